From an optimization exercise on the open Yosys and OpenROAD flow, aimed at small area; shortcuts taken in it are not production practice. Where RTL was checked, it was by simulation tests only, not by an equivalence proof against the original. Order is by start time. A run may have started before the one above it ended, and the first run may already hold edits. Some runs may be left out. An edit can pass the tests and still lose a function that they never use. The RTL of run 8 was laid out without a check of its function.

File: design/flow/config.mk
export PLATFORM = sky130hd
export DESIGN_NAME = uart_core
export DESIGN_NICKNAME = uart_core
export VERILOG_FILES = /design/flow/design.v
export SDC_FILE = /design/flow/constraint.sdc
export NUM_CORES = 4
export LEC_CHECK = 0
export CAP_MARGIN = 20
export CORE_MARGIN = 2
export CORE_UTILIZATION = 40
export SLEW_MARGIN = 20
File: design/flow/constraint.sdc
create_clock -name core_clock -period 10.0 [get_ports {clk}]
set_input_delay 2.0000 -clock core_clock [delete_from_list [all_inputs] [get_ports {clk}]]
set_output_delay 2.0000 -clock core_clock [all_outputs]
set_load 0.01 [all_outputs]
File: design/flow/design.v
`default_nettype none
package uart_pkg;
  localparam logic [1:0] UART_PARITY_NONE = 2'd0;
  localparam logic [1:0] UART_PARITY_EVEN = 2'd1;
  localparam logic [1:0] UART_PARITY_ODD  = 2'd2;
  localparam logic [1:0] UART_PARITY_RSVD = 2'd3;
  localparam logic [1:0] UART_STOP_1     = 2'd0;
  localparam logic [1:0] UART_STOP_2     = 2'd1;
  localparam logic [1:0] UART_STOP_RSVD0 = 2'd2;
  localparam logic [1:0] UART_STOP_RSVD1 = 2'd3;
  localparam logic [1:0] UART_DATA_5 = 2'd0;
  localparam logic [1:0] UART_DATA_6 = 2'd1;
  localparam logic [1:0] UART_DATA_7 = 2'd2;
  localparam logic [1:0] UART_DATA_8 = 2'd3;
endpackage
`default_nettype none
module uart_rx_sync #(
  parameter bit RTL_DBG = 1'b1
) (
  input  wire clk,
  input  wire rst_n,
  input  wire uart_rx_i,
  output wire rx_sync_o
);
  localparam int unsigned SYNC_STAGES = 3;
  logic [SYNC_STAGES-1:0] rx_sync_q;
  always_ff @(posedge clk) begin
    if (!rst_n) begin
      rx_sync_q <= {SYNC_STAGES{1'b1}};
    end else begin
      rx_sync_q <= {rx_sync_q[SYNC_STAGES-2:0], uart_rx_i};
    end
  end
  assign rx_sync_o = rx_sync_q[SYNC_STAGES-1];
endmodule
`default_nettype none
module uart_baud_gen #(
  parameter int unsigned BAUD_ACC_W = 32,
  parameter int unsigned OVERSAMPLE = 16,
  parameter bit RTL_DBG = 1'b1
) (
  input  wire                  clk,
  input  wire                  rst_n,
  input  wire                  cfg_enable,
  input  wire [BAUD_ACC_W-1:0] cfg_baud_inc,
  output wire                  oversample_tick,
  output wire                  baud_tick
);
  localparam int unsigned OS_COUNT_W = (OVERSAMPLE <= 1) ? 1 : $clog2(OVERSAMPLE);
  localparam int unsigned OS_LAST_INT = (OVERSAMPLE <= 1) ? 0 : OVERSAMPLE - 1;
  logic [BAUD_ACC_W-1:0]  baud_acc_q;
  logic [BAUD_ACC_W:0]    baud_sum;
  logic [OS_COUNT_W-1:0]  oversample_count_q;
  logic                   oversample_tick_q;
  logic                   baud_tick_q;
  assign baud_sum = {1'b0, baud_acc_q} + {1'b0, cfg_baud_inc};
  always_ff @(posedge clk) begin
    if (!rst_n) begin
      baud_acc_q         <= '0;
      oversample_count_q <= '0;
      oversample_tick_q  <= 1'b0;
      baud_tick_q        <= 1'b0;
    end else begin
      oversample_tick_q <= 1'b0;
      baud_tick_q       <= 1'b0;
      if (!cfg_enable) begin
        baud_acc_q         <= '0;
        oversample_count_q <= '0;
      end else begin
        baud_acc_q <= baud_sum[BAUD_ACC_W-1:0];
        if (baud_sum[BAUD_ACC_W]) begin
          oversample_tick_q <= 1'b1;
          if (int'(oversample_count_q) == OS_LAST_INT) begin
            oversample_count_q <= '0;
            baud_tick_q        <= 1'b1;
          end else begin
            oversample_count_q <= oversample_count_q + 1'b1;
          end
        end
      end
    end
  end
  assign oversample_tick = oversample_tick_q;
  assign baud_tick       = baud_tick_q;
endmodule
`default_nettype none
module uart_rx #(
  parameter int unsigned OVERSAMPLE = 16,
  parameter bit RTL_DBG = 1'b1
) (
  input  wire       clk,
  input  wire       rst_n,
  input  wire       cfg_enable,
  input  wire       cfg_rx_enable,
  input  wire [1:0] cfg_parity_mode,
  input  wire [1:0] cfg_stop_bits,
  input  wire [1:0] cfg_data_bits,
  input  wire       oversample_tick,
  input  wire       rx_sync_i,
  output wire       rx_char_valid,
  output wire [7:0] rx_char_data,
  output wire       rx_char_frame_error,
  output wire       rx_char_parity_error,
  output wire       rx_char_break_detect,
  output wire       rx_busy,
  output wire       event_rx_frame_error,
  output wire       event_rx_parity_error,
  output wire       event_rx_break_detect
);
  typedef enum logic [2:0] {
    S_IDLE,
    S_START,
    S_DATA,
    S_PARITY,
    S_STOP,
    S_DONE
  } uart_rx_state_t;
  localparam int unsigned OS_COUNT_W       = (OVERSAMPLE <= 1) ? 1 : $clog2(OVERSAMPLE);
  localparam int unsigned BIT_LAST_INT     = (OVERSAMPLE <= 1) ? 0 : OVERSAMPLE - 1;
  localparam int unsigned HALF_LAST_INT    = (OVERSAMPLE <= 2) ? 0 : (OVERSAMPLE / 2) - 1;
  uart_rx_state_t s_current;
  logic [OS_COUNT_W-1:0] sample_count_q;
  logic [3:0]            data_bit_index_q;
  logic [3:0]            stop_bit_index_q;
  logic [3:0]            active_data_bits_q;
  logic [3:0]            active_stop_bits_q;
  logic [1:0]            active_parity_mode_q;
  logic [7:0]            data_q;
  logic                  all_data_zero_q;
  logic                  stop_low_seen_q;
  logic                  frame_error_q;
  logic                  parity_error_q;
  logic                  break_detect_q;
  logic                  start_armed_q;
  logic                  rx_char_valid_q;
  logic                  event_rx_frame_error_q;
  logic                  event_rx_parity_error_q;
  logic                  event_rx_break_detect_q;
  function automatic logic [3:0] decode_data_bits(input logic [1:0] data_bits);
    begin
      case (data_bits)
        uart_pkg::UART_DATA_5: decode_data_bits = 4'd5;
        uart_pkg::UART_DATA_6: decode_data_bits = 4'd6;
        uart_pkg::UART_DATA_7: decode_data_bits = 4'd7;
        uart_pkg::UART_DATA_8: decode_data_bits = 4'd8;
        default:     decode_data_bits = 4'd8;
      endcase
    end
  endfunction
  function automatic logic [3:0] decode_stop_bits(input logic [1:0] stop_bits);
    begin
      case (stop_bits)
        uart_pkg::UART_STOP_1: decode_stop_bits = 4'd1;
        uart_pkg::UART_STOP_2: decode_stop_bits = 4'd2;
        uart_pkg::UART_STOP_RSVD0,
        uart_pkg::UART_STOP_RSVD1: decode_stop_bits = 4'd1;
        default:         decode_stop_bits = 4'd1;
      endcase
    end
  endfunction
  function automatic logic parity_is_enabled(input logic [1:0] parity_mode);
    begin
      case (parity_mode)
        uart_pkg::UART_PARITY_EVEN,
        uart_pkg::UART_PARITY_ODD: parity_is_enabled = 1'b1;
        uart_pkg::UART_PARITY_NONE,
        uart_pkg::UART_PARITY_RSVD: parity_is_enabled = 1'b0;
        default:          parity_is_enabled = 1'b0;
      endcase
    end
  endfunction
  function automatic logic calc_parity_error(
    input logic [7:0] data,
    input logic [1:0] parity_mode,
    input logic       parity_bit
  );
    begin
      case (parity_mode)
        uart_pkg::UART_PARITY_EVEN: calc_parity_error = (^data) ^ parity_bit;
        uart_pkg::UART_PARITY_ODD:  calc_parity_error = !((^data) ^ parity_bit);
        default:          calc_parity_error = 1'b0;
      endcase
    end
  endfunction
  always_ff @(posedge clk) begin
    if (!rst_n) begin
      s_current                <= S_IDLE;
      sample_count_q           <= '0;
      data_bit_index_q         <= '0;
      stop_bit_index_q         <= '0;
      active_data_bits_q       <= 4'd8;
      active_stop_bits_q       <= 4'd1;
      active_parity_mode_q     <= uart_pkg::UART_PARITY_NONE;
      data_q                   <= 8'h00;
      all_data_zero_q          <= 1'b1;
      stop_low_seen_q          <= 1'b0;
      frame_error_q            <= 1'b0;
      parity_error_q           <= 1'b0;
      break_detect_q           <= 1'b0;
      start_armed_q            <= 1'b1;
      rx_char_valid_q          <= 1'b0;
      event_rx_frame_error_q   <= 1'b0;
      event_rx_parity_error_q  <= 1'b0;
      event_rx_break_detect_q  <= 1'b0;
    end else begin
      rx_char_valid_q         <= 1'b0;
      event_rx_frame_error_q  <= 1'b0;
      event_rx_parity_error_q <= 1'b0;
      event_rx_break_detect_q <= 1'b0;
      case (s_current)
        S_IDLE: begin
          sample_count_q       <= '0;
          data_bit_index_q     <= '0;
          stop_bit_index_q     <= '0;
          stop_low_seen_q      <= 1'b0;
          frame_error_q        <= 1'b0;
          parity_error_q       <= 1'b0;
          break_detect_q       <= 1'b0;
          if (rx_sync_i) begin
            start_armed_q <= 1'b1;
          end else if (start_armed_q) begin
            start_armed_q <= 1'b0;
            if (cfg_enable && cfg_rx_enable) begin
              s_current            <= S_START;
              active_data_bits_q   <= decode_data_bits(cfg_data_bits);
              active_stop_bits_q   <= decode_stop_bits(cfg_stop_bits);
              active_parity_mode_q <= cfg_parity_mode;
              data_q               <= 8'h00;
              all_data_zero_q      <= 1'b1;
            end
          end
        end
        S_START: begin
          if (oversample_tick) begin
            if (int'(sample_count_q) == HALF_LAST_INT) begin
              sample_count_q <= '0;
              if (!rx_sync_i) begin
                s_current <= S_DATA;
              end else begin
                s_current <= S_IDLE;
              end
            end else begin
              sample_count_q <= sample_count_q + 1'b1;
            end
          end
        end
        S_DATA: begin
          if (oversample_tick) begin
            if (int'(sample_count_q) == BIT_LAST_INT) begin
              sample_count_q                  <= '0;
              data_q[data_bit_index_q[2:0]]   <= rx_sync_i;
              all_data_zero_q                 <= all_data_zero_q && !rx_sync_i;
              if (data_bit_index_q == (active_data_bits_q - 4'd1)) begin
                data_bit_index_q <= '0;
                if (parity_is_enabled(active_parity_mode_q)) begin
                  s_current <= S_PARITY;
                end else begin
                  s_current <= S_STOP;
                end
              end else begin
                data_bit_index_q <= data_bit_index_q + 4'd1;
              end
            end else begin
              sample_count_q <= sample_count_q + 1'b1;
            end
          end
        end
        S_PARITY: begin
          if (oversample_tick) begin
            if (int'(sample_count_q) == BIT_LAST_INT) begin
              sample_count_q <= '0;
              parity_error_q <= calc_parity_error(data_q,
                                                   active_parity_mode_q,
                                                   rx_sync_i);
              s_current <= S_STOP;
            end else begin
              sample_count_q <= sample_count_q + 1'b1;
            end
          end
        end
        S_STOP: begin
          if (oversample_tick) begin
            if (int'(sample_count_q) == BIT_LAST_INT) begin
              sample_count_q <= '0;
              if (!rx_sync_i) begin
                frame_error_q   <= 1'b1;
                stop_low_seen_q <= 1'b1;
              end
              if (stop_bit_index_q == (active_stop_bits_q - 4'd1)) begin
                break_detect_q <= (frame_error_q || !rx_sync_i) &&
                                  all_data_zero_q &&
                                  (stop_low_seen_q || !rx_sync_i);
                stop_bit_index_q <= '0;
                s_current        <= S_DONE;
              end else begin
                stop_bit_index_q <= stop_bit_index_q + 4'd1;
              end
            end else begin
              sample_count_q <= sample_count_q + 1'b1;
            end
          end
        end
        S_DONE: begin
          rx_char_valid_q         <= 1'b1;
          event_rx_frame_error_q  <= frame_error_q;
          event_rx_parity_error_q <= parity_error_q;
          event_rx_break_detect_q <= break_detect_q;
          s_current               <= S_IDLE;
        end
        default: begin
          s_current <= S_IDLE;
        end
      endcase
    end
  end
  assign rx_char_valid        = rx_char_valid_q;
  assign rx_char_data         = data_q;
  assign rx_char_frame_error  = frame_error_q;
  assign rx_char_parity_error = parity_error_q;
  assign rx_char_break_detect = break_detect_q;
  assign rx_busy              = (s_current != S_IDLE);
  assign event_rx_frame_error = event_rx_frame_error_q;
  assign event_rx_parity_error = event_rx_parity_error_q;
  assign event_rx_break_detect = event_rx_break_detect_q;
endmodule
`default_nettype none
module uart_byte_fifo #(
  parameter int unsigned DATA_W = 8,
  parameter int unsigned DEPTH  = 16,
  parameter bit RTL_DBG = 1'b1
) (
  input  wire                             clk,
  input  wire                             rst_n,
  input  wire                             clear,
  input  wire                             push_valid,
  output wire                             push_ready,
  input  wire [DATA_W-1:0]                push_data,
  output wire                             pop_valid,
  input  wire                             pop_ready,
  output wire [DATA_W-1:0]                pop_data,
  output wire [$clog2(DEPTH + 1)-1:0]     level,
  output wire                             empty,
  output wire                             full
);
  localparam int unsigned LEVEL_W = $clog2(DEPTH + 1);
  localparam int unsigned PTR_W   = (DEPTH <= 2) ? 1 : $clog2(DEPTH);
  logic [DATA_W-1:0]  mem_q [0:DEPTH-1];
  logic [PTR_W-1:0]   wr_ptr_q;
  logic [PTR_W-1:0]   rd_ptr_q;
  logic [LEVEL_W-1:0] level_q;
  logic push_fire;
  logic pop_fire;
  assign empty = (level_q == '0);
  assign full  = (int'(level_q) == DEPTH);
  assign pop_valid  = !empty;
  assign pop_fire   = pop_valid && pop_ready;
  assign push_ready = !full || pop_fire;
  assign push_fire  = push_valid && push_ready;
  assign pop_data = mem_q[rd_ptr_q];
  assign level    = level_q;
  always_ff @(posedge clk) begin
    if (!rst_n) begin
      wr_ptr_q <= '0;
      rd_ptr_q <= '0;
      level_q  <= '0;
    end else if (clear) begin
      wr_ptr_q <= '0;
      rd_ptr_q <= '0;
      level_q  <= '0;
    end else begin
      if (push_fire) begin
        mem_q[wr_ptr_q] <= push_data;
        if (int'(wr_ptr_q) == (DEPTH - 1)) begin
          wr_ptr_q <= '0;
        end else begin
          wr_ptr_q <= wr_ptr_q + 1'b1;
        end
      end
      if (pop_fire) begin
        if (int'(rd_ptr_q) == (DEPTH - 1)) begin
          rd_ptr_q <= '0;
        end else begin
          rd_ptr_q <= rd_ptr_q + 1'b1;
        end
      end
      case ({push_fire, pop_fire})
        2'b10: begin
          level_q <= level_q + 1'b1;
        end
        2'b01: begin
          level_q <= level_q - 1'b1;
        end
        default: begin
          level_q <= level_q;
        end
      endcase
    end
  end
endmodule
`default_nettype none
module uart_tx #(
  parameter bit RTL_DBG = 1'b1
) (
  input  wire       clk,
  input  wire       rst_n,
  input  wire       cfg_enable,
  input  wire       cfg_tx_enable,
  input  wire [1:0] cfg_parity_mode,
  input  wire [1:0] cfg_stop_bits,
  input  wire [1:0] cfg_data_bits,
  input  wire       baud_tick,
  input  wire       tx_start,
  input  wire [7:0] tx_data,
  output wire       tx_ready_for_start,
  output wire       tx_busy,
  output wire       uart_tx_o,
  output wire       event_tx_done
);
  typedef enum logic [2:0] {
    S_IDLE,
    S_START,
    S_DATA,
    S_PARITY,
    S_STOP
  } uart_tx_state_t;
  uart_tx_state_t s_current;
  logic [7:0] data_q;
  logic [3:0] bit_index_q;
  logic [3:0] stop_bit_index_q;
  logic [3:0] active_data_bits_q;
  logic [3:0] active_stop_bits_q;
  logic [1:0] active_parity_mode_q;
  logic       parity_bit_q;
  logic       uart_tx_q;
  logic       event_tx_done_q;
  logic [2:0] next_bit_index;
  assign next_bit_index = bit_index_q[2:0] + 3'd1;
  function automatic logic [3:0] decode_data_bits(input logic [1:0] data_bits);
    begin
      case (data_bits)
        uart_pkg::UART_DATA_5: decode_data_bits = 4'd5;
        uart_pkg::UART_DATA_6: decode_data_bits = 4'd6;
        uart_pkg::UART_DATA_7: decode_data_bits = 4'd7;
        uart_pkg::UART_DATA_8: decode_data_bits = 4'd8;
        default:     decode_data_bits = 4'd8;
      endcase
    end
  endfunction
  function automatic logic [3:0] decode_stop_bits(input logic [1:0] stop_bits);
    begin
      case (stop_bits)
        uart_pkg::UART_STOP_1: decode_stop_bits = 4'd1;
        uart_pkg::UART_STOP_2: decode_stop_bits = 4'd2;
        uart_pkg::UART_STOP_RSVD0,
        uart_pkg::UART_STOP_RSVD1: decode_stop_bits = 4'd1;
        default:         decode_stop_bits = 4'd1;
      endcase
    end
  endfunction
  function automatic logic parity_is_enabled(input logic [1:0] parity_mode);
    begin
      case (parity_mode)
        uart_pkg::UART_PARITY_EVEN,
        uart_pkg::UART_PARITY_ODD: parity_is_enabled = 1'b1;
        uart_pkg::UART_PARITY_NONE,
        uart_pkg::UART_PARITY_RSVD: parity_is_enabled = 1'b0;
        default:          parity_is_enabled = 1'b0;
      endcase
    end
  endfunction
  function automatic logic data_parity(
    input logic [7:0] data,
    input logic [3:0] data_bits
  );
    begin
      case (data_bits)
        4'd5:    data_parity = ^data[4:0];
        4'd6:    data_parity = ^data[5:0];
        4'd7:    data_parity = ^data[6:0];
        default: data_parity = ^data[7:0];
      endcase
    end
  endfunction
  function automatic logic calc_parity_bit(
    input logic [7:0] data,
    input logic [3:0] data_bits,
    input logic [1:0] parity_mode
  );
    logic data_ones_odd;
    begin
      data_ones_odd = data_parity(data, data_bits);
      case (parity_mode)
        uart_pkg::UART_PARITY_EVEN: calc_parity_bit = data_ones_odd;
        uart_pkg::UART_PARITY_ODD:  calc_parity_bit = !data_ones_odd;
        default:          calc_parity_bit = 1'b0;
      endcase
    end
  endfunction
  always_ff @(posedge clk) begin
    if (!rst_n) begin
      s_current            <= S_IDLE;
      data_q               <= 8'h00;
      bit_index_q          <= '0;
      stop_bit_index_q     <= '0;
      active_data_bits_q   <= 4'd8;
      active_stop_bits_q   <= 4'd1;
      active_parity_mode_q <= uart_pkg::UART_PARITY_NONE;
      parity_bit_q         <= 1'b0;
      uart_tx_q            <= 1'b1;
      event_tx_done_q      <= 1'b0;
    end else begin
      event_tx_done_q <= 1'b0;
      case (s_current)
        S_IDLE: begin
          uart_tx_q        <= 1'b1;
          bit_index_q      <= '0;
          stop_bit_index_q <= '0;
          if (tx_start && cfg_enable && cfg_tx_enable) begin
            s_current            <= S_START;
            data_q               <= tx_data;
            active_data_bits_q   <= decode_data_bits(cfg_data_bits);
            active_stop_bits_q   <= decode_stop_bits(cfg_stop_bits);
            active_parity_mode_q <= cfg_parity_mode;
            parity_bit_q         <= calc_parity_bit(tx_data,
                                                    decode_data_bits(cfg_data_bits),
                                                    cfg_parity_mode);
            uart_tx_q            <= 1'b0;
          end else if (tx_start) begin
          end
        end
        S_START: begin
          if (baud_tick) begin
            s_current   <= S_DATA;
            bit_index_q <= '0;
            uart_tx_q   <= data_q[0];
          end
        end
        S_DATA: begin
          if (baud_tick) begin
            if (bit_index_q == (active_data_bits_q - 4'd1)) begin
              bit_index_q <= '0;
              if (parity_is_enabled(active_parity_mode_q)) begin
                s_current <= S_PARITY;
                uart_tx_q <= parity_bit_q;
              end else begin
                s_current        <= S_STOP;
                stop_bit_index_q <= '0;
                uart_tx_q        <= 1'b1;
              end
            end else begin
              bit_index_q <= bit_index_q + 4'd1;
              uart_tx_q   <= data_q[next_bit_index];
            end
          end
        end
        S_PARITY: begin
          if (baud_tick) begin
            s_current        <= S_STOP;
            stop_bit_index_q <= '0;
            uart_tx_q        <= 1'b1;
          end
        end
        S_STOP: begin
          uart_tx_q <= 1'b1;
          if (baud_tick) begin
            if (stop_bit_index_q == (active_stop_bits_q - 4'd1)) begin
              event_tx_done_q <= 1'b1;
              s_current       <= S_IDLE;
            end else begin
              stop_bit_index_q <= stop_bit_index_q + 4'd1;
            end
          end
        end
        default: begin
          s_current <= S_IDLE;
        end
      endcase
    end
  end
  assign tx_ready_for_start = (s_current == S_IDLE);
  assign tx_busy            = (s_current != S_IDLE);
  assign uart_tx_o          = uart_tx_q;
  assign event_tx_done      = event_tx_done_q;
endmodule
`default_nettype none
module uart_hw_flow_ctrl #(
  parameter int unsigned RX_LEVEL_W         = 5,
  parameter bit          RTS_ACTIVE_LOW     = 1'b1,
  parameter bit          CTS_ACTIVE_LOW     = 1'b1,
  parameter int unsigned RTS_DEASSERT_LEVEL = 14,
  parameter int unsigned RTS_ASSERT_LEVEL   = 8,
  parameter bit RTL_DBG = 1'b1
) (
  input  wire                    clk,
  input  wire                    rst_n,
  input  wire                    cfg_enable,
  input  wire                    cfg_rx_enable,
  input  wire                    cfg_hw_flow_enable,
  input  wire                    uart_cts_i,
  input  wire [RX_LEVEL_W-1:0]   rx_fifo_level,
  input  wire                    tx_launch_wanted,
  output wire                    tx_start_allowed,
  output wire                    uart_rts_o,
  output wire                    cts_active,
  output wire                    rts_active,
  output wire                    cts_blocked
);
  localparam int unsigned CTS_SYNC_STAGES = 3;
  localparam logic CTS_RESET_LEVEL = CTS_ACTIVE_LOW ? 1'b0 : 1'b1;
  logic [CTS_SYNC_STAGES-1:0] cts_sync_q;
  logic                       rts_active_q;
  logic                       cts_active_raw;
  logic                       rts_active_selected;
  always_ff @(posedge clk) begin
    if (!rst_n) begin
      cts_sync_q <= {CTS_SYNC_STAGES{CTS_RESET_LEVEL}};
    end else begin
      cts_sync_q <= {cts_sync_q[CTS_SYNC_STAGES-2:0], uart_cts_i};
    end
  end
  always_ff @(posedge clk) begin
    if (!rst_n) begin
      rts_active_q <= 1'b1;
    end else if (!cfg_enable || !cfg_rx_enable) begin
      rts_active_q <= 1'b0;
    end else if (!cfg_hw_flow_enable) begin
      rts_active_q <= 1'b1;
    end else if (rts_active_q && (int'(rx_fifo_level) >= RTS_DEASSERT_LEVEL)) begin
      rts_active_q <= 1'b0;
    end else if (!rts_active_q && (int'(rx_fifo_level) <= RTS_ASSERT_LEVEL)) begin
      rts_active_q <= 1'b1;
    end
  end
  assign cts_active_raw = CTS_ACTIVE_LOW ? !cts_sync_q[CTS_SYNC_STAGES-1] :
                                           cts_sync_q[CTS_SYNC_STAGES-1];
  assign cts_active      = cfg_hw_flow_enable ? cts_active_raw : 1'b1;
  assign tx_start_allowed = !cfg_hw_flow_enable || cts_active_raw;
  assign cts_blocked     = cfg_hw_flow_enable && tx_launch_wanted && !cts_active_raw;
  assign rts_active_selected = cfg_hw_flow_enable ? rts_active_q :
                                                    (cfg_enable && cfg_rx_enable);
  assign rts_active = rts_active_selected;
  assign uart_rts_o = RTS_ACTIVE_LOW ? !rts_active_selected : rts_active_selected;
endmodule
`default_nettype none
module uart_core #(
    parameter int unsigned BAUD_ACC_W         = 32,  
    parameter int unsigned OVERSAMPLE = 16,
    parameter int unsigned RX_FIFO_DEPTH = 16,
    parameter int unsigned TX_FIFO_DEPTH = 16,
    parameter bit HAS_RTS_CTS = 1'b1,
    parameter bit RTS_ACTIVE_LOW = 1'b1,
    parameter bit CTS_ACTIVE_LOW = 1'b1,
    parameter int unsigned RTS_DEASSERT_LEVEL = RX_FIFO_DEPTH - 2,
    parameter int unsigned RTS_ASSERT_LEVEL = RX_FIFO_DEPTH / 2,
    parameter bit RTL_DBG = 1'b1
) (
    input wire clk,
    input wire rst_n,
    input  wire uart_rx_i,
    output wire uart_tx_o,
    input  wire uart_cts_i,
    output wire uart_rts_o,
    input wire                  cfg_enable,           
    input wire                  cfg_rx_enable,        
    input wire                  cfg_tx_enable,        
    input wire [BAUD_ACC_W-1:0] cfg_baud_inc,         
    input wire [           1:0] cfg_parity_mode,      
    input wire [           1:0] cfg_stop_bits,        
    input wire [           1:0] cfg_data_bits,        
    input wire                  cfg_hw_flow_enable,   
    input wire                  ctrl_rx_fifo_clear,   
    input wire                  ctrl_tx_fifo_clear,   
    input  wire       tx_byte_valid,   
    output wire       tx_byte_ready,   
    input  wire [7:0] tx_byte_data,    
    output wire       rx_byte_valid,   
    input  wire       rx_byte_ready,   
    output wire [7:0] rx_byte_data,    
    output wire rx_byte_frame_error,    
    output wire rx_byte_parity_error,   
    output wire rx_byte_break_detect,   
    output wire [$clog2(RX_FIFO_DEPTH + 1)-1:0] rx_fifo_level,   
    output wire [$clog2(TX_FIFO_DEPTH + 1)-1:0] tx_fifo_level,   
    output wire rx_fifo_empty,   
    output wire rx_fifo_full,   
    output wire tx_fifo_empty,   
    output wire tx_fifo_full,   
    output wire rx_busy,      
    output wire tx_busy,      
    output wire cts_active,   
    output wire rts_active,   
    output wire cts_blocked,  
    output wire event_rx_overrun,        
    output wire event_rx_frame_error,    
    output wire event_rx_parity_error,   
    output wire event_rx_break_detect,   
    output wire event_tx_done            
);
  localparam int unsigned RX_LEVEL_W = $clog2(RX_FIFO_DEPTH + 1);
  localparam int unsigned TX_LEVEL_W = $clog2(TX_FIFO_DEPTH + 1);
  localparam int unsigned RX_FIFO_DATA_W = 11;
  localparam int unsigned TX_FIFO_DATA_W = 8;
  logic                      rx_sync;
  logic                      oversample_tick;
  logic                      baud_tick;
  logic                      rx_char_valid;
  logic [               7:0] rx_char_data;
  logic                      rx_char_frame_error;
  logic                      rx_char_parity_error;
  logic                      rx_char_break_detect;
  logic                      rx_fifo_push_valid;
  logic                      rx_fifo_push_ready;
  logic [RX_FIFO_DATA_W-1:0] rx_fifo_push_data;
  logic                      rx_fifo_pop_valid;
  logic [RX_FIFO_DATA_W-1:0] rx_fifo_pop_data;
  logic [    RX_LEVEL_W-1:0] rx_fifo_level_w;
  logic                      rx_fifo_empty_w;
  logic                      rx_fifo_full_w;
  logic                      tx_fifo_push_valid;
  logic                      tx_fifo_push_ready;
  logic                      tx_fifo_pop_ready;
  logic                      tx_fifo_pop_valid;
  logic [TX_FIFO_DATA_W-1:0] tx_fifo_pop_data;
  logic [    TX_LEVEL_W-1:0] tx_fifo_level_w;
  logic                      tx_fifo_empty_w;
  logic                      tx_fifo_full_w;
  logic                      tx_ready_for_start;
  logic                      tx_launch_wanted;
  logic                      tx_start_allowed;
  logic                      tx_start;
  logic                      flow_uart_rts;
  logic                      flow_cts_active;
  logic                      flow_rts_active;
  logic                      flow_cts_blocked;
  uart_rx_sync #(
      .RTL_DBG(RTL_DBG)
  ) u_rx_sync (
      .clk      (clk),
      .rst_n    (rst_n),
      .uart_rx_i(uart_rx_i),
      .rx_sync_o(rx_sync)
  );
  uart_baud_gen #(
      .BAUD_ACC_W     (BAUD_ACC_W),
      .OVERSAMPLE     (OVERSAMPLE),
      .RTL_DBG        (RTL_DBG)
  ) u_baud_gen (
      .clk            (clk),
      .rst_n          (rst_n),
      .cfg_enable     (cfg_enable),
      .cfg_baud_inc   (cfg_baud_inc),
      .oversample_tick(oversample_tick),
      .baud_tick      (baud_tick)
  );
  uart_rx #(
      .OVERSAMPLE     (OVERSAMPLE),
      .RTL_DBG        (RTL_DBG)
  ) u_rx (
      .clk                  (clk),
      .rst_n                (rst_n),
      .cfg_enable           (cfg_enable),
      .cfg_rx_enable        (cfg_rx_enable),
      .cfg_parity_mode      (cfg_parity_mode),
      .cfg_stop_bits        (cfg_stop_bits),
      .cfg_data_bits        (cfg_data_bits),
      .oversample_tick      (oversample_tick),
      .rx_sync_i            (rx_sync),
      .rx_char_valid        (rx_char_valid),
      .rx_char_data         (rx_char_data),
      .rx_char_frame_error  (rx_char_frame_error),
      .rx_char_parity_error (rx_char_parity_error),
      .rx_char_break_detect (rx_char_break_detect),
      .rx_busy              (rx_busy),
      .event_rx_frame_error (event_rx_frame_error),
      .event_rx_parity_error(event_rx_parity_error),
      .event_rx_break_detect(event_rx_break_detect)
  );
  assign rx_fifo_push_valid = rx_char_valid && !ctrl_rx_fifo_clear;
  assign rx_fifo_push_data = {
    rx_char_break_detect, rx_char_parity_error, rx_char_frame_error, rx_char_data
  };
  uart_byte_fifo #(
      .DATA_W         (RX_FIFO_DATA_W),
      .DEPTH          (RX_FIFO_DEPTH),
      .RTL_DBG        (RTL_DBG)
  ) u_rx_fifo (
      .clk       (clk),
      .rst_n     (rst_n),
      .clear     (ctrl_rx_fifo_clear),
      .push_valid(rx_fifo_push_valid),
      .push_ready(rx_fifo_push_ready),
      .push_data (rx_fifo_push_data),
      .pop_valid (rx_fifo_pop_valid),
      .pop_ready (rx_byte_ready),
      .pop_data  (rx_fifo_pop_data),
      .level     (rx_fifo_level_w),
      .empty     (rx_fifo_empty_w),
      .full      (rx_fifo_full_w)
  );
  assign event_rx_overrun     = rx_char_valid && !ctrl_rx_fifo_clear && !rx_fifo_push_ready;
  assign rx_byte_valid        = rx_fifo_pop_valid;
  assign rx_byte_data         = rx_fifo_pop_data[7:0];
  assign rx_byte_frame_error  = rx_fifo_pop_data[8];
  assign rx_byte_parity_error = rx_fifo_pop_data[9];
  assign rx_byte_break_detect = rx_fifo_pop_data[10];
  assign rx_fifo_level        = rx_fifo_level_w;
  assign rx_fifo_empty        = rx_fifo_empty_w;
  assign rx_fifo_full         = rx_fifo_full_w;
  assign tx_fifo_push_valid   = tx_byte_valid && !ctrl_tx_fifo_clear;
  assign tx_byte_ready        = tx_fifo_push_ready && !ctrl_tx_fifo_clear;
  uart_byte_fifo #(
      .DATA_W         (TX_FIFO_DATA_W),
      .DEPTH          (TX_FIFO_DEPTH),
      .RTL_DBG        (RTL_DBG)
  ) u_tx_fifo (
      .clk       (clk),
      .rst_n     (rst_n),
      .clear     (ctrl_tx_fifo_clear),
      .push_valid(tx_fifo_push_valid),
      .push_ready(tx_fifo_push_ready),
      .push_data (tx_byte_data),
      .pop_valid (tx_fifo_pop_valid),
      .pop_ready (tx_fifo_pop_ready),
      .pop_data  (tx_fifo_pop_data),
      .level     (tx_fifo_level_w),
      .empty     (tx_fifo_empty_w),
      .full      (tx_fifo_full_w)
  );
  assign tx_launch_wanted  = cfg_enable && cfg_tx_enable && tx_fifo_pop_valid && tx_ready_for_start;
  assign tx_start          = tx_launch_wanted && tx_start_allowed && baud_tick;
  assign tx_fifo_pop_ready = tx_start;
  uart_tx #(
      .RTL_DBG(RTL_DBG)
  ) u_tx (
      .clk               (clk),
      .rst_n             (rst_n),
      .cfg_enable        (cfg_enable),
      .cfg_tx_enable     (cfg_tx_enable),
      .cfg_parity_mode   (cfg_parity_mode),
      .cfg_stop_bits     (cfg_stop_bits),
      .cfg_data_bits     (cfg_data_bits),
      .baud_tick         (baud_tick),
      .tx_start          (tx_start),
      .tx_data           (tx_fifo_pop_data),
      .tx_ready_for_start(tx_ready_for_start),
      .tx_busy           (tx_busy),
      .uart_tx_o         (uart_tx_o),
      .event_tx_done     (event_tx_done)
  );
  generate
    if (HAS_RTS_CTS) begin : g_hw_flow_ctrl
      uart_hw_flow_ctrl #(
          .RX_LEVEL_W        (RX_LEVEL_W),
          .RTS_ACTIVE_LOW    (RTS_ACTIVE_LOW),
          .CTS_ACTIVE_LOW    (CTS_ACTIVE_LOW),
          .RTS_DEASSERT_LEVEL(RTS_DEASSERT_LEVEL),
          .RTS_ASSERT_LEVEL  (RTS_ASSERT_LEVEL),
          .RTL_DBG           (RTL_DBG)
      ) u_hw_flow_ctrl (
          .clk               (clk),
          .rst_n             (rst_n),
          .cfg_enable        (cfg_enable),
          .cfg_rx_enable     (cfg_rx_enable),
          .cfg_hw_flow_enable(cfg_hw_flow_enable),
          .uart_cts_i        (uart_cts_i),
          .rx_fifo_level     (rx_fifo_level_w),
          .tx_launch_wanted  (tx_launch_wanted),
          .tx_start_allowed  (tx_start_allowed),
          .uart_rts_o        (flow_uart_rts),
          .cts_active        (flow_cts_active),
          .rts_active        (flow_rts_active),
          .cts_blocked       (flow_cts_blocked)
      );
    end else begin : g_no_hw_flow_ctrl
      assign tx_start_allowed = 1'b1;
      assign flow_uart_rts    = RTS_ACTIVE_LOW ? 1'b1 : 1'b0;
      assign flow_cts_active  = 1'b1;
      assign flow_rts_active  = 1'b0;
      assign flow_cts_blocked = 1'b0;
    end
  endgenerate
  assign uart_rts_o  = flow_uart_rts;
  assign cts_active  = flow_cts_active;
  assign rts_active  = flow_rts_active;
  assign cts_blocked = flow_cts_blocked;
  assign tx_fifo_level = tx_fifo_level_w;
  assign tx_fifo_empty = tx_fifo_empty_w;
  assign tx_fifo_full  = tx_fifo_full_w;
endmodule
File: design/flow/run.sh
#!/bin/bash
# synth_recipe.tcl (not shown) runs the flow's synth.tcl, then flattens the netlist and writes it again
# the make line also repeats each setting of config.mk as NAME=value (left out here)
make -C /OpenROAD-flow-scripts/flow DESIGN_CONFIG=/design/flow/config.mk WORK_HOME=/design/flow/orfs CLKGATE_MAP_FILE= SYNTH_SCRIPT=/design/flow/synth_recipe.tcl finish
==> results of run 1 <==
## sequential cells by signal, indices dropped and copies added, names as in the netlist, 4 cells and up, named ones only
| name | cells |
|---|---|
| u_baud_gen.baud_acc_q | 32 |
| u_baud_gen.oversample_count_q | 4 |
| u_rx.active_data_bits_q | 4 |
| u_rx.data_bit_index_q | 4 |
| u_rx.data_q | 8 |
| u_rx.sample_count_q | 4 |
| u_rx.stop_bit_index_q | 4 |
| u_rx_fifo.level_q | 5 |
| u_rx_fifo.mem_q | 176 |
| u_rx_fifo.rd_ptr_q | 4 |
| u_rx_fifo.wr_ptr_q | 4 |
| u_tx.active_data_bits_q | 4 |
| u_tx.bit_index_q | 4 |
| u_tx.data_q | 8 |
| u_tx.stop_bit_index_q | 4 |
| u_tx_fifo.level_q | 5 |
| u_tx_fifo.mem_q | 128 |
| u_tx_fifo.rd_ptr_q | 4 |
| u_tx_fifo.wr_ptr_q | 4 |
## metrics by stage
stage          setup slack, ps  std cells
3_5_place_dp              3220       2221
2_1_floorplan             4960       1513
5_1_grt                   3060       2311
6_report                  3250       2311
3_3_place_gp              3300       2219
4_1_cts                   3250       2311
## Yosys cell counts (7+ instances only)
master and count:
a22oi_1 15, xnor2_1 31, nand3_1 31, nor2b_1 12, edfxtp_1 304, a21oi_1 104
a21o_1 14, mux2i_1 14, mux4_2 90, or3_1 19, xor2_1 43, a211oi_1 8
inv_1 50, a31oi_1 11, nor2_1 144, nor3_1 24, nand2b_1 14, o21ai_0 40
clkbuf_1 49, nand2_1 127, o211ai_1 7, o21bai_1 10, o21ai_1 7, dfxtp_1 149
nand4_1 8, and2_1 12, buf_1 10, and3_1 7, ha_1 72
## how the worst min path moves through the flow
stage / from / endpoint / slack (ps)
after floorplan: u_rx_sync.rx_sync_q[0] / u_rx_sync.rx_sync_q[1] / 390
after global placement: u_rx_sync.rx_sync_q[1] / u_rx_sync.rx_sync_q[2] / 390
after CTS: u_rx_sync.rx_sync_q[1] / u_rx_sync.rx_sync_q[2] / 410
after detailed placement: u_rx_sync.rx_sync_q[1] / u_rx_sync.rx_sync_q[2] / 390
after global routing: u_rx_sync.rx_sync_q[0] / u_rx_sync.rx_sync_q[1] / 430
final: u_rx_sync.rx_sync_q[1] / u_rx_sync.rx_sync_q[2] / 410
## layout make-up
type                    instances  area, um2
fillers                      4322      26000
flip-flops and latches        453      12100
multi-input cells             942       7400
clock buffers                  75       1380
repair buffers                110       1060
well taps                     664        831
inverters                      52        195
clock inverters                15        149
## logic make-up after synthesis
family                   synth area share, %
AO/OA/AOI/OAI                           7.88
multiplexers                            10.9
buffers and inverters                   2.41
flip-flops                              60.7
AND/OR/NAND/NOR                         9.99
XOR/XNOR                                3.49
adder cells (fa/ha/maj)                 4.71
## worst register-to-register path, stage by stage (launching register included)
cell and delay (ps):
dfxtp_1 430, or3_1 490, nor3_1 160, nand3_1 620, a21oi_1 460, and2_1 360, inv_1 150, ha_1 330
xor2_1 190, ha_1 220, o21ai_0 150, a21oi_1 90, a21oi_1 180, xor2_1 90, or3_1 320, a21oi_1 140
## layer usage
layer  vias to the layer above  wire, um  part of all wire, %  GRT usage, %
li1                       5827         -                    -             -
met1                      5880     18100                   45          21.2
met2                       239     19900                   49          27.2
met3                        64      1620                  4.0          2.54
met4                         2       935                  2.3          5.46
met5                         -        13                0.032             0
==> flow_summary.toml, run 1 <==
[timing]
rsz0062_at_grt = "false"
finalMaxSlewViolations = 0
setup_viol = 0
max-slew-margin-rel_pct = 27.5
layout_min_cycle_time_ps = 6750
hold_viol = 0
setup_tns_ps = 0
fmax_mhz = 148
holdWs_ps = 405
skew_ps = 29.4
tightestPinTransition_ps = 1080
finalCritPeriodShare_pct = 67.5

[place]
port_buffers = 96
dp_hpwl_um = 27100
gp_congestion = 0.861
placed_cell_area_um2 = 21600

[floorplanning]
die_w_um = 227
core_area_um2 = 49200
pin_count = 97
dieArea_um2 = 51700
start_util_pct = 40.6
core.rowCount = 81
die_h_um = 227

[setup_path]
critPathRequiredTime_ps = 8000
critical_path_depth = 6
cp_max_fo = 20
path_cells = "clkdlybuf4s50_1, nand2_1, nor3_1, nand3_1, a21oi_1, clkdlybuf4s50_1"
r2r_cells = 15
rrSetupSlack_ps = 5540
critPathLaunch = "cfg_enable"
r2r-end = "u_tx_fifo.level_q[4]"
cp-endpoint = "tx_byte_ready"
arrival_ps = 4750
slowest_delay_ps = 690
r2r-start = "u_tx.s_current[2]"
cp_top_family = "buffers and inverters"
cpMaxStageDelayCell = "clkdlybuf4s50_1"
path_class = "primary input to primary output"
cpMostUsedCell = "clkdlybuf4s50_1"
path_buf_inv = 2
crit_path_start_kind = "primary input"
endpoint_kind = "primary output"

[global_route]
grt_max_degree = 45
grt_pass1_vias = 12000
grt_pass1_wl_um = 65200
track_usage_pct = 16.1
overflow = 0
grt_antenna_before_repair = 1

[clock_tree]
cts_resized = 0
htree_levels = 2
cts_made_buffers = 49
cts-root-buf = "clkbuf_16"
insertion_delay_ps = 590
cts_tree = "done"
cts-hold-fix-buffers = 0
clockBufferDepth = 3
clock_sinks = 453
cts_setup_buffers = 0
clk_pin_slew_ps = 60

[yosys]
synth_edf_count = 304
yosys.cell_types.count = 71
synth_top_area_share_pct = 45.7
synth_seq_cells = 453
syn_area_um2 = 20000
avgSynthCellArea_um2 = 13.2
synthesis.nets = 1645
yosys_most_used_dff = "edfxtp_1"
synth_area_leaders = "edfxtp_1 (46%), dfxtp_1 (15%), mux4_2 (10%)"
ys_seq_area_share_pct = 60.7
syn_inst = 1513
synth_top_area_cell = "edfxtp_1"
yosys_warnings = 7
async_flop_share_pct = 0

[status]
outcome = "timing/DRC/antenna clean"

[layout]
drive_gt1_share_pct = 11.6
n_antenna_cell = 0
utilization_pct = 47.1
final_common_cell = "edfxtp_1"
most-common-layout-cells = "edfxtp_1 (304), dfxtp_1 (146), nor2_1 (141)"
area_growth_pct = 15.9
design_area_um2 = 23100
nets = 1740

[route]
drc = 0
routed_wl_um = 40500
wire_per_inst_um = 17.5
vias = 12000
drt_pass1_iterations = 5
drt-vias-per-instance = 5.20
postRouteAntennaNets = 0
initialDrtViolationCount = 688

[job]
max_cap_viol_count = 0

[hold_path]
hold_path_depth = 1
hp-class = "flip-flop to flip-flop"
Power of run 1 is not shown: the default activity estimate is doubtful for this run.
==> run 2: changes to the inputs <==
==> design/flow/design.v (replaced) <==
`default_nettype none
package uart_pkg;
  localparam logic [1:0] UART_PARITY_NONE = 2'd0;
  localparam logic [1:0] UART_PARITY_EVEN = 2'd1;
  localparam logic [1:0] UART_PARITY_ODD  = 2'd2;
  localparam logic [1:0] UART_PARITY_RSVD = 2'd3;
  localparam logic [1:0] UART_STOP_1     = 2'd0;
  localparam logic [1:0] UART_STOP_2     = 2'd1;
  localparam logic [1:0] UART_STOP_RSVD0 = 2'd2;
  localparam logic [1:0] UART_STOP_RSVD1 = 2'd3;
  localparam logic [1:0] UART_DATA_5 = 2'd0;
  localparam logic [1:0] UART_DATA_6 = 2'd1;
  localparam logic [1:0] UART_DATA_7 = 2'd2;
  localparam logic [1:0] UART_DATA_8 = 2'd3;
endpackage
`default_nettype none
module uart_core (
    input wire clk,
    input wire rst_n,
    input  wire uart_rx_i,
    output wire uart_tx_o,
    input  wire uart_cts_i,
    output wire uart_rts_o,
    input wire        cfg_enable,
    input wire        cfg_rx_enable,
    input wire        cfg_tx_enable,
    input wire [31:0] cfg_baud_inc,
    input wire [ 1:0] cfg_parity_mode,
    input wire [ 1:0] cfg_stop_bits,
    input wire [ 1:0] cfg_data_bits,
    input wire        cfg_hw_flow_enable,
    input wire        ctrl_rx_fifo_clear,
    input wire        ctrl_tx_fifo_clear,
    input  wire       tx_byte_valid,
    output wire       tx_byte_ready,
    input  wire [7:0] tx_byte_data,
    output wire       rx_byte_valid,
    input  wire       rx_byte_ready,
    output wire [7:0] rx_byte_data,
    output wire rx_byte_frame_error,
    output wire rx_byte_parity_error,
    output wire rx_byte_break_detect,
    output wire [4:0] rx_fifo_level,
    output wire [4:0] tx_fifo_level,
    output wire rx_fifo_empty,
    output wire rx_fifo_full,
    output wire tx_fifo_empty,
    output wire tx_fifo_full,
    output wire rx_busy,
    output wire tx_busy,
    output wire cts_active,
    output wire rts_active,
    output wire cts_blocked,
    output wire event_rx_overrun,
    output wire event_rx_frame_error,
    output wire event_rx_parity_error,
    output wire event_rx_break_detect,
    output wire event_tx_done
);
  logic [31:0] acc_q;
  logic [ 3:0] os_cnt_q;
  logic        ot_q;   
  logic        bt_q;   
  logic [32:0] acc_c;
  logic [31:0] acc_s;
  logic        nco_run;
  assign nco_run  = rst_n & cfg_enable;
  assign acc_c[0] = 1'b0;
  for (genvar i = 0; i < 32; i++) begin : g_acc
    assign acc_s[i]   = acc_q[i] ^ cfg_baud_inc[i] ^ acc_c[i];
    assign acc_c[i+1] = (acc_q[i] & cfg_baud_inc[i]) | (acc_c[i] & (acc_q[i] ^ cfg_baud_inc[i]));
  end
  always_ff @(posedge clk) begin
    acc_q <= nco_run ? acc_s : 32'd0;
    ot_q  <= nco_run & acc_c[32];
    bt_q  <= nco_run & acc_c[32] & (&os_cnt_q);
    if (!nco_run) os_cnt_q <= 4'd0;
    else if (acc_c[32]) os_cnt_q <= os_cnt_q + 4'd1;
  end
  logic [2:0] rx_sync_q;
  logic [2:0] cts_sync_q;
  logic       rx;
  always_ff @(posedge clk) begin
    if (!rst_n) begin
      rx_sync_q  <= 3'b111;
      cts_sync_q <= 3'b000;
    end else begin
      rx_sync_q  <= {rx_sync_q[1:0], uart_rx_i};
      cts_sync_q <= {cts_sync_q[1:0], uart_cts_i};
    end
  end
  assign rx = rx_sync_q[2];
  localparam logic [2:0] R_IDLE = 3'd0, R_IDLEV = 3'd1, R_START = 3'd2, R_DATA = 3'd3,
                         R_PAR = 3'd4, R_STOP = 3'd5, R_DONE = 3'd6;
  logic [2:0] r_st_q;
  logic [3:0] r_cnt_q;
  logic [2:0] r_bi_q;
  logic [1:0] r_nd_q;     
  logic       r_ns_q;     
  logic       r_pen_q;    
  logic       r_podd_q;   
  logic [7:0] r_data_q;
  logic       r_fe_q;
  logic       r_pe_q;
  logic       r_armed_q;
  logic       r_idle;
  logic       r_valid;
  logic       r_brk;
  logic       r_full_tick;
  logic [7:0] r_data_shift;
  assign r_idle      = (r_st_q == R_IDLE) || (r_st_q == R_IDLEV);
  assign r_valid     = (r_st_q == R_IDLEV);
  assign r_full_tick = ot_q && (r_cnt_q == 4'd15);
  assign r_brk       = r_fe_q && (r_data_q == 8'd0);
  for (genvar j = 0; j < 8; j++) begin : g_rsh
    if (j < 4) begin : g_lo
      assign r_data_shift[j] = r_data_q[j+1];
    end else if (j < 7) begin : g_mid
      assign r_data_shift[j] = (r_nd_q == 2'(j - 4)) ? rx : r_data_q[j+1];
    end else begin : g_top
      assign r_data_shift[j] = (r_nd_q == 2'd3) ? rx : 1'b0;
    end
  end
  always_ff @(posedge clk) begin
    if (!rst_n) begin
      r_st_q    <= R_IDLE;
      r_armed_q <= 1'b1;
    end else begin
      case (r_st_q)
        R_IDLE, R_IDLEV: begin
          r_cnt_q <= 4'd0;
          r_bi_q  <= 3'd0;
          r_st_q  <= R_IDLE;
          if (rx) begin
            r_armed_q <= 1'b1;
          end else if (r_armed_q) begin
            r_armed_q <= 1'b0;
            if (cfg_enable && cfg_rx_enable) begin
              r_st_q   <= R_START;
              r_nd_q   <= cfg_data_bits;
              r_ns_q   <= (cfg_stop_bits == 2'd1);
              r_pen_q  <= cfg_parity_mode[0] ^ cfg_parity_mode[1];
              r_podd_q <= cfg_parity_mode[1];
            end
          end
        end
        R_START: begin
          if (ot_q) begin
            if (r_cnt_q == 4'd7) begin
              r_cnt_q <= 4'd0;
              r_st_q  <= rx ? R_IDLE : R_DATA;
            end else begin
              r_cnt_q <= r_cnt_q + 4'd1;
            end
          end
        end
        R_DATA: begin
          if (ot_q) r_cnt_q <= r_cnt_q + 4'd1;
          if (r_full_tick) begin
            r_data_q <= r_data_shift;
            r_pe_q   <= r_pen_q & (((r_bi_q == 3'd0) ? r_podd_q : r_pe_q) ^ rx);
            if (r_bi_q == {1'b1, r_nd_q}) begin
              r_bi_q <= 3'd0;
              r_st_q <= r_pen_q ? R_PAR : R_STOP;
            end else begin
              r_bi_q <= r_bi_q + 3'd1;
            end
          end
        end
        R_PAR: begin
          if (ot_q) r_cnt_q <= r_cnt_q + 4'd1;
          if (r_full_tick) begin
            r_pe_q <= r_pe_q ^ rx;
            r_st_q <= R_STOP;
          end
        end
        R_STOP: begin
          if (ot_q) r_cnt_q <= r_cnt_q + 4'd1;
          if (r_full_tick) begin
            r_fe_q <= !rx || (r_bi_q[0] && r_fe_q);
            if (r_bi_q[0] == r_ns_q) r_st_q <= R_DONE;
            else r_bi_q[0] <= 1'b1;
          end
        end
        R_DONE: begin
          r_st_q <= R_IDLEV;
        end
        default: begin
          r_st_q <= R_IDLE;
        end
      endcase
    end
  end
  logic [9:0] ring_q [0:15];
  logic [3:0] r_head_q;
  logic       r_pend_q;
  logic [4:0] r_lev_q;
  logic [9:0] r_din;
  logic [9:0] r_dout;
  logic       r_empty;
  logic       r_full;
  logic       r_pop;
  logic       r_push_ready;
  logic       r_push;
  logic [3:0] r_tail_pos;
  logic       r_wr;
  assign r_din        = {r_pe_q, r_fe_q, r_data_q};
  assign r_empty      = (r_lev_q == 5'd0);
  assign r_full       = r_lev_q[4];
  assign r_pop        = !r_empty && rx_byte_ready;
  assign r_push_ready = !r_full || r_pop;
  assign r_push       = r_valid && !ctrl_rx_fifo_clear && r_push_ready;
  assign r_tail_pos   = r_head_q - r_lev_q[3:0] + 4'd1;
  assign r_wr         = r_pend_q && (r_tail_pos == 4'd15);
  assign r_dout       = (r_pend_q && (r_lev_q == 5'd1)) ? r_din : ring_q[r_head_q];
  always_ff @(posedge clk) begin
    ring_q[0] <= r_wr ? r_din : ring_q[15];
    for (int k = 1; k < 16; k++) ring_q[k] <= ring_q[k-1];
    r_head_q <= r_head_q + {3'd0, !r_pop};
  end
  always_ff @(posedge clk) begin
    if (!rst_n) begin
      r_pend_q <= 1'b0;
      r_lev_q  <= 5'd0;
    end else begin
      if (r_push) r_pend_q <= 1'b1;
      else if (r_wr) r_pend_q <= 1'b0;
      if (ctrl_rx_fifo_clear) r_lev_q <= 5'd0;
      else if (r_push && !r_pop) r_lev_q <= r_lev_q + 5'd1;
      else if (r_pop && !r_push) r_lev_q <= r_lev_q - 5'd1;
    end
  end
  assign rx_byte_valid        = !r_empty;
  assign rx_byte_data         = r_dout[7:0];
  assign rx_byte_frame_error  = r_dout[8];
  assign rx_byte_parity_error = r_dout[9];
  assign rx_byte_break_detect = r_dout[8] && (r_dout[7:0] == 8'd0);
  assign rx_fifo_level        = r_lev_q;
  assign rx_fifo_empty        = r_empty;
  assign rx_fifo_full         = r_full;
  assign event_rx_overrun     = r_valid && !ctrl_rx_fifo_clear && !r_push_ready;
  assign event_rx_frame_error = r_valid && r_fe_q;
  assign event_rx_parity_error = r_valid && r_pe_q;
  assign event_rx_break_detect = r_valid && r_brk;
  assign rx_busy              = !r_idle;
  logic [7:0] tm_q [0:15];
  logic [4:0] t_lev_q;
  logic       t_empty;
  logic       t_full;
  logic       t_push_ready;
  logic       t_push;
  logic [7:0] t_head;
  logic       tx_start;
  assign t_empty      = (t_lev_q == 5'd0);
  assign t_full       = t_lev_q[4];
  assign t_push_ready = !t_full || tx_start;
  assign t_push       = tx_byte_valid && !ctrl_tx_fifo_clear && t_push_ready;
  assign t_head       = tm_q[t_lev_q[3:0] - 4'd1];
  always_ff @(posedge clk) begin
    if (t_push) begin
      tm_q[0] <= tx_byte_data;
      for (int k = 1; k < 16; k++) tm_q[k] <= tm_q[k-1];
    end
  end
  always_ff @(posedge clk) begin
    if (!rst_n || ctrl_tx_fifo_clear) t_lev_q <= 5'd0;
    else if (t_push && !tx_start) t_lev_q <= t_lev_q + 5'd1;
    else if (tx_start && !t_push) t_lev_q <= t_lev_q - 5'd1;
  end
  assign tx_byte_ready = t_push_ready && !ctrl_tx_fifo_clear;
  assign tx_fifo_level = t_lev_q;
  assign tx_fifo_empty = t_empty;
  assign tx_fifo_full  = t_full;
  localparam logic [2:0] T_IDLE = 3'd0, T_IDLED = 3'd1, T_START = 3'd2, T_DATA = 3'd3,
                         T_PAR = 3'd4, T_STOP = 3'd5;
  logic [2:0] t_st_q;
  logic [7:0] t_data_q;
  logic [2:0] t_bi_q;
  logic [1:0] t_nd_q;
  logic       t_ns_q;
  logic       t_pen_q;
  logic       t_par_q;
  logic       t_idle;
  logic       t_bit;
  logic       launch_wanted;
  logic       cts_ok;
  assign t_idle = (t_st_q == T_IDLE) || (t_st_q == T_IDLED);
  assign t_bit  = t_data_q[t_bi_q];
  always_ff @(posedge clk) begin
    if (!rst_n) begin
      t_st_q <= T_IDLE;
    end else begin
      case (t_st_q)
        T_IDLE, T_IDLED: begin
          t_bi_q <= 3'd0;
          t_st_q <= T_IDLE;
          if (tx_start) begin
            t_st_q   <= T_START;
            t_data_q <= t_head;
            t_nd_q   <= cfg_data_bits;
            t_ns_q   <= (cfg_stop_bits == 2'd1);
            t_pen_q  <= cfg_parity_mode[0] ^ cfg_parity_mode[1];
            t_par_q  <= cfg_parity_mode[1];
          end
        end
        T_START: begin
          if (bt_q) t_st_q <= T_DATA;
        end
        T_DATA: begin
          if (bt_q) begin
            t_par_q <= t_par_q ^ t_bit;
            if (t_bi_q == {1'b1, t_nd_q}) begin
              t_bi_q <= 3'd0;
              t_st_q <= t_pen_q ? T_PAR : T_STOP;
            end else begin
              t_bi_q <= t_bi_q + 3'd1;
            end
          end
        end
        T_PAR: begin
          if (bt_q) t_st_q <= T_STOP;
        end
        T_STOP: begin
          if (bt_q) begin
            if (t_bi_q[0] == t_ns_q) t_st_q <= T_IDLED;
            else t_bi_q[0] <= 1'b1;
          end
        end
        default: begin
          t_st_q <= T_IDLE;
        end
      endcase
    end
  end
  assign uart_tx_o     = (t_st_q == T_START) ? 1'b0 :
                         (t_st_q == T_DATA)  ? t_bit :
                         (t_st_q == T_PAR)   ? t_par_q : 1'b1;
  assign tx_busy       = !t_idle;
  assign event_tx_done = (t_st_q == T_IDLED);
  logic rts_q;
  assign cts_ok        = !cts_sync_q[2];
  assign launch_wanted = cfg_enable && cfg_tx_enable && !t_empty && t_idle;
  assign tx_start      = launch_wanted && (!cfg_hw_flow_enable || cts_ok) && bt_q;
  always_ff @(posedge clk) begin
    if (!rst_n) rts_q <= 1'b1;
    else if (!cfg_enable || !cfg_rx_enable) rts_q <= 1'b0;
    else if (!cfg_hw_flow_enable) rts_q <= 1'b1;
    else if (rts_q && (r_lev_q >= 5'd14)) rts_q <= 1'b0;
    else if (!rts_q && (r_lev_q <= 5'd8)) rts_q <= 1'b1;
  end
  assign cts_active  = !cfg_hw_flow_enable || cts_ok;
  assign cts_blocked = cfg_hw_flow_enable && launch_wanted && !cts_ok;
  assign rts_active  = cfg_hw_flow_enable ? rts_q : (cfg_enable && cfg_rx_enable);
  assign uart_rts_o  = !rts_active;
endmodule
==> run 2 against run 1 <==
Effect of this change:
- sequential share of layout area down 0.51 points
- flip-flop and latch count fell by 60
- cell count down 19%
- register-to-register slack lost 7100 ps
- via count fell by 17%
- synthesized cell count fell by 19%
- die area fell by 22%
- worst setup slack worse by 6000 ps
- clock skew is 4.8 ps lower
- the layout now fails its checks (negative setup slack)
==> flow_summary.toml, run 2 <==
[yosys]
synth_top_area_share_pct = 32.2
synthesis.nets = 1335
syn_inst = 1223
synth_seq_cells = 393
synth_top_area_cell = "edfxtp_1"
synth_most_common_cell = "dfxtp_1"
ys_seq_area_share_pct = 61.6
yosys_warnings = 3
syn_area_um2 = 15500
synth_common_cells = "dfxtp_1 (227), edfxtp_1 (166), nor2_1 (85)"
async_flop_share_pct = 0
synth_edf_count = 166
synth_area_leaders = "edfxtp_1 (32%), dfxtp_1 (29%), fa_1 (4.3%)"
yosys_most_used_dff = "dfxtp_1"
avgSynthCellArea_um2 = 12.6
yosys.cell_types.count = 87

[clock_tree]
clockBufferDepth = 3
cts_tree = "done"
insertion_delay_ps = 560
clk_pin_slew_ps = 60
clock_sinks = 393
htree_levels = 2
cts-root-buf = "clkbuf_16"
cts_made_buffers = 42
cts-hold-fix-buffers = 0

[floorplanning]
start_util_pct = 40.3
pin_count = 97
die_w_um = 201
core.rowCount = 72
die_h_um = 201
core_area_um2 = 38400
dieArea_um2 = 40300

[setup_path]
r2r-start = "acc_q[0]"
cpMostUsedCell = "fa_2"
endpoint_kind = "flip-flop"
cpMaxStageDelayCell = "fa_2"
cp_max_fo = 5
critPathRequiredTime_ps = 10440
crit_path_start_kind = "primary input"
r2r_cells = 36
path_class = "primary input to flip-flop"
critPathLaunch = "cfg_baud_inc[0]"
arrival_ps = 13220
slowest_delay_ps = 390

[layout]
reg_top3 = "ring_q x160, tm_q x128, acc_q x32"
regMostFlops = "ring_q"
area_growth_pct = 18.8
nets = 1424
n_antenna_cell = 0
largest_reg_flops = 160
most-common-layout-cells = "dfxtp_1 (224), edfxtp_1 (166), clkdlybuf4s50_1 (93)"
final_common_cell = "dfxtp_1"
fillers = 3476
drive_gt1_share_pct = 13.2

[timing]
finalCritPeriodShare_pct = 128
rsz0062_at_grt = "true"
setup_tns_ps = -29320
tightestPinTransition_ps = 1140
fmax_mhz = 78.3
hold_viol = 0
fin_ws_ps = -2780
finalMaxSlewViolations = 0
max-slew-margin-rel_pct = 23.7
setup_viol = 15
layout_min_cycle_time_ps = 12780
skew_ps = 24.5

[route]
drt-vias-per-instance = 5.36
drc = 0
initialDrtViolationCount = 745
routed_wl_um = 35700
wire_per_inst_um = 19.2
vias = 9976
drt_pass1_iterations = 5
postRouteAntennaNets = 0

[place]
gp_congestion = 0.809
port_buffers = 96
dp_hpwl_um = 23100

[status]
failed_checks = "negative setup slack"
outcome = "failed layout checks"

[global_route]
grt_pass1_vias = 9826
grt_antenna_before_repair = 0
grt_pass1_wl_um = 56600
track_usage_pct = 17.7
grt_max_degree = 66
overflow = 0

[hold_path]
hold_path_depth = 0
hp-class = "flip-flop to flip-flop"
hold_start = "ring_q[12][9]"

[job]
max_cap_viol_count = 0
[run 2: changes by cell type after synthesis, sizes merged, moves of 51 or more]
cell / before / now
nand2: 127 / 56
dfxtp: 149 / 227
edfxtp: 304 / 166
ha: 72 / 21
nor2: 144 / 86
mux4: 90 / 5
[run 2: cells by family after synthesis]
| group | after synthesis | share of synthesized area (%) |
|---|---|---|
| flops | 393 | 61.6 |
| simple gates | 329 | 11.4 |
| compound gates | 238 | 10.7 |
| buf+inv | 105 | 3.15 |
| mux | 73 | 5.37 |
| fa+ha+maj | 55 | 6.03 |
| xor+xnor | 30 | 1.70 |
[run 2: through the flow]
stage                     instance area [um2]  util (%)  hold slack, ps  worst slack [ps]  cells
after floorplan                         15600         -             322             -2890   1223
after global placement                  16900      44.2             326             -3620   1784
after detailed placement                16900      44.2             329             -3780   1784
after global routing                    18400      47.9             349             -3060   1862
final                                   18400      47.9             334             -2780   1862
after CTS                               18400      47.9             337             -2840   1862
[run 2: layout make-up]
cell class,instances,area [um2],area share (%)
inverter,37,139,0.756
clock inverter,14,169,0.919
sequential,393,9530,51.9
multi-input combinational,725,5560,30.2
tap,518,648,3.53
clock buffer,62,1250,6.79
timing repair buffer,113,1090,5.92
[run 2: final timing paths]
kind | to | slack (ps)
worst min-delay path | ring_q[13][9] | 330
worst max register to register | os_cnt_q[3] | -1540
worst min register to register | ring_q[13][9] | 330
worst max-delay path | os_cnt_q[3] | -2780
[run 2: metal layers]
metal | global-route usage [%] | share of wire [%]
met5 | 0 | 0
met4 | 5.37 | 2.3
met3 | 3.43 | 6.4
met2 | 26.3 | 44
met1 | 26.1 | 48
[run 2: what timing repair did]
item | CTS | global route
pin swaps | 5 | 3
gates resized for setup | 7 | 0
setup endpoints to repair | 16 | 15
buffers inserted | 2 | 0
[run 2: worst max-delay path, delay by kind of cell]
kind	cells	cell delay, ps
and+or+nand+nor	2	190
buffers and inverters	2	160
adders and majority gates	32	10670
xor gates and xnor gates	1	160
Power of run 2 is not shown: the default activity estimate is doubtful for this run.
==> run 3: changes to the inputs <==
--- a/design/flow/design.v
+++ b/design/flow/design.v
@@ -61,21 +61,34 @@
   logic [ 3:0] os_cnt_q;
   logic        ot_q;   
   logic        bt_q;   
-  logic [32:0] acc_c;
+  logic [16:0] acc_c;    
+  logic [32:16] acc_d;   
+  logic [32:16] acc_k;   
+  logic [31:16] acc_x;   
   logic [31:0] acc_s;
+  logic        acc_co;
   logic        nco_run;
   assign nco_run  = rst_n & cfg_enable;
   assign acc_c[0] = 1'b0;
-  for (genvar i = 0; i < 32; i++) begin : g_acc
+  for (genvar i = 0; i < 16; i++) begin : g_lo
     assign acc_s[i]   = acc_q[i] ^ cfg_baud_inc[i] ^ acc_c[i];
     assign acc_c[i+1] = (acc_q[i] & cfg_baud_inc[i]) | (acc_c[i] & (acc_q[i] ^ cfg_baud_inc[i]));
   end
+  assign acc_d[16] = 1'b0;
+  assign acc_k[16] = 1'b1;
+  for (genvar i = 16; i < 32; i++) begin : g_hi
+    assign acc_x[i]   = acc_q[i] ^ cfg_baud_inc[i] ^ acc_d[i];
+    assign acc_d[i+1] = (acc_q[i] & cfg_baud_inc[i]) | (acc_d[i] & (acc_q[i] ^ cfg_baud_inc[i]));
+    assign acc_k[i+1] = acc_k[i] & acc_x[i];
+    assign acc_s[i]   = acc_x[i] ^ (acc_c[16] & acc_k[i]);
+  end
+  assign acc_co = acc_d[32] | (acc_c[16] & acc_k[32]);
   always_ff @(posedge clk) begin
     acc_q <= nco_run ? acc_s : 32'd0;
-    ot_q  <= nco_run & acc_c[32];
-    bt_q  <= nco_run & acc_c[32] & (&os_cnt_q);
+    ot_q  <= nco_run & acc_co;
+    bt_q  <= nco_run & acc_co & (&os_cnt_q);
     if (!nco_run) os_cnt_q <= 4'd0;
-    else if (acc_c[32]) os_cnt_q <= os_cnt_q + 4'd1;
+    else if (acc_co) os_cnt_q <= os_cnt_q + 4'd1;
   end
   logic [2:0] rx_sync_q;
   logic [2:0] cts_sync_q;
==> run 3 against run 2 <==
Effect of this change:
- the run now finishes clean
- routed wire length hardly changed
- flip-flop and latch count unchanged
- first-iteration DRC count decreased by 5.9%
- worst hold slack improved by 11 ps
- maximum frequency up 38%
- worst setup slack improved by 3500 ps
- core utilization shrank 0.21 points
- synthesized cell count up 3.3%
- critical path type unchanged
==> flow_summary.toml, run 3 <==
[status]
outcome = "timing/DRC/antenna clean"

[route]
initialDrtViolationCount = 701
drt_pass1_iterations = 6
routed_wl_um = 35800
wire_per_inst_um = 18.8
drc = 0
postRouteAntennaNets = 0
vias = 10100
drt-vias-per-instance = 5.33

[floorplanning]
core.rowCount = 72
dieArea_um2 = 40700
die_h_um = 202
pin_count = 97
core_area_um2 = 38600
start_util_pct = 40.5
die_w_um = 202

[global_route]
track_usage_pct = 17.7
grt_antenna_before_repair = 0
overflow = 0
grt_pass1_vias = 10300
grt_max_degree = 70
grt_pass1_wl_um = 57000

[yosys]
async_flop_share_pct = 0
synth_seq_cells = 393
synthesis.nets = 1376
avgSynthCellArea_um2 = 12.4
synth_edf_count = 166
synth_area_leaders = "edfxtp_1 (32%), dfxtp_1 (29%), fa_1 (4.1%)"
synth_top_area_share_pct = 31.9
ys_seq_area_share_pct = 61.0
syn_inst = 1263
yosys.cell_types.count = 81
syn_area_um2 = 15600
synth_most_common_cell = "dfxtp_1"
synth_top_area_cell = "edfxtp_1"
yosys_warnings = 3
synth_common_cells = "dfxtp_1 (227), edfxtp_1 (166), nor2_1 (91)"
yosys_most_used_dff = "dfxtp_1"

[setup_path]
endpoint_kind = "flip-flop"
path_class = "primary input to flip-flop"
cp_max_fo = 5
arrival_ps = 9670
crit_path_start_kind = "primary input"
critPathRequiredTime_ps = 10410

[timing]
layout_min_cycle_time_ps = 9260
tightestPinTransition_ps = 1050
setup_viol = 0
finalMaxSlewViolations = 0
fmax_mhz = 108
hold_viol = 0
max-slew-margin-rel_pct = 29.8
finalCritPeriodShare_pct = 92.6
setup_tns_ps = 0
rsz0062_at_grt = "false"
skew_ps = 11.8

[clock_tree]
clockBufferDepth = 3
cts_tree = "done"
cts-hold-fix-buffers = 0
cts_setup_buffers = 0
insertion_delay_ps = 550
cts_resized = 0
cts-root-buf = "clkbuf_16"
htree_levels = 2
clock_sinks = 393
clk_pin_slew_ps = 60
cts_made_buffers = 42

[layout]
nets = 1465
reg_top3 = "ring_q x160, tm_q x128, acc_q x32"
regMostFlops = "ring_q"
most-common-layout-cells = "dfxtp_1 (225), edfxtp_1 (166), clkdlybuf4s50_1 (96)"
largest_reg_flops = 160
final_common_cell = "dfxtp_1"
fin_cells = 1903
n_antenna_cell = 0
drive_gt1_share_pct = 9.31
area_growth_pct = 17.7

[job]
max_cap_viol_count = 0

[place]
port_buffers = 96
gp_congestion = 0.825
dpl.cell_count = 1826
dp_hpwl_um = 23600

[hold_path]
hp-class = "flip-flop to flip-flop"
-- run 3: cell type report --
type | instances | area [um2]
fill | 3500 | 20200
sequential | 393 | 9530
multi-input combinational | 746 | 5570
clock buffer | 55 | 1150
timing repair buffer | 110 | 1070
tap | 518 | 648
inverter | 59 | 221
clock inverter | 22 | 201
-- run 3: cells by family (layout without fill, tap and decap cells) --
logic type | count (synthesis) | after routing | synth area share (%)
AND/OR/NAND/NOR | 340 | 340 | 11.5
adder cells (fa/ha/maj) | 56 | 56 | 6.01
multiplexers | 59 | 59 | 4.54
XOR/XNOR | 37 | 37 | 2.07
buffers and inverters | 124 | 246 | 3.40
flip-flops | 393 | 393 | 61.0
AO/OA/AOI/OAI | 254 | 254 | 11.4
-- run 3: per-layer routing --
layer	vias up	share of wire (%)	GRT usage [%]
met1	4950	46	25.1
met2	329	45	27.2
met3	77	5.9	3.13
met4	0	2.8	6.72
li1	4782	-	-
met5	-	0	0
-- run 3: stage by stage --
| stage | hold WS [ps] | worst slack [ps] | util (%) | instance area [um2] |
|---|---|---|---|---|
| after floorplan | 323 | 1100 | - | 15600 |
| after global placement | 326 | 415 | 44.2 | 17000 |
| after detailed placement | 332 | 175 | 44.2 | 17000 |
| after CTS | 344 | 734 | 47.7 | 18400 |
| after global routing | 350 | 441 | 47.7 | 18400 |
| final | 345 | 739 | 47.7 | 18400 |
-- run 3: worst max-delay path, stage by stage --
cell,delay [ps]
clkdlybuf4s50_1,460
ha_1,140
inv_1,50
fa_1,370
fa_1,390
fa_1,390
fa_1,390
fa_1,390
fa_1,390
fa_1,390
fa_1,400
fa_1,410
fa_1,400
fa_1,410
fa_1,400
fa_1,420
fa_1,420
fa_1,520
o41ai_4,510
nand4_1,180
xor2_1,180
nor2_1,60
-- run 3: final timing paths --
kind | from | endpoint | slack [ps] | cells after the start
setup reg to reg | acc_q[16] | os_cnt_q[3] | 2350 | 21
hold reg to reg | ring_q[5][5] | ring_q[6][5] | 340 | 0
hold / removal | ring_q[5][5] | ring_q[6][5] | 340 | 0
setup / recovery | cfg_baud_inc[16] | os_cnt_q[3] | 740 | 22
Power of run 3 is not shown: the default activity estimate is doubtful for this run.
==> run 4: changes to the inputs <==
--- a/design/flow/config.mk
+++ b/design/flow/config.mk
@@ -5,6 +5,7 @@
 export SDC_FILE = /design/flow/constraint.sdc
 export NUM_CORES = 4
 export LEC_CHECK = 0
+export ABC_AREA = 1
 export CAP_MARGIN = 20
 export CORE_MARGIN = 2
 export CORE_UTILIZATION = 40
==> run 4 against run 3 <==
Effect of this change:
- register-to-register slack gained 210 ps
- critical endpoint is now os_cnt_q[2]
- core utilization grew 0.78 points
- routed wire length shrank 9.9%
==> flow_summary.toml, run 4 <==
[timing]
setup_viol = 0
skew_ps = 23.4
max-slew-margin-rel_pct = 32.8
fmax_mhz = 111
rsz0062_at_grt = "false"
finalMaxSlewViolations = 0
setup_tns_ps = 0
tightestPinTransition_ps = 1010
finalCritPeriodShare_pct = 90.3
hold_viol = 0
layout_min_cycle_time_ps = 9030

[setup_path]
cp_max_fo = 10
r2r-end = "os_cnt_q[2]"
rrSetupSlack_ps = 2560
critPathRequiredTime_ps = 10440
cpMostUsedCell = "fa_1"
r2r_cells = 28
path_class = "primary input to flip-flop"
arrival_ps = 9470
cpMaxStageDelayCell = "clkdlybuf4s50_1"
endpoint_kind = "flip-flop"
r2r-start = "acc_q[0]"
slowest_delay_ps = 410
crit_path_start_kind = "primary input"

[yosys]
synth_most_common_cell = "nand2_1"
synth_common_cells = "nand2_1 (306), dfxtp_1 (227), inv_1 (182)"
yosys.cell_types.count = 53
synth_seq_cells = 393
ys_seq_area_share_pct = 62.8
yosys_most_used_dff = "dfxtp_1"
synth_top_area_share_pct = 32.8
synth_top_area_cell = "edfxtp_1"
yosys_warnings = 3
async_flop_share_pct = 0
syn_area_um2 = 15200
syn_inst = 1445
synth_edf_count = 166
avgSynthCellArea_um2 = 10.5
synthesis.nets = 1558
synth_area_leaders = "edfxtp_1 (33%), dfxtp_1 (30%), nand2_1 (7.6%)"

[clock_tree]
cts-root-buf = "clkbuf_16"
clk_pin_slew_ps = 60
clockBufferDepth = 3
cts_setup_buffers = 0
cts-hold-fix-buffers = 0
cts_resized = 0
clock_sinks = 393
htree_levels = 2
cts_tree = "done"
cts_made_buffers = 41
insertion_delay_ps = 550

[layout]
reg_top3 = "ring_q x160, tm_q x128, acc_q x32"
regMostFlops = "ring_q"
area_growth_pct = 19.7
fillers = 3492
final_common_cell = "nand2_1"
most-common-layout-cells = "nand2_1 (306), dfxtp_1 (227), inv_1 (182)"
nets = 1683
largest_reg_flops = 160
drive_gt1_share_pct = 7.55
n_antenna_cell = 0

[floorplanning]
start_util_pct = 40.5
core_area_um2 = 37500
die_w_um = 199
dieArea_um2 = 39500
core.rowCount = 71
die_h_um = 199
pin_count = 97

[hold_path]
hp-class = "flip-flop to flip-flop"
hold_start = "ring_q[9][8]"
worst_hold_path.endpoint = "ring_q[10][8]"
hold_path_depth = 0

[place]
port_buffers = 96
dp_hpwl_um = 21800
gp_congestion = 0.835

[global_route]
track_usage_pct = 16.6
grt_pass1_vias = 9954
grt_max_degree = 83
overflow = 0
grt_pass1_wl_um = 51600
grt_antenna_before_repair = 0

[route]
routed_wl_um = 32200
wire_per_inst_um = 15.2
drt-vias-per-instance = 4.81
initialDrtViolationCount = 711
vias = 10200
postRouteAntennaNets = 0
drt_pass1_iterations = 5
drc = 0

[status]
outcome = "timing/DRC/antenna clean"

[job]
max_cap_viol_count = 0
-- run 4: layer usage --
layer / vias up / GRT usage (%) / part of all wire (%)
met5: - / 0 / 0
met1: 4815 / 23.4 / 48
met4: 0 / 5.58 / 2.5
met3: 59 / 2.75 / 4.8
li1: 5067 / - / -
met2: 230 / 25.9 / 45
-- run 4: stage by stage --
step / area [um2] / hold WS [ps] / instances / setup WS (ps) / util, %
final: 18200 / 341 / 2113 / 971 / 48.5
after global routing: 18200 / 352 / 2113 / 603 / 48.5
after detailed placement: 16700 / 330 / 2038 / 403 / 44.6
after global placement: 16700 / 325 / 2038 / 603 / 44.6
after CTS: 18200 / 342 / 2113 / 987 / 48.5
after floorplan: 15200 / 324 / 1445 / 1190 / -
-- run 4: worst max-delay path, delay by kind of cell --
kind                       cells  cell delay [ps]
adders and majority gates     16             6090
and+or+nand+nor               12              960
buffers and inverters          1              410
-- run 4: logic make-up after synthesis --
kind of cell | Yosys count | synth area share [%]
adders and majority gates | 55 | 6.12
buffers and inverters | 208 | 5.30
AOI/OAI and AO/OA | 170 | 6.70
xor gates and xnor gates | 18 | 1.04
muxes | 1 | 0.0659
and+or+nand+nor | 600 | 18.0
DFF | 393 | 62.8
-- run 4: worst max-delay path by stage --
stage                    start          end  slack (ps)  cells after the start
2_1_floorplan  cfg_baud_inc[0]  os_cnt_q[0]        1190                     28
3_5_place_dp   cfg_baud_inc[0]  os_cnt_q[1]         400                     29
5_1_grt        cfg_baud_inc[0]  os_cnt_q[0]         600                     29
3_3_place_gp   cfg_baud_inc[0]  os_cnt_q[0]         600                     29
4_1_cts        cfg_baud_inc[0]  os_cnt_q[2]         990                     29
6_report       cfg_baud_inc[0]  os_cnt_q[2]         970                     29
-- run 4: layout make-up --
class                           count  area [um2]  area share (%)
Clock buffer                       54        1180            6.48
Clock inverter                     21         268            1.47
Inverter                          191         717            3.95
Multi-Input combinational cell    844        4850            26.7
Sequential cell                   393        9530            52.4
Tap cell                          511         639            3.52
Timing Repair Buffer               99         983            5.41
Power of run 4 is not shown: the default activity estimate is doubtful for this run.
==> run 5: changes to the inputs <==
--- a/design/flow/config.mk
+++ b/design/flow/config.mk
@@ -9,4 +9,5 @@
 export CAP_MARGIN = 20
 export CORE_MARGIN = 2
 export CORE_UTILIZATION = 40
+export CTS_BUF_LIST = sky130_fd_sc_hd__clkbuf_4
 export SLEW_MARGIN = 20
==> run 5 against run 4 <==
Effect of this change:
- global-route usage rose by 0.42 points
- synthesized area did not move
- final area fell by 1.1%
- worst hold slack got worse by 34 ps
- still clean on timing, DRC and antenna
- cell count rose by 4.6%
- count of clock-buffer cells in the layout rose by 90
- core utilization fell by 0.51 points
- flip-flop and latch count did not move
- register-to-register slack barely moved
- non-clock buffer count did not move
==> flow_summary.toml, run 5 <==
[status]
outcome = "timing/DRC/antenna clean"

[timing]
max-slew-margin-rel_pct = 33.1
tightestPinTransition_ps = 1000
setup_tns_ps = 0
rsz0062_at_grt = "false"
finalMaxSlewViolations = 0
finalCritPeriodShare_pct = 88.1
layout_min_cycle_time_ps = 8810
setup_viol = 0
fmax_mhz = 114
skew_ps = 54.7
hold_viol = 0

[clock_tree]
clk_pin_slew_ps = 60
cts-hold-fix-buffers = 0
cts_made_buffers = 101
clockBufferDepth = 3
htree_levels = 3
clock_sinks = 393
cts_tree = "done"
cts_setup_buffers = 0
cts_resized = 0
cts-root-buf = "clkbuf_4"
insertion_delay_ps = 770

[route]
drt_pass1_iterations = 5
vias = 10500
drc = 0
initialDrtViolationCount = 686
wire_per_inst_um = 14.8
drt-vias-per-instance = 4.75
postRouteAntennaNets = 0
routed_wl_um = 32800

[place]
dpl.cell_count = 2038
port_buffers = 96
gp_congestion = 0.835
dp_hpwl_um = 21800

[yosys]
synthesis.nets = 1558
synth_seq_cells = 393
avgSynthCellArea_um2 = 10.5
synth_top_area_cell = "edfxtp_1"
synth_common_cells = "nand2_1 (306), dfxtp_1 (227), inv_1 (182)"
synth_area_leaders = "edfxtp_1 (33%), dfxtp_1 (30%), nand2_1 (7.6%)"
yosys_most_used_dff = "dfxtp_1"
syn_inst = 1445
syn_area_um2 = 15200
synth_top_area_share_pct = 32.8
ys_seq_area_share_pct = 62.8
yosys.cell_types.count = 53
synth_most_common_cell = "nand2_1"
synth_edf_count = 166
yosys_warnings = 3
async_flop_share_pct = 0

[job]
max_cap_viol_count = 0

[layout]
multi_input_area_um2 = 4850
largest_reg_flops = 160
nets = 1743
fin_cells = 2210
drive_gt1_share_pct = 12.4
final_common_cell = "nand2_1"
seqCellArea_um2 = 9530
area_growth_pct = 18.4
fillers = 3572
most-common-layout-cells = "nand2_1 (306), dfxtp_1 (227), inv_1 (182)"
regMostFlops = "ring_q"
reg_top3 = "ring_q x160, tm_q x128, acc_q x32"

[setup_path]
endpoint_kind = "flip-flop"
crit_path_start_kind = "primary input"
cp_top_family = "adder cells"
path_buf_inv = 1
critPathRequiredTime_ps = 10650
cpMaxStageDelayCell = "clkdlybuf4s50_1"
slowest_delay_ps = 410
cpMostUsedCell = "fa_1"
path_class = "primary input to flip-flop"
cp_max_fo = 10
arrival_ps = 9450

[floorplanning]
core_area_um2 = 37500
start_util_pct = 40.5
pin_count = 97
core.rowCount = 71
dieArea_um2 = 39500
die_w_um = 199
die_h_um = 199

[global_route]
grt_antenna_before_repair = 1
grt_pass1_vias = 10500
track_usage_pct = 17.0
overflow = 0
grt_max_degree = 83
grt_pass1_wl_um = 52600

[hold_path]
hp-class = "flip-flop to flip-flop"
## run 5: cell count changes in the layout (fill, tap and decap cells not counted), sizes merged
cell,previous run,this run
clkbuf,54,144
diode,0,1
clkinv,18,26
bufinv,4,2
## run 5: path summary, 6_finish.rpt
kind	start	endpoint	slack (ps)	depth (start not counted)
max reg2reg	acc_q[0]	os_cnt_q[1]	2560	28
min reg2reg	ring_q[9][8]	ring_q[10][8]	310	0
max	cfg_baud_inc[0]	os_cnt_q[1]	1190	29
min	ring_q[9][8]	ring_q[10][8]	310	0
## run 5: area by class of cell
class | instances | area share (%)
Timing Repair Buffer | 99 | 5.47
Clock buffer | 144 | 6.01
Tap cell | 511 | 3.56
Antenna cell | 1 | 0.0139
Clock inverter | 27 | 0.947
Inverter | 191 | 3.99
Multi-Input combinational cell | 844 | 27.0
Sequential cell | 393 | 53.0
## run 5: cells by family (layout without fill, tap and decap cells)
logic type               count (synthesis)  count (layout)  share of synthesized area [%]
adder cells (fa/ha/maj)                 55              55                           6.12
XOR/XNOR                                18              18                           1.04
flip-flops                             393             393                           62.8
multiplexers                             1               1                         0.0659
AND/OR/NAND/NOR                        600             600                           18.0
buffers and inverters                  208             461                           5.30
AO/OA/AOI/OAI                          170             170                           6.70
other                                    0               1                              0
## run 5: worst register-to-register path: cells and delay by family (launching register included)
kind	cells	cell delay, ps
flip-flops	1	310
adder cells (fa/ha/maj)	16	6080
AND/OR/NAND/NOR	12	950
## run 5: per-layer routing
layer  vias up  GRT usage, %  routed length (um)
li1       5248             -                   -
met1      4927          23.1               15400
met2       276          26.1               14900
met3        49          3.88                1770
met4         0          7.21                 704
met5         -             0                   0
## run 5: per-stage QoR
step           setup WS [ps]  cell area [um2]  util, %  hold slack, ps
2_1_floorplan           1190            15200        -             324
3_3_place_gp             603            16700     44.6             325
3_5_place_dp             403            16700     44.6             330
4_1_cts                 1260            18000     47.9             312
5_1_grt                  884            18000     48.0             320
6_report                1190            18000     48.0             307
Power of run 5 is not shown: the default activity estimate is doubtful for this run.
==> run 6: changes to the inputs <==
--- a/design/flow/config.mk
+++ b/design/flow/config.mk
@@ -8,6 +8,5 @@
 export ABC_AREA = 1
 export CAP_MARGIN = 20
 export CORE_MARGIN = 2
-export CORE_UTILIZATION = 40
-export CTS_BUF_LIST = sky130_fd_sc_hd__clkbuf_4
+export CORE_UTILIZATION = 60
 export SLEW_MARGIN = 20
==> run 6 against run 5 <==
Effect of this change:
- still clean
- count of clock-buffer cells in the layout shrank 88
- non-clock buffer count shrank 1
- via count shrank 0.66%
- maximum frequency shrank 2.4%
- largest cell class unchanged
==> flow_summary.toml, run 6 <==
[global_route]
grt_max_degree = 76
grt_antenna_before_repair = 0
overflow = 0
grt_pass1_vias = 9843
grt_pass1_wl_um = 51500
track_usage_pct = 24.8

[timing]
finalMaxSlewViolations = 0
setup_tns_ps = 0
holdWs_ps = 328
layout_min_cycle_time_ps = 9020
rsz0062_at_grt = "false"
fmax_mhz = 111
max-slew-margin-rel_pct = 33.0
hold_viol = 0
finalCritPeriodShare_pct = 90.2
fin_ws_ps = 979
skew_ps = 25.1
setup_viol = 0
tightestPinTransition_ps = 1000

[layout]
nets = 1681
area_growth_pct = 17.6
regMostFlops = "ring_q"
n_antenna_cell = 0
drive_gt1_share_pct = 7.13
reg_top3 = "ring_q x160, tm_q x128, acc_q x32"
most-common-layout-cells = "nand2_1 (306), dfxtp_1 (227), inv_1 (182)"
final_common_cell = "nand2_1"
largest_reg_flops = 160
utilization_pct = 71.3

[clock_tree]
clk_pin_slew_ps = 60
cts-root-buf = "clkbuf_16"
cts_setup_buffers = 0
cts_resized = 0
cts_tree = "done"
htree_levels = 2
cts-hold-fix-buffers = 0
insertion_delay_ps = 540
cts_made_buffers = 40
clock_sinks = 393
clockBufferDepth = 3

[yosys]
synth_edf_count = 166
syn_area_um2 = 15200
synth_common_cells = "nand2_1 (306), dfxtp_1 (227), inv_1 (182)"
yosys_warnings = 3
synth_top_area_share_pct = 32.8
async_flop_share_pct = 0
avgSynthCellArea_um2 = 10.5
syn_inst = 1445
yosys.cell_types.count = 53
synthesis.nets = 1558
synth_most_common_cell = "nand2_1"
ys_seq_area_share_pct = 62.8
synth_top_area_cell = "edfxtp_1"
synth_seq_cells = 393
yosys_most_used_dff = "dfxtp_1"
synth_area_leaders = "edfxtp_1 (33%), dfxtp_1 (30%), nand2_1 (7.6%)"

[setup_path]
r2r-end = "bt_q"
endpoint_kind = "flip-flop"
crit_path_start_kind = "primary input"
arrival_ps = 9430
cpMaxStageDelayCell = "fa_1"
slowest_delay_ps = 410
r2r-start = "acc_q[0]"
cp_max_fo = 10
path_class = "primary input to flip-flop"
rrSetupSlack_ps = 2600
cpMostUsedCell = "fa_1"
critPathRequiredTime_ps = 10410
r2r_cells = 28

[floorplanning]
dieArea_um2 = 26600
start_util_pct = 60.6
die_h_um = 163
core.rowCount = 58
die_w_um = 163
core_area_um2 = 25000
pin_count = 97

[route]
routed_wl_um = 32200
wire_per_inst_um = 16.7
drt_pass1_iterations = 5
drc = 0
initialDrtViolationCount = 1004
vias = 10400
drt-vias-per-instance = 5.41
postRouteAntennaNets = 0

[hold_path]
hold_start = "ring_q[14][1]"
hp-class = "flip-flop to flip-flop"
worst_hold_path.endpoint = "ring_q[15][1]"
hold_path_depth = 0

[place]
pre_cts_ws_ps = 448
gp_congestion = 0.833
dp_hpwl_um = 21300
port_buffers = 96

[status]
outcome = "timing/DRC/antenna clean"

[job]
max_cap_viol_count = 0
[run 6: cell types whose count changed in the layout (fill, tap and decap cells not counted), sizes merged]
cell    previous run  this run
clkbuf           144        56
bufinv             2         5
buf                3         2
diode              1         0
clkinv            26        13
[run 6: critical path: cells and delay by family]
family / cells / cell delay, ps
AND/OR/NAND/NOR: 12 / 960
buffers and inverters: 1 / 400
adder cells (fa/ha/maj): 16 / 6060
[run 6: logic make-up (layout without fill, tap and decap cells)]
group | count (synthesis) | count (layout) | synth area share [%]
xor+xnor | 18 | 18 | 1.04
buf+inv | 208 | 362 | 5.30
simple gates | 600 | 600 | 18.0
fa+ha+maj | 55 | 55 | 6.12
flops | 393 | 393 | 62.8
compound gates | 170 | 170 | 6.70
mux | 1 | 1 | 0.0659
[run 6: through the flow]
step,area [um2],std cells
after floorplan,15200,1445
after global placement,16500,1856
after detailed placement,16500,1856
after CTS,17900,1929
after global routing,17900,1929
final,17900,1929
[run 6: worst max-delay path by stage]
| stage | from | to | cells past startpoint |
|---|---|---|---|
| final | cfg_baud_inc[0] | bt_q | 29 |
| after CTS | cfg_baud_inc[0] | os_cnt_q[3] | 29 |
| after detailed placement | cfg_baud_inc[0] | os_cnt_q[3] | 29 |
| after floorplan | cfg_baud_inc[0] | os_cnt_q[0] | 28 |
| after global routing | cfg_baud_inc[0] | bt_q | 29 |
| after global placement | cfg_baud_inc[0] | os_cnt_q[2] | 29 |
[run 6: cell type report]
type / count / area (um2)
Multi-Input combinational cell: 844 / 4850
Clock inverter: 17 / 231
Sequential cell: 393 / 9530
Fill cell: 1834 / 7180
Clock buffer: 56 / 1140
Tap cell: 330 / 413
Timing Repair Buffer: 98 / 976
Inverter: 191 / 717
[run 6: metal layers]
metal | up-vias | track usage [%] | share of wire [%]
li1 | 5065 | - | -
met1 | 4954 | 37.1 | 47
met2 | 346 | 37.3 | 44
met3 | 66 | 4.32 | 7.0
met4 | 0 | 7.28 | 2.3
met5 | - | 0 | 0
Power of run 6 is not shown: the default activity estimate is doubtful for this run.
==> run 7: changes to the inputs <==
--- a/design/flow/config.mk
+++ b/design/flow/config.mk
@@ -8,5 +8,8 @@
 export ABC_AREA = 1
 export CAP_MARGIN = 20
 export CORE_MARGIN = 2
-export CORE_UTILIZATION = 60
+export CORE_UTILIZATION = 40
+export CTS_BUF_LIST = sky130_fd_sc_hd__clkbuf_16
+export CTS_CLUSTER_DIAMETER = 100
+export CTS_CLUSTER_SIZE = 30
 export SLEW_MARGIN = 20
==> run 7 against run 6 <==
Effect of this change:
- via count shrank 4.5%
- die area grew 49%
- count of clock-buffer cells in the layout shrank 39
- critical endpoint is now os_cnt_q[0]
- still clean
- cell count grew 7.1%
- routed wire length shrank 2.7%
- flip-flop and latch count is the same
- clock skew shrank 1.8 ps
- critical path depth is the same
- synthesized cell count is the same
- global-route usage shrank 8.7 points
- non-clock buffer count grew 1
- synthesized area is the same
==> flow_summary.toml, run 7 <==
[clock_tree]
htree_levels = 1
cts_tree = "done"
clock_sinks = 393
cts_setup_buffers = 0
cts-hold-fix-buffers = 0
clk_pin_slew_ps = 110
clockBufferDepth = 3
insertion_delay_ps = 530
cts-root-buf = "clkbuf_16"
cts_resized = 0
cts_made_buffers = 17

[layout]
nets = 1659
largest_reg_flops = 160
final_common_cell = "nand2_1"
drive_gt1_share_pct = 4.89
fillers = 3570
reg_top3 = "ring_q x160, tm_q x128, acc_q x32"
most-common-layout-cells = "nand2_1 (306), dfxtp_1 (227), inv_1 (188)"
area_growth_pct = 13.4
n_antenna_cell = 0
regMostFlops = "ring_q"

[setup_path]
crit_path_start_kind = "primary input"
critPathRequiredTime_ps = 10410
slowest_delay_ps = 410
path_class = "primary input to flip-flop"
endpoint_kind = "flip-flop"
rrSetupSlack_ps = 2550
cpMaxStageDelayCell = "clkdlybuf4s50_1"
cp_max_fo = 10
arrival_ps = 9450
cpMostUsedCell = "fa_1"

[place]
port_buffers = 96
dp_hpwl_um = 21800
gp_congestion = 0.835

[yosys]
synth_area_leaders = "edfxtp_1 (33%), dfxtp_1 (30%), nand2_1 (7.6%)"
synthesis.nets = 1558
ys_seq_area_share_pct = 62.8
async_flop_share_pct = 0
synth_seq_cells = 393
synth_most_common_cell = "nand2_1"
syn_area_um2 = 15200
synth_top_area_share_pct = 32.8
synth_top_area_cell = "edfxtp_1"
syn_inst = 1445
yosys_most_used_dff = "dfxtp_1"
synth_edf_count = 166
synth_common_cells = "nand2_1 (306), dfxtp_1 (227), inv_1 (182)"
avgSynthCellArea_um2 = 10.5
yosys.cell_types.count = 53
yosys_warnings = 3

[route]
initialDrtViolationCount = 747
drc = 0
wire_per_inst_um = 15.2
drt_pass1_iterations = 7
vias = 9963
routed_wl_um = 31400
postRouteAntennaNets = 0
drt-vias-per-instance = 4.82

[global_route]
grt_antenna_before_repair = 0
grt_pass1_vias = 9661
grt_max_degree = 83
grt_pass1_wl_um = 50400
track_usage_pct = 16.0
overflow = 0

[floorplanning]
core.rowCount = 71
die_h_um = 199
pin_count = 97
start_util_pct = 40.5
core_area_um2 = 37500
die_w_um = 199
dieArea_um2 = 39500

[timing]
hold_viol = 0
layout_min_cycle_time_ps = 9040
setup_tns_ps = 0
max-slew-margin-rel_pct = 32.6
finalMaxSlewViolations = 0
tightestPinTransition_ps = 1010
skew_ps = 23.3
fmax_mhz = 111
setup_viol = 0
rsz0062_at_grt = "false"
finalCritPeriodShare_pct = 90.4

[job]
max_cap_viol_count = 0

[hold_path]
hp-class = "flip-flop to flip-flop"

[status]
outcome = "timing/DRC/antenna clean"
## run 7: stage by stage
stage / utilization, % / hold WS [ps] / area (um2) / setup slack (ps) / cells
3_3_place_gp: 44.6 / 325 / 16700 / 603 / 2038
5_1_grt: 45.9 / 360 / 17200 / 582 / 2065
2_1_floorplan: - / 324 / 15200 / 1190 / 1445
4_1_cts: 45.9 / 351 / 17200 / 964 / 2065
3_5_place_dp: 44.6 / 330 / 16700 / 403 / 2038
6_report: 45.9 / 352 / 17200 / 964 / 2065
## run 7: area by class of cell
| class | instances | area (um2) | area share, % |
|---|---|---|---|
| inverter | 191 | 717 | 4.16 |
| multi-input combinational | 844 | 4850 | 28.2 |
| clock buffer | 17 | 425 | 2.47 |
| clock inverter | 10 | 71.3 | 0.414 |
| tap | 511 | 639 | 3.71 |
| timing repair buffer | 99 | 983 | 5.71 |
| sequential | 393 | 9530 | 55.3 |
## run 7: worst max-delay path, delay by kind of cell
kind | cells | cell delay [ps]
buffers and inverters | 1 | 410
adders and majority gates | 16 | 6090
and+or+nand+nor | 12 | 940
## run 7: path summary, 6_finish.rpt
check	startpoint	endpoint	cells past startpoint
min	ring_q[0][3]	ring_q[1][3]	0
min reg2reg	ring_q[0][3]	ring_q[1][3]	0
max reg2reg	acc_q[0]	os_cnt_q[0]	28
max	cfg_baud_inc[0]	os_cnt_q[0]	29
## run 7: per-layer routing
layer	vias up	wire length (um)	global-route usage [%]
li1	4995	-	-
met1	4742	15300	23.3
met3	39	1190	1.85
met5	-	0	0
met4	0	652	3.84
met2	187	14200	25.7
## run 7: cells by family (layout without fill, tap and decap cells)
group           Yosys count  count (layout)  synth area share [%]
simple gates            600             600                  18.0
flops                   393             393                  62.8
buf+inv                 208             317                  5.30
compound gates          170             170                  6.70
fa+ha+maj                55              55                  6.12
xor+xnor                 18              18                  1.04
mux                       1               1                0.0659
Power of run 7 is not shown: the default activity estimate is doubtful for this run.
==> run 8: changes to the inputs <==
--- a/design/flow/design.v
+++ b/design/flow/design.v
@@ -263,12 +263,16 @@
   logic       t_push_ready;
   logic       t_push;
   logic [7:0] t_head;
+  logic [7:0] t_by_lev [0:15];   
   logic       tx_start;
   assign t_empty      = (t_lev_q == 5'd0);
   assign t_full       = t_lev_q[4];
   assign t_push_ready = !t_full || tx_start;
   assign t_push       = tx_byte_valid && !ctrl_tx_fifo_clear && t_push_ready;
-  assign t_head       = tm_q[t_lev_q[3:0] - 4'd1];
+  for (genvar k = 0; k < 16; k++) begin : g_tsel
+    assign t_by_lev[k] = tm_q[(k + 15) % 16];
+  end
+  assign t_head       = t_by_lev[t_lev_q[3:0]];
   always_ff @(posedge clk) begin
     if (t_push) begin
       tm_q[0] <= tx_byte_data;
==> design/flow/flow/run.sh (new file) <==
#!/bin/bash
# Own layout flow: the standard synthesis, then the combinational logic of its netlist
# re-mapped by ABC with an area-oriented script (registers, full and half adders untouched, so
# every register keeps its name and cell), then the standard layout steps, with the port
# buffers made from the smallest buffer cell. Each tool's output goes to a log file here.
set -euo pipefail
W=$PWD
R=$W/orfs/results/$FLOW_PLATFORM/uart_core/base
LIB=$FLOW_HOME/platforms/$FLOW_PLATFORM/lib/sky130_fd_sc_hd__tt_025C_1v80.lib
YOSYS=$(command -v yosys || echo "$FLOW_HOME/../tools/install/yosys/bin/yosys")

bash standard.sh synth > "$W/log_1_standard_synth.txt" 2>&1

mkdir -p "$W/reabc"
python3 flow/split_lib.py "$LIB" "$W/reabc" > "$W/log_2_split_lib.txt" 2>&1
cp "$R/1_2_yosys.v" "$W/reabc/standard_1_2_yosys.v"
cat > "$W/reabc/reabc.ys" <<YS
read_liberty -lib $W/reabc/keep.lib
read_liberty -ignore_miss_func $W/reabc/comb.lib
read_verilog $W/reabc/standard_1_2_yosys.v
hierarchy -check -top $FLOW_TOP
flatten
opt_clean
abc -liberty $LIB $(for c in sky130_fd_sc_hd__probe_p_8 sky130_fd_sc_hd__probec_p_8 '*lpflow*'; do printf -- '-dont_use %s ' "$c"; done) -script $W/flow/area.abc
read_liberty -lib -ignore_redef $LIB
opt_clean -purge
hilomap -singleton -hicell sky130_fd_sc_hd__conb_1 HI -locell sky130_fd_sc_hd__conb_1 LO
splitnets
opt_clean -purge
insbuf -buf sky130_fd_sc_hd__buf_4 A X
check -assert
stat -liberty $LIB
write_verilog -noattr -nohex -nodec $W/reabc/1_2_yosys.v
YS
"$YOSYS" -s "$W/reabc/reabc.ys" > "$W/log_3_reabc.txt" 2>&1
cp "$W/reabc/1_2_yosys.v" "$R/1_2_yosys.v"

bash standard.sh BUFFER_PORTS_ARGS="-buffer_cell sky130_fd_sc_hd__buf_1" finish > "$W/log_4_standard_layout.txt" 2>&1
==> design/flow/flow/area.abc (new file) <==
&get -n
&st
&dch
&nf -R 1000
&put
topo
dnsize -c
==> design/flow/flow/split_lib.py (new file) <==
#!/usr/bin/env python3
"""Split the platform liberty into keep.lib (sequential cells, full and half adders: left as
they are) and comb.lib (other cells: read with their functions so ABC can re-map them)."""
import re, sys
src, out = sys.argv[1], sys.argv[2]
txt = open(src).read()
idx = [m.start() for m in re.finditer(r'\n\s*cell\s*\(', txt)]
head = txt[:idx[0]]
cells = []
for i, s in enumerate(idx):
    e = idx[i + 1] if i + 1 < len(idx) else txt.rfind('}')
    cells.append(txt[s:e])
def name(c):
    return re.search(r'cell\s*\(\s*"?(\w+)', c).group(1)
def keep(c):
    return re.search(r'\b(ff|latch|statetable)\s*\(', c) or re.search(r'__(fa|ha)_\d', name(c))
open(out + '/keep.lib', 'w').write(head + ''.join(c for c in cells if keep(c)) + '\n}\n')
open(out + '/comb.lib', 'w').write(head + ''.join(c for c in cells if not keep(c)) + '\n}\n')
==> design/flow/standard.sh (new file) <==
#!/bin/bash
# synth_recipe.tcl (not shown) runs the flow's synth.tcl, then flattens the netlist and writes it again
# the make line also repeats each setting of config.mk as NAME=value (left out here)
make -C /OpenROAD-flow-scripts/flow DESIGN_CONFIG=/design/flow/config.mk WORK_HOME=/design/flow/orfs CLKGATE_MAP_FILE= SYNTH_SCRIPT=/design/flow/synth_recipe.tcl "${@:-finish}"
--- a/design/flow/config.mk
+++ b/design/flow/config.mk
@@ -9,7 +9,4 @@
 export CAP_MARGIN = 20
 export CORE_MARGIN = 2
 export CORE_UTILIZATION = 40
-export CTS_BUF_LIST = sky130_fd_sc_hd__clkbuf_16
-export CTS_CLUSTER_DIAMETER = 100
-export CTS_CLUSTER_SIZE = 30
 export SLEW_MARGIN = 20
removed: design/flow/run.sh
==> run 8 against run 7 <==
Effect of this change:
- maximum frequency shrank 4.4%
- critical endpoint unchanged
- global-route usage grew 1.5 points
- sequential share of layout area grew 2.2 points
- flip-flop and latch count is the same
- first-iteration DRC count grew 16%
- final area shrank 3.8%
- worst hold slack lost 5.6 ps
- register-to-register slack lost 740 ps
- still clean
- cell count shrank 18%
==> flow_summary.toml, run 8 <==
[layout]
regMostFlops = "ring_q"
most-common-layout-cells = "dfxtp_1 (227), edfxtp_1 (166), buf_1 (95)"
drive_gt1_share_pct = 7.51
largest_reg_flops = 160
n_antenna_cell = 0
area_growth_pct = 16.6
reg_top3 = "ring_q x160, tm_q x128, acc_q x32"
nets = 1317
fillers = 3161
design_area_um2 = 16600
final_common_cell = "dfxtp_1"

[hold_path]
hold_path_depth = 0
hp-class = "flip-flop to flip-flop"

[yosys]
syn_inst = 1063
syn_area_um2 = 14200
synthesis.nets = 1176
yosys_warnings = 4
avgSynthCellArea_um2 = 13.4

[clock_tree]
cts-root-buf = "clkbuf_16"
cts-hold-fix-buffers = 0
cts_made_buffers = 43
insertion_delay_ps = 550
cts_resized = 0
clockBufferDepth = 3
clk_pin_slew_ps = 60
clock_sinks = 393
cts_setup_buffers = 0
cts_tree = "done"
htree_levels = 2

[timing]
fin_ws_ps = 549
fmax_mhz = 106
layout_min_cycle_time_ps = 9450
hold_viol = 0
finalMaxSlewViolations = 0
setup_viol = 0
rsz0062_at_grt = "false"
skew_ps = 28.9
setup_tns_ps = 0
max-slew-margin-rel_pct = 22.3
finalCritPeriodShare_pct = 94.5
tightestPinTransition_ps = 1160

[route]
postRouteAntennaNets = 0
initialDrtViolationCount = 869
drc = 0
vias = 9050
routed_wl_um = 32100
drt-vias-per-instance = 5.33
drt_pass1_iterations = 5
wire_per_inst_um = 18.9

[setup_path]
crit_path_start_kind = "primary input"
path_class = "primary input to flip-flop"
endpoint_kind = "flip-flop"
critPathRequiredTime_ps = 10410
cpMostUsedCell = "fa_1"
slowest_delay_ps = 410
r2r_cells = 28
cpMaxStageDelayCell = "fa_1"
cp_max_fo = 8
arrival_ps = 9860

[floorplanning]
die_w_um = 192
start_util_pct = 40.2
pin_count = 97
dieArea_um2 = 37000
die_h_um = 192
core.rowCount = 69
core_area_um2 = 35300

[global_route]
grt_pass1_wl_um = 49600
grt_pass1_vias = 8811
grt_max_degree = 73
overflow = 0
grt_antenna_before_repair = 0
track_usage_pct = 17.5

[place]
dp_hpwl_um = 20800
port_buffers = 96
gp_congestion = 0.811
placed_cell_area_um2 = 15200
pre_cts_ws_ps = -28.5

[status]
outcome = "timing/DRC/antenna clean"

[job]
max_cap_viol_count = 0
==> run 8: final cells by class <==
| type | instances | area (um2) | share of cell area, % |
|---|---|---|---|
| Timing Repair Buffer | 114 | 500 | 3.02 |
| Multi-Input combinational cell | 595 | 4380 | 26.4 |
| Clock buffer | 69 | 1270 | 7.64 |
| Sequential cell | 393 | 9530 | 57.5 |
| Inverter | 57 | 214 | 1.29 |
| Clock inverter | 10 | 103 | 0.619 |
| Tap cell | 461 | 577 | 3.48 |
==> run 8: metrics by stage <==
stage	cells	hold slack (ps)	utilization, %
2_1_floorplan	1063	326	-
3_3_place_gp	1618	332	43.0
3_5_place_dp	1619	334	43.0
4_1_cts	1698	339	46.9
5_1_grt	1699	350	46.9
6_report	1699	347	46.9
==> run 8: per-layer routing <==
metal / track usage [%] / share of wire (%) / vias up
li1: - / - / 4288
met1: 25.2 / 47 / 4416
met2: 26.5 / 44 / 294
met3: 3.86 / 7.5 / 52
met4: 4.87 / 2.2 / 0
met5: 0 / 0 / -
==> run 8: final timing paths <==
| check | start | end | slack [ps] |
|---|---|---|---|
| setup reg to reg | acc_q[0] | os_cnt_q[0] | 1810 |
| hold reg to reg | ring_q[6][9] | ring_q[7][9] | 350 |
| hold / removal | ring_q[6][9] | ring_q[7][9] | 350 |
| setup / recovery | cfg_baud_inc[0] | os_cnt_q[0] | 550 |
==> run 8: worst max-delay path, delay by kind of cell <==
family | cells | cell delay (ps)
buffers and inverters | 1 | 80
and+or+nand+nor | 10 | 1480
adders and majority gates | 16 | 6030
AOI/OAI and AO/OA | 2 | 240
Power of run 8 is not shown: the default activity estimate is doubtful for this run.
==> run 9: changes to the inputs <==
--- a/design/flow/design.v
+++ b/design/flow/design.v
@@ -263,16 +263,12 @@
   logic       t_push_ready;
   logic       t_push;
   logic [7:0] t_head;
-  logic [7:0] t_by_lev [0:15];   
   logic       tx_start;
   assign t_empty      = (t_lev_q == 5'd0);
   assign t_full       = t_lev_q[4];
   assign t_push_ready = !t_full || tx_start;
   assign t_push       = tx_byte_valid && !ctrl_tx_fifo_clear && t_push_ready;
-  for (genvar k = 0; k < 16; k++) begin : g_tsel
-    assign t_by_lev[k] = tm_q[(k + 15) % 16];
-  end
-  assign t_head       = t_by_lev[t_lev_q[3:0]];
+  assign t_head       = tm_q[t_lev_q[3:0] - 4'd1];
   always_ff @(posedge clk) begin
     if (t_push) begin
       tm_q[0] <= tx_byte_data;
==> design/flow/run.sh (new file) <==
#!/bin/bash
# synth_recipe.tcl (not shown) runs the flow's synth.tcl, then flattens the netlist and writes it again
# the make line also repeats each setting of config.mk as NAME=value (left out here)
make -C /OpenROAD-flow-scripts/flow DESIGN_CONFIG=/design/flow/config.mk WORK_HOME=/design/flow/orfs CLKGATE_MAP_FILE= SYNTH_SCRIPT=/design/flow/synth_recipe.tcl finish
--- a/design/flow/config.mk
+++ b/design/flow/config.mk
@@ -9,4 +9,7 @@
 export CAP_MARGIN = 20
 export CORE_MARGIN = 2
 export CORE_UTILIZATION = 40
+export CTS_BUF_LIST = sky130_fd_sc_hd__clkbuf_16
+export CTS_CLUSTER_DIAMETER = 80
+export CTS_CLUSTER_SIZE = 22
 export SLEW_MARGIN = 20
removed: design/flow/flow/run.sh
removed: design/flow/flow/area.abc
removed: design/flow/flow/split_lib.py
removed: design/flow/standard.sh
==> run 9 against run 8 <==
Effect of this change:
- still clean
- worst hold slack got worse by 1.3 ps
- routed wire length fell by 1.7%
- global-route usage fell by 1.3 points
- via count rose by 11%
- register-to-register slack improved by 750 ps
- die area rose by 6.7%
- synthesized area rose by 6.9%
- non-clock buffer count fell by 15
- flip-flop and latch count did not move
- core utilization fell by 0.29 points
- count of clock-buffer cells in the layout fell by 43
- maximum frequency rose by 4.8%
- critical path type unchanged
- largest cell class unchanged
==> flow_summary.toml, run 9 <==
[layout]
nets = 1666
reg_top3 = "ring_q x160, tm_q x128, acc_q x32"
area_growth_pct = 15.1
largest_reg_flops = 160
fillers = 3547
most-common-layout-cells = "nand2_1 (306), dfxtp_1 (227), inv_1 (190)"
drive_gt1_share_pct = 5.55
final_common_cell = "nand2_1"
n_antenna_cell = 0
regMostFlops = "ring_q"

[timing]
skew_ps = 30.3
layout_min_cycle_time_ps = 9020
setup_tns_ps = 0
tightestPinTransition_ps = 991
setup_viol = 0
finalMaxSlewViolations = 0
hold_viol = 0
finalCritPeriodShare_pct = 90.2
max-slew-margin-rel_pct = 33.9
rsz0062_at_grt = "false"
fmax_mhz = 111

[setup_path]
endpoint_kind = "flip-flop"
cp_top_family = "adder cells"
crit_path_start_kind = "primary input"
r2r_cells = 28
critPathRequiredTime_ps = 10430
arrival_ps = 9450
rrSetupSlack_ps = 2560
path_class = "primary input to flip-flop"
critPathLaunch = "cfg_baud_inc[0]"
cp_max_fo = 10
cpMostUsedCell = "fa_1"
critical_path_depth = 29
path_buf_inv = 2
r2r-end = "ot_q"
r2r-start = "acc_q[0]"
slowest_delay_ps = 410
cp-endpoint = "ot_q"
cpMaxStageDelayCell = "clkdlybuf4s50_1"

[global_route]
overflow = 0
grt_antenna_before_repair = 0
track_usage_pct = 16.2
grt_pass1_vias = 9785
grt_max_degree = 83
grt_pass1_wl_um = 50900

[floorplanning]
die_w_um = 199
core_area_um2 = 37500
pin_count = 97
die_h_um = 199
dieArea_um2 = 39500
core.rowCount = 71
start_util_pct = 40.5

[clock_tree]
cts_made_buffers = 24
cts-hold-fix-buffers = 0
clk_pin_slew_ps = 90
clockBufferDepth = 3
cts_resized = 0
cts_tree = "done"
insertion_delay_ps = 540
htree_levels = 1
cts-root-buf = "clkbuf_16"
clock_sinks = 393
cts_setup_buffers = 0

[yosys]
synth_common_cells = "nand2_1 (306), dfxtp_1 (227), inv_1 (182)"
synthesis.nets = 1558
yosys_warnings = 3
avgSynthCellArea_um2 = 10.5
synth_area_leaders = "edfxtp_1 (33%), dfxtp_1 (30%), nand2_1 (7.6%)"
async_flop_share_pct = 0
synth_edf_count = 166
synth_most_common_cell = "nand2_1"
ys_seq_area_share_pct = 62.8
yosys_most_used_dff = "dfxtp_1"
syn_inst = 1445
synth_top_area_cell = "edfxtp_1"
syn_area_um2 = 15200
synth_top_area_share_pct = 32.8
synth_seq_cells = 393
yosys.cell_types.count = 53

[route]
drc = 0
wire_per_inst_um = 15.2
drt_pass1_iterations = 7
postRouteAntennaNets = 0
routed_wl_um = 31600
vias = 10100
drt-vias-per-instance = 4.84
initialDrtViolationCount = 645

[place]
gp_congestion = 0.835
port_buffers = 96
dp_hpwl_um = 21800

[job]
max_cap_viol_count = 0

[status]
outcome = "timing/DRC/antenna clean"

[hold_path]
hp-class = "flip-flop to flip-flop"
==> run 9: logic make-up after synthesis <==
group	Yosys count	share of synthesized area, %
buffers and inverters	208	5.30
and+or+nand+nor	600	18.0
AOI/OAI and AO/OA	170	6.70
xor gates and xnor gates	18	1.04
DFF	393	62.8
adders and majority gates	55	6.12
muxes	1	0.0659
==> run 9: cell type report <==
type                    instances  area, um2  share of cell area, %
repair buffers                 99        983                   5.63
clock buffers                  26        651                   3.72
multi-input cells             844       4850                   27.8
inverters                     191        717                   4.10
well taps                     511        639                   3.66
clock inverters                14        105                  0.601
flip-flops and latches        393       9530                   54.5
==> run 9: worst reg2reg max path: cells and delay by family (launching register included) <==
kind / cells / cell delay (ps)
simple gates: 11 / 880
flops: 1 / 310
buf+inv: 1 / 50
fa+ha+maj: 16 / 6070
==> run 9: routing by layer <==
layer	GRT usage, %	vias to the layer above	wire length [um]
met4	4.67	0	836
li1	-	5014	-
met3	1.92	56	1380
met1	23.3	4773	15200
met5	0	-	0
met2	25.8	223	14200
==> run 9: through the flow <==
stage                     instances  area [um2]  hold slack, ps  util, %  setup WS (ps)
after floorplan                1445       15200             324        -           1190
after global placement         2038       16700             325     44.6            603
after detailed placement       2038       16700             330     44.6            403
after CTS                      2078       17500             349     46.6            987
after global routing           2078       17500             354     46.6            607
final                          2078       17500             345     46.6            982
==> run 9: how the worst min path moves through the flow <==
stage / startpoint / end / slack (ps) / cells after the start
after floorplan: ring_q[0][7] / ring_q[1][7] / 320 / 0
after global placement: ring_q[0][7] / ring_q[1][7] / 320 / 0
after detailed placement: ring_q[0][7] / ring_q[1][7] / 330 / 0
after CTS: ring_q[0][7] / ring_q[1][7] / 350 / 0
after global routing: ring_q[0][7] / ring_q[1][7] / 350 / 0
final: ring_q[12][0] / ring_q[13][0] / 350 / 0
Power of run 9 is not shown: the default activity estimate is doubtful for this run.
==> run 10: changes to the inputs <==
--- a/design/flow/design.v
+++ b/design/flow/design.v
@@ -83,10 +83,10 @@
     assign acc_s[i]   = acc_x[i] ^ (acc_c[16] & acc_k[i]);
   end
   assign acc_co = acc_d[32] | (acc_c[16] & acc_k[32]);
+  assign bt_q = ot_q && (os_cnt_q == 4'd0);
   always_ff @(posedge clk) begin
     acc_q <= nco_run ? acc_s : 32'd0;
     ot_q  <= nco_run & acc_co;
-    bt_q  <= nco_run & acc_co & (&os_cnt_q);
     if (!nco_run) os_cnt_q <= 4'd0;
     else if (acc_co) os_cnt_q <= os_cnt_q + 4'd1;
   end
@@ -263,12 +263,16 @@
   logic       t_push_ready;
   logic       t_push;
   logic [7:0] t_head;
+  logic [7:0] t_by_lev [0:15];   
   logic       tx_start;
   assign t_empty      = (t_lev_q == 5'd0);
   assign t_full       = t_lev_q[4];
   assign t_push_ready = !t_full || tx_start;
   assign t_push       = tx_byte_valid && !ctrl_tx_fifo_clear && t_push_ready;
-  assign t_head       = tm_q[t_lev_q[3:0] - 4'd1];
+  for (genvar k = 0; k < 16; k++) begin : g_tsel
+    assign t_by_lev[k] = tm_q[(k + 15) % 16];
+  end
+  assign t_head       = t_by_lev[t_lev_q[3:0]];
   always_ff @(posedge clk) begin
     if (t_push) begin
       tm_q[0] <= tx_byte_data;
==> design/flow/flow/run.sh (new file) <==
#!/bin/bash
# Own layout flow: the standard synthesis, then the combinational logic of its netlist
# re-mapped by ABC with an area-oriented script (registers, full and half adders untouched, so
# every register keeps its name and cell), then the standard layout steps, with the port
# buffers made from the smallest buffer cell. Each tool's output goes to a log file here.
set -euo pipefail
W=$PWD
R=$W/orfs/results/$FLOW_PLATFORM/uart_core/base
LIB=$FLOW_HOME/platforms/$FLOW_PLATFORM/lib/sky130_fd_sc_hd__tt_025C_1v80.lib
YOSYS=$(command -v yosys || echo "$FLOW_HOME/../tools/install/yosys/bin/yosys")

bash standard.sh synth > "$W/log_1_standard_synth.txt" 2>&1

mkdir -p "$W/reabc"
python3 flow/split_lib.py "$LIB" "$W/reabc" > "$W/log_2_split_lib.txt" 2>&1
cp "$R/1_2_yosys.v" "$W/reabc/standard_1_2_yosys.v"
cat > "$W/reabc/reabc.ys" <<YS
read_liberty -lib $W/reabc/keep.lib
read_liberty -ignore_miss_func $W/reabc/comb.lib
read_verilog $W/reabc/standard_1_2_yosys.v
hierarchy -check -top $FLOW_TOP
flatten
opt_clean
abc -liberty $LIB $(for c in sky130_fd_sc_hd__probe_p_8 sky130_fd_sc_hd__probec_p_8 '*lpflow*'; do printf -- '-dont_use %s ' "$c"; done) -script $W/flow/area.abc
read_liberty -lib -ignore_redef $LIB
opt_clean -purge
hilomap -singleton -hicell sky130_fd_sc_hd__conb_1 HI -locell sky130_fd_sc_hd__conb_1 LO
splitnets
opt_clean -purge
insbuf -buf sky130_fd_sc_hd__buf_4 A X
check -assert
stat -liberty $LIB
write_verilog -noattr -nohex -nodec $W/reabc/1_2_yosys.v
YS
"$YOSYS" -s "$W/reabc/reabc.ys" > "$W/log_3_reabc.txt" 2>&1
cp "$W/reabc/1_2_yosys.v" "$R/1_2_yosys.v"

bash standard.sh BUFFER_PORTS_ARGS="-buffer_cell sky130_fd_sc_hd__buf_1" finish > "$W/log_4_standard_layout.txt" 2>&1
==> design/flow/flow/area.abc (new file) <==
&get -n
&st
&dch
&nf -R 1000
&put
topo
dnsize -c
==> design/flow/flow/split_lib.py (new file) <==
#!/usr/bin/env python3
"""Split the platform liberty into keep.lib (sequential cells, full and half adders: left as
they are) and comb.lib (other cells: read with their functions so ABC can re-map them)."""
import re, sys
src, out = sys.argv[1], sys.argv[2]
txt = open(src).read()
idx = [m.start() for m in re.finditer(r'\n\s*cell\s*\(', txt)]
head = txt[:idx[0]]
cells = []
for i, s in enumerate(idx):
    e = idx[i + 1] if i + 1 < len(idx) else txt.rfind('}')
    cells.append(txt[s:e])
def name(c):
    return re.search(r'cell\s*\(\s*"?(\w+)', c).group(1)
def keep(c):
    return re.search(r'\b(ff|latch|statetable)\s*\(', c) or re.search(r'__(fa|ha)_\d', name(c))
open(out + '/keep.lib', 'w').write(head + ''.join(c for c in cells if keep(c)) + '\n}\n')
open(out + '/comb.lib', 'w').write(head + ''.join(c for c in cells if not keep(c)) + '\n}\n')
==> design/flow/standard.sh (new file) <==
#!/bin/bash
# synth_recipe.tcl (not shown) runs the flow's synth.tcl, then flattens the netlist and writes it again
# the make line also repeats each setting of config.mk as NAME=value (left out here)
make -C /OpenROAD-flow-scripts/flow DESIGN_CONFIG=/design/flow/config.mk WORK_HOME=/design/flow/orfs CLKGATE_MAP_FILE= SYNTH_SCRIPT=/design/flow/synth_recipe.tcl "${@:-finish}"
--- a/design/flow/config.mk
+++ b/design/flow/config.mk
@@ -10,6 +10,6 @@
 export CORE_MARGIN = 2
 export CORE_UTILIZATION = 40
 export CTS_BUF_LIST = sky130_fd_sc_hd__clkbuf_16
-export CTS_CLUSTER_DIAMETER = 80
-export CTS_CLUSTER_SIZE = 22
+export CTS_CLUSTER_DIAMETER = 100
+export CTS_CLUSTER_SIZE = 30
 export SLEW_MARGIN = 20
removed: design/flow/run.sh
==> run 10 against run 9 <==
Effect of this change:
- critical path type unchanged
- first-iteration DRC count up 44%
- via count down 13%
- largest cell class unchanged
- still clean
- final area down 10%
==> flow_summary.toml, run 10 <==
[route]
drt-vias-per-instance = 5.36
initialDrtViolationCount = 931
postRouteAntennaNets = 0
drc = 0
drt_pass1_iterations = 9
routed_wl_um = 30300
wire_per_inst_um = 18.5
vias = 8770

[layout]
area_growth_pct = 10.7
multi_input_area_um2 = 4330
largest_reg_flops = 160
regMostFlops = "ring_q"
reg_top3 = "ring_q x160, tm_q x128, acc_q x32"
n_antenna_cell = 0
final_common_cell = "dfxtp_1"
seqCellArea_um2 = 9510
drive_gt1_share_pct = 4.40
fillers = 3157
nets = 1286
most-common-layout-cells = "dfxtp_1 (226), edfxtp_1 (166), buf_1 (96)"

[floorplanning]
start_util_pct = 40.8
die_h_um = 192
core_area_um2 = 34700
pin_count = 97
dieArea_um2 = 36900
core.rowCount = 68
die_w_um = 192

[setup_path]
endpoint_kind = "flip-flop"
path_class = "primary input to flip-flop"
cp_max_fo = 9
arrival_ps = 9660
cp_top_family = "adder cells"
crit_path_start_kind = "primary input"
cpMaxStageDelayCell = "fa_1"
critPathRequiredTime_ps = 10400
cpMostUsedCell = "fa_1"
path_buf_inv = 2
slowest_delay_ps = 410

[place]
gp_congestion = 0.791
port_buffers = 96
dp_hpwl_um = 20000

[clock_tree]
clockBufferDepth = 3
cts_made_buffers = 17
insertion_delay_ps = 530
cts-root-buf = "clkbuf_16"
cts_resized = 0
cts_setup_buffers = 0
clk_pin_slew_ps = 110
htree_levels = 1
clock_sinks = 392
cts-hold-fix-buffers = 0
cts_tree = "done"

[global_route]
grt_max_degree = 90
grt_pass1_wl_um = 48200
track_usage_pct = 16.7
grt_pass1_vias = 8655
grt_antenna_before_repair = 0
overflow = 0

[status]
outcome = "timing/DRC/antenna clean"

[timing]
finalMaxSlewViolations = 0
fmax_mhz = 108
tightestPinTransition_ps = 1140
rsz0062_at_grt = "false"
finalCritPeriodShare_pct = 92.6
skew_ps = 28.8
setup_viol = 0
max-slew-margin-rel_pct = 23.8
layout_min_cycle_time_ps = 9260
hold_viol = 0
setup_tns_ps = 0

[yosys]
syn_inst = 1052
yosys_warnings = 4
syn_area_um2 = 14200
synthesis.nets = 1166
avgSynthCellArea_um2 = 13.5

[job]
max_cap_viol_count = 0

[hold_path]
hp-class = "flip-flop to flip-flop"
## run 10: final cells by class
| cell class | count | share of cell area [%] |
|---|---|---|
| Sequential cell | 392 | 60.6 |
| Multi-Input combinational cell | 584 | 27.6 |
| Tap cell | 455 | 3.63 |
| Timing Repair Buffer | 119 | 3.53 |
| Clock buffer | 17 | 2.71 |
| Inverter | 58 | 1.39 |
| Clock inverter | 12 | 0.479 |
## run 10: worst paths after layout
path,from,to,slack [ps],depth (start not counted)
max,cfg_baud_inc[0],os_cnt_q[1],740,30
min,ring_q[7][1],ring_q[8][1],350,0
max reg2reg,acc_q[0],os_cnt_q[1],2000,29
min reg2reg,ring_q[7][1],ring_q[8][1],350,0
## run 10: worst reg2reg max path, delay by kind of cell (launching register included)
family          cells  cell delay [ps]
fa+ha+maj          16             5650
buf+inv             1               60
compound gates      3              450
flops               1              310
simple gates        9             1410
## run 10: metrics by stage
step                      setup slack (ps)  std cells  instance area (um2)  utilization, %  hold WS [ps]
after global routing                   125       1637                15700            45.2           359
after global placement                 292       1607                15100            43.6           331
after detailed placement              12.0       1607                15100            43.6           332
final                                  738       1637                15700            45.2           352
after CTS                              534       1636                15700            45.1           354
after floorplan                        721       1052                14200               -           326
## run 10: routing by layer
layer	vias to the layer above	global-route usage, %	wire length [um]
met5	-	0	0
met4	0	3.64	518
met3	40	2.38	2040
met2	282	28.0	14300
li1	4172	-	-
met1	4276	23.1	13500
Power of run 10 is not shown: the default activity estimate is doubtful for this run.
==> run 11: changes to the inputs <==
--- a/design/flow/design.v
+++ b/design/flow/design.v
@@ -141,7 +141,7 @@
     end else begin
       case (r_st_q)
         R_IDLE, R_IDLEV: begin
-          r_cnt_q <= 4'd0;
+          r_cnt_q <= 4'd8;   
           r_bi_q  <= 3'd0;
           r_st_q  <= R_IDLE;
           if (rx) begin
@@ -158,14 +158,8 @@
           end
         end
         R_START: begin
-          if (ot_q) begin
-            if (r_cnt_q == 4'd7) begin
-              r_cnt_q <= 4'd0;
-              r_st_q  <= rx ? R_IDLE : R_DATA;
-            end else begin
-              r_cnt_q <= r_cnt_q + 4'd1;
-            end
-          end
+          if (ot_q) r_cnt_q <= r_cnt_q + 4'd1;
+          if (r_full_tick) r_st_q <= rx ? R_IDLE : R_DATA;
         end
         R_DATA: begin
           if (ot_q) r_cnt_q <= r_cnt_q + 4'd1;
--- a/design/flow/config.mk
+++ b/design/flow/config.mk
@@ -9,7 +9,7 @@
 export CAP_MARGIN = 20
 export CORE_MARGIN = 2
 export CORE_UTILIZATION = 40
-export CTS_BUF_LIST = sky130_fd_sc_hd__clkbuf_16
-export CTS_CLUSTER_DIAMETER = 100
-export CTS_CLUSTER_SIZE = 30
+export CTS_BUF_LIST = sky130_fd_sc_hd__clkbuf_8
+export CTS_CLUSTER_DIAMETER = 60
+export CTS_CLUSTER_SIZE = 16
 export SLEW_MARGIN = 20
==> run 11 against run 10 <==
Effect of this change:
- cell count rose by 2.4%
- core utilization shrank 0.58 points
- first-iteration DRC count down 5.8%
- non-clock buffer count decreased by 5
- flip-flop and latch count did not move
- still clean on timing, DRC and antenna
- worst setup slack improved by 130 ps
- largest cell class unchanged
- clock skew is 9.6 ps lower
==> flow_summary.toml, run 11 <==
[setup_path]
path_class = "primary input to flip-flop"
r2r-start = "acc_q[0]"
critPathRequiredTime_ps = 10500
cp_top_family = "adder cells"
rrSetupSlack_ps = 2050
endpoint_kind = "flip-flop"
r2r_cells = 30
arrival_ps = 9630
cpMostUsedCell = "fa_1"
cp_max_fo = 5
cpMaxStageDelayCell = "fa_1"
slowest_delay_ps = 400
r2r-end = "os_cnt_q[3]"
crit_path_start_kind = "primary input"
path_buf_inv = 2

[layout]
reg_top3 = "ring_q x160, tm_q x128, acc_q x32"
regMostFlops = "ring_q"
most-common-layout-cells = "dfxtp_1 (226), edfxtp_1 (166), buf_1 (96)"
largest_reg_flops = 160
drive_gt1_share_pct = 5.76
n_antenna_cell = 0
fin_cells = 1677
area_growth_pct = 10.7
final_common_cell = "dfxtp_1"
nets = 1313
fillers = 3196

[clock_tree]
cts_tree = "done"
insertion_delay_ps = 610
clockBufferDepth = 3
cts_resized = 0
cts-root-buf = "clkbuf_8"
cts-hold-fix-buffers = 0
clk_pin_slew_ps = 100
htree_levels = 1
cts_setup_buffers = 0
cts_made_buffers = 30
clock_sinks = 392

[yosys]
synthesis.nets = 1185
syn_inst = 1070
syn_area_um2 = 14200
avgSynthCellArea_um2 = 13.3
yosys_warnings = 4

[global_route]
met2_usage_pct = 26.1
overflow = 0
use_met1_pct = 24.6
grt_busiest_layer = "met2"
grt_pass1_wl_um = 48600
use_met3_pct = 2.89
track_usage_pct = 17.0
grt_antenna_before_repair = 0
grt_pass1_vias = 8605
grt_max_degree = 77

[route]
routed_wl_um = 31600
drt-vias-per-instance = 5.37
postRouteAntennaNets = 0
initialDrtViolationCount = 877
drt_pass1_iterations = 6
vias = 9002
drc = 0
wire_per_inst_um = 18.9

[timing]
finalMaxSlewViolations = 0
setup_viol = 0
max-slew-margin-rel_pct = 24.1
finalCritPeriodShare_pct = 91.3
rsz0062_at_grt = "false"
skew_ps = 19.2
fmax_mhz = 110
setup_tns_ps = 0
layout_min_cycle_time_ps = 9130
holdWs_ps = 350
tightestPinTransition_ps = 1130
fin_ws_ps = 872
hold_viol = 0

[place]
gp_congestion = 0.824
pre_cts_ws_ps = 204
dpl.cell_count = 1627
port_buffers = 96
dp_hpwl_um = 21000

[floorplanning]
dieArea_um2 = 37100
core.rowCount = 69
pin_count = 97
start_util_pct = 40.3
die_h_um = 193
core_area_um2 = 35300
die_w_um = 193

[status]
outcome = "timing/DRC/antenna clean"

[hold_path]
worst_hold_path.endpoint = "ring_q[15][4]"
hp-class = "flip-flop to flip-flop"
hold_path_depth = 0
hold_start = "ring_q[14][4]"

[job]
max_cap_viol_count = 0
## run 11: worst register-to-register path: cells and delay by family (launching register included)
kind	cells	cell delay, ps
compound gates	3	310
fa+ha+maj	16	5580
simple gates	10	1570
flops	1	320
buf+inv	1	60
## run 11: area by class of cell
class,instances,area (um2),area share [%]
tap,461,577,3.66
clock buffer,31,427,2.71
clock inverter,19,101,0.644
multi-input combinational,596,4390,27.9
sequential,392,9510,60.4
timing repair buffer,114,495,3.15
inverter,64,240,1.53
## run 11: stage by stage
step / utilization, % / instance area, um2
floorplan: - / 14200
global placement: 43.0 / 15200
detailed placement: 43.1 / 15200
CTS: 44.6 / 15700
global route: 44.6 / 15700
finish: 44.6 / 15700
## run 11: worst max path at each step
stage / to / cells after the start / start / slack, ps
2_1_floorplan: os_cnt_q[3] / 30 / cfg_baud_inc[0] / 610
3_3_place_gp: os_cnt_q[3] / 31 / cfg_baud_inc[0] / 380
3_5_place_dp: os_cnt_q[3] / 31 / cfg_baud_inc[0] / 200
4_1_cts: os_cnt_q[3] / 31 / cfg_baud_inc[0] / 890
5_1_grt: os_cnt_q[3] / 31 / cfg_baud_inc[0] / 430
6_report: os_cnt_q[3] / 31 / cfg_baud_inc[0] / 870
## run 11: metal layers
| metal | share of wire, % | up-vias | wire length, um |
|---|---|---|---|
| li1 | - | 4247 | - |
| met1 | 47 | 4426 | 14700 |
| met2 | 45 | 261 | 14300 |
| met3 | 5.4 | 68 | 1710 |
| met4 | 2.9 | 0 | 932 |
| met5 | 0 | - | 0 |
Power of run 11 is not shown: the default activity estimate is doubtful for this run.
==> run 12: changes to the inputs <==
--- a/design/flow/config.mk
+++ b/design/flow/config.mk
@@ -8,8 +8,8 @@
 export ABC_AREA = 1
 export CAP_MARGIN = 20
 export CORE_MARGIN = 2
-export CORE_UTILIZATION = 40
-export CTS_BUF_LIST = sky130_fd_sc_hd__clkbuf_8
-export CTS_CLUSTER_DIAMETER = 60
-export CTS_CLUSTER_SIZE = 16
+export CORE_UTILIZATION = 60
+export CTS_BUF_LIST = sky130_fd_sc_hd__clkbuf_16
+export CTS_CLUSTER_DIAMETER = 100
+export CTS_CLUSTER_SIZE = 30
 export SLEW_MARGIN = 20
==> run 12 against run 11 <==
Effect of this change:
- worst hold slack got worse by 12 ps
- clock skew is 8.2 ps higher
- synthesized cell count did not move
- die area shrank 33%
- cell count down 9.6%
==> flow_summary.toml, run 12 <==
[status]
outcome = "timing/DRC/antenna clean"

[route]
wire_per_inst_um = 19.3
drt_pass1_iterations = 8
drt-vias-per-instance = 5.84
vias = 8854
routed_wl_um = 29300
initialDrtViolationCount = 790
drc = 0
postRouteAntennaNets = 0

[timing]
finalMaxSlewViolations = 0
holdWs_ps = 338
skew_ps = 27.4
setup_viol = 0
fin_ws_ps = 756
finalCritPeriodShare_pct = 92.4
max-slew-margin-rel_pct = 22.6
tightestPinTransition_ps = 1160
layout_min_cycle_time_ps = 9240
hold_viol = 0
fmax_mhz = 108
rsz0062_at_grt = "false"
setup_tns_ps = 0

[clock_tree]
cts-root-buf = "clkbuf_16"
clockBufferDepth = 3
cts_tree = "done"
clk_pin_slew_ps = 110
clock_sinks = 392
cts_resized = 0
cts_made_buffers = 17
insertion_delay_ps = 510
cts_setup_buffers = 0
cts-hold-fix-buffers = 0
htree_levels = 1

[place]
port_buffers = 96
gp_congestion = 0.802
pre_cts_ws_ps = 216
placed_cell_area_um2 = 15000
dp_hpwl_um = 19600

[global_route]
overflow = 0
track_usage_pct = 23.5
grt_antenna_before_repair = 0
grt_pass1_vias = 8237
grt_max_degree = 72
grt_pass1_wl_um = 45400

[yosys]
synthesis.nets = 1185
yosys_warnings = 4
syn_inst = 1070
syn_area_um2 = 14200
avgSynthCellArea_um2 = 13.3

[floorplanning]
core.rowCount = 56
die_w_um = 158
pin_count = 97
dieArea_um2 = 24900
start_util_pct = 60.8
core_area_um2 = 23400
die_h_um = 158

[layout]
regMostFlops = "ring_q"
drive_gt1_share_pct = 4.09
seqCellArea_um2 = 9510
multi_input_area_um2 = 4370
area_growth_pct = 9.30
fillers = 1851
reg_top3 = "ring_q x160, tm_q x128, acc_q x32"
nets = 1303
n_antenna_cell = 0
largest_reg_flops = 160
design_area_um2 = 15500
most-common-layout-cells = "dfxtp_1 (226), edfxtp_1 (166), buf_1 (96)"
final_common_cell = "dfxtp_1"

[setup_path]
r2r_cells = 30
cp_max_fo = 5
critPathRequiredTime_ps = 10410
endpoint_kind = "flip-flop"
slowest_delay_ps = 400
crit_path_start_kind = "primary input"
arrival_ps = 9660
cpMostUsedCell = "fa_1"
cpMaxStageDelayCell = "fa_1"
path_class = "primary input to flip-flop"

[hold_path]
hold_path_depth = 0
hp-class = "flip-flop to flip-flop"

[job]
max_cap_viol_count = 0
run 12: path summary, 6_finish.rpt:
check                                      from           end  slack [ps]
worst min register to register     ring_q[2][8]  ring_q[3][8]         340
worst min-delay path               ring_q[2][8]  ring_q[3][8]         340
worst max-delay path            cfg_baud_inc[0]   os_cnt_q[3]         760
worst max register to register         acc_q[0]   os_cnt_q[3]        2010
run 12: layout make-up:
| type | instances | area share, % |
|---|---|---|
| clock buffer | 18 | 2.90 |
| clock inverter | 10 | 0.411 |
| inverter | 64 | 1.55 |
| multi-input combinational | 596 | 28.1 |
| sequential | 392 | 61.2 |
| tap | 319 | 2.57 |
| timing repair buffer | 117 | 3.30 |
run 12: stage by stage:
stage	util, %	std cells
4_1_cts	66.4	1515
3_5_place_dp	64.2	1487
5_1_grt	66.4	1516
6_report	66.4	1516
2_1_floorplan	-	1070
3_3_place_gp	64.1	1486
run 12: per-layer routing:
metal / vias to the layer above / track usage (%) / share of wire [%]
met1: 4306 / 34.1 / 45
met2: 283 / 38.0 / 47
met3: 33 / 2.68 / 5.5
met4: 0 / 6.52 / 2.1
met5: - / 0 / 0
li1: 4232 / - / -
run 12: critical path: cells and delay by family:
family,cells,cell delay (ps)
AND/OR/NAND/NOR,10,1610
AO/OA/AOI/OAI,3,300
buffers and inverters,2,140
adder cells (fa/ha/maj),16,5580
Power of run 12 is not shown: the default activity estimate is doubtful for this run.
==> run 13: changes to the inputs <==
--- a/design/flow/config.mk
+++ b/design/flow/config.mk
@@ -6,10 +6,10 @@
 export NUM_CORES = 4
 export LEC_CHECK = 0
 export ABC_AREA = 1
-export CAP_MARGIN = 20
+export CAP_MARGIN = 0
 export CORE_MARGIN = 2
-export CORE_UTILIZATION = 60
+export CORE_UTILIZATION = 40
 export CTS_BUF_LIST = sky130_fd_sc_hd__clkbuf_16
 export CTS_CLUSTER_DIAMETER = 100
 export CTS_CLUSTER_SIZE = 30
-export SLEW_MARGIN = 20
+export SLEW_MARGIN = 0
==> run 13 against run 12 <==
Effect of this change:
- still clean
- maximum frequency grew 0.47%
- flip-flop and latch count stayed put
- synthesized cell count unchanged
- synthesized area is the same
- sequential share of layout area fell by 0.58 points
- routed wire length rose by 7.6%
- core utilization down 22 points
- largest cell class unchanged
==> flow_summary.toml, run 13 <==
[clock_tree]
cts-root-buf = "clkbuf_16"
cts_resized = 0
insertion_delay_ps = 530
clk_pin_slew_ps = 110
cts_made_buffers = 17
cts-hold-fix-buffers = 0
htree_levels = 1
cts_tree = "done"
clock_sinks = 392
clockBufferDepth = 3
cts_setup_buffers = 0

[route]
initialDrtViolationCount = 1040
wire_per_inst_um = 19.1
drt_pass1_iterations = 6
routed_wl_um = 31600
postRouteAntennaNets = 0
drc = 0
drt-vias-per-instance = 5.43
vias = 8977

[setup_path]
cpMaxStageDelayCell = "fa_1"
cp_max_fo = 5
rrSetupSlack_ps = 2050
endpoint_kind = "flip-flop"
arrival_ps = 9630
crit_path_start_kind = "primary input"
r2r-start = "acc_q[0]"
r2r-end = "os_cnt_q[3]"
slowest_delay_ps = 400
critPathRequiredTime_ps = 10430
r2r_cells = 30
cpMostUsedCell = "fa_1"
path_class = "primary input to flip-flop"

[timing]
setup_tns_ps = 0
tightestPinTransition_ps = 1250
max-slew-margin-rel_pct = 16.5
hold_viol = 0
finalMaxSlewViolations = 0
rsz0062_at_grt = "false"
setup_viol = 0
fmax_mhz = 109
skew_ps = 42.2
finalCritPeriodShare_pct = 92.0
layout_min_cycle_time_ps = 9200

[global_route]
track_usage_pct = 16.9
grt_pass1_wl_um = 48500
overflow = 0
grt_max_degree = 77
grt_pass1_vias = 8518
grt_antenna_before_repair = 0

[layout]
multi_input_area_um2 = 4380
nets = 1300
final_common_cell = "dfxtp_1"
reg_top3 = "ring_q x160, tm_q x128, acc_q x32"
regMostFlops = "ring_q"
fillers = 3240
largest_reg_flops = 160
most-common-layout-cells = "dfxtp_1 (226), edfxtp_1 (166), buf_1 (96)"
n_antenna_cell = 0
area_growth_pct = 10.3
drive_gt1_share_pct = 3.94
seqCellArea_um2 = 9510

[yosys]
synthesis.nets = 1185
avgSynthCellArea_um2 = 13.3
yosys_warnings = 4
syn_area_um2 = 14200
syn_inst = 1070

[place]
gp_congestion = 0.824
port_buffers = 96
dp_hpwl_um = 21000

[floorplanning]
pin_count = 97
die_h_um = 193
core_area_um2 = 35300
core.rowCount = 69
dieArea_um2 = 37100
start_util_pct = 40.3
die_w_um = 193

[job]
max_cap_viol_count = 0

[hold_path]
hp-class = "flip-flop to flip-flop"
hold_start = "ring_q[13][4]"
hold_path_depth = 0
worst_hold_path.endpoint = "ring_q[14][4]"

[status]
outcome = "timing/DRC/antenna clean"
-- run 13: metal layers --
metal  GRT usage, %  up-vias  wire, um
met5              0        -         0
met4           3.70        0       584
met3           2.27       39      1860
met2           26.9      279     14600
met1           24.8     4441     14500
li1               -     4218         -
-- run 13: cell type report --
class / count / share of cell area, %
inverter: 64 / 1.53
tap: 461 / 3.68
clock inverter: 10 / 0.407
timing repair buffer: 114 / 3.16
sequential: 392 / 60.6
multi-input combinational: 596 / 27.9
clock buffer: 17 / 2.71
-- run 13: stage by stage --
step | std cells | hold slack, ps | instance area [um2] | setup WS (ps) | utilization (%)
2_1_floorplan | 1070 | 326 | 14200 | 608 | -
4_1_cts | 1654 | 349 | 15700 | 770 | 44.4
5_1_grt | 1654 | 359 | 15700 | 329 | 44.4
3_3_place_gp | 1627 | 333 | 15200 | 380 | 43.0
6_report | 1654 | 352 | 15700 | 799 | 44.4
3_5_place_dp | 1627 | 337 | 15200 | 177 | 43.0
-- run 13: how the worst max path moves through the flow --
stage | start | end | cells after the start
floorplan | cfg_baud_inc[0] | os_cnt_q[3] | 30
global placement | cfg_baud_inc[0] | os_cnt_q[3] | 31
detailed placement | cfg_baud_inc[0] | os_cnt_q[3] | 31
CTS | cfg_baud_inc[0] | os_cnt_q[3] | 31
global route | cfg_baud_inc[0] | os_cnt_q[3] | 31
finish | cfg_baud_inc[0] | os_cnt_q[3] | 31
-- run 13: worst max-delay path: cells and delay by family --
family,cells,cell delay (ps)
AO/OA/AOI/OAI,3,300
buffers and inverters,2,130
adder cells (fa/ha/maj),16,5600
AND/OR/NAND/NOR,10,1580
Power of run 13 is not shown: the default activity estimate is doubtful for this run.
==> run 14: changes to the inputs <==
==> design/flow/config.mk (replaced) <==
export PLATFORM = sky130hd
export DESIGN_NAME = uart_core
export DESIGN_NICKNAME = uart_core
export VERILOG_FILES = /design/flow/design.v
export SDC_FILE = /design/flow/constraint.sdc
export NUM_CORES = 4
export LEC_CHECK = 0
export ABC_AREA = 1
export CAP_MARGIN = 20
export CORE_MARGIN = 2
export CORE_UTILIZATION = 40
export CTS_BUF_LIST = sky130_fd_sc_hd__clkbuf_16
export CTS_CLUSTER_DIAMETER = 70
export CTS_CLUSTER_SIZE = 36
export SLEW_MARGIN = 20
==> run 14 against run 13 <==
Effect of this change:
- still clean
- routed wire length down 0.91%
- global-route usage down 0.15 points
- synthesized cell count unchanged
- core utilization up 0.61 points
- maximum frequency down 0.13%
- critical path depth unchanged
- die area unchanged
- cell count up 0.36%
- flip-flop and latch count unchanged
- first-iteration DRC count down 23%
- worst setup slack worse by 12 ps
- register-to-register slack worse by 20 ps
- critical path type unchanged
- critical endpoint unchanged
- largest cell class unchanged
==> flow_summary.toml, run 14 <==
[timing]
finalCritPeriodShare_pct = 92.1
tightestPinTransition_ps = 1150
setup_viol = 0
setup_tns_ps = 0
hold_viol = 0
max-slew-margin-rel_pct = 22.9
layout_min_cycle_time_ps = 9210
fmax_mhz = 109
skew_ps = 27.7
finalMaxSlewViolations = 0
rsz0062_at_grt = "false"

[clock_tree]
cts_setup_buffers = 0
insertion_delay_ps = 540
clk_pin_slew_ps = 120
cts_made_buffers = 19
cts_resized = 0
htree_levels = 1
clockBufferDepth = 3
cts-root-buf = "clkbuf_16"
cts_tree = "done"
cts-hold-fix-buffers = 0
clock_sinks = 392

[floorplanning]
pin_count = 97
start_util_pct = 40.3
core_area_um2 = 35300
core.rowCount = 69
die_w_um = 193
die_h_um = 193
dieArea_um2 = 37100

[route]
drt-vias-per-instance = 5.39
wire_per_inst_um = 18.8
routed_wl_um = 31300
postRouteAntennaNets = 0
vias = 8945
drc = 0
initialDrtViolationCount = 800
drt_pass1_iterations = 6

[layout]
reg_top3 = "ring_q x160, tm_q x128, acc_q x32"
n_antenna_cell = 0
area_growth_pct = 11.9
regMostFlops = "ring_q"
largest_reg_flops = 160
final_common_cell = "dfxtp_1"
nets = 1302
most-common-layout-cells = "dfxtp_1 (226), edfxtp_1 (166), buf_1 (96)"
drive_gt1_share_pct = 5.34

[place]
gp_congestion = 0.824
dp_hpwl_um = 21000
port_buffers = 96

[setup_path]
endpoint_kind = "flip-flop"
rrSetupSlack_ps = 2030
critPathRequiredTime_ps = 10430
crit_path_start_kind = "primary input"
arrival_ps = 9640
cpMaxStageDelayCell = "fa_1"
r2r-start = "acc_q[0]"
path_class = "primary input to flip-flop"
r2r-end = "os_cnt_q[3]"
slowest_delay_ps = 400
cp_max_fo = 5
r2r_cells = 30
cpMostUsedCell = "fa_1"

[yosys]
avgSynthCellArea_um2 = 13.3
yosys_warnings = 4
syn_area_um2 = 14200
syn_inst = 1070
synthesis.nets = 1185

[global_route]
grt_max_degree = 77
grt_antenna_before_repair = 0
track_usage_pct = 16.8
grt_pass1_wl_um = 48100
grt_pass1_vias = 8440
overflow = 0

[job]
max_cap_viol_count = 0

[hold_path]
hold_start = "ring_q[13][6]"
hp-class = "flip-flop to flip-flop"
worst_hold_path.endpoint = "ring_q[14][6]"
hold_path_depth = 0

[status]
outcome = "timing/DRC/antenna clean"
[run 14: final cells by class]
class / instances / area [um2]
multi-input combinational: 596 / 4390
clock inverter: 14 / 214
tap: 461 / 577
clock buffer: 19 / 475
fill: 3170 / 19400
inverter: 64 / 240
sequential: 392 / 9510
timing repair buffer: 114 / 495
[run 14: worst max-delay path by stage]
stage	startpoint	endpoint	slack, ps	cells after the start
floorplan	cfg_baud_inc[0]	os_cnt_q[3]	610	30
global placement	cfg_baud_inc[0]	os_cnt_q[3]	380	31
detailed placement	cfg_baud_inc[0]	os_cnt_q[3]	200	31
CTS	cfg_baud_inc[0]	os_cnt_q[3]	780	31
global route	cfg_baud_inc[0]	os_cnt_q[3]	330	31
finish	cfg_baud_inc[0]	os_cnt_q[3]	790	31
[run 14: per-stage QoR]
| stage | setup slack (ps) | utilization [%] | hold slack (ps) | cell area, um2 | cells |
|---|---|---|---|---|---|
| 2_1_floorplan | 608 | - | 326 | 14200 | 1070 |
| 3_3_place_gp | 380 | 43.0 | 333 | 15200 | 1627 |
| 3_5_place_dp | 204 | 43.1 | 336 | 15200 | 1627 |
| 4_1_cts | 781 | 45.0 | 350 | 15900 | 1660 |
| 5_1_grt | 333 | 45.0 | 345 | 15900 | 1660 |
| 6_report | 787 | 45.0 | 334 | 15900 | 1660 |
[run 14: critical path: cells and delay by family]
kind	cells	cell delay, ps
compound gates	3	310
simple gates	10	1580
buf+inv	2	130
fa+ha+maj	16	5600
[run 14: routing by layer]
layer	track usage [%]	vias to the layer above	wire (um)
met4	4.14	0	732
met5	0	-	0
met3	2.36	44	1740
li1	-	4230	-
met1	24.9	4412	14600
met2	26.0	259	14200
Power of run 14 is not shown: the default activity estimate is doubtful for this run.
==> run 15: changes to the inputs <==
--- a/design/flow/flow/run.sh
+++ b/design/flow/flow/run.sh
@@ -1,6 +1,6 @@
 #!/bin/bash
 # Own layout flow: the standard synthesis, then the combinational logic of its netlist
-# re-mapped by ABC with an area-oriented script (registers, full and half adders untouched, so
+# re-mapped by ABC with an area-oriented script (registers and full adders untouched, so
 # every register keeps its name and cell), then the standard layout steps, with the port
 # buffers made from the smallest buffer cell. Each tool's output goes to a log file here.
 set -euo pipefail
==> design/flow/flow/split_lib.py (replaced) <==
#!/usr/bin/env python3
"""Split the platform liberty into keep.lib (sequential cells and full adders: left as
they are) and comb.lib (other cells: read with their functions so ABC can re-map them)."""
import re, sys
src, out = sys.argv[1], sys.argv[2]
txt = open(src).read()
idx = [m.start() for m in re.finditer(r'\n\s*cell\s*\(', txt)]
head = txt[:idx[0]]
cells = []
for i, s in enumerate(idx):
    e = idx[i + 1] if i + 1 < len(idx) else txt.rfind('}')
    cells.append(txt[s:e])
def name(c):
    return re.search(r'cell\s*\(\s*"?(\w+)', c).group(1)
def keep(c):
    return re.search(r'\b(ff|latch|statetable)\s*\(', c) or re.search(r'__fa_\d', name(c))
open(out + '/keep.lib', 'w').write(head + ''.join(c for c in cells if keep(c)) + '\n}\n')
open(out + '/comb.lib', 'w').write(head + ''.join(c for c in cells if not keep(c)) + '\n}\n')
--- a/design/flow/config.mk
+++ b/design/flow/config.mk
@@ -10,6 +10,6 @@
 export CORE_MARGIN = 2
 export CORE_UTILIZATION = 40
 export CTS_BUF_LIST = sky130_fd_sc_hd__clkbuf_16
-export CTS_CLUSTER_DIAMETER = 70
-export CTS_CLUSTER_SIZE = 36
+export CTS_CLUSTER_DIAMETER = 100
+export CTS_CLUSTER_SIZE = 30
 export SLEW_MARGIN = 20
==> run 15 against run 14 <==
Effect of this change:
- sequential share of layout area rose by 1.3 points
- final area fell by 2.2%
- via count fell by 0.15%
- critical path type unchanged
- largest cell class unchanged
- routed wire length fell by 1.8%
==> flow_summary.toml, run 15 <==
[setup_path]
crit_path_start_kind = "primary input"
r2r-start = "acc_q[0]"
arrival_ps = 9940
critPathLaunch = "cfg_baud_inc[0]"
cp_max_fo = 6
cpMaxStageDelayCell = "fa_1"
path_class = "primary input to flip-flop"
slowest_delay_ps = 430
cpMostUsedCell = "fa_1"
endpoint_kind = "flip-flop"
critPathRequiredTime_ps = 10410

[layout]
design_area_um2 = 15600
n_antenna_cell = 0
final_common_cell = "dfxtp_1"
drive_gt1_share_pct = 4.42
fillers = 3201
most-common-layout-cells = "dfxtp_1 (226), edfxtp_1 (166), buf_1 (96)"
area_growth_pct = 10.8
regMostFlops = "ring_q"
largest_reg_flops = 160
nets = 1280
reg_top3 = "ring_q x160, tm_q x128, acc_q x32"

[clock_tree]
htree_levels = 1
cts-root-buf = "clkbuf_16"
insertion_delay_ps = 520
clock_sinks = 392
cts_made_buffers = 17
cts-hold-fix-buffers = 0
clk_pin_slew_ps = 110
cts_tree = "done"
clockBufferDepth = 3

[timing]
tightestPinTransition_ps = 1050
skew_ps = 13.4
hold_viol = 0
max-slew-margin-rel_pct = 29.8
setup_viol = 0
rsz0062_at_grt = "false"
layout_min_cycle_time_ps = 9530
fmax_mhz = 105
finalCritPeriodShare_pct = 95.3
finalMaxSlewViolations = 0

[place]
placed_cell_area_um2 = 15100
dp_hpwl_um = 20500
port_buffers = 96
gp_congestion = 0.842

[floorplanning]
start_util_pct = 40.7
core.rowCount = 68
dieArea_um2 = 36600
die_w_um = 191
pin_count = 97
die_h_um = 191
core_area_um2 = 34500

[job]
max_cap_viol_count = 0

[global_route]
grt_pass1_wl_um = 48500
grt_pass1_vias = 8730
grt_antenna_before_repair = 0
grt_max_degree = 90
track_usage_pct = 16.9
overflow = 0

[route]
initialDrtViolationCount = 1007
wire_per_inst_um = 18.6
postRouteAntennaNets = 0
routed_wl_um = 30700
vias = 8932
drt-vias-per-instance = 5.40
drc = 0
drt_pass1_iterations = 7

[yosys]
yosys_warnings = 4
syn_area_um2 = 14000
syn_inst = 1066
synthesis.nets = 1156
avgSynthCellArea_um2 = 13.2

[hold_path]
hold_start = "ring_q[4][4]"
hp-class = "flip-flop to flip-flop"

[status]
outcome = "timing/DRC/antenna clean"
[run 15: repair_timing]
item,4_1_cts,5_1_grt
buffers inserted,0,0
gates resized for setup,0,1
setup endpoints to repair,0,1
[run 15: worst max-delay path, delay by kind of cell]
kind / cells / cell delay (ps)
fa+ha+maj: 15 / 5540
buf+inv: 2 / 140
simple gates: 10 / 1900
compound gates: 3 / 360
[run 15: cell type report]
type / instances / area (um2) / share of cell area [%]
well taps: 455 / 569 / 3.66
multi-input cells: 609 / 4240 / 27.2
clock inverters: 12 / 72.6 / 0.466
repair buffers: 123 / 567 / 3.64
flip-flops and latches: 392 / 9510 / 61.1
inverters: 47 / 179 / 1.15
clock buffers: 17 / 425 / 2.73
[run 15: worst paths after layout]
path	slack (ps)	cells after the start	to
worst min register to register	350	0	ring_q[5][4]
worst min-delay path	350	0	ring_q[5][4]
worst max-delay path	470	30	os_cnt_q[3]
worst max register to register	1720	29	os_cnt_q[3]
[run 15: metal layers]
layer	wire length [um]	up-vias	GRT usage, %
li1	-	4222	-
met1	13600	4363	23.6
met2	14400	303	27.4
met3	2050	44	2.90
met4	633	0	3.91
met5	0	-	0
[run 15: metrics by stage]
step / hold WS [ps] / setup WS [ps] / std cells / utilization (%) / setup TNS, ps
floorplan: 326 / 611 / 1066 / - / 0
detailed placement: 336 / -125 / 1626 / 43.6 / -182
global placement: 330 / 160 / 1626 / 43.6 / 0
global route: 353 / 88.2 / 1655 / 45.1 / 0
finish: 347 / 471 / 1655 / 45.1 / 0
CTS: 353 / 410 / 1655 / 45.0 / 0
Power of run 15 is not shown: the default activity estimate is doubtful for this run.
==> run 16: changes to the inputs <==
--- a/design/flow/flow/run.sh
+++ b/design/flow/flow/run.sh
@@ -27,7 +27,7 @@
 hilomap -singleton -hicell sky130_fd_sc_hd__conb_1 HI -locell sky130_fd_sc_hd__conb_1 LO
 splitnets
 opt_clean -purge
-insbuf -buf sky130_fd_sc_hd__buf_4 A X
+insbuf -buf sky130_fd_sc_hd__buf_1 A X
 check -assert
 stat -liberty $LIB
 write_verilog -noattr -nohex -nodec $W/reabc/1_2_yosys.v
--- a/design/flow/config.mk
+++ b/design/flow/config.mk
@@ -12,4 +12,5 @@
 export CTS_BUF_LIST = sky130_fd_sc_hd__clkbuf_16
 export CTS_CLUSTER_DIAMETER = 100
 export CTS_CLUSTER_SIZE = 30
+export GPL_TIMING_DRIVEN = 0
 export SLEW_MARGIN = 20
==> run 16 against run 15 <==
Effect of this change:
- register-to-register slack improved by 60 ps
- clock skew rose by 12 ps
- sequential share of layout area fell by 0.25 points
- core utilization rose by 0.30 points
- non-clock buffer count rose by 1
- critical endpoint unchanged
- highest routed layer unchanged
==> flow_summary.toml, run 16 <==
[setup_path]
crit_path_start_kind = "primary input"
critPathRequiredTime_ps = 10420
path_class = "primary input to flip-flop"
cpMaxStageDelayCell = "fa_1"
path_buf_inv = 2
cp_max_fo = 6
cp_top_family = "adder cells"
arrival_ps = 9910
cpMostUsedCell = "fa_1"
endpoint_kind = "flip-flop"
slowest_delay_ps = 440

[layout]
drive_gt1_share_pct = 4.41
most-common-layout-cells = "dfxtp_1 (226), edfxtp_1 (166), buf_1 (113)"
seqCellArea_um2 = 9510
reg_top3 = "ring_q x160, tm_q x128, acc_q x32"
fillers = 3171
final_common_cell = "dfxtp_1"
n_antenna_cell = 0
design_area_um2 = 15600
area_growth_pct = 11.8
regMostFlops = "ring_q"
multi_input_area_um2 = 4320
nets = 1281
largest_reg_flops = 160

[timing]
fmax_mhz = 105
rsz0062_at_grt = "false"
tightestPinTransition_ps = 1130
setup_viol = 0
finalMaxSlewViolations = 0
finalCritPeriodShare_pct = 94.9
max-slew-margin-rel_pct = 24.2
layout_min_cycle_time_ps = 9490
skew_ps = 25.1
hold_viol = 0

[route]
drc = 0
drt_pass1_iterations = 5
routed_wl_um = 30500
wire_per_inst_um = 18.4
initialDrtViolationCount = 719
vias = 8905
postRouteAntennaNets = 0
drt-vias-per-instance = 5.38

[global_route]
grt_antenna_before_repair = 0
grt_pass1_wl_um = 48400
track_usage_pct = 16.8
grt_max_degree = 66
overflow = 0
grt_pass1_vias = 8810

[hold_path]
hp-class = "flip-flop to flip-flop"

[floorplanning]
pin_count = 97
die_h_um = 191
die_w_um = 191
core.rowCount = 68
start_util_pct = 40.6
dieArea_um2 = 36500
core_area_um2 = 34500

[clock_tree]
cts_tree = "done"
clockBufferDepth = 3
htree_levels = 1
clock_sinks = 392
cts-root-buf = "clkbuf_16"
cts-hold-fix-buffers = 0
cts_setup_buffers = 0
cts_made_buffers = 17
clk_pin_slew_ps = 110
insertion_delay_ps = 520

[yosys]
yosys_warnings = 4
synthesis.nets = 1156
syn_inst = 1066
avgSynthCellArea_um2 = 13.1
syn_area_um2 = 14000

[place]
gp_congestion = 0.817
port_buffers = 96
placed_cell_area_um2 = 15100
dp_hpwl_um = 20500

[job]
max_cap_viol_count = 0

[status]
outcome = "timing/DRC/antenna clean"
==> run 16: final cells by class <==
type | count | area share [%]
sequential | 392 | 60.9
multi-input combinational | 609 | 27.6
tap | 455 | 3.64
timing repair buffer | 106 | 3.07
clock buffer | 17 | 2.72
inverter | 47 | 1.16
clock inverter | 12 | 0.488
buffer | 18 | 0.432
==> run 16: path summary, 6_finish.rpt <==
path	startpoint	end	slack, ps	depth (start not counted)
worst max-delay path	cfg_baud_inc[0]	os_cnt_q[3]	510	30
worst min-delay path	ring_q[0][2]	ring_q[1][2]	350	0
worst max register to register	acc_q[0]	os_cnt_q[3]	1780	29
worst min register to register	ring_q[0][2]	ring_q[1][2]	350	0
==> run 16: worst reg2reg max path, delay by kind of cell, from the launching register on <==
| kind | cells | cell delay, ps |
|---|---|---|
| fa+ha+maj | 15 | 5510 |
| buf+inv | 1 | 60 |
| simple gates | 10 | 1830 |
| compound gates | 3 | 360 |
| flops | 1 | 330 |
==> run 16: per-layer routing <==
layer	wire, um	share of wire [%]	vias to the layer above	global-route usage, %
met1	13800	45	4319	23.8
met5	0	0	-	0
met2	14000	46	305	27.1
met4	759	2.5	0	4.98
li1	-	-	4228	-
met3	1880	6.2	53	2.26
==> run 16: what timing repair did <==
action	CTS	global route
gates resized for setup	0	4
setup endpoints to repair	0	4
hold endpoints to repair	0	0
==> run 16: per-stage QoR <==
stage | util (%) | TNS (ps) | std cells | hold WS [ps] | setup WS, ps
2_1_floorplan | - | 0 | 1066 | 326 | 611
3_3_place_gp | 43.3 | -192 | 1617 | 332 | -116
3_5_place_dp | 43.8 | -797 | 1626 | 330 | -309
4_1_cts | 45.3 | 0 | 1655 | 354 | 244
5_1_grt | 45.3 | 0 | 1656 | 358 | 61.6
6_report | 45.3 | 0 | 1656 | 353 | 508
Power of run 16 is not shown: the default activity estimate is doubtful for this run.
==> run 17: changes to the inputs <==
--- a/design/flow/flow/run.sh
+++ b/design/flow/flow/run.sh
@@ -1,6 +1,6 @@
 #!/bin/bash
 # Own layout flow: the standard synthesis, then the combinational logic of its netlist
-# re-mapped by ABC with an area-oriented script (registers and full adders untouched, so
+# re-mapped by ABC with an area-oriented script (registers, full and half adders untouched, so
 # every register keeps its name and cell), then the standard layout steps, with the port
 # buffers made from the smallest buffer cell. Each tool's output goes to a log file here.
 set -euo pipefail
@@ -27,7 +27,7 @@
 hilomap -singleton -hicell sky130_fd_sc_hd__conb_1 HI -locell sky130_fd_sc_hd__conb_1 LO
 splitnets
 opt_clean -purge
-insbuf -buf sky130_fd_sc_hd__buf_1 A X
+insbuf -buf sky130_fd_sc_hd__buf_4 A X
 check -assert
 stat -liberty $LIB
 write_verilog -noattr -nohex -nodec $W/reabc/1_2_yosys.v
==> design/flow/flow/split_lib.py (replaced) <==
#!/usr/bin/env python3
"""Split the platform liberty into keep.lib (sequential cells, full and half adders: left as
they are) and comb.lib (other cells: read with their functions so ABC can re-map them)."""
import re, sys
src, out = sys.argv[1], sys.argv[2]
txt = open(src).read()
idx = [m.start() for m in re.finditer(r'\n\s*cell\s*\(', txt)]
head = txt[:idx[0]]
cells = []
for i, s in enumerate(idx):
    e = idx[i + 1] if i + 1 < len(idx) else txt.rfind('}')
    cells.append(txt[s:e])
def name(c):
    return re.search(r'cell\s*\(\s*"?(\w+)', c).group(1)
def keep(c):
    return re.search(r'\b(ff|latch|statetable)\s*\(', c) or re.search(r'__(fa|ha)_\d', name(c))
open(out + '/keep.lib', 'w').write(head + ''.join(c for c in cells if keep(c)) + '\n}\n')
open(out + '/comb.lib', 'w').write(head + ''.join(c for c in cells if not keep(c)) + '\n}\n')
--- a/design/flow/config.mk
+++ b/design/flow/config.mk
@@ -8,9 +8,8 @@
 export ABC_AREA = 1
 export CAP_MARGIN = 20
 export CORE_MARGIN = 2
-export CORE_UTILIZATION = 40
+export CORE_UTILIZATION = 60
 export CTS_BUF_LIST = sky130_fd_sc_hd__clkbuf_16
-export CTS_CLUSTER_DIAMETER = 100
-export CTS_CLUSTER_SIZE = 30
-export GPL_TIMING_DRIVEN = 0
+export CTS_CLUSTER_DIAMETER = 60
+export CTS_CLUSTER_SIZE = 40
 export SLEW_MARGIN = 20
==> run 17 against run 16 <==
Effect of this change:
- still clean on timing, DRC and antenna
- synthesized area increased by 1.7%
- critical path depth rose by 1
- worst hold slack got worse by 23 ps
- via count up 0.56%
- die area decreased by 32%
- register-to-register slack better by 290 ps
- core utilization up 23 points
- flip-flop and latch count did not move
- routed wire length down 3.1%
- worst setup slack improved by 320 ps
- maximum frequency is 3.5% higher
- non-clock buffer count decreased by 7
- critical path type unchanged
- highest routed layer unchanged
==> flow_summary.toml, run 17 <==
[global_route]
grt_antenna_before_repair = 0
grt_pass1_wl_um = 45800
overflow = 0
grt_max_degree = 72
track_usage_pct = 23.7
grt_pass1_vias = 8431

[timing]
tightestPinTransition_ps = 1150
setup_tns_ps = 0
hold_viol = 0
rsz0062_at_grt = "false"
layout_min_cycle_time_ps = 9170
finalMaxSlewViolations = 0
max-slew-margin-rel_pct = 23.3
skew_ps = 29.5
setup_viol = 0
fmax_mhz = 109
holdWs_ps = 330
finalCritPeriodShare_pct = 91.7

[setup_path]
arrival_ps = 9610
r2r_cells = 30
crit_path_start_kind = "primary input"
cpMostUsedCell = "fa_1"
endpoint_kind = "flip-flop"
cp_max_fo = 5
path_buf_inv = 2
path_class = "primary input to flip-flop"
critical_path_depth = 31
cpMaxStageDelayCell = "fa_1"
critPathRequiredTime_ps = 10440
slowest_delay_ps = 390
cp_top_family = "adder cells"

[layout]
final_common_cell = "dfxtp_1"
most-common-layout-cells = "dfxtp_1 (226), edfxtp_1 (166), buf_1 (96)"
n_antenna_cell = 0
largest_reg_flops = 160
area_growth_pct = 12.8
regMostFlops = "ring_q"
multi_input_area_um2 = 4370
nets = 1311
seqCellArea_um2 = 9510
fillers = 1774
reg_top3 = "ring_q x160, tm_q x128, acc_q x32"
drive_gt1_share_pct = 6.18

[hold_path]
hp-class = "flip-flop to flip-flop"
hold_path_depth = 0

[clock_tree]
cts_setup_buffers = 0
cts-root-buf = "clkbuf_16"
cts_made_buffers = 25
cts-hold-fix-buffers = 0
clk_pin_slew_ps = 120
cts_tree = "done"
cts_resized = 0
clockBufferDepth = 3
htree_levels = 1
clock_sinks = 392
insertion_delay_ps = 560

[route]
postRouteAntennaNets = 0
drc = 0
routed_wl_um = 29500
wire_per_inst_um = 19.2
vias = 8955
drt_pass1_iterations = 6
drt-vias-per-instance = 5.84
initialDrtViolationCount = 829

[place]
dp_hpwl_um = 19600
port_buffers = 96
gp_congestion = 0.802

[yosys]
avgSynthCellArea_um2 = 13.3
syn_inst = 1070
syn_area_um2 = 14200
synthesis.nets = 1185
yosys_warnings = 4

[floorplanning]
dieArea_um2 = 24900
die_w_um = 158
pin_count = 97
start_util_pct = 60.8
core.rowCount = 56
die_h_um = 158
core_area_um2 = 23400

[job]
max_cap_viol_count = 0

[status]
outcome = "timing/DRC/antenna clean"
-- run 17: layout make-up --
| type | instances | area share, % |
|---|---|---|
| Clock buffer | 26 | 4.06 |
| Clock inverter | 19 | 2.25 |
| Inverter | 64 | 1.50 |
| Multi-Input combinational cell | 596 | 27.2 |
| Sequential cell | 392 | 59.3 |
| Tap cell | 319 | 2.49 |
| Timing Repair Buffer | 117 | 3.20 |
-- run 17: final timing paths --
path / slack [ps] / end / startpoint
min reg2reg: 330 / ring_q[13][7] / ring_q[12][7]
max: 830 / os_cnt_q[3] / cfg_baud_inc[0]
max reg2reg: 2070 / os_cnt_q[3] / acc_q[0]
min: 330 / ring_q[13][7] / ring_q[12][7]
-- run 17: stage by stage --
step                instance area (um2)  cells  setup slack [ps]  utilization [%]
floorplan                         14200   1070               608                -
global placement                  15000   1486               395             64.1
detailed placement                15000   1487               216             64.2
CTS                               16000   1532               811             68.5
global route                      16000   1533               416             68.5
finish                            16000   1533               826             68.5
-- run 17: layer usage --
| metal | global-route usage (%) | share of wire (%) | vias to the layer above |
|---|---|---|---|
| li1 | - | - | 4262 |
| met1 | 34.1 | 44 | 4329 |
| met2 | 37.6 | 47 | 301 |
| met3 | 3.48 | 6.0 | 63 |
| met4 | 7.38 | 2.8 | 0 |
| met5 | 0 | 0 | - |
Power of run 17 is not shown: the default activity estimate is doubtful for this run.
==> run 18: changes to the inputs <==
--- a/design/flow/flow/run.sh
+++ b/design/flow/flow/run.sh
@@ -1,6 +1,6 @@
 #!/bin/bash
 # Own layout flow: the standard synthesis, then the combinational logic of its netlist
-# re-mapped by ABC with an area-oriented script (registers, full and half adders untouched, so
+# re-mapped by ABC with an area-oriented script (registers and full adders untouched, so
 # every register keeps its name and cell), then the standard layout steps, with the port
 # buffers made from the smallest buffer cell. Each tool's output goes to a log file here.
 set -euo pipefail
==> design/flow/flow/area.abc (replaced) <==
&get -n
&st
&deepsyn -T 60
&dch
&nf -R 1000
&put
topo
dnsize -c
==> design/flow/flow/split_lib.py (replaced) <==
#!/usr/bin/env python3
"""Split the platform liberty into keep.lib (sequential cells and full adders: left as
they are) and comb.lib (other cells: read with their functions so ABC can re-map them)."""
import re, sys
src, out = sys.argv[1], sys.argv[2]
txt = open(src).read()
idx = [m.start() for m in re.finditer(r'\n\s*cell\s*\(', txt)]
head = txt[:idx[0]]
cells = []
for i, s in enumerate(idx):
    e = idx[i + 1] if i + 1 < len(idx) else txt.rfind('}')
    cells.append(txt[s:e])
def name(c):
    return re.search(r'cell\s*\(\s*"?(\w+)', c).group(1)
def keep(c):
    return re.search(r'\b(ff|latch|statetable)\s*\(', c) or re.search(r'__fa_\d', name(c))
open(out + '/keep.lib', 'w').write(head + ''.join(c for c in cells if keep(c)) + '\n}\n')
open(out + '/comb.lib', 'w').write(head + ''.join(c for c in cells if not keep(c)) + '\n}\n')
--- a/design/flow/config.mk
+++ b/design/flow/config.mk
@@ -8,8 +8,8 @@
 export ABC_AREA = 1
 export CAP_MARGIN = 20
 export CORE_MARGIN = 2
-export CORE_UTILIZATION = 60
+export CORE_UTILIZATION = 40
 export CTS_BUF_LIST = sky130_fd_sc_hd__clkbuf_16
-export CTS_CLUSTER_DIAMETER = 60
-export CTS_CLUSTER_SIZE = 40
+export CTS_CLUSTER_DIAMETER = 100
+export CTS_CLUSTER_SIZE = 30
 export SLEW_MARGIN = 20
==> run 18 against run 17 <==
Effect of this change:
- still clean
- critical path depth grew 1
- worst setup slack got worse by 310 ps
- synthesized area down 2.0%
- synthesized cell count decreased by 1.1%
- critical path type unchanged
- largest cell class unchanged
==> flow_summary.toml, run 18 <==
[status]
outcome = "timing/DRC/antenna clean"

[floorplanning]
pin_count = 97
start_util_pct = 40.5
dieArea_um2 = 36400
die_h_um = 191
core.rowCount = 68
core_area_um2 = 34500
die_w_um = 191

[clock_tree]
cts_resized = 0
cts_tree = "done"
htree_levels = 1
cts-root-buf = "clkbuf_16"
clockBufferDepth = 3
insertion_delay_ps = 520
cts_made_buffers = 17
clk_pin_slew_ps = 110
cts-hold-fix-buffers = 0
cts_setup_buffers = 0
clock_sinks = 392

[layout]
fillers = 3175
n_antenna_cell = 0
regMostFlops = "ring_q"
area_growth_pct = 10.9
design_area_um2 = 15500
largest_reg_flops = 160
fin_cells = 1642
nets = 1267
final_common_cell = "dfxtp_1"
most-common-layout-cells = "dfxtp_1 (226), edfxtp_1 (166), buf_1 (96)"
drive_gt1_share_pct = 4.13
reg_top3 = "ring_q x160, tm_q x128, acc_q x32"

[yosys]
syn_inst = 1058
avgSynthCellArea_um2 = 13.2
synthesis.nets = 1148
yosys_warnings = 4
syn_area_um2 = 13900

[job]
max_cap_viol_count = 0

[route]
drt_pass1_iterations = 8
vias = 8766
drt-vias-per-instance = 5.34
routed_wl_um = 30800
drc = 0
initialDrtViolationCount = 688
wire_per_inst_um = 18.7
postRouteAntennaNets = 0

[setup_path]
rrSetupSlack_ps = 1780
arrival_ps = 9940
path_class = "primary input to flip-flop"
cpMaxStageDelayCell = "fa_1"
cpMostUsedCell = "fa_1"
endpoint_kind = "flip-flop"
critPathRequiredTime_ps = 10450
slowest_delay_ps = 460
crit_path_start_kind = "primary input"
cp_max_fo = 5

[global_route]
grt_pass1_vias = 8679
grt_busiest_layer = "met2"
met2_usage_pct = 27.6
track_usage_pct = 16.9
overflow = 0
grt_antenna_before_repair = 0
grt_pass1_wl_um = 48400
use_met3_pct = 2.39
grt_max_degree = 66
use_met1_pct = 23.5

[place]
dp_hpwl_um = 20300
placed_cell_area_um2 = 14900
gp_congestion = 0.778
dpl.cell_count = 1613
port_buffers = 96

[timing]
fmax_mhz = 105
hold_viol = 0
tightestPinTransition_ps = 1180
skew_ps = 14.6
layout_min_cycle_time_ps = 9490
max-slew-margin-rel_pct = 21.0
setup_tns_ps = 0
finalCritPeriodShare_pct = 94.9
rsz0062_at_grt = "false"
finalMaxSlewViolations = 0
setup_viol = 0

[hold_path]
hp-class = "flip-flop to flip-flop"
run 18: layout make-up:
type | instances | area, um2 | area share, %
clock buffers | 19 | 475 | 3.08
clock inverters | 10 | 57.6 | 0.372
well taps | 455 | 569 | 3.68
repair buffers | 118 | 526 | 3.40
flip-flops and latches | 392 | 9510 | 61.5
inverters | 48 | 183 | 1.18
multi-input cells | 600 | 4130 | 26.8
run 18: final timing paths:
path / start / to / cells past startpoint
setup / recovery: cfg_baud_inc[0] / os_cnt_q[3] / 32
hold / removal: ring_q[3][8] / ring_q[4][8] / 0
setup reg to reg: acc_q[0] / os_cnt_q[3] / 31
hold reg to reg: ring_q[3][8] / ring_q[4][8] / 0
run 18: per-layer routing:
metal | wire length, um | part of all wire, %
met1 | 13900 | 45
met2 | 14400 | 47
met3 | 1720 | 5.6
met4 | 790 | 2.6
met5 | 0 | 0
run 18: worst max-delay path: cells and delay by family:
family | cells | cell delay [ps]
adder cells (fa/ha/maj) | 15 | 5560
AND/OR/NAND/NOR | 15 | 2200
buffers and inverters | 2 | 150
run 18: metrics by stage:
step	setup slack, ps	util [%]	hold WS (ps)
detailed placement	-78.5	43.3	337
CTS	454	44.8	352
floorplan	519	-	330
global placement	169	43.3	332
finish	512	44.8	351
global route	42.6	44.8	358
Power of run 18 is not shown: the default activity estimate is doubtful for this run.
==> run 19: changes to the inputs <==
--- a/design/flow/flow/run.sh
+++ b/design/flow/flow/run.sh
@@ -35,4 +35,6 @@
 "$YOSYS" -s "$W/reabc/reabc.ys" > "$W/log_3_reabc.txt" 2>&1
 cp "$W/reabc/1_2_yosys.v" "$R/1_2_yosys.v"
 
-bash standard.sh BUFFER_PORTS_ARGS="-buffer_cell sky130_fd_sc_hd__buf_1" finish > "$W/log_4_standard_layout.txt" 2>&1
+CTS="-sink_clustering_enable -repair_clock_nets -sink_clustering_size 30 -sink_clustering_max_diameter 100"
+CTS="$CTS -buf_list sky130_fd_sc_hd__clkbuf_16 -dont_use_dummy_load"
+bash standard.sh BUFFER_PORTS_ARGS="-buffer_cell sky130_fd_sc_hd__buf_1" CTS_ARGS="$CTS" finish > "$W/log_4_standard_layout.txt" 2>&1
==> run 19 against run 18 <==
Effect of this change:
- routed wire length down 0.31%
- largest cell class unchanged
- synthesized area unchanged
- non-clock buffer count unchanged
- via count up 0.22%
==> flow_summary.toml, run 19 <==
[status]
outcome = "timing/DRC/antenna clean"

[setup_path]
endpoint_kind = "flip-flop"
path_class = "primary input to flip-flop"
crit_path_start_kind = "primary input"
slowest_delay_ps = 460
critPathRequiredTime_ps = 10440
cpMaxStageDelayCell = "fa_1"
cp_top_family = "adder cells"
cp_max_fo = 5
cpMostUsedCell = "fa_1"
arrival_ps = 9940
path_buf_inv = 2

[floorplanning]
pin_count = 97
dieArea_um2 = 36400
core.rowCount = 68
die_w_um = 191
die_h_um = 191
core_area_um2 = 34500
start_util_pct = 40.5

[place]
port_buffers = 96
gp_congestion = 0.778
pre_cts_ws_ps = -78.5
placed_cell_area_um2 = 14900
dp_hpwl_um = 20300

[route]
initialDrtViolationCount = 738
drt-vias-per-instance = 5.39
drt_pass1_iterations = 6
wire_per_inst_um = 18.8
routed_wl_um = 30700
vias = 8785
drc = 0
postRouteAntennaNets = 0

[timing]
layout_min_cycle_time_ps = 9500
rsz0062_at_grt = "false"
fmax_mhz = 105
tightestPinTransition_ps = 1150
skew_ps = 29.8
finalCritPeriodShare_pct = 95.0
max-slew-margin-rel_pct = 22.8
setup_tns_ps = 0
hold_viol = 0
setup_viol = 0
fin_ws_ps = 499
finalMaxSlewViolations = 0

[global_route]
grt_antenna_before_repair = 0
grt_pass1_wl_um = 48300
grt_pass1_vias = 8655
grt_max_degree = 66
track_usage_pct = 17.0
overflow = 0

[clock_tree]
clockBufferDepth = 3
clock_sinks = 392
cts_tree = "done"
cts-root-buf = "clkbuf_16"
cts_setup_buffers = 0
htree_levels = 1
clk_pin_slew_ps = 110
cts_made_buffers = 17
insertion_delay_ps = 530

[job]
max_cap_viol_count = 0

[layout]
design_area_um2 = 15300
largest_reg_flops = 160
n_antenna_cell = 0
most-common-layout-cells = "dfxtp_1 (226), edfxtp_1 (166), buf_1 (96)"
area_growth_pct = 10.1
regMostFlops = "ring_q"
seqCellArea_um2 = 9510
reg_top3 = "ring_q x160, tm_q x128, acc_q x32"
nets = 1267
drive_gt1_share_pct = 3.74
multi_input_area_um2 = 4130
final_common_cell = "dfxtp_1"
fillers = 3185

[yosys]
synthesis.nets = 1148
yosys_warnings = 4
syn_inst = 1058
syn_area_um2 = 13900
avgSynthCellArea_um2 = 13.2

[hold_path]
hp-class = "flip-flop to flip-flop"
## run 19: cell types whose count changed in the layout (fill, tap and decap cells not counted), sizes merged
cell    delta
inv        -9
clkinv     -1
clkbuf     -2
## run 19: repair_timing
item                                    in CTS  in global routing
endpoints found under the setup margin       0                  1
hold buffers                                 0                  0
resized for setup                            0                  1
## run 19: worst paths after layout
path	start	end	slack [ps]	cells past startpoint
worst max register to register	acc_q[0]	os_cnt_q[3]	1780	31
worst max-delay path	cfg_baud_inc[0]	os_cnt_q[3]	500	32
worst min-delay path	ring_q[1][7]	ring_q[2][7]	330	0
worst min register to register	ring_q[1][7]	ring_q[2][7]	330	0
## run 19: cell type report
type / count / share of cell area (%)
Tap cell: 455 / 3.71
Clock buffer: 17 / 2.77
Inverter: 48 / 1.19
Multi-Input combinational cell: 600 / 26.9
Timing Repair Buffer: 118 / 3.42
Sequential cell: 392 / 62.0
## run 19: routing by layer
layer,up-vias,global-route usage [%],routed length [um]
li1,4157,-,-
met1,4282,23.5,13600
met2,296,27.7,14300
met3,50,2.28,1960
met4,0,5.19,838
met5,-,0,0
## run 19: per-stage QoR
step | hold WS, ps | instances | utilization (%)
finish | 333 | 1630 | 44.5
global route | 348 | 1630 | 44.5
CTS | 337 | 1630 | 44.5
detailed placement | 337 | 1613 | 43.3
global placement | 332 | 1613 | 43.3
floorplan | 330 | 1058 | -
Power of run 19 is not shown: the default activity estimate is doubtful for this run.
==> run 20: changes to the inputs <==
--- a/design/flow/flow/run.sh
+++ b/design/flow/flow/run.sh
@@ -35,6 +35,6 @@
 "$YOSYS" -s "$W/reabc/reabc.ys" > "$W/log_3_reabc.txt" 2>&1
 cp "$W/reabc/1_2_yosys.v" "$R/1_2_yosys.v"
 
-CTS="-sink_clustering_enable -repair_clock_nets -sink_clustering_size 30 -sink_clustering_max_diameter 100"
-CTS="$CTS -buf_list sky130_fd_sc_hd__clkbuf_16 -dont_use_dummy_load"
+CTS="-sink_clustering_enable -repair_clock_nets -sink_clustering_size 16 -sink_clustering_max_diameter 60"
+CTS="$CTS -buf_list sky130_fd_sc_hd__clkbuf_8 -dont_use_dummy_load"
 bash standard.sh BUFFER_PORTS_ARGS="-buffer_cell sky130_fd_sc_hd__buf_1" CTS_ARGS="$CTS" finish > "$W/log_4_standard_layout.txt" 2>&1
==> run 20 against run 19 <==
Effect of this change:
- cell count rose by 1.1%
- worst setup slack got worse by 28 ps
- die area did not move
- worst hold slack got worse by 48 ps
- via count rose by 0.74%
- synthesized cell count did not move
- non-clock buffer count did not move
- register-to-register slack got worse by 40 ps
- sequential share of layout area fell by 0.23 points
- largest cell class unchanged
- critical path depth did not move
- final area rose by 0.37%
- core utilization rose by 0.16 points
==> flow_summary.toml, run 20 <==
[layout]
regMostFlops = "ring_q"
fillers = 3185
most-common-layout-cells = "dfxtp_1 (226), edfxtp_1 (166), buf_1 (96)"
drive_gt1_share_pct = 5.20
n_antenna_cell = 0
reg_top3 = "ring_q x160, tm_q x128, acc_q x32"
nets = 1285
final_common_cell = "dfxtp_1"
area_growth_pct = 10.5
largest_reg_flops = 160

[yosys]
avgSynthCellArea_um2 = 13.2
syn_area_um2 = 13900
yosys_warnings = 4
synthesis.nets = 1148
syn_inst = 1058

[global_route]
use_met3_pct = 3.42
use_met1_pct = 23.6
grt_max_degree = 66
grt_antenna_before_repair = 0
grt_pass1_wl_um = 48800
grt_busiest_layer = "met2"
overflow = 0
grt_pass1_vias = 8794
met2_usage_pct = 27.6
track_usage_pct = 17.3

[clock_tree]
insertion_delay_ps = 550
clock_sinks = 392
clockBufferDepth = 3
clk_pin_slew_ps = 90
cts-root-buf = "clkbuf_8"
cts-hold-fix-buffers = 0
cts_resized = 0
htree_levels = 2
cts_made_buffers = 35
cts_setup_buffers = 0
cts_tree = "done"

[setup_path]
r2r_cells = 31
rrSetupSlack_ps = 1740
critPathLaunch = "cfg_baud_inc[0]"
critPathRequiredTime_ps = 10470
cpMostUsedCell = "fa_1"
slowest_delay_ps = 460
cp_max_fo = 5
crit_path_start_kind = "primary input"
path_class = "primary input to flip-flop"
endpoint_kind = "flip-flop"
arrival_ps = 10000
cpMaxStageDelayCell = "fa_1"
r2r-start = "acc_q[0]"
r2r-end = "os_cnt_q[3]"
cp-endpoint = "os_cnt_q[3]"

[place]
gp_congestion = 0.778
port_buffers = 96
dp_hpwl_um = 20300
pre_cts_ws_ps = -78.5

[route]
initialDrtViolationCount = 783
drt_pass1_iterations = 6
routed_wl_um = 31100
vias = 8850
drt-vias-per-instance = 5.37
wire_per_inst_um = 18.9
drc = 0
postRouteAntennaNets = 0

[timing]
rsz0062_at_grt = "false"
hold_viol = 0
skew_ps = 83.2
finalCritPeriodShare_pct = 95.3
fin_ws_ps = 471
setup_viol = 0
tightestPinTransition_ps = 1180
fmax_mhz = 105
finalMaxSlewViolations = 0
layout_min_cycle_time_ps = 9530
max-slew-margin-rel_pct = 21.1

[floorplanning]
core.rowCount = 68
start_util_pct = 40.5
die_h_um = 191
pin_count = 97
dieArea_um2 = 36400
core_area_um2 = 34500
die_w_um = 191

[status]
outcome = "timing/DRC/antenna clean"

[hold_path]
hp-class = "flip-flop to flip-flop"

[job]
max_cap_viol_count = 0
## run 20: cell types whose count changed in the layout (fill, tap and decap cells not counted)
cell | before | now
clkbuf_8 | 0 | 35
or2_1 | 1 | 0
or2_0 | 4 | 5
clkbuf_16 | 17 | 0
## run 20: how the worst min path moves through the flow
stage	start	to	slack [ps]	cells past startpoint
after floorplan	ring_q[10][2]	ring_q[11][2]	330	0
after global placement	ring_q[3][1]	ring_q[4][1]	330	0
after detailed placement	ring_q[3][9]	ring_q[4][9]	340	0
after CTS	ring_q[7][4]	ring_q[8][4]	290	0
after global routing	ring_q[7][4]	ring_q[8][4]	280	0
final	ring_q[7][4]	ring_q[8][4]	280	0
## run 20: metrics by stage
step	utilization [%]	TNS [ps]	instance area [um2]	hold slack, ps	cells
floorplan	-	0	13900	330	1058
global placement	43.3	0	14900	332	1613
detailed placement	43.3	-103	14900	337	1613
CTS	44.7	0	15400	285	1648
global route	44.7	0	15400	278	1648
finish	44.7	0	15400	285	1648
## run 20: final cells by class
| cell class | count | area [um2] | share of cell area (%) |
|---|---|---|---|
| timing repair buffer | 118 | 526 | 3.41 |
| multi-input combinational | 600 | 4130 | 26.8 |
| inverter | 48 | 183 | 1.19 |
| tap | 455 | 569 | 3.70 |
| sequential | 392 | 9510 | 61.7 |
| clock buffer | 35 | 482 | 3.13 |
## run 20: per-layer routing
metal / vias up / part of all wire (%)
met5: - / 0
li1: 4185 / -
met2: 264 / 47
met3: 60 / 6.1
met4: 0 / 2.6
met1: 4341 / 45
## run 20: critical path, delay by kind of cell
| family | cells | cell delay (ps) |
|---|---|---|
| and+or+nand+nor | 15 | 2260 |
| adders and majority gates | 15 | 5560 |
| buffers and inverters | 2 | 150 |
Power of run 20 is not shown: the default activity estimate is doubtful for this run.
==> run 21: changes to the inputs <==
--- a/design/flow/flow/run.sh
+++ b/design/flow/flow/run.sh
@@ -35,6 +35,6 @@
 "$YOSYS" -s "$W/reabc/reabc.ys" > "$W/log_3_reabc.txt" 2>&1
 cp "$W/reabc/1_2_yosys.v" "$R/1_2_yosys.v"
 
-CTS="-sink_clustering_enable -repair_clock_nets -sink_clustering_size 16 -sink_clustering_max_diameter 60"
-CTS="$CTS -buf_list sky130_fd_sc_hd__clkbuf_8 -dont_use_dummy_load"
+CTS="-sink_clustering_enable -repair_clock_nets -sink_clustering_size 30 -sink_clustering_max_diameter 100"
+CTS="$CTS -buf_list sky130_fd_sc_hd__clkbuf_16 -root_buf sky130_fd_sc_hd__clkbuf_8 -tree_buf sky130_fd_sc_hd__clkbuf_8 -dont_use_dummy_load"
 bash standard.sh BUFFER_PORTS_ARGS="-buffer_cell sky130_fd_sc_hd__buf_1" CTS_ARGS="$CTS" finish > "$W/log_4_standard_layout.txt" 2>&1
==> run 21 against run 20 <==
Effect of this change:
- routed wire length down 1.0%
- maximum frequency is 0.20% higher
- cell count is 1.1% lower
- clock skew down 47 ps
- non-clock buffer count did not move
==> flow_summary.toml, run 21 <==
[setup_path]
r2r-start = "acc_q[0]"
cp_max_fo = 5
arrival_ps = 10000
path_class = "primary input to flip-flop"
rrSetupSlack_ps = 1700
cpMostUsedCell = "fa_1"
slowest_delay_ps = 460
cpMaxStageDelayCell = "fa_1"
cp-endpoint = "os_cnt_q[3]"
crit_path_start_kind = "primary input"
endpoint_kind = "flip-flop"
r2r-end = "os_cnt_q[3]"
critPathRequiredTime_ps = 10490
critPathLaunch = "cfg_baud_inc[0]"
r2r_cells = 31

[timing]
finalCritPeriodShare_pct = 95.1
rsz0062_at_grt = "false"
skew_ps = 36.0
tightestPinTransition_ps = 1180
hold_viol = 0
layout_min_cycle_time_ps = 9510
fmax_mhz = 105
max-slew-margin-rel_pct = 21.3
setup_viol = 0
finalMaxSlewViolations = 0
setup_tns_ps = 0

[layout]
final_common_cell = "dfxtp_1"
largest_reg_flops = 160
n_antenna_cell = 0
drive_gt1_share_pct = 3.74
nets = 1267
reg_top3 = "ring_q x160, tm_q x128, acc_q x32"
most-common-layout-cells = "dfxtp_1 (226), edfxtp_1 (166), buf_1 (96)"
regMostFlops = "ring_q"
area_growth_pct = 9.84

[yosys]
syn_inst = 1058
yosys_warnings = 4
avgSynthCellArea_um2 = 13.2
syn_area_um2 = 13900
synthesis.nets = 1148

[status]
outcome = "timing/DRC/antenna clean"

[place]
dp_hpwl_um = 20300
gp_congestion = 0.778
port_buffers = 96

[route]
vias = 8777
drt-vias-per-instance = 5.38
drt_pass1_iterations = 5
routed_wl_um = 30800
wire_per_inst_um = 18.9
initialDrtViolationCount = 696
postRouteAntennaNets = 0
drc = 0

[floorplanning]
die_w_um = 191
core.rowCount = 68
start_util_pct = 40.5
die_h_um = 191
core_area_um2 = 34500
dieArea_um2 = 36400
pin_count = 97

[clock_tree]
clk_pin_slew_ps = 110
clock_sinks = 392
cts_made_buffers = 17
cts_tree = "done"
clockBufferDepth = 3
cts_resized = 0
cts_setup_buffers = 0
htree_levels = 1
cts-hold-fix-buffers = 0
insertion_delay_ps = 590
cts-root-buf = "clkbuf_8"

[global_route]
grt_antenna_before_repair = 0
grt_max_degree = 66
overflow = 0
grt_pass1_wl_um = 48300
track_usage_pct = 17.0
grt_pass1_vias = 8655

[hold_path]
hp-class = "flip-flop to flip-flop"

[job]
max_cap_viol_count = 0
[run 21: area by class of cell]
class                   count  area [um2]
clock buffers              17         392
multi-input cells         600        4130
well taps                 455         569
inverters                  48         183
fillers                  3189       19100
repair buffers            118         526
flip-flops and latches    392        9510
[run 21: stage by stage]
| step | hold WS, ps | cell area, um2 | instances | setup slack, ps | utilization [%] |
|---|---|---|---|---|---|
| final | 334 | 15300 | 1630 | 490 | 44.4 |
| after global placement | 332 | 14900 | 1613 | 169 | 43.3 |
| after global routing | 348 | 15300 | 1630 | 13.5 | 44.4 |
| after CTS | 336 | 15300 | 1630 | 504 | 44.4 |
| after detailed placement | 337 | 14900 | 1613 | -78.5 | 43.3 |
| after floorplan | 330 | 13900 | 1058 | 519 | - |
[run 21: worst min-delay path by stage]
stage,endpoint,depth (start not counted),start
2_1_floorplan,ring_q[11][2],0,ring_q[10][2]
3_3_place_gp,ring_q[4][1],0,ring_q[3][1]
3_5_place_dp,ring_q[4][9],0,ring_q[3][9]
4_1_cts,ring_q[2][7],0,ring_q[1][7]
5_1_grt,ring_q[2][7],0,ring_q[1][7]
6_report,ring_q[2][7],0,ring_q[1][7]
[run 21: critical path: cells and delay by family]
| family | cells | cell delay (ps) |
|---|---|---|
| fa+ha+maj | 15 | 5560 |
| simple gates | 15 | 2260 |
| buf+inv | 2 | 150 |
[run 21: per-layer routing]
layer  routed length, um  up-vias  GRT usage [%]
met2               14300      261           27.7
li1                    -     4158              -
met4                 807        0           5.19
met1               13900     4309           23.5
met5                   0        -              0
met3                1760       49           2.28
Power of run 21 is not shown: the default activity estimate is doubtful for this run.
==> run 22: changes to the inputs <==
--- a/design/flow/flow/run.sh
+++ b/design/flow/flow/run.sh
@@ -36,5 +36,5 @@
 cp "$W/reabc/1_2_yosys.v" "$R/1_2_yosys.v"
 
 CTS="-sink_clustering_enable -repair_clock_nets -sink_clustering_size 30 -sink_clustering_max_diameter 100"
-CTS="$CTS -buf_list sky130_fd_sc_hd__clkbuf_16 -root_buf sky130_fd_sc_hd__clkbuf_8 -tree_buf sky130_fd_sc_hd__clkbuf_8 -dont_use_dummy_load"
+CTS="$CTS -buf_list sky130_fd_sc_hd__clkbuf_16 -dont_use_dummy_load"
 bash standard.sh BUFFER_PORTS_ARGS="-buffer_cell sky130_fd_sc_hd__buf_1" CTS_ARGS="$CTS" finish > "$W/log_4_standard_layout.txt" 2>&1
--- a/design/flow/config.mk
+++ b/design/flow/config.mk
@@ -12,4 +12,5 @@
 export CTS_BUF_LIST = sky130_fd_sc_hd__clkbuf_16
 export CTS_CLUSTER_DIAMETER = 100
 export CTS_CLUSTER_SIZE = 30
+export PLACE_DENSITY = 0.8
 export SLEW_MARGIN = 20
==> run 22 against run 21 <==
Effect of this change:
- via count increased by 2.5%
- count of clock-buffer cells in the layout unchanged
- synthesized area unchanged
- maximum frequency decreased by 0.57%
- routed wire length increased by 0.14%
- critical path depth unchanged
- synthesized cell count unchanged
- die area unchanged
- core utilization decreased by 0.13 points
- critical path type unchanged
==> flow_summary.toml, run 22 <==
[place]
dpl.cell_count = 1600
port_buffers = 96
dp_hpwl_um = 20600
gp_congestion = 0.842

[setup_path]
crit_path_start_kind = "primary input"
cp_max_fo = 5
arrival_ps = 9990
path_class = "primary input to flip-flop"
cpMaxStageDelayCell = "fa_1"
slowest_delay_ps = 440
critPathRequiredTime_ps = 10430
endpoint_kind = "flip-flop"
cpMostUsedCell = "fa_1"

[layout]
final_common_cell = "dfxtp_1"
reg_top3 = "ring_q x160, tm_q x128, acc_q x32"
n_antenna_cell = 0
nets = 1254
most-common-layout-cells = "dfxtp_1 (226), edfxtp_1 (166), buf_1 (96)"
largest_reg_flops = 160
area_growth_pct = 9.50
regMostFlops = "ring_q"
drive_gt1_share_pct = 2.93
fin_cells = 1617

[route]
initialDrtViolationCount = 1038
drt-vias-per-instance = 5.56
vias = 8993
drt_pass1_iterations = 7
routed_wl_um = 30800
wire_per_inst_um = 19.1
postRouteAntennaNets = 0
drc = 0

[job]
max_cap_viol_count = 0

[global_route]
grt_pass1_wl_um = 48500
overflow = 0
grt_pass1_vias = 8928
grt_max_degree = 76
track_usage_pct = 16.8
grt_antenna_before_repair = 0

[timing]
finalMaxSlewViolations = 0
skew_ps = 54.0
layout_min_cycle_time_ps = 9560
holdWs_ps = 313
finalCritPeriodShare_pct = 95.6
hold_viol = 0
max-slew-margin-rel_pct = 18.8
tightestPinTransition_ps = 1210
fmax_mhz = 105
rsz0062_at_grt = "false"
setup_viol = 0
setup_tns_ps = 0

[floorplanning]
dieArea_um2 = 36400
die_h_um = 191
die_w_um = 191
core.rowCount = 68
core_area_um2 = 34500
start_util_pct = 40.5
pin_count = 97

[yosys]
syn_area_um2 = 13900
avgSynthCellArea_um2 = 13.2
syn_inst = 1058
synthesis.nets = 1148
yosys_warnings = 4

[clock_tree]
cts_made_buffers = 17
cts_tree = "done"
cts_setup_buffers = 0
clockBufferDepth = 3
insertion_delay_ps = 520
cts-root-buf = "clkbuf_16"
htree_levels = 1
cts-hold-fix-buffers = 0
clk_pin_slew_ps = 110
cts_resized = 0
clock_sinks = 392

[status]
outcome = "timing/DRC/antenna clean"

[hold_path]
hp-class = "flip-flop to flip-flop"
[run 22: cell count changes in the layout (fill, tap and decap cells not counted)]
cell and change:
buf_4 -13, clkbuf_8 -3, nor3_1 -4, nor2_2 -1, nor2_1 +1, nor3_2 +4
clkbuf_16 +3
[run 22: cell type report]
type	count	area, um2
inverters	48	183
repair buffers	105	428
fillers	3050	19200
multi-input cells	600	4150
well taps	455	569
flip-flops and latches	392	9510
clock buffers	17	425
[run 22: worst paths after layout]
path | start | endpoint | slack (ps) | depth (start not counted)
worst max register to register | acc_q[0] | os_cnt_q[3] | 1700 | 31
worst max-delay path | cfg_baud_inc[0] | os_cnt_q[3] | 440 | 32
worst min register to register | ring_q[4][9] | ring_q[5][9] | 310 | 0
worst min-delay path | ring_q[4][9] | ring_q[5][9] | 310 | 0
[run 22: layer usage]
layer / part of all wire [%] / up-vias / GRT usage, %
met5: 0 / - / 0
met4: 2.4 / 0 / 4.65
met3: 7.9 / 53 / 2.26
met2: 49 / 423 / 29.0
met1: 41 / 4397 / 22.2
li1: - / 4120 / -
[run 22: per-stage QoR]
stage,util (%),setup slack [ps],area [um2]
after floorplan,-,519,13900
after global placement,43.1,349,14800
after detailed placement,43.1,-11.9,14800
after CTS,44.3,493,15300
after global routing,44.3,43.3,15300
final,44.3,435,15300
[run 22: worst max-delay path: cells and delay by family]
family,cells,cell delay [ps]
and+or+nand+nor,15,2230
adders and majority gates,15,5630
buffers and inverters,2,140
Power of run 22 is not shown: the default activity estimate is doubtful for this run.
==> run 23: changes to the inputs <==
--- a/design/flow/flow/run.sh
+++ b/design/flow/flow/run.sh
@@ -36,5 +36,5 @@
 cp "$W/reabc/1_2_yosys.v" "$R/1_2_yosys.v"
 
 CTS="-sink_clustering_enable -repair_clock_nets -sink_clustering_size 30 -sink_clustering_max_diameter 100"
-CTS="$CTS -buf_list sky130_fd_sc_hd__clkbuf_16 -dont_use_dummy_load"
+CTS="$CTS -buf_list sky130_fd_sc_hd__clkbuf_16 -root_buf sky130_fd_sc_hd__clkbuf_8 -tree_buf sky130_fd_sc_hd__clkbuf_8 -dont_use_dummy_load"
 bash standard.sh BUFFER_PORTS_ARGS="-buffer_cell sky130_fd_sc_hd__buf_1" CTS_ARGS="$CTS" finish > "$W/log_4_standard_layout.txt" 2>&1
==> run 23 against run 22 <==
Effect of this change:
- still clean on timing, DRC and antenna
- core utilization fell by 0.098 points
- sequential share of layout area rose by 0.14 points
- cell count unchanged
- first-iteration DRC count increased by 9.5%
- register-to-register slack is essentially flat
- critical path depth did not move
- final area decreased by 0.22%
- clock skew up 16 ps
==> flow_summary.toml, run 23 <==
[layout]
fillers = 3051
final_common_cell = "dfxtp_1"
regMostFlops = "ring_q"
area_growth_pct = 9.26
design_area_um2 = 15200
utilization_pct = 44.2
largest_reg_flops = 160
reg_top3 = "ring_q x160, tm_q x128, acc_q x32"
drive_gt1_share_pct = 2.93
nets = 1254
n_antenna_cell = 0
most-common-layout-cells = "dfxtp_1 (226), edfxtp_1 (166), buf_1 (96)"

[timing]
skew_ps = 70.1
layout_min_cycle_time_ps = 9500
tightestPinTransition_ps = 1210
finalCritPeriodShare_pct = 95.0
finalMaxSlewViolations = 0
holdWs_ps = 313
setup_viol = 0
max-slew-margin-rel_pct = 18.9
setup_tns_ps = 0
hold_viol = 0
fmax_mhz = 105
rsz0062_at_grt = "false"

[setup_path]
cp_max_fo = 5
crit_path_start_kind = "primary input"
r2r-start = "acc_q[0]"
rrSetupSlack_ps = 1710
endpoint_kind = "flip-flop"
path_buf_inv = 2
slowest_delay_ps = 440
cpMaxStageDelayCell = "fa_1"
r2r_cells = 31
cpMostUsedCell = "fa_1"
critPathRequiredTime_ps = 10480
cp_top_family = "adder cells"
path_class = "primary input to flip-flop"
r2r-end = "os_cnt_q[3]"
arrival_ps = 9980

[global_route]
grt_pass1_wl_um = 48500
grt_antenna_before_repair = 0
grt_max_degree = 76
grt_pass1_vias = 8939
track_usage_pct = 16.8
overflow = 0

[floorplanning]
dieArea_um2 = 36400
pin_count = 97
die_w_um = 191
die_h_um = 191
start_util_pct = 40.5
core.rowCount = 68
core_area_um2 = 34500

[status]
outcome = "timing/DRC/antenna clean"

[route]
drt-vias-per-instance = 5.53
wire_per_inst_um = 19.0
vias = 8943
drc = 0
routed_wl_um = 30700
postRouteAntennaNets = 0
initialDrtViolationCount = 1137
drt_pass1_iterations = 8

[clock_tree]
htree_levels = 1
cts-hold-fix-buffers = 0
cts_made_buffers = 17
cts-root-buf = "clkbuf_8"
cts_resized = 0
clockBufferDepth = 3
cts_tree = "done"
cts_setup_buffers = 0
clock_sinks = 392
insertion_delay_ps = 590
clk_pin_slew_ps = 110

[hold_path]
hold_start = "ring_q[4][9]"
hp-class = "flip-flop to flip-flop"
worst_hold_path.endpoint = "ring_q[5][9]"
hold_path_depth = 0

[yosys]
syn_area_um2 = 13900
avgSynthCellArea_um2 = 13.2
synthesis.nets = 1148
yosys_warnings = 4
syn_inst = 1058

[place]
gp_congestion = 0.842
placed_cell_area_um2 = 14800
dp_hpwl_um = 20600
port_buffers = 96

[job]
max_cap_viol_count = 0
## run 23: metal layers
layer / vias to the layer above / track usage [%] / share of wire [%]
li1: 4120 / - / -
met5: - / 0 / 0
met4: 0 / 4.65 / 2.3
met1: 4400 / 22.1 / 41
met2: 373 / 29.0 / 50
met3: 50 / 2.30 / 7.1
## run 23: area by class of cell
| class | instances | area [um2] | share of cell area (%) |
|---|---|---|---|
| Multi-Input combinational cell | 600 | 4150 | 27.3 |
| Inverter | 48 | 183 | 1.20 |
| Tap cell | 455 | 569 | 3.74 |
| Sequential cell | 392 | 9510 | 62.4 |
| Timing Repair Buffer | 105 | 428 | 2.81 |
| Clock buffer | 17 | 392 | 2.57 |
## run 23: worst max-delay path by stage
stage / start / slack, ps / cells after the start / to
3_3_place_gp: cfg_baud_inc[0] / 350 / 32 / os_cnt_q[3]
4_1_cts: cfg_baud_inc[0] / 560 / 32 / os_cnt_q[3]
2_1_floorplan: cfg_baud_inc[0] / 520 / 31 / os_cnt_q[3]
5_1_grt: cfg_baud_inc[0] / 100 / 32 / os_cnt_q[3]
3_5_place_dp: cfg_baud_inc[0] / -10 / 32 / os_cnt_q[3]
6_report: cfg_baud_inc[0] / 500 / 32 / os_cnt_q[3]
## run 23: stage by stage
stage,worst slack (ps),cells
after floorplan,519,1058
after global routing,99.5,1617
after CTS,557,1617
after global placement,349,1600
after detailed placement,-11.9,1600
final,497,1617
Power of run 23 is not shown: the default activity estimate is doubtful for this run.
==> run 24: changes to the inputs <==
--- a/design/flow/config.mk
+++ b/design/flow/config.mk
@@ -12,5 +12,5 @@
 export CTS_BUF_LIST = sky130_fd_sc_hd__clkbuf_16
 export CTS_CLUSTER_DIAMETER = 100
 export CTS_CLUSTER_SIZE = 30
-export PLACE_DENSITY = 0.8
+export PLACE_DENSITY = 0.92
 export SLEW_MARGIN = 20
==> run 24 against run 23 <==
Effect of this change:
- worst setup slack worse by 6.8 ps
- synthesized cell count stayed put
- worst hold slack better by 24 ps
- count of clock-buffer cells in the layout stayed put
- cell count is 0.25% higher
- routed wire length is 3.3% higher
- final area is 0.20% higher
==> flow_summary.toml, run 24 <==
[status]
outcome = "timing/DRC/antenna clean"

[global_route]
grt_busiest_layer = "met2"
overflow = 0
grt_max_degree = 84
met2_usage_pct = 29.3
use_met3_pct = 3.53
grt_pass1_vias = 9237
use_met1_pct = 21.8
grt_antenna_before_repair = 1
track_usage_pct = 17.2
grt_pass1_wl_um = 49500

[place]
pre_cts_ws_ps = -119
port_buffers = 96
dp_hpwl_um = 21900
gp_congestion = 0.865

[timing]
rsz0062_at_grt = "false"
fmax_mhz = 105
hold_viol = 0
setup_viol = 0
tightestPinTransition_ps = 1160
setup_tns_ps = 0
max-slew-margin-rel_pct = 22.1
finalCritPeriodShare_pct = 95.1
layout_min_cycle_time_ps = 9510
skew_ps = 65.2
fin_ws_ps = 490
finalMaxSlewViolations = 0

[setup_path]
path_class = "primary input to flip-flop"
slowest_delay_ps = 430
r2r-end = "os_cnt_q[3]"
cp-endpoint = "os_cnt_q[3]"
cpMostUsedCell = "fa_1"
crit_path_start_kind = "primary input"
r2r-start = "acc_q[0]"
path_buf_inv = 2
cpMaxStageDelayCell = "fa_1"
rrSetupSlack_ps = 1740
cp_top_family = "adder cells"
r2r_cells = 31
arrival_ps = 9990
endpoint_kind = "flip-flop"
critical_path_depth = 32
critPathRequiredTime_ps = 10480
cp_max_fo = 5
critPathLaunch = "cfg_baud_inc[0]"

[hold_path]
hp-class = "flip-flop to flip-flop"
hold_start = "ring_q[8][1]"

[yosys]
syn_area_um2 = 13900
avgSynthCellArea_um2 = 13.2
syn_inst = 1058
synthesis.nets = 1148
yosys_warnings = 4

[route]
vias = 9142
drc = 0
wire_per_inst_um = 19.5
drt-vias-per-instance = 5.64
routed_wl_um = 31700
drt_pass1_iterations = 6
postRouteAntennaNets = 0
initialDrtViolationCount = 1046

[floorplanning]
die_w_um = 191
die_h_um = 191
core_area_um2 = 34500
core.rowCount = 68
start_util_pct = 40.5
dieArea_um2 = 36400
pin_count = 97

[layout]
final_common_cell = "dfxtp_1"
n_antenna_cell = 0
reg_top3 = "ring_q x160, tm_q x128, acc_q x32"
most-common-layout-cells = "dfxtp_1 (226), edfxtp_1 (166), buf_1 (96)"
largest_reg_flops = 160
drive_gt1_share_pct = 3.26
nets = 1258
regMostFlops = "ring_q"
area_growth_pct = 9.48

[job]
max_cap_viol_count = 0

[clock_tree]
clockBufferDepth = 3
clk_pin_slew_ps = 100
cts-root-buf = "clkbuf_8"
cts_made_buffers = 17
cts_setup_buffers = 0
cts_resized = 0
htree_levels = 1
clock_sinks = 392
insertion_delay_ps = 600
cts-hold-fix-buffers = 0
cts_tree = "done"
## run 24: cell count changes in the layout (fill, tap and decap cells not counted), sizes merged
| cell | change |
|---|---|
| buf | +4 |
## run 24: worst min path at each step
stage	endpoint	cells after the start
detailed placement	ring_q[14][4]	0
finish	ring_q[9][1]	0
global route	ring_q[9][1]	0
global placement	ring_q[15][4]	0
CTS	ring_q[11][1]	0
floorplan	ring_q[11][2]	0
## run 24: per-layer routing
metal	wire, um	vias to the layer above
li1	-	4133
met1	12300	4456
met2	15400	470
met3	2950	81
met4	1030	2
met5	13	-
## run 24: worst register-to-register path: cells and delay by family, from the launching register on
family / cells / cell delay, ps
buffers and inverters: 1 / 60
flip-flops: 1 / 320
AND/OR/NAND/NOR: 15 / 2250
adder cells (fa/ha/maj): 15 / 5570
## run 24: cell type report
type | instances | area (um2)
fill | 3029 | 19200
sequential | 392 | 9510
multi-input combinational | 600 | 4150
tap | 455 | 569
timing repair buffer | 109 | 458
clock buffer | 17 | 392
inverter | 48 | 183
## run 24: metrics by stage
stage / instances / hold slack, ps / area [um2] / util (%)
floorplan: 1058 / 330 / 13900 / -
global placement: 1604 / 332 / 14900 / 43.2
detailed placement: 1604 / 336 / 14900 / 43.2
CTS: 1621 / 335 / 15300 / 44.3
global route: 1621 / 339 / 15300 / 44.3
finish: 1621 / 337 / 15300 / 44.3
Power of run 24 is not shown: the default activity estimate is doubtful for this run.
==> run 25: changes to the inputs <==
--- a/design/flow/flow/run.sh
+++ b/design/flow/flow/run.sh
@@ -2,7 +2,9 @@
 # Own layout flow: the standard synthesis, then the combinational logic of its netlist
 # re-mapped by ABC with an area-oriented script (registers and full adders untouched, so
 # every register keeps its name and cell), then the standard layout steps, with the port
-# buffers made from the smallest buffer cell. Each tool's output goes to a log file here.
+# buffers made from the smallest buffer cell and a clock tree of clkbuf_16 leaves (clusters of at
+# most 30 registers), clkbuf_8 root and tree buffers and no dummy loads. Each tool's output goes to
+# a log file here.
 set -euo pipefail
 W=$PWD
 R=$W/orfs/results/$FLOW_PLATFORM/uart_core/base
--- a/design/flow/config.mk
+++ b/design/flow/config.mk
@@ -12,5 +12,5 @@
 export CTS_BUF_LIST = sky130_fd_sc_hd__clkbuf_16
 export CTS_CLUSTER_DIAMETER = 100
 export CTS_CLUSTER_SIZE = 30
-export PLACE_DENSITY = 0.92
+export PLACE_DENSITY = 0.8
 export SLEW_MARGIN = 20
==> run 25 against run 24 <==
Effect of this change:
- routed wire length shrank 3.2%
- register-to-register slack worse by 30 ps
- global-route usage down 0.42 points
- critical path depth stayed put
- worst setup slack better by 6.8 ps
- still clean on timing, DRC and antenna
- count of clock-buffer cells in the layout did not move
- via count is 2.2% lower
- final area is 0.20% lower
- worst hold slack got worse by 24 ps
- core utilization shrank 0.087 points
- flip-flop and latch count is the same
- largest cell class unchanged
- cell count shrank 0.25%
==> flow_summary.toml, run 25 <==
[layout]
drive_gt1_share_pct = 2.93
fillers = 3051
reg_top3 = "ring_q x160, tm_q x128, acc_q x32"
n_antenna_cell = 0
area_growth_pct = 9.26
final_common_cell = "dfxtp_1"
regMostFlops = "ring_q"
most-common-layout-cells = "dfxtp_1 (226), edfxtp_1 (166), buf_1 (96)"
nets = 1254
largest_reg_flops = 160

[floorplanning]
start_util_pct = 40.5
die_w_um = 191
core.rowCount = 68
dieArea_um2 = 36400
die_h_um = 191
core_area_um2 = 34500
pin_count = 97

[timing]
skew_ps = 70.1
finalMaxSlewViolations = 0
max-slew-margin-rel_pct = 18.9
setup_viol = 0
fmax_mhz = 105
finalCritPeriodShare_pct = 95.0
tightestPinTransition_ps = 1210
hold_viol = 0
holdWs_ps = 313
layout_min_cycle_time_ps = 9500
rsz0062_at_grt = "false"

[clock_tree]
cts_tree = "done"
cts-root-buf = "clkbuf_8"
cts_made_buffers = 17
cts_setup_buffers = 0
htree_levels = 1
cts_resized = 0
cts-hold-fix-buffers = 0
clock_sinks = 392
insertion_delay_ps = 590
clk_pin_slew_ps = 110
clockBufferDepth = 3

[global_route]
track_usage_pct = 16.8
grt_antenna_before_repair = 0
grt_pass1_vias = 8939
grt_max_degree = 76
overflow = 0
grt_pass1_wl_um = 48500

[place]
port_buffers = 96
gp_congestion = 0.842
dp_hpwl_um = 20600

[route]
drt_pass1_iterations = 8
initialDrtViolationCount = 1137
vias = 8943
drt-vias-per-instance = 5.53
wire_per_inst_um = 19.0
routed_wl_um = 30700
postRouteAntennaNets = 0
drc = 0

[setup_path]
path_class = "primary input to flip-flop"
slowest_delay_ps = 440
cpMostUsedCell = "fa_1"
cp_max_fo = 5
path_buf_inv = 2
cpMaxStageDelayCell = "fa_1"
cp_top_family = "adder cells"
endpoint_kind = "flip-flop"
critPathLaunch = "cfg_baud_inc[0]"
r2r-start = "acc_q[0]"
arrival_ps = 9980
crit_path_start_kind = "primary input"
critPathRequiredTime_ps = 10480

[job]
max_cap_viol_count = 0

[status]
outcome = "timing/DRC/antenna clean"

[yosys]
avgSynthCellArea_um2 = 13.2
yosys_warnings = 4
syn_inst = 1058
synthesis.nets = 1148
syn_area_um2 = 13900

[hold_path]
hp-class = "flip-flop to flip-flop"
hold_start = "ring_q[4][9]"
## run 25: per-layer routing
layer | routed length, um | vias to the layer above | global-route usage [%] | part of all wire, %
li1 | - | 4120 | - | -
met1 | 12600 | 4400 | 22.1 | 41
met2 | 15200 | 373 | 29.0 | 50
met3 | 2190 | 50 | 2.30 | 7.1
met4 | 710 | 0 | 4.65 | 2.3
met5 | 0 | - | 0 | 0
## run 25: cell type report
cell class	instances	area [um2]	area share, %
Clock buffer	17	392	2.57
Inverter	48	183	1.20
Multi-Input combinational cell	600	4150	27.3
Sequential cell	392	9510	62.4
Tap cell	455	569	3.74
Timing Repair Buffer	105	428	2.81
## run 25: through the flow
| stage | util [%] | setup slack (ps) | setup TNS (ps) | cells | area, um2 |
|---|---|---|---|---|---|
| after floorplan | - | 519 | 0 | 1058 | 13900 |
| after global placement | 43.1 | 349 | 0 | 1600 | 14800 |
| after detailed placement | 43.1 | -11.9 | -11.9 | 1600 | 14800 |
| after CTS | 44.2 | 557 | 0 | 1617 | 15200 |
| after global routing | 44.2 | 99.5 | 0 | 1617 | 15200 |
| final | 44.2 | 497 | 0 | 1617 | 15200 |
## run 25: worst paths after layout
kind	to	slack [ps]	cells after the start
worst min register to register	ring_q[5][9]	310	0
worst max register to register	os_cnt_q[3]	1710	31
worst max-delay path	os_cnt_q[3]	500	32
worst min-delay path	ring_q[5][9]	310	0
## run 25: worst reg2reg max path, delay by kind of cell, from the launching register on
| family | cells | cell delay [ps] |
|---|---|---|
| DFF | 1 | 330 |
| adders and majority gates | 15 | 5630 |
| and+or+nand+nor | 15 | 2200 |
| buffers and inverters | 1 | 60 |
Power of run 25 is not shown: the default activity estimate is doubtful for this run.
==> run 26: changes to the inputs <==
--- a/design/flow/config.mk
+++ b/design/flow/config.mk
@@ -8,7 +8,7 @@
 export ABC_AREA = 1
 export CAP_MARGIN = 20
 export CORE_MARGIN = 2
-export CORE_UTILIZATION = 40
+export CORE_UTILIZATION = 55
 export CTS_BUF_LIST = sky130_fd_sc_hd__clkbuf_16
 export CTS_CLUSTER_DIAMETER = 100
 export CTS_CLUSTER_SIZE = 30
==> run 26 against run 25 <==
Effect of this change:
- routed wire length is 2.3% lower
- critical path type unchanged
- still clean
- worst hold slack better by 35 ps
- global-route usage increased by 5.9 points
- flip-flop and latch count stayed put
==> flow_summary.toml, run 26 <==
[status]
outcome = "timing/DRC/antenna clean"

[hold_path]
hp-class = "flip-flop to flip-flop"

[timing]
skew_ps = 74.0
finalCritPeriodShare_pct = 95.2
setup_viol = 0
tightestPinTransition_ps = 1230
max-slew-margin-rel_pct = 17.8
layout_min_cycle_time_ps = 9520
finalMaxSlewViolations = 0
fmax_mhz = 105
hold_viol = 0
rsz0062_at_grt = "false"

[setup_path]
path_buf_inv = 2
cpMostUsedCell = "fa_1"
cpMaxStageDelayCell = "fa_1"
arrival_ps = 9990
cp_top_family = "adder cells"
cp_max_fo = 5
crit_path_start_kind = "primary input"
endpoint_kind = "flip-flop"
rrSetupSlack_ps = 1680
slowest_delay_ps = 430
path_class = "primary input to flip-flop"
critPathRequiredTime_ps = 10470

[layout]
largest_reg_flops = 160
final_common_cell = "dfxtp_1"
regMostFlops = "ring_q"
reg_top3 = "ring_q x160, tm_q x128, acc_q x32"
design_area_um2 = 15100
drive_gt1_share_pct = 3.50
nets = 1264
most-common-layout-cells = "dfxtp_1 (226), edfxtp_1 (166), buf_1 (96)"
area_growth_pct = 8.57

[global_route]
grt_pass1_wl_um = 47400
grt_antenna_before_repair = 1
grt_max_degree = 87
track_usage_pct = 22.7
overflow = 0
grt_pass1_vias = 8893

[route]
drt_pass1_iterations = 8
drc = 0
drt-vias-per-instance = 5.99
routed_wl_um = 30000
wire_per_inst_um = 19.9
postRouteAntennaNets = 0
initialDrtViolationCount = 1077
vias = 9006

[floorplanning]
die_w_um = 163
core_area_um2 = 25000
pin_count = 97
core.rowCount = 58
die_h_um = 163
start_util_pct = 55.7
dieArea_um2 = 26600

[yosys]
syn_area_um2 = 13900
synthesis.nets = 1148
yosys_warnings = 4
syn_inst = 1058
avgSynthCellArea_um2 = 13.2

[place]
gp_congestion = 0.849
placed_cell_area_um2 = 14700
dp_hpwl_um = 19700
port_buffers = 96

[clock_tree]
insertion_delay_ps = 580
htree_levels = 1
clk_pin_slew_ps = 110
clock_sinks = 392
cts-hold-fix-buffers = 0
cts_tree = "done"
clockBufferDepth = 3
cts_made_buffers = 17
cts-root-buf = "clkbuf_8"

[job]
max_cap_viol_count = 0
==> run 26: cell types whose count changed in the layout (fill, tap and decap cells not counted), sizes merged <==
cell   change
diode      +1
buf       +10
==> run 26: layout make-up <==
cell class              instances  area (um2)
multi-input cells             600        4130
fillers                      1939        9900
inverters                      48         183
well taps                     330         413
clock buffers                  17         392
diodes                          1        2.50
repair buffers                115         503
flip-flops and latches        392        9510
==> run 26: through the flow <==
| step | util [%] | setup TNS [ps] | cells | hold slack (ps) | setup slack [ps] |
|---|---|---|---|---|---|
| 4_1_cts | 60.4 | 0 | 1502 | 346 | 472 |
| 3_5_place_dp | 58.9 | -194 | 1485 | 337 | -115 |
| 5_1_grt | 60.4 | 0 | 1502 | 356 | 18.0 |
| 2_1_floorplan | - | 0 | 1058 | 330 | 519 |
| 3_3_place_gp | 58.9 | 0 | 1485 | 333 | 219 |
| 6_report | 60.5 | 0 | 1503 | 348 | 484 |
==> run 26: worst reg2reg max path, delay by kind of cell, from the launching register on <==
kind	cells	cell delay [ps]
simple gates	15	2290
fa+ha+maj	15	5550
buf+inv	1	60
flops	1	320
==> run 26: path summary, 6_finish.rpt <==
check                  startpoint            to  cells after the start
hold / removal       ring_q[3][4]  ring_q[4][4]                      0
hold reg to reg      ring_q[3][4]  ring_q[4][4]                      0
setup reg to reg         acc_q[0]   os_cnt_q[3]                     31
setup / recovery  cfg_baud_inc[0]   os_cnt_q[3]                     32
==> run 26: what timing repair did <==
action	CTS	global route
resized for setup	0	1
setup endpoints to repair	0	2
setup buffers	0	0
==> run 26: layer usage <==
metal | wire [um] | track usage (%) | up-vias
met3 | 2450 | 3.66 | 70
met1 | 12300 | 31.2 | 4412
met4 | 916 | 7.28 | 0
met5 | 0 | 0 | -
li1 | - | - | 4155
met2 | 14300 | 37.1 | 369
Power of run 26 is not shown: the default activity estimate is doubtful for this run.
==> run 27: changes to the inputs <==
--- a/design/flow/config.mk
+++ b/design/flow/config.mk
@@ -8,7 +8,7 @@
 export ABC_AREA = 1
 export CAP_MARGIN = 20
 export CORE_MARGIN = 2
-export CORE_UTILIZATION = 55
+export CORE_UTILIZATION = 30
 export CTS_BUF_LIST = sky130_fd_sc_hd__clkbuf_16
 export CTS_CLUSTER_DIAMETER = 100
 export CTS_CLUSTER_SIZE = 30
==> run 27 against run 26 <==
Effect of this change:
- still clean
- cell count increased by 17%
- count of clock-buffer cells in the layout stayed put
- register-to-register slack gained 100 ps
- first-iteration DRC count shrank 0.37%
- core utilization shrank 27 points
- maximum frequency rose by 0.80%
- synthesized area unchanged
- routed wire length grew 6.3%
- via count is 0.52% higher
- critical path depth is the same
- worst hold slack gained 5.3 ps
==> flow_summary.toml, run 27 <==
[status]
outcome = "timing/DRC/antenna clean"

[layout]
largest_reg_flops = 160
reg_top3 = "ring_q x160, tm_q x128, acc_q x32"
n_antenna_cell = 0
final_common_cell = "dfxtp_1"
nets = 1258
drive_gt1_share_pct = 3.26
most-common-layout-cells = "dfxtp_1 (226), edfxtp_1 (166), buf_1 (96)"
area_growth_pct = 10.8
fillers = 4402
regMostFlops = "ring_q"

[route]
routed_wl_um = 31800
drt_pass1_iterations = 6
drc = 0
postRouteAntennaNets = 0
vias = 9053
initialDrtViolationCount = 1073
wire_per_inst_um = 18.0
drt-vias-per-instance = 5.13

[yosys]
yosys_warnings = 4
synthesis.nets = 1148
syn_inst = 1058
avgSynthCellArea_um2 = 13.2
syn_area_um2 = 13900

[clock_tree]
clk_pin_slew_ps = 120
cts-root-buf = "clkbuf_8"
cts_setup_buffers = 0
cts_made_buffers = 17
cts_tree = "done"
cts-hold-fix-buffers = 0
htree_levels = 1
insertion_delay_ps = 620
clockBufferDepth = 3
cts_resized = 0
clock_sinks = 392

[timing]
rsz0062_at_grt = "false"
skew_ps = 102
max-slew-margin-rel_pct = 24.7
tightestPinTransition_ps = 1130
setup_viol = 0
fmax_mhz = 106
setup_tns_ps = 0
layout_min_cycle_time_ps = 9440
fin_ws_ps = 559
hold_viol = 0
finalCritPeriodShare_pct = 94.4
finalMaxSlewViolations = 0

[hold_path]
worst_hold_path.endpoint = "ring_q[1][6]"
hold_path_depth = 0
hold_start = "ring_q[0][6]"
hp-class = "flip-flop to flip-flop"

[setup_path]
r2r_cells = 31
r2r-start = "acc_q[0]"
endpoint_kind = "flip-flop"
cpMostUsedCell = "fa_1"
r2r-end = "os_cnt_q[3]"
critPathRequiredTime_ps = 10550
cpMaxStageDelayCell = "fa_1"
crit_path_start_kind = "primary input"
cp_max_fo = 5
path_class = "primary input to flip-flop"
rrSetupSlack_ps = 1780
slowest_delay_ps = 430
arrival_ps = 9990

[job]
max_cap_viol_count = 0

[place]
gp_congestion = 0.856
dp_hpwl_um = 21500
pre_cts_ws_ps = -3.21
port_buffers = 96

[global_route]
grt_pass1_wl_um = 49800
grt_antenna_before_repair = 2
overflow = 0
grt_pass1_vias = 8980
grt_max_degree = 66
track_usage_pct = 13.1

[floorplanning]
dieArea_um2 = 48200
die_w_um = 220
die_h_um = 220
core_area_um2 = 45600
pin_count = 97
start_util_pct = 30.6
core.rowCount = 78
[run 27: worst max-delay path by stage]
stage	startpoint	end	slack (ps)
3_3_place_gp	cfg_baud_inc[0]	os_cnt_q[3]	330
5_1_grt	cfg_baud_inc[0]	os_cnt_q[3]	140
6_report	cfg_baud_inc[0]	os_cnt_q[3]	560
4_1_cts	cfg_baud_inc[0]	os_cnt_q[3]	620
3_5_place_dp	cfg_baud_inc[0]	os_cnt_q[3]	-3
2_1_floorplan	cfg_baud_inc[0]	os_cnt_q[3]	520
[run 27: layout make-up]
type                            count  area [um2]  share of cell area, %
Tap cell                          600         751                   4.86
Timing Repair Buffer              109         458                   2.97
Sequential cell                   392        9510                   61.6
Multi-Input combinational cell    600        4150                   26.9
Inverter                           48         183                   1.18
Clock buffer                       17         392                   2.54
[run 27: metal layers]
metal	up-vias	track usage [%]	share of wire [%]
li1	4145	-	-
met1	4449	17.6	42
met2	394	21.5	47
met3	65	2.72	8.3
met4	0	3.65	2.5
met5	-	0	0
[run 27: through the flow]
| stage | cells | utilization, % | area [um2] | hold WS [ps] |
|---|---|---|---|---|
| 5_1_grt | 1766 | 33.9 | 15400 | 362 |
| 2_1_floorplan | 1058 | - | 13900 | 330 |
| 3_5_place_dp | 1749 | 33.0 | 15100 | 336 |
| 4_1_cts | 1766 | 33.9 | 15400 | 355 |
| 3_3_place_gp | 1749 | 33.0 | 15100 | 332 |
| 6_report | 1766 | 33.9 | 15400 | 353 |
[run 27: worst max-delay path: cells and delay by family]
kind                       cells  cell delay, ps
and+or+nand+nor               15            2240
adders and majority gates     15            5610
buffers and inverters          2             150
Power of run 27 is not shown: the default activity estimate is doubtful for this run.
==> run 28: changes to the inputs <==
==> design/flow/flow/area.abc (replaced) <==
&get -n
&st
&deepsyn -J 200
&dch
&nf -R 1000
&put
topo
dnsize -c
--- a/design/flow/flow/split_lib.py
+++ b/design/flow/flow/split_lib.py
@@ -13,6 +13,6 @@
 def name(c):
     return re.search(r'cell\s*\(\s*"?(\w+)', c).group(1)
 def keep(c):
-    return re.search(r'\b(ff|latch|statetable)\s*\(', c) or re.search(r'__fa_\d', name(c))
+    return re.search(r'\b(ff|latch|statetable)\s*\(', c)
 open(out + '/keep.lib', 'w').write(head + ''.join(c for c in cells if keep(c)) + '\n}\n')
 open(out + '/comb.lib', 'w').write(head + ''.join(c for c in cells if not keep(c)) + '\n}\n')
--- a/design/flow/config.mk
+++ b/design/flow/config.mk
@@ -8,7 +8,7 @@
 export ABC_AREA = 1
 export CAP_MARGIN = 20
 export CORE_MARGIN = 2
-export CORE_UTILIZATION = 30
+export CORE_UTILIZATION = 40
 export CTS_BUF_LIST = sky130_fd_sc_hd__clkbuf_16
 export CTS_CLUSTER_DIAMETER = 100
 export CTS_CLUSTER_SIZE = 30
==> run 28 against run 27 <==
Effect of this change:
- now fails the layout checks on negative setup slack
- maximum frequency is 16% lower
- count of clock-buffer cells in the layout unchanged
- non-clock buffer count up 44
- worst setup slack got worse by 1800 ps
- synthesized area decreased by 1.2%
- global-route usage increased by 3.4 points
- worst hold slack worse by 33 ps
- largest cell class unchanged
- highest routed layer unchanged
- clock skew shrank 31 ps
==> flow_summary.toml, run 28 <==
[timing]
tightestPinTransition_ps = 1220
layout_min_cycle_time_ps = 11210
setup_viol = 8
skew_ps = 70.3
max-slew-margin-rel_pct = 18.3
hold_viol = 0
fmax_mhz = 89.2
finalMaxSlewViolations = 0
fin_ws_ps = -1210
rsz0062_at_grt = "true"
finalCritPeriodShare_pct = 112

[place]
dp_hpwl_um = 20600
dpl.cell_count = 1621
gp_congestion = 0.878
port_buffers = 96

[clock_tree]
insertion_delay_ps = 600
clock_sinks = 392
clockBufferDepth = 3
htree_levels = 1
cts-root-buf = "clkbuf_8"
cts_made_buffers = 17
clk_pin_slew_ps = 110
cts_tree = "done"
cts-hold-fix-buffers = 0

[route]
initialDrtViolationCount = 1164
postRouteAntennaNets = 0
drt_pass1_iterations = 5
routed_wl_um = 30900
wire_per_inst_um = 18.5
vias = 9274
drc = 0
drt-vias-per-instance = 5.57

[global_route]
grt_busiest_layer = "met2"
use_met3_pct = 2.42
use_met1_pct = 21.0
grt_antenna_before_repair = 0
grt_max_degree = 71
grt_pass1_vias = 9016
overflow = 0
track_usage_pct = 16.5
grt_pass1_wl_um = 47800
met2_usage_pct = 29.4

[layout]
n_antenna_cell = 0
nets = 1278
largest_reg_flops = 160
regMostFlops = "ring_q"
fillers = 3000
reg_top3 = "ring_q x160, tm_q x128, acc_q x32"
fin_cells = 1666
final_common_cell = "dfxtp_1"
area_growth_pct = 12.6
drive_gt1_share_pct = 9.93
most-common-layout-cells = "dfxtp_1 (226), edfxtp_1 (166), buf_1 (94)"

[setup_path]
r2r-start = "acc_q[0]"
slowest_delay_ps = 330
r2r-end = "os_cnt_q[3]"
cpMostUsedCell = "maj3_2"
cpMaxStageDelayCell = "maj3_2"
rrSetupSlack_ps = -30
cp_max_fo = 4
arrival_ps = 11740
crit_path_start_kind = "primary input"
r2r_cells = 37
endpoint_kind = "flip-flop"
critPathRequiredTime_ps = 10530
cp-endpoint = "os_cnt_q[3]"
critPathLaunch = "cfg_baud_inc[3]"
path_class = "primary input to flip-flop"

[yosys]
yosys_warnings = 4
syn_inst = 1066
syn_area_um2 = 13800
avgSynthCellArea_um2 = 12.9
synthesis.nets = 1124

[floorplanning]
core_area_um2 = 33700
die_h_um = 190
die_w_um = 190
start_util_pct = 40.9
pin_count = 97
dieArea_um2 = 36000
core.rowCount = 67

[status]
outcome = "failed layout checks"
failed_checks = "negative setup slack"

[hold_path]
hp-class = "flip-flop to flip-flop"
hold_start = "ring_q[10][7]"

[job]
max_cap_viol_count = 0
==> run 28: worst min-delay path by stage <==
stage	to	slack, ps	depth (start not counted)
final	ring_q[11][7]	320	0
after global routing	ring_q[11][7]	330	0
after CTS	ring_q[8][7]	320	0
after detailed placement	ring_q[5][1]	340	0
after global placement	ring_q[9][7]	330	0
after floorplan	ring_q[9][6]	320	0
==> run 28: area by class of cell <==
cell class / instances / area [um2] / share of cell area (%)
clock buffers: 17 / 392 / 2.52
flip-flops and latches: 392 / 9510 / 61.3
multi-input cells: 646 / 4200 / 27.1
well taps: 448 / 561 / 3.61
repair buffers: 153 / 818 / 5.27
inverters: 10 / 40.0 / 0.258
==> run 28: timing repair <==
action | in CTS | in global routing
setup buffers | 16 | 12
resized for setup | 11 | 17
setup endpoints to repair | 8 | 9
pin swaps | 27 | 19
==> run 28: routing by layer <==
metal / part of all wire (%) / up-vias
li1: - / 4335
met1: 41 / 4503
met2: 50 / 370
met3: 6.4 / 66
met4: 2.7 / 0
met5: 0 / -
==> run 28: metrics by stage <==
| step | cell area (um2) | setup TNS [ps] | hold slack (ps) | setup WS, ps | utilization, % |
|---|---|---|---|---|---|
| after global routing | 15500 | -9200 | 329 | -1440 | 46.1 |
| after CTS | 15400 | -6480 | 317 | -1140 | 45.6 |
| after global placement | 14800 | -10830 | 331 | -1670 | 44.0 |
| final | 15500 | -7390 | 321 | -1210 | 46.1 |
| after detailed placement | 14800 | -13130 | 337 | -1930 | 44.0 |
| after floorplan | 13800 | -9020 | 323 | -1490 | - |
==> run 28: worst max-delay path: cells and delay by family <==
| family | cells | cell delay (ps) |
|---|---|---|
| buffers and inverters | 1 | 140 |
| AOI/OAI and AO/OA | 3 | 340 |
| xor gates and xnor gates | 1 | 270 |
| adders and majority gates | 26 | 8240 |
| and+or+nand+nor | 5 | 740 |
Power of run 28 is not shown: the default activity estimate is doubtful for this run.
==> run 29: changes to the inputs <==
--- a/design/flow/design.v
+++ b/design/flow/design.v
@@ -14,7 +14,18 @@
   localparam logic [1:0] UART_DATA_8 = 2'd3;
 endpackage
 `default_nettype none
-module uart_core (
+module uart_core #(
+    parameter int unsigned BAUD_ACC_W         = 32,
+    parameter int unsigned OVERSAMPLE         = 16,
+    parameter int unsigned RX_FIFO_DEPTH      = 16,
+    parameter int unsigned TX_FIFO_DEPTH      = 16,
+    parameter bit          HAS_RTS_CTS        = 1'b1,
+    parameter bit          RTS_ACTIVE_LOW     = 1'b1,
+    parameter bit          CTS_ACTIVE_LOW     = 1'b1,
+    parameter int unsigned RTS_DEASSERT_LEVEL = RX_FIFO_DEPTH - 2,
+    parameter int unsigned RTS_ASSERT_LEVEL   = RX_FIFO_DEPTH / 2,
+    parameter bit          RTL_DBG            = 1'b1
+) (
     input wire clk,
     input wire rst_n,
     input  wire uart_rx_i,
--- a/design/flow/flow/split_lib.py
+++ b/design/flow/flow/split_lib.py
@@ -13,6 +13,6 @@
 def name(c):
     return re.search(r'cell\s*\(\s*"?(\w+)', c).group(1)
 def keep(c):
-    return re.search(r'\b(ff|latch|statetable)\s*\(', c)
+    return re.search(r'\b(ff|latch|statetable)\s*\(', c) or re.search(r'__fa_\d', name(c))
 open(out + '/keep.lib', 'w').write(head + ''.join(c for c in cells if keep(c)) + '\n}\n')
 open(out + '/comb.lib', 'w').write(head + ''.join(c for c in cells if not keep(c)) + '\n}\n')
==> run 29 against run 28 <==
Effect of this change:
- now clean on timing, DRC and antenna
- via count decreased by 2.4%
- maximum frequency increased by 18%
- flip-flop and latch count did not move
- worst hold slack improved by 4.0 ps
- worst setup slack better by 1700 ps
- cell count down 2.6%
- first-iteration DRC count decreased by 17%
- sequential share of layout area grew 0.79 points
- routed wire length down 1.4%
- die area rose by 1.1%
- critical path depth shrank 4
- register-to-register slack improved by 1800 ps
==> flow_summary.toml, run 29 <==
[clock_tree]
htree_levels = 1
cts_tree = "done"
clock_sinks = 392
clockBufferDepth = 3
clk_pin_slew_ps = 110
cts-root-buf = "clkbuf_8"
insertion_delay_ps = 580
cts_made_buffers = 17

[status]
outcome = "timing/DRC/antenna clean"

[place]
dp_hpwl_um = 21000
gp_congestion = 0.858
port_buffers = 96

[setup_path]
slowest_delay_ps = 420
cp_max_fo = 5
arrival_ps = 10000
endpoint_kind = "flip-flop"
rrSetupSlack_ps = 1730
r2r_cells = 31
path_class = "primary input to flip-flop"
cpMaxStageDelayCell = "fa_1"
crit_path_start_kind = "primary input"
cpMostUsedCell = "fa_1"
critPathRequiredTime_ps = 10480

[route]
postRouteAntennaNets = 0
drt_pass1_iterations = 7
drt-vias-per-instance = 5.58
vias = 9049
wire_per_inst_um = 18.8
routed_wl_um = 30500
drc = 0
initialDrtViolationCount = 961

[timing]
max-slew-margin-rel_pct = 23.3
fmax_mhz = 105
finalMaxSlewViolations = 0
finalCritPeriodShare_pct = 95.2
setup_tns_ps = 0
holdWs_ps = 325
hold_viol = 0
tightestPinTransition_ps = 1150
rsz0062_at_grt = "false"
setup_viol = 0
skew_ps = 48.1
layout_min_cycle_time_ps = 9520

[global_route]
grt_antenna_before_repair = 0
grt_max_degree = 91
track_usage_pct = 16.8
grt_pass1_wl_um = 48600
grt_pass1_vias = 9047
overflow = 0

[yosys]
synthesis.nets = 1144
syn_area_um2 = 13900
avgSynthCellArea_um2 = 13.2
yosys_warnings = 4
syn_inst = 1054

[layout]
most-common-layout-cells = "dfxtp_1 (226), edfxtp_1 (166), buf_1 (96)"
area_growth_pct = 9.94
nets = 1260
final_common_cell = "dfxtp_1"
fillers = 3095
largest_reg_flops = 160
regMostFlops = "ring_q"
reg_top3 = "ring_q x160, tm_q x128, acc_q x32"
n_antenna_cell = 0
drive_gt1_share_pct = 3.85

[floorplanning]
core_area_um2 = 34500
die_w_um = 191
pin_count = 97
die_h_um = 191
start_util_pct = 40.5
core.rowCount = 68
dieArea_um2 = 36400

[hold_path]
hp-class = "flip-flop to flip-flop"
hold_path_depth = 0

[job]
max_cap_viol_count = 0
## run 29: cell type report
cell class	instances	area, um2	share of cell area, %
timing repair buffer	115	523	3.41
inverter	48	180	1.18
clock buffer	17	392	2.56
tap	455	569	3.71
sequential	392	9510	62.0
multi-input combinational	596	4150	27.1
## run 29: critical path: cells and delay by family
family	cells	cell delay, ps
adder cells (fa/ha/maj)	15	5530
AND/OR/NAND/NOR	14	2150
AO/OA/AOI/OAI	1	170
buffers and inverters	2	150
## run 29: routing by layer
layer / vias to the layer above / track usage, % / share of wire (%)
met2: 395 / 28.9 / 49
met1: 4456 / 22.3 / 41
li1: 4133 / - / -
met3: 65 / 2.30 / 7.2
met4: 0 / 4.74 / 2.5
met5: - / 0 / 0
## run 29: repair_timing
| item | CTS | global route |
|---|---|---|
| resized for setup | 0 | 2 |
| setup endpoints to repair | 0 | 2 |
| hold buffers | 0 | 0 |
| setup buffers | 0 | 0 |
## run 29: through the flow
stage | utilization (%) | std cells | cell area, um2 | setup WS [ps]
final | 44.5 | 1623 | 15300 | 478
after global routing | 44.5 | 1623 | 15300 | 70.7
after CTS | 44.4 | 1622 | 15300 | 371
after detailed placement | 43.2 | 1605 | 14900 | -189
after global placement | 43.2 | 1605 | 14900 | 103
after floorplan | - | 1054 | 13900 | 416
## run 29: path summary, 6_finish.rpt
kind / startpoint / to
min: ring_q[13][8] / ring_q[14][8]
min reg2reg: ring_q[13][8] / ring_q[14][8]
max reg2reg: acc_q[0] / os_cnt_q[3]
max: cfg_baud_inc[0] / os_cnt_q[3]
Power of run 29 is not shown: the default activity estimate is doubtful for this run.
==> run 30: changes to the inputs <==
--- a/design/flow/config.mk
+++ b/design/flow/config.mk
@@ -6,11 +6,11 @@
 export NUM_CORES = 4
 export LEC_CHECK = 0
 export ABC_AREA = 1
-export CAP_MARGIN = 20
+export CAP_MARGIN = 0
 export CORE_MARGIN = 2
 export CORE_UTILIZATION = 40
 export CTS_BUF_LIST = sky130_fd_sc_hd__clkbuf_16
 export CTS_CLUSTER_DIAMETER = 100
 export CTS_CLUSTER_SIZE = 30
 export PLACE_DENSITY = 0.8
-export SLEW_MARGIN = 20
+export SLEW_MARGIN = 0
==> run 30 against run 29 <==
Effect of this change:
- sequential share of layout area is 0.11 points higher
- non-clock buffer count down 1
- worst setup slack better by 3.5 ps
- cell count hardly changed
- critical endpoint unchanged
- global-route usage unchanged
- critical path type unchanged
==> flow_summary.toml, run 30 <==
[route]
initialDrtViolationCount = 995
drt-vias-per-instance = 5.62
vias = 9114
drc = 0
routed_wl_um = 30500
postRouteAntennaNets = 0
wire_per_inst_um = 18.8
drt_pass1_iterations = 6

[timing]
finalCritPeriodShare_pct = 95.2
finalMaxSlewViolations = 0
max-slew-margin-rel_pct = 24.5
rsz0062_at_grt = "false"
hold_viol = 0
fin_ws_ps = 482
layout_min_cycle_time_ps = 9520
tightestPinTransition_ps = 1130
fmax_mhz = 105
skew_ps = 47.1
setup_viol = 0

[layout]
final_common_cell = "dfxtp_1"
fillers = 3098
largest_reg_flops = 160
n_antenna_cell = 0
multi_input_area_um2 = 4150
regMostFlops = "ring_q"
seqCellArea_um2 = 9510
drive_gt1_share_pct = 3.77
area_growth_pct = 9.75
nets = 1259
fin_cells = 1622
most-common-layout-cells = "dfxtp_1 (226), edfxtp_1 (166), buf_1 (96)"
reg_top3 = "ring_q x160, tm_q x128, acc_q x32"

[floorplanning]
pin_count = 97
core.rowCount = 68
die_w_um = 191
die_h_um = 191
dieArea_um2 = 36400
core_area_um2 = 34500
start_util_pct = 40.5

[yosys]
synthesis.nets = 1144
syn_inst = 1054
avgSynthCellArea_um2 = 13.2
yosys_warnings = 4
syn_area_um2 = 13900

[setup_path]
crit_path_start_kind = "primary input"
cpMostUsedCell = "fa_1"
cp_max_fo = 5
critPathRequiredTime_ps = 10490
critPathLaunch = "cfg_baud_inc[0]"
arrival_ps = 10010
slowest_delay_ps = 420
endpoint_kind = "flip-flop"
path_class = "primary input to flip-flop"
r2r-start = "acc_q[0]"
r2r_cells = 31
cpMaxStageDelayCell = "fa_1"

[clock_tree]
clock_sinks = 392
clk_pin_slew_ps = 110
cts-hold-fix-buffers = 0
cts_made_buffers = 17
clockBufferDepth = 3
insertion_delay_ps = 580
cts_tree = "done"
htree_levels = 1
cts-root-buf = "clkbuf_8"
cts_setup_buffers = 0
cts_resized = 0

[job]
max_cap_viol_count = 0

[global_route]
overflow = 0
grt_antenna_before_repair = 0
grt_pass1_wl_um = 48600
grt_max_degree = 91
track_usage_pct = 16.8
grt_pass1_vias = 9047

[place]
dpl.cell_count = 1605
dp_hpwl_um = 21000
gp_congestion = 0.858
port_buffers = 96
pre_cts_ws_ps = -189

[hold_path]
hold_path_depth = 0
hp-class = "flip-flop to flip-flop"
hold_start = "ring_q[13][8]"

[status]
outcome = "timing/DRC/antenna clean"
## run 30: cell types whose count changed in the layout (fill, tap and decap cells not counted), sizes merged
cell,delta
buf,-1
## run 30: path summary, 6_finish.rpt
path	end	slack, ps
setup / recovery	os_cnt_q[3]	480
hold / removal	ring_q[14][8]	320
setup reg to reg	os_cnt_q[3]	1730
hold reg to reg	ring_q[14][8]	320
## run 30: routing by layer
layer	up-vias	wire [um]	part of all wire, %	global-route usage [%]
met5	-	0	0	0
met4	0	814	2.7	4.74
met3	68	2350	7.7	2.30
met2	427	14900	49	28.9
met1	4488	12500	41	22.3
li1	4131	-	-	-
## run 30: metrics by stage
stage          instance area, um2  setup TNS, ps  utilization, %  hold slack [ps]
5_1_grt                     15300              0            44.4              327
3_5_place_dp                14900           -327            43.2              335
4_1_cts                     15300              0            44.4              322
6_report                    15300              0            44.4              324
2_1_floorplan               13900              0               -              330
3_3_place_gp                14900              0            43.2              333
## run 30: final cells by class
| cell class | instances | share of cell area (%) |
|---|---|---|
| clock buffers | 17 | 2.56 |
| flip-flops and latches | 392 | 62.2 |
| inverters | 48 | 1.18 |
| multi-input cells | 596 | 27.1 |
| well taps | 455 | 3.72 |
| repair buffers | 114 | 3.24 |
## run 30: worst max-delay path: cells and delay by family
family                     cells  cell delay, ps
AOI/OAI and AO/OA              1             170
adders and majority gates     15            5530
buffers and inverters          2             150
and+or+nand+nor               14            2150
Power of run 30 is not shown: the default activity estimate is doubtful for this run.
==> run 31: changes to the inputs <==
--- a/design/flow/design.v
+++ b/design/flow/design.v
@@ -114,8 +114,8 @@
     end
   end
   assign rx = rx_sync_q[2];
-  localparam logic [2:0] R_IDLE = 3'd0, R_IDLEV = 3'd1, R_START = 3'd2, R_DATA = 3'd3,
-                         R_PAR = 3'd4, R_STOP = 3'd5, R_DONE = 3'd6;
+  localparam logic [2:0] R_IDLE = 3'd0, R_IDLEV = 3'd4, R_START = 3'd1, R_DATA = 3'd3,
+                         R_PAR = 3'd2, R_STOP = 3'd6, R_DONE = 3'd7;
   logic [2:0] r_st_q;
   logic [3:0] r_cnt_q;
   logic [2:0] r_bi_q;
@@ -293,8 +293,8 @@
   assign tx_fifo_level = t_lev_q;
   assign tx_fifo_empty = t_empty;
   assign tx_fifo_full  = t_full;
-  localparam logic [2:0] T_IDLE = 3'd0, T_IDLED = 3'd1, T_START = 3'd2, T_DATA = 3'd3,
-                         T_PAR = 3'd4, T_STOP = 3'd5;
+  localparam logic [2:0] T_IDLE = 3'd0, T_IDLED = 3'd4, T_START = 3'd1, T_DATA = 3'd3,
+                         T_PAR = 3'd2, T_STOP = 3'd6;
   logic [2:0] t_st_q;
   logic [7:0] t_data_q;
   logic [2:0] t_bi_q;
--- a/design/flow/config.mk
+++ b/design/flow/config.mk
@@ -6,11 +6,11 @@
 export NUM_CORES = 4
 export LEC_CHECK = 0
 export ABC_AREA = 1
-export CAP_MARGIN = 0
+export CAP_MARGIN = 20
 export CORE_MARGIN = 2
 export CORE_UTILIZATION = 40
 export CTS_BUF_LIST = sky130_fd_sc_hd__clkbuf_16
 export CTS_CLUSTER_DIAMETER = 100
 export CTS_CLUSTER_SIZE = 30
 export PLACE_DENSITY = 0.8
-export SLEW_MARGIN = 0
+export SLEW_MARGIN = 20
==> run 31 against run 30 <==
Effect of this change:
- count of clock-buffer cells in the layout unchanged
- critical path depth unchanged
- final area about the same
- via count down 0.16%
- global-route usage down 0.051 points
- sequential share of layout area about the same
- non-clock buffer count down 3
- die area up 0.19%
- worst hold slack better by 14 ps
- register-to-register slack about the same
==> flow_summary.toml, run 31 <==
[setup_path]
slowest_delay_ps = 410
critPathRequiredTime_ps = 10500
cpMaxStageDelayCell = "fa_1"
arrival_ps = 9970
cpMostUsedCell = "fa_1"
path_class = "primary input to flip-flop"
endpoint_kind = "flip-flop"
crit_path_start_kind = "primary input"
cp_max_fo = 5

[yosys]
syn_inst = 1073
syn_area_um2 = 14000
synthesis.nets = 1163
yosys_warnings = 4
avgSynthCellArea_um2 = 13.0

[floorplanning]
pin_count = 97
dieArea_um2 = 36400
core.rowCount = 68
core_area_um2 = 34500
start_util_pct = 40.5
die_w_um = 191
die_h_um = 191

[job]
max_cap_viol_count = 0

[route]
vias = 9099
drt-vias-per-instance = 5.55
wire_per_inst_um = 18.7
drt_pass1_iterations = 5
routed_wl_um = 30700
drc = 0
initialDrtViolationCount = 1045
postRouteAntennaNets = 0

[layout]
final_common_cell = "dfxtp_1"
nets = 1275
drive_gt1_share_pct = 3.47
fin_cells = 1638
regMostFlops = "ring_q"
reg_top3 = "ring_q x160, tm_q x128, acc_q x32"
design_area_um2 = 15300
area_growth_pct = 9.60
largest_reg_flops = 160
most-common-layout-cells = "dfxtp_1 (226), edfxtp_1 (166), buf_1 (95)"
utilization_pct = 44.4
n_antenna_cell = 0

[clock_tree]
cts_tree = "done"
htree_levels = 1
cts-root-buf = "clkbuf_8"
clockBufferDepth = 3
clk_pin_slew_ps = 110
clock_sinks = 392
cts_made_buffers = 17
insertion_delay_ps = 590
cts-hold-fix-buffers = 0

[global_route]
overflow = 0
grt_max_degree = 97
grt_pass1_wl_um = 48500
grt_antenna_before_repair = 0
grt_pass1_vias = 9130
track_usage_pct = 16.8

[place]
gp_congestion = 0.830
port_buffers = 96
placed_cell_area_um2 = 14900
dpl.cell_count = 1621
dp_hpwl_um = 21100

[timing]
rsz0062_at_grt = "false"
max-slew-margin-rel_pct = 21.4
finalCritPeriodShare_pct = 94.7
tightestPinTransition_ps = 1180
setup_viol = 0
finalMaxSlewViolations = 0
hold_viol = 0
skew_ps = 85.4
layout_min_cycle_time_ps = 9470
fmax_mhz = 106

[status]
outcome = "timing/DRC/antenna clean"

[hold_path]
hp-class = "flip-flop to flip-flop"
[run 31: timing repair]
item	4_1_cts	5_1_grt
resized for setup	0	2
endpoints found under the hold margin	0	0
endpoints found under the setup margin	0	1
buffers inserted	0	0
[run 31: through the flow]
stage	setup WS, ps	hold slack, ps	TNS [ps]
floorplan	444	323	0
global placement	160	331	0
detailed placement	-98.8	336	-98.8
CTS	450	335	0
global route	90.9	342	0
finish	531	338	0
[run 31: path summary, 6_finish.rpt]
| path | from | to | slack [ps] | cells after the start |
|---|---|---|---|---|
| worst min register to register | ring_q[9][2] | ring_q[10][2] | 340 | 0 |
| worst max register to register | acc_q[0] | os_cnt_q[3] | 1720 | 31 |
| worst min-delay path | ring_q[9][2] | ring_q[10][2] | 340 | 0 |
| worst max-delay path | cfg_baud_inc[0] | os_cnt_q[3] | 530 | 32 |
[run 31: cell type report]
type,instances,area [um2]
Fill cell,3074,19100
Sequential cell,392,9510
Multi-Input combinational cell,612,4170
Tap cell,455,569
Timing Repair Buffer,111,478
Clock buffer,17,392
Inverter,51,194
[run 31: metal layers]
metal	global-route usage (%)	vias to the layer above	wire [um]
met4	4.53	0	874
met2	28.9	357	14900
met1	21.9	4479	12600
met3	2.74	73	2280
met5	0	-	0
li1	-	4190	-
[run 31: worst max-delay path, delay by kind of cell]
kind / cells / cell delay (ps)
AOI/OAI and AO/OA: 3 / 440
adders and majority gates: 15 / 5540
buffers and inverters: 2 / 140
and+or+nand+nor: 12 / 1840
Power of run 31 is not shown: the default activity estimate is doubtful for this run.

[re-timing with driven ports]
The flow's constraints put no driver on any port. The routed layouts listed below were extracted and timed again, unchanged, in two steps. Step 1 sets driving cells, clkbuf_16 on the clock port and buf_2 on the other inputs (assumed; they add their load-dependent delay and slew). Step 2 moves the port delays by t, midway between the first and last clock arrival at a register: inputs arrive t later, outputs are due t later. That takes back most of the time a late clock gives input paths. a / b / c = ideal ports / drivers / drivers and shift; a / b = the first two.
run | shift t [ns] | slack for setup (ns) | worst setup path at the end
run 1 | 0.629 | 3.246 / 3.224 / 3.224 | input to output
run 2 | 0.600 | -2.776 / -2.758 / -3.358 | input to register
run 3 | 0.599 | 0.739 / 0.766 / 0.167 | input to register
run 4 | 0.595 | 0.971 / 1.002 / 0.407 | input to register
run 5 | 0.784 | 1.194 / 1.216 / 0.432 | input to register
run 6 | 0.574 | 0.979 / 1.008 / 0.434 | input to register
run 7 | 0.568 | 0.964 / 0.993 / 0.425 | input to register
run 8 | 0.587 | 0.549 / 0.575 / -0.013 | input to register
run 9 | 0.582 | 0.982 / 1.012 / 0.430 | input to register
run 10 | 0.562 | 0.738 / 0.763 / 0.201 | input to register
run 11 | 0.652 | 0.872 / 0.899 / 0.247 | input to register
run 12 | 0.551 | 0.756 / 0.785 / 0.234 | input to register
run 13 | 0.563 | 0.799 / 0.835 / 0.272 | input to register
run 14 | 0.578 | 0.787 / 0.818 / 0.240 | input to register
run 15 | 0.564 | 0.471 / 0.500 / -0.064 | input to register
run 16 | 0.562 | 0.508 / 0.534 / -0.029 | input to register
run 17 | 0.593 | 0.826 / 0.855 / 0.261 | input to register
run 18 | 0.565 | 0.512 / 0.538 / -0.027 | input to register
run 19 | 0.556 | 0.499 / 0.526 / -0.031 | input to register
run 20 | 0.572 | 0.471 / 0.497 / -0.074 | input to register
run 21 | 0.611 | 0.490 / 0.513 / -0.098 | input to register
run 22 | 0.545 | 0.435 / 0.461 / -0.084 | input to register
run 23 | 0.601 | 0.497 / 0.518 / -0.083 | input to register
run 24 | 0.605 | 0.490 / 0.500 / -0.104 | input to register
run 25 | 0.601 | 0.497 / 0.518 / -0.083 | input to register
run 26 | 0.590 | 0.484 / 0.502 / -0.088 | input to register
run 27 | 0.611 | 0.559 / 0.584 / -0.027 | input to register
run 28 | 0.599 | -1.212 / -1.194 / -1.793 | input to register
run 29 | 0.599 | 0.478 / 0.497 / -0.101 | input to register
run 30 | 0.601 | 0.482 / 0.501 / -0.100 | input to register
run 31 | 0.595 | 0.531 / 0.552 / -0.043 | input to register
With both steps, setup timing fails in 16 of these runs, where it was met with ideal ports. The setup slack of run 5, which loses most, moves by +0.022 ns with the drivers and by -0.762 ns with both steps.
